This design comes from an exercise in tuning for small area and a short achievable clock period on the open sky130 flow, not from production work.
In this exercise RTL edits were held to simulation tests only and were not proved equivalent to the original.
Order is by start time. A run may have started before the one above it ended, and the first run may already hold edits.
Not every run is shown, and edits may drop behaviour that the tests do not exercise.
Power figures rest on the tool's default switching activity, not on a simulated workload.

### constraint.sdc
create_clock -name core_clock -period 18.0 [get_ports {clk}]
set_input_delay 3.6000 -clock core_clock [delete_from_list [all_inputs] [get_ports {clk}]]
set_output_delay 3.6000 -clock core_clock [all_outputs]
set_load 0.01 [all_outputs]
### config.mk
export PLATFORM = sky130hd
export DESIGN_NAME = mips
export DESIGN_NICKNAME = mips
export VERILOG_FILES = /design/flow/design.v
export SDC_FILE = /design/flow/constraint.sdc
export NUM_CORES = 4
export LEC_CHECK = 0
export CAP_MARGIN = 20
export CORE_MARGIN = 2
export CORE_UTILIZATION = 40
export SLEW_MARGIN = 20
### run.sh
#!/bin/bash
# synth_recipe.tcl (not shown) runs the flow's synth.tcl, then flattens the netlist and writes it again
# the make line also repeats each setting of config.mk as NAME=value (left out here)
make -C /OpenROAD-flow-scripts/flow DESIGN_CONFIG=/design/flow/config.mk WORK_HOME=/design/flow/orfs CLKGATE_MAP_FILE= SYNTH_SCRIPT=/design/flow/synth_recipe.tcl finish
### design.v
	parameter ori = 'b001101, addi= 'b001000,
				 addiu='b001001,
				 lw  = 'b100011, 
				 lh  = 'b100001, lhu = 'b100101,
				 lb  = 'b100000, lbu = 'b100100,
				 sw  = 'b101011, sh  = 'b101001, sb  = 'b101000,
				 beq = 'b000100, bne = 'b000101,
				 bgtz= 'b000111, blez= 'b000110,
				 lui = 'b001111,
				 j   = 'b000010, jal = 'b000011,
				 lwl = 'b100010, lwr = 'b100110,
				 xori= 'b001110, slti= 'b001010,
				 sltiu='b001011, andi= 'b001100;
	parameter addu= 'b100001, subu= 'b100011,
				 jr  = 'b001000, sll = 'b000000,
				 jalr= 'b001001, movn= 'b001011,
				 movz= 'b001010, add = 'b100000,
				 sub = 'b100010, srl = 'b000010,
				 and_= 'b100100, or_ = 'b100101,
				 xor_= 'b100110, sra = 'b000011,
				 sllv= 'b000100, srlv= 'b000110,
				 srav= 'b000111, nor_= 'b100111,
				 sltu= 'b101011, slt = 'b101010,
				 mult= 'b011000, multu='b011001,
				 mthi= 'b010001, mtlo= 'b010011,
				 mfhi= 'b010000, mflo= 'b010010,
				 div = 'b011010, divu= 'b011011,
				 break_='b001101,
				 eret= 'b011000;
	parameter R   = 'b000000, SP2 = 'b011100,
				 SP3 = 'b011111, REGIMM = 'b000001,
				 COP0= 'b010000;
	parameter clo = 'b100001, clz = 'b100000,
				 mul = 'b000010, madd= 'b000000,
				 msub= 'b000100, maddu='b000001,
				 msubu='b000101;
	parameter ins = 'b000100, ext = 'b000000,
				 bshfl='b100000;
	parameter bgez= 'b00001, bltz= 'b00000,
				 bgezal = 'b10001, bltzal = 'b10000,
				 bal = 'b10001;
	parameter mfc0= 'b00000, mtc0= 'b00100;
`timescale 1ns / 1ps
module Ctrl(
    input [31:0] instr,
    output reg RegDst,
    output reg AluSrcA,
	 output reg AluSrcB,
    output reg [3:0] Branch,
    output reg MemtoReg,
    output reg [1:0] ExtOp,
    output reg RegWrite,
    output reg MemRead,
    output reg MemWrite,
	 output reg [3:0] MemMask,
	 output reg [1:0] MemExtPos,
    output reg [3:0] AluOp,
    output reg Jump,
	 output reg JumpSrc,
	 output reg Link,
	 output reg LinkSrc,
	 output reg Unsigned,
	 output reg [3:0] MDOp,
	 output reg MDStart,
	 output reg MDOutSel,
	 output reg ERet,
	 output reg CPWrite,
	 output reg Rd2AltCP,
	 output reg SWInt
    );
	 	parameter ori = 'b001101, addi= 'b001000,
				 addiu='b001001,
				 lw  = 'b100011, 
				 lh  = 'b100001, lhu = 'b100101,
				 lb  = 'b100000, lbu = 'b100100,
				 sw  = 'b101011, sh  = 'b101001, sb  = 'b101000,
				 beq = 'b000100, bne = 'b000101,
				 bgtz= 'b000111, blez= 'b000110,
				 lui = 'b001111,
				 j   = 'b000010, jal = 'b000011,
				 lwl = 'b100010, lwr = 'b100110,
				 xori= 'b001110, slti= 'b001010,
				 sltiu='b001011, andi= 'b001100;
	parameter addu= 'b100001, subu= 'b100011,
				 jr  = 'b001000, sll = 'b000000,
				 jalr= 'b001001, movn= 'b001011,
				 movz= 'b001010, add = 'b100000,
				 sub = 'b100010, srl = 'b000010,
				 and_= 'b100100, or_ = 'b100101,
				 xor_= 'b100110, sra = 'b000011,
				 sllv= 'b000100, srlv= 'b000110,
				 srav= 'b000111, nor_= 'b100111,
				 sltu= 'b101011, slt = 'b101010,
				 mult= 'b011000, multu='b011001,
				 mthi= 'b010001, mtlo= 'b010011,
				 mfhi= 'b010000, mflo= 'b010010,
				 div = 'b011010, divu= 'b011011,
				 break_='b001101,
				 eret= 'b011000;
	parameter R   = 'b000000, SP2 = 'b011100,
				 SP3 = 'b011111, REGIMM = 'b000001,
				 COP0= 'b010000;
	parameter clo = 'b100001, clz = 'b100000,
				 mul = 'b000010, madd= 'b000000,
				 msub= 'b000100, maddu='b000001,
				 msubu='b000101;
	parameter ins = 'b000100, ext = 'b000000,
				 bshfl='b100000;
	parameter bgez= 'b00001, bltz= 'b00000,
				 bgezal = 'b10001, bltzal = 'b10000,
				 bal = 'b10001;
	parameter mfc0= 'b00000, mtc0= 'b00100;
	wire [5:0] func = instr[5:0];
	wire [4:0] shamt = instr[10:6];
	wire [4:0] rd = instr[15:11];
	wire [4:0] rt = instr[20:16];
	wire [4:0] rs = instr[25:21];
	wire [5:0] op = instr[31:26];
	wire [15:0] imm16 = instr[15:0];
	wire [25:0] imm26 = instr[25:0];
	always @(*) begin
		RegDst = 0; AluSrcA = 0; AluSrcB = 0; Branch = 0; MemtoReg = 0; ExtOp = 0;
		RegWrite = 0; MemRead = 0; MemWrite = 0; MemMask = 0; MemExtPos = 0; AluOp = 0;
		Jump = 0; JumpSrc = 0; Link = 0; LinkSrc = 0; Unsigned = 0; 
		MDOp = 0; MDStart = 0; MDOutSel = 0;
		ERet = 0; CPWrite = 0; Rd2AltCP = 0; SWInt = 0;
		case (op)
			R: begin
				case (func)
					add: begin 
						RegDst = 1;
						RegWrite = 1;
						AluOp = 0;
						Unsigned = 0;
					end
					addu: begin 
						RegDst = 1;
						RegWrite = 1;
						AluOp = 0;
						Unsigned = 1;
					end
					sub: begin
						RegDst = 1;
						RegWrite = 1;
						AluOp = 1;
						Unsigned = 0;
					end
					subu: begin
						RegDst = 1;
						RegWrite = 1;
						AluOp = 1;
						Unsigned = 1;
					end
					jr: begin
						Jump = 1;
						JumpSrc = 1;
					end
					jalr: begin
						RegWrite = 1;
						Jump = 1;
						JumpSrc = 1;
						Link = 1;
						LinkSrc = 1;
					end
					sll: 
						if (instr != 0) begin
							RegDst = 1;
							AluSrcA = 1;
							ExtOp = 2;
							RegWrite = 1;
							AluOp = 15;
						end
					srl : begin
						RegDst = 1;
						AluSrcA = 1;
						ExtOp = 2;
						RegWrite = 1;
						if (rs == 0)
							AluOp = 13;
						else AluOp = 4;
					end
					sra: begin
						RegDst = 1;
						AluSrcA = 1;
						ExtOp = 2;
						RegWrite = 1;
						AluOp = 12;
					end
					sllv: begin
						RegDst = 1;
						RegWrite = 1;
						AluOp = 15;
					end
					srlv : begin
						RegDst = 1;
						RegWrite = 1;
						if (shamt == 0)
							AluOp = 13;
						else AluOp = 4;
					end
					srav: begin
						RegDst = 1;
						RegWrite = 1;
						AluOp = 12;
					end					
					and_: begin 
						RegDst = 1;
						RegWrite = 1;
						AluOp = 6;
					end
					or_: begin 
						RegDst = 1;
						RegWrite = 1;
						AluOp = 7;
					end
					xor_: begin 
						RegDst = 1;
						RegWrite = 1;
						AluOp = 9;
					end
					nor_: begin 
						RegDst = 1;
						RegWrite = 1;
						AluOp = 8;
					end
					slt: begin 
						RegDst = 1;
						RegWrite = 1;
						AluOp = 10;
						Unsigned = 0;
					end
					sltu: begin 
						RegDst = 1;
						RegWrite = 1;
						AluOp = 10;
						Unsigned = 1;
					end
					mult: begin
						MDStart = 1;
						MDOp = 1;
					end
					multu: begin
						MDStart = 1;
						MDOp = 2;
					end
					mthi: begin
						MDStart = 1;
						MDOp = 7;
					end
					mtlo: begin
						MDStart = 1;
						MDOp = 8;
					end
					mfhi: begin
						RegDst = 1;
						RegWrite = 1;
						MDStart = 1;
						MDOp = 9;
						MDOutSel = 1;
					end
					mflo: begin
						RegDst = 1;
						RegWrite = 1;
						MDStart = 1;
						MDOp = 10;
						MDOutSel = 1;
					end
					div: begin
						MDStart = 1;
						MDOp = 14;
					end
					divu: begin
						MDStart = 1;
						MDOp = 15;
					end
					break_: begin
						SWInt = 1;
					end
					default: ;
				endcase
			end
			SP2: begin
				case (func)
					madd: begin
						MDStart = 1;
						MDOp = 3;
					end
					maddu: begin
						MDStart = 1;
						MDOp = 4;
					end
					msub: begin
						MDStart = 1;
						MDOp = 5;
					end
					msubu: begin
						MDStart = 1;
						MDOp = 6;
					end
					default: ;
				endcase
			end
			COP0: begin
				if (rs == mfc0) begin
					RegWrite = 1;
					AluOp = 2;
					Rd2AltCP = 1;
				end
				else if (rs == mtc0) begin
					CPWrite = 1;
				end
				else if (func == eret) begin
					ERet = 1;
				end
			end
			ori: begin
				AluSrcB = 1;
				RegWrite = 1;
				AluOp = 7;
			end
			xori: begin
				AluSrcB = 1;
				RegWrite = 1;
				AluOp = 9;
			end
			andi: begin
				AluSrcB = 1;
				RegWrite = 1;
				AluOp = 6;
			end
			addi: begin
				AluSrcB = 1;
				ExtOp = 1;
				RegWrite = 1;
				AluOp = 0;
				Unsigned = 0;
			end
			addiu: begin
				AluSrcB = 1;
				ExtOp = 1;
				RegWrite = 1;
				AluOp = 0;
				Unsigned = 1;
			end
			slti: begin
				AluSrcB = 1;
				ExtOp = 1;
				RegWrite = 1;
				AluOp = 10;
				Unsigned = 0;
			end
			sltiu: begin
				AluSrcB = 1;
				ExtOp = 1;
				RegWrite = 1;
				AluOp = 10;
				Unsigned = 1;
			end
			lw: begin
				AluSrcB = 1;
				MemtoReg = 1;
				MemMask = 'b1111;
				MemExtPos = 3;
				ExtOp = 1;
				RegWrite = 1;
				MemRead = 1;
				AluOp = 0;
			end
			lh: begin
				AluSrcB = 1;
				MemtoReg = 1;
				MemMask = 'b0011;
				MemExtPos = 1;
				ExtOp = 1;
				RegWrite = 1;
				MemRead = 1;
				AluOp = 0;
			end
			lb: begin
				AluSrcB = 1;
				MemtoReg = 1;
				MemMask = 'b0001;
				MemExtPos = 0;
				ExtOp = 1;
				RegWrite = 1;
				MemRead = 1;
				AluOp = 0;
			end
			lhu: begin
				AluSrcB = 1;
				MemtoReg = 1;
				MemMask = 'b0011;
				MemExtPos = 3;
				ExtOp = 1;
				RegWrite = 1;
				MemRead = 1;
				AluOp = 0;
			end
			lbu: begin
				AluSrcB = 1;
				MemtoReg = 1;
				MemMask = 'b0001;
				MemExtPos = 3;
				ExtOp = 1;
				RegWrite = 1;
				MemRead = 1;
				AluOp = 0;
			end
			sw: begin
				AluSrcB = 1;
				ExtOp = 1;
				MemWrite = 1;
				MemMask = 'b1111;
				AluOp = 0;
			end
			sh: begin
				AluSrcB = 1;
				ExtOp = 1;
				MemWrite = 1;
				MemMask = 'b0011;
				AluOp = 0;
			end
			sb: begin
				AluSrcB = 1;
				ExtOp = 1;
				MemWrite = 1;
				MemMask = 'b0001;
				AluOp = 0;
			end
			beq: begin
				Branch = 'b0010;
				ExtOp = 1;
			end
			bne: begin
				Branch = 'b0101;
				ExtOp = 1;
			end
			lui: begin
				AluSrcB = 1;
				ExtOp = 0;
				RegWrite = 1;
				AluOp = 5;
			end
			j: begin
				ExtOp = 3;
				Jump = 1;
				JumpSrc = 0;
			end
			jal: begin
				ExtOp = 3;
				RegWrite = 1;
				Jump = 1;
				JumpSrc = 0;
				Link = 1;
				LinkSrc = 0;
			end
			bgtz: begin
				ExtOp = 1;
				Branch = 'b1100;
			end
			blez: begin
				ExtOp = 1;
				Branch = 'b1011;
			end
			REGIMM: begin
				ExtOp = 1;
				if (rt == bgez)
					Branch = 'b1110;
				else if (rt == bltz)
					Branch = 'b1001;
			end
			default: ;
		endcase
	end
endmodule
`timescale 1ns / 1ps
module InstrAnalysis(
    input [31:0] instr,
    output movC,
    output alr,
    output al,
    output cal_rd,
    output cal_rt,
    output load,
	 output readRs,
	 output readRt,
	 output needRsD,
	 output needRtD,
	 output useMD
    );
	 	parameter ori = 'b001101, addi= 'b001000,
				 addiu='b001001,
				 lw  = 'b100011, 
				 lh  = 'b100001, lhu = 'b100101,
				 lb  = 'b100000, lbu = 'b100100,
				 sw  = 'b101011, sh  = 'b101001, sb  = 'b101000,
				 beq = 'b000100, bne = 'b000101,
				 bgtz= 'b000111, blez= 'b000110,
				 lui = 'b001111,
				 j   = 'b000010, jal = 'b000011,
				 lwl = 'b100010, lwr = 'b100110,
				 xori= 'b001110, slti= 'b001010,
				 sltiu='b001011, andi= 'b001100;
	parameter addu= 'b100001, subu= 'b100011,
				 jr  = 'b001000, sll = 'b000000,
				 jalr= 'b001001, movn= 'b001011,
				 movz= 'b001010, add = 'b100000,
				 sub = 'b100010, srl = 'b000010,
				 and_= 'b100100, or_ = 'b100101,
				 xor_= 'b100110, sra = 'b000011,
				 sllv= 'b000100, srlv= 'b000110,
				 srav= 'b000111, nor_= 'b100111,
				 sltu= 'b101011, slt = 'b101010,
				 mult= 'b011000, multu='b011001,
				 mthi= 'b010001, mtlo= 'b010011,
				 mfhi= 'b010000, mflo= 'b010010,
				 div = 'b011010, divu= 'b011011,
				 break_='b001101,
				 eret= 'b011000;
	parameter R   = 'b000000, SP2 = 'b011100,
				 SP3 = 'b011111, REGIMM = 'b000001,
				 COP0= 'b010000;
	parameter clo = 'b100001, clz = 'b100000,
				 mul = 'b000010, madd= 'b000000,
				 msub= 'b000100, maddu='b000001,
				 msubu='b000101;
	parameter ins = 'b000100, ext = 'b000000,
				 bshfl='b100000;
	parameter bgez= 'b00001, bltz= 'b00000,
				 bgezal = 'b10001, bltzal = 'b10000,
				 bal = 'b10001;
	parameter mfc0= 'b00000, mtc0= 'b00100;
	wire [5:0] func = instr[5:0];
	wire [4:0] rd = instr[15:11];
	wire [4:0] rt = instr[20:16];
	wire [4:0] rs = instr[25:21];
	wire [5:0] op = instr[31:26];
	wire [15:0] imm16 = instr[15:0];
	wire [25:0] imm26 = instr[25:0];
	wire cal_i = op == addi || op == addiu || op == lui || op == slti || op == sltiu
	|| op == ori || op == andi || op == xori;
	assign useMD = (op == R && (func == mflo || func == mfhi || func == mtlo || func == mthi
	|| func == mult || func == multu || func == div || func == divu))
	|| (op == SP2 && (func == madd || func == msub || func == maddu || func == msubu || func == mul));
	assign movC = op == R && (func == movn || func == movz);
	assign alr = op == R && func == jalr;
	assign al = op == jal || (op == REGIMM && (rt == bal || rt == bgezal || rt == bltzal));
	assign cal_rd = (op == R && (!al && !alr && !movC && instr != 0 && (!useMD || func == mfhi || func == mflo))) 
	|| (op == SP2 && (func == clo || func == clz))
	|| (op == SP3 && (func == bshfl));
	assign cal_rt = (op == SP3 && (func == ins || func == ext)) || cal_i || (op == COP0 && rs == mfc0);
	assign load = op == lw || op == lh || op == lb || op == lhu || op == lbu;
	assign needRsD = movC || op == bgtz || op == blez || op == beq || op == bne
	|| (op == REGIMM && (rt == bgez || rt == bltz || rt == bgezal || rt == bltzal))
	|| (op == R && (func == jr || func == jalr));
	assign needRtD = movC || op == beq || op == bne || (op == COP0 && rs == mtc0);
	wire noReg = op == j || op == jal || op == lui 
	|| (op == R && (func == mfhi || func == mflo));
	wire singRs = op == bgtz || op == blez 
	|| (op == R && (func == jr || func == jalr || func == mthi || func == mtlo))
	|| (op == SP2 && (func == clo || func == clz))
	|| (op == SP3 && (func == ext))
	|| cal_i
	|| (load && op != lwl && op != lwr)
	|| (op == REGIMM && (rt == bgez || rt == bltz || rt == bgezal || rt == bltzal));
	wire singRt = (op == SP3 && func == bshfl)
	|| (op == R && (func == sll || func == sra || func == srl))
	|| (op == COP0 && rs == mtc0);
	assign readRs = !singRt && !noReg;
	assign readRt = !singRs && !noReg;
endmodule
`timescale 1ns / 1ps
module StageReg(
    input Clk,
    input Rst,
	 input StallClr,
    input Stall,
    input [31:0] PC_in,
    input [31:0] instr_in,
    input [31:0] Din1,
    input [31:0] Din2,
    input [31:0] Din3,
    output reg [31:0] PC,
    output reg [31:0] instr,
    output reg [31:0] D1,
    output reg [31:0] D2,
    output reg [31:0] D3
    );
	always @(posedge Clk) begin
		if (Rst) begin
			PC <= 'h0000_0000;
			instr <= 0;
			D1 <= 0;
			D2 <= 0;
			D3 <= 0;
		end
		else if (StallClr === 1) begin
			PC <= PC_in;
			instr <= 0;
			D1 <= 0;
			D2 <= 0;
			D3 <= 0;
		end
		else if (Stall !== 1) begin
			PC <= PC_in;
			instr <= instr_in;
			D1 <= Din1;
			D2 <= Din2;
			D3 <= Din3;
		end
	end
endmodule
`timescale 1ns / 1ps
module pc(
    input Clk,
    input Rst,
	 input Stall,
	 input [31:0] nPC,
    output reg [31:0] PC
    );
	always @(posedge Clk) begin
		if (Rst)
			PC <= 'h0000_3000;
		else if (!Stall)
			PC <= nPC;
	end
endmodule
`timescale 1ns / 1ps
module IF(
	 input Clk,
	 input Rst,
    input [31:0] nPCAlt,
	 input nPCSel,
	 input Stall,
	 input [31:0] InstrData,
    output [31:0] PC,
    output [31:0] instr
    );
	wire [31:0] nPC, cur_PC;
	assign nPC = nPCSel? nPCAlt : cur_PC + 4;
	pc pc (
		.Clk(Clk),
		.Rst(Rst),
		.Stall(Stall),
		.nPC(nPC),
		.PC(cur_PC)
	);
	assign instr = InstrData;
	assign PC = cur_PC;
endmodule
`timescale 1ns / 1ps
module grf(
    input Clk,
    input Rst,
    input [4:0] RS1,
    input [4:0] RS2,
    input [4:0] WAddr,
    input RegWrite,
    input [31:0] WData,
    output [31:0] RData1,
    output [31:0] RData2
    );
	reg [31:0] _reg[31:0];
	integer i;
	always @(posedge Clk) begin
		if (Rst) begin
			for (i=0;i<32;i=i+1)
				_reg[i] <= 0;
		end else
			if (RegWrite) begin
					_reg[WAddr] <= WData;
				end
	end
	assign RData1 = RS1 == 0? 0 : ( RegWrite && RS1 == WAddr ? WData : _reg[RS1]);
	assign RData2 = RS2 == 0? 0 : ( RegWrite && RS2 == WAddr ? WData : _reg[RS2]);
endmodule
`timescale 1ns / 1ps
module ImmExt(
    input [31:0] instr,
    input [1:0] ExtOp,
    output reg [31:0] imm32
    );
	wire [15:0] imm16 = instr[15:0];
	wire signed [15:0] sig_imm = imm16;
	wire [4:0] shamt = instr[10:6];
	wire [25:0] target = instr[25:0];
	always @(*) begin
		case (ExtOp)
			0: imm32 = imm16;
			1: imm32 = sig_imm;
			2: imm32 = shamt;
			3: imm32 = target;
			default: ;
		endcase
	end
endmodule
`timescale 1ns / 1ps
module nPC_Ctrl(
    input signed [31:0] Rd1,
    input signed [31:0] Rd2,
    input [31:0] imm,
	 input [31:0] target,
    input [31:0] PC,
    input Jump,
	 input JumpSrc,
    input [3:0] Branch,
    output reg [31:0] nPCAlt,
	 output reg nPCSel
    );
	wire signed [31:0] Res = Branch[3] ? Rd1 : Rd1 - Rd2;
	wire gtz = Res > 0;
	wire zero = Res == 0;
	wire ltz = Res < 0;
	always @(*) begin
		nPCSel = 0;
		nPCAlt = 0;
		if (Jump) begin
			nPCAlt = PC + 4;
			nPCSel = 1;
			if (JumpSrc)
				nPCAlt = target;
			else nPCAlt = {nPCAlt[31:28], imm[25:0], 2'b00};
		end
		else if ((Branch[2]&gtz) | (Branch[1]&zero) | (Branch[0]&ltz)) begin
			nPCSel = 1;
			nPCAlt = PC + 4 + (imm <<< 2);
		end
		else ;
	end
endmodule
`timescale 1ns / 1ps
module ID(
    input Clk,
    input Rst,
    input [31:0] PC_in,
    input [31:0] instr_in,
    input [31:0] Rd1F,
    input [31:0] Rd2F,
    input Rd1FSel,
    input Rd2FSel,
    input [31:0] RegWData,
	 input RegWrite,
	 input [4:0] RegWAddr,
    input Stall,
	 input ExcStall,
	 input [31:0] CPRData,
	 output CPWrite,
	 output ERet,
	 output SWInt,
    output [31:0] nPCAlt,
	 output nPCSel,
    output [31:0] Rd1,
    output [31:0] Rd2,
    output [31:0] imm,
	 output [31:0] PC,
    output [31:0] instr
    );
	StageReg IF_ID(
		.Clk(Clk),
		.Rst(Rst),
		.Stall(Stall),
		.StallClr(ExcStall),
		.PC_in(PC_in),
		.instr_in(instr_in),
		.Din1(32'b0),
		.Din2(32'b0),
		.Din3(32'b0),
		.PC(PC),
		.instr(instr)
	);
	wire [5:0] func = instr[5:0];
	wire [4:0] shamt = instr[10:6];
	wire [4:0] rd = instr[15:11];
	wire [4:0] rt = instr[20:16];
	wire [4:0] rs = instr[25:21];
	wire [5:0] op = instr[31:26];
	wire [3:0] Branch;
	wire [1:0] ExtOp;
	wire [3:0] AluOp;
	Ctrl Ctrl(
		.instr(instr),
		.Branch(Branch),
		.ExtOp(ExtOp),
		.AluOp(AluOp),
		.Jump(Jump),
		.JumpSrc(JumpSrc),
		.Link(Link),
		.LinkSrc(LinkSrc),
		.ERet(ERet),
		.CPWrite(CPWrite),
		.Rd2AltCP(Rd2AltCP),
		.SWInt(SWInt)
	);
	wire [31:0] RData1, RData2;
	grf grf(
		.Clk(Clk),
		.Rst(Rst),
		.RS1(rs),
		.RS2(rt),
		.WAddr(RegWAddr),
		.RegWrite(RegWrite),
		.WData(RegWData),
		.RData1(RData1),
		.RData2(RData2)
	);
	assign Rd1 = Rd1FSel? Rd1F : RData1;
	assign Rd2 = Rd2AltCP? CPRData : (Rd2FSel? Rd2F : RData2);
	ImmExt ImmExt(
		.instr(instr),
		.ExtOp(ExtOp),
		.imm32(imm)
	);
	nPC_Ctrl nPC_Ctrl(
		.Rd1(Rd1),
		.Rd2(Rd2),
		.imm(imm),
		.target(Rd1),
		.PC(PC),
		.Jump(Jump),
		.JumpSrc(JumpSrc),
		.Branch(Branch),
		.nPCAlt(nPCAlt),
		.nPCSel(nPCSel)
	);
endmodule
`timescale 1ns / 1ps
module alu(
    input signed [31:0] A,
    input signed [31:0] B,
	 input Unsigned,
    input [3:0] AluOp,
    output reg [31:0] Res,
    output gtz,
    output zero,
    output ltz
    );
	integer i;
	always@(*) begin
		case (AluOp)
			0: Res = A + B;
			1: Res = A - B;
			2: Res = B;
			4: Res = {B,B}>>A;
			5: Res = B << 16;
			6: Res = A & B;
			7: Res = A | B;
			8: Res = ~ (A | B);
			9: Res = A ^ B;
			10:
				if (Unsigned)
					Res = $unsigned(A)<$unsigned(B);
				else Res = A < B;
			11: Res = A;
			12: Res = (B >>> A[4:0]);
			13: Res = (B >> A[4:0]);
			14: Res = (B <<< A[4:0]);
			15: Res = (B << A[4:0]);
			default: Res = 32'b0;
		endcase
	end
	assign gtz = $signed(Res) > 0;
	assign zero = $signed(Res) == 0;
	assign ltz = $signed(Res) < 0;
endmodule
`timescale 1ns / 1ps
module MD(
    input Clk,
    input Rst,
    input [3:0] MDOp,
    input MDStart,
    input signed [31:0] A,
    input signed [31:0] B,
	 output [31:0] Out,
	 output MDBusy
    );
	integer cnt;
	reg signed [31:0] Hi, Lo;
	assign Out = MDOp == 9 ? Hi : (MDOp == 10 ? Lo : 32'b0);
	assign MDBusy = cnt > 0;
	reg [31:0] dq, dr, dv;
	reg dnq, dnr, drun;
	reg [3:0] dstep;
	wire sgn = MDOp == 14;
	wire [31:0] absA = (sgn && A[31]) ? -A : A;
	wire [31:0] absB = (sgn && B[31]) ? -B : B;
	reg [31:0] nq, nr;
	reg [32:0] t;
	integer k;
	always @(*) begin
		nq = dq;
		nr = dr;
		for (k = 0; k < 4; k = k + 1) begin
			t = {nr, nq[31]};
			nq = {nq[30:0], 1'b0};
			if (t >= {1'b0, dv}) begin
				t = t - {1'b0, dv};
				nq[0] = 1'b1;
			end
			nr = t[31:0];
		end
	end
	always @(posedge Clk) begin
		if (Rst) begin
			Hi <= 0;
			Lo <= 0;
			cnt <= 0;
			drun <= 0;
			dstep <= 0;
		end
		else if (MDOp == 7) begin
			Hi <= A;
		end
		else if (MDOp == 8) begin
			Lo <= A;
		end
		else if (MDStart && !(MDOp >= 14 && B == 0)) begin
			if (MDOp < 7)
				cnt <= 5;
			else if (MDOp >= 14)
				cnt <= 10;
			else ;
			case (MDOp)
				1: {Hi,Lo} <= A * B;
				2: {Hi,Lo} <= $unsigned({0,A}) * $unsigned({0,B});
				3: {Hi,Lo} <= {Hi,Lo} + A * B;
				4: {Hi,Lo} <= $unsigned({Hi,Lo}) + $unsigned({0,A}) * $unsigned({0,B});
				5: {Hi,Lo} <= {Hi,Lo} - A * B;
				6: {Hi,Lo} <= $unsigned({Hi,Lo}) - $unsigned({0,A}) * $unsigned({0,B});
				14, 15: begin
					dq <= absA;
					dr <= 0;
					dv <= absB;
					dnq <= sgn && (A[31] ^ B[31]);
					dnr <= sgn && A[31];
					drun <= 1;
					dstep <= 0;
				end
				default: ;
			endcase
		end
		else begin
			if (cnt > 0)
				cnt <= cnt - 1;
			if (drun) begin
				if (dstep == 8) begin
					drun <= 0;
					Lo <= dnq ? -dq : dq;
					Hi <= dnr ? -dr : dr;
				end
				else begin
					dq <= nq;
					dr <= nr;
					dstep <= dstep + 1;
				end
			end
		end
	end	
endmodule
`timescale 1ns / 1ps
module EX(
    input Clk,
    input Rst,
    input [31:0] PC_in,
    input [31:0] instr_in,
    input [31:0] Rd1,
    input [31:0] Rd2,
    input [31:0] imm_in,
    input [31:0] AF,
    input [31:0] BF,
    input [31:0] DataF,
    input AFSel,
    input BFSel,
    input DataFSel,
    input Stall,
	 output MDBusy,
	 output [31:0] Rd1E,
    output [31:0] Res,
    output [31:0] Data,
	 output [31:0] PC,
    output [31:0] instr
    );
	wire [31:0] RegA, RegB, imm;
	StageReg ID_EX(
		.Clk(Clk),
		.Rst(Rst),
		.StallClr(Stall),
		.Stall(1'b0),
		.PC_in(PC_in),
		.instr_in(instr_in),
		.Din1(Rd1),
		.Din2(Rd2),
		.Din3(imm_in),
		.D1(RegA),
		.D2(RegB),
		.D3(imm),
		.PC(PC),
		.instr(instr)
	);
	assign Rd1E = RegA;
	wire [3:0] AluOp, MDOp;
	Ctrl Ctrl(
		.instr(instr),
		.AluSrcA(AluSrcA),
		.AluSrcB(AluSrcB),
		.AluOp(AluOp),
		.Unsigned(Unsigned),
		.MDOp(MDOp),
		.MDStart(MDStart),
		.MDOutSel(MDOutSel),
		.Rd2AltCP(Rd2AltCP)
	);
	wire [31:0] AluA, AluB, AluRes;
	assign AluA = AluSrcA ? imm : (AFSel? AF: RegA);
	assign AluB = AluSrcB ? imm : (BFSel && !Rd2AltCP ? BF: RegB);
	alu alu(
		.A(AluA),
		.B(AluB),
		.Unsigned(Unsigned),
		.AluOp(AluOp),
		.Res(AluRes)
	);
	assign Data = DataFSel ? DataF : RegB;
	wire [31:0] MDOut;
	wire MDBusy_;
	MD MD(
		.Clk(Clk),
		.Rst(Rst),
		.MDOp(MDOp),
		.MDStart(MDStart),
		.A(AluA),
		.B(AluB),
		.Out(MDOut),
		.MDBusy(MDBusy_)
	);
	assign MDBusy = MDBusy_ || (MDStart && !(MDOp >= 7 && MDOp <= 10));
	assign Res = MDOutSel ? MDOut : AluRes;
endmodule
`timescale 1ns / 1ps
module MEM(
    input Clk,
    input Rst,
    input [31:0] PC_in,
    input [31:0] instr_in,
    input [31:0] Res_in,
    input [31:0] Data_in,
    input [31:0] DataF,
    input DataFSel,
	 input [31:0] PrRData,
	 output [31:0] PrAddr,
	 output [31:0] PrWData,
	 output [3:0] PrMask,
	 output PrWrite,
	 input [31:0] DmRData,
	 output [31:0] DmAddr,
	 output [31:0] DmWData,
	 output [3:0] DmBE,
	 output DmWrite,
    output [31:0] Res,
    output [31:0] MemRData,
	 output [31:0] PC,
    output [31:0] instr
    );
	wire AccessPr = Res >= 'h7f00;
	assign PrAddr = Res;
	assign PrWData = MemWData;
	assign PrMask = MemMask;
	assign PrWrite = AccessPr && MemWrite_;
	wire MemWrite = !AccessPr && MemWrite_;
	assign MemRData = AccessPr ? PrRData : MemRDataOut;
	wire [31:0] Data;
	StageReg EX_MEM(
		.Clk(Clk),
		.Rst(Rst),
		.PC_in(PC_in),
		.instr_in(instr_in),
		.Din1(Res_in),
		.StallClr(1'b0),
		.Stall(1'b0),
		.Din3(32'b0),
		.Din2(Data_in),
		.D1(Res),
		.D2(Data),
		.PC(PC),
		.instr(instr)
	);
	wire [3:0] MemMask;
	Ctrl Ctrl(
		.instr(instr),
		.MemRead(MemRead),
		.MemWrite(MemWrite_),
		.MemMask(MemMask)
	);
	wire [31:0] MemRDataOut;
	wire [31:0] MemWData = DataFSel ? DataF : Data;
	assign DmAddr = Res;
	assign DmWrite = MemWrite;
	assign DmBE = MemMask << Res[1:0];
	assign DmWData = MemMask[3] ? MemWData :
		(MemMask[1] ? {2{MemWData[15:0]}} : {4{MemWData[7:0]}});
	assign MemRDataOut = DmRData;
endmodule
`timescale 1ns / 1ps
module MemExt(
    input [31:0] MemRData,
    input [3:0] MemMask,
    input [1:0] MemExtPos,
	 input [1:0] subAddr,
    output reg [31:0] MemData
    );
	wire [3:0] mask;
	assign mask = MemMask << subAddr;
	always @(*) begin
		MemData = 0;
		if (mask[3])
			MemData[31:24] = MemRData[31:24];
		if (mask[2])
			MemData[23:16] = MemRData[23:16];
		if (mask[1])
			MemData[15:8] = MemRData[15:8];
		if (mask[0])
			MemData[7:0] = MemRData[7:0];
		MemData = MemData >> ( {32'b0,subAddr} << 3);
		case (MemExtPos)
			3: ;
			2: MemData[31:24] = {8{MemData[23]}};
			1: MemData[31:16] = {16{MemData[15]}};
			0: MemData[31:8] = {24{MemData[7]}};
		endcase
	end
endmodule
`timescale 1ns / 1ps
module WB(
    input Clk,
    input Rst,
	 input [31:0] PC_in,
    input [31:0] instr_in,
    input [31:0] Res_in,
    input [31:0] MemRData_in,
    output reg [31:0] RegWData,
    output RegWrite,
    output reg [4:0] RegWAddr,
	 output [31:0] ResW,
	 output [31:0] DataW,
	 output [31:0] PC,
	 output [31:0] instr
    );
	wire [31:0] Res, MemRData, MemData;
	StageReg EX_MEM(
		.Clk(Clk),
		.Rst(Rst),
		.PC_in(PC_in),
		.instr_in(instr_in),
		.Din1(Res_in),
		.StallClr(1'b0),
		.Stall(1'b0),
		.Din3(32'b0),
		.Din2(MemRData_in),
		.D1(Res),
		.D2(MemRData),
		.PC(PC),
		.instr(instr)
	);
	assign ResW = Res;
	assign DataW = MemData;
	wire [3:0] MemMask;
	wire [1:0] MemExtPos;
	Ctrl Ctrl(
		.instr(instr),
		.RegDst(RegDst),
		.MemtoReg(MemtoReg),
		.MemMask(MemMask),
		.MemExtPos(MemExtPos),
		.RegWrite(RegWrite),
		.Link(Link),
		.LinkSrc(LinkSrc)
	);
	wire [4:0] rd = instr[15:11];
	wire [4:0] rt = instr[20:16];
	always @(*) begin
		RegWData = 0;
		RegWAddr = 0;
		if (Link) begin
			RegWData = PC + 8;
			if (LinkSrc)
				RegWAddr = rd;
			else RegWAddr = 31;
		end
		else begin
			if (RegDst)
				RegWAddr = rd;
			else RegWAddr = rt;
			if (MemtoReg)
				RegWData = MemData;
			else RegWData = Res;
		end
	end
	MemExt MemExt(
		.MemRData(MemRData),
		.MemMask(MemMask),
		.MemExtPos(MemExtPos),
		.subAddr(Res[1:0]),
		.MemData(MemData)
	);
	assign RegData = MemtoReg ? MemData : Res;
endmodule
`timescale 1ns / 1ps
module Hazard(
    input [31:0] instrD,
    input [31:0] instrE,
    input [31:0] instrM,
	 input [31:0] instrW,
	 input [31:0] D_E_Rd1,
	 input [31:0] D_E_PC,
	 input E_MDBusy,
	 input [31:0] E_M_Res,
	 input [31:0] M_W_Res,
	 input [31:0] M_W_Data,
	 input [31:0] E_M_PC,
	 input [31:0] M_W_PC,
    output reg [31:0] Rd1F,
    output reg [31:0] Rd2F,
    output reg Rd1FSel,
    output reg Rd2FSel,
    output reg [31:0] AF,
    output reg [31:0] BF,
    output reg [31:0] DataF_E,
    output reg AFSel,
    output reg BFSel,
    output reg DataF_ESel,
    output reg [31:0] DataF_M,
    output reg DataF_MSel,
	 output reg Stall
    );
	InstrAnalysis InstrD(
		.instr(instrD),
		.readRs(readRsD),
		.readRt(readRtD),
		.needRsD(needRsD),
		.needRtD(needRtD),
		.useMD(D_useMD)
	);
	InstrAnalysis InstrE(
		.instr(instrE),
		.movC(E_movC),
		.alr(E_alr),
		.al(E_al),
		.cal_rd(E_cal_rd),
		.cal_rt(E_cal_rt),
		.load(E_load),
		.useMD(E_useMD)
	);
	InstrAnalysis InstrM(
		.instr(instrM),
		.movC(M_movC),
		.alr(M_alr),
		.al(M_al),
		.cal_rd(M_cal_rd),
		.cal_rt(M_cal_rt),
		.load(M_load)
	);
	InstrAnalysis InstrW(
		.instr(instrW),
		.movC(W_movC),
		.alr(W_alr),
		.al(W_al),
		.cal_rd(W_cal_rd),
		.cal_rt(W_cal_rt),
		.load(W_load)
	);
	wire [4:0] rdD = instrD[15:11];
	wire [4:0] rtD = instrD[20:16];
	wire [4:0] rsD = instrD[25:21];
	wire [5:0] opD = instrD[31:26];
	wire [5:0] funcD = instrD[5:0];
	wire [4:0] rdE = instrE[15:11];
	wire [4:0] rtE = instrE[20:16];
	wire [4:0] rsE = instrE[25:21];
	wire [5:0] opE = instrE[31:26];
	wire [5:0] funcE = instrE[5:0];
	wire [4:0] rdM = instrM[15:11];
	wire [4:0] rtM = instrM[20:16];
	wire [4:0] rsM = instrM[25:21];
	wire [5:0] opM = instrM[31:26];
	wire [5:0] funcM = instrM[5:0];
	wire [4:0] rdW = instrW[15:11];
	wire [4:0] rtW = instrW[20:16];
	wire [4:0] rsW = instrW[25:21];
	wire [5:0] opW = instrW[31:26];
	wire [5:0] funcW = instrW[5:0];
	reg [31:0] E_F, M_F, W_F;
	reg [4:0] E_Addr, M_Addr, W_Addr;
	reg E_toWrite, M_toWrite, W_toWrite;
	reg E_Unready, M_Unready;
	always @(*) begin
		Rd1FSel = 0; Rd2FSel = 0; AFSel = 0; BFSel = 0;
		DataF_ESel = 0; DataF_MSel = 0; Stall = 0;
		E_toWrite = 0; M_toWrite = 0; W_toWrite = 0;
		E_Unready = 0; M_Unready = 0;
		E_F = 0; M_F = 0; W_F = 0;
		E_Addr = 0; M_Addr = 0; W_Addr = 0;
		Rd1F = 0; Rd2F = 0;
		AF = 0; BF = 0; DataF_E = 0;
		DataF_M = 0;
		if (E_movC) begin
			E_F = D_E_Rd1;
			E_Addr = rdE;
			E_toWrite = 1;
		end
		else if (E_alr) begin
			E_F = D_E_PC+8;
			E_Addr = rdE;
			E_toWrite = 1;
		end
		else if (E_al) begin
			E_F = D_E_PC+8;
			E_Addr = 31;
			E_toWrite = 1;
		end
		else if (E_cal_rd || E_cal_rt || E_load) begin
			E_Unready = 1; E_toWrite = 1;
			if (E_cal_rd)
				E_Addr = rdE;
			else E_Addr = rtE;
		end
		else ;
		if (M_movC || M_cal_rd) begin
			M_F = E_M_Res;
			M_Addr = rdM;
			M_toWrite = 1;
		end
		else if (M_cal_rt) begin
			M_F = E_M_Res;
			M_Addr = rtM;
			M_toWrite = 1;
		end
		else if (M_alr) begin
			M_F = E_M_PC+8;
			M_Addr = rdM;
			M_toWrite = 1;
		end
		else if (M_al) begin
			M_F = E_M_PC+8;
			M_Addr = 31;
			M_toWrite = 1;
		end
		else if (M_load) begin
			M_Unready = 1; M_toWrite = 1;
			M_Addr = rtM;
		end
		else ;
		if (W_movC || W_cal_rd) begin
			W_F = M_W_Res;
			W_Addr = rdW;
			W_toWrite = 1;
		end
		else if (W_cal_rt) begin
			W_F = M_W_Res;
			W_Addr = rtW;
			W_toWrite = 1;
		end
		else if (W_alr) begin
			W_F = M_W_PC+8;
			W_Addr = rdW;
			W_toWrite = 1;
		end
		else if (W_al) begin
			W_F = M_W_PC+8;
			W_Addr = 31;
			W_toWrite = 1;
		end
		else if (W_load) begin
			W_F = M_W_Data;
			W_Addr = rtW;
			W_toWrite = 1;
		end
		else ;
		if (readRsD && rsD != 0)
			if (E_toWrite && rsD == E_Addr) begin
				if ((needRsD || E_load) && E_Unready)
					Stall = 1;
				else if (!E_Unready) begin
					Rd1F = E_F;
					Rd1FSel = 1;
				end
				else ;
			end
			else if (M_toWrite && rsD == M_Addr) begin
				if (M_Unready)
					if (needRsD)
						Stall = 1;
					else ;
				else begin
					Rd1F = M_F;
					Rd1FSel = 1;
				end
			end
			else ;
		else ;
		if (readRtD && rtD != 0)
			if (E_toWrite && rtD == E_Addr) begin
				if ((needRtD || E_load) && E_Unready)
					Stall = 1;
				else if (!E_Unready) begin
					Rd2F = E_F;
					Rd2FSel = 1;
				end
			end
			else if (M_toWrite && rtD == M_Addr) begin
				if (M_Unready)
					if (needRtD)
						Stall = 1;
					else ;
				else begin
					Rd2F = M_F;
					Rd2FSel = 1;
				end
			end
			else ;
		else ;
		if (D_useMD && E_MDBusy)
			Stall = 1;
		else ;
		if (rsE != 0)
			if (M_toWrite && rsE == M_Addr) begin
				AF = M_F;
				AFSel = 1;
			end
			else if (W_toWrite && rsE == W_Addr) begin
				AF = W_F;
				AFSel = 1;
			end
			else ;
		else ;
		if (rtE != 0)
			if (M_toWrite && rtE == M_Addr) begin
				BF = M_F; DataF_E = M_F;
				BFSel = 1; DataF_ESel = 1;
			end
			else if (W_toWrite && rtE == W_Addr) begin
				BF = W_F; DataF_E = W_F;
				BFSel = 1; DataF_ESel = 1;
			end
			else ;
		else ;
	end
endmodule
`timescale 1ns / 1ps
module cp0(
    input [4:0] Addr,
    input [31:0] WData,
    input [31:0] PC_F,
	 input [31:0] nPCAlt_in,
	 input nPCSel_in,
    input [6:2] ExcCode,
    input [7:2] HWInt,
    input CPWrite,
    input ERet,
	 input Clk,
	 input Rst,
    output reg [31:0] nPCAlt,
    output reg nPCSel,
    output reg [31:0] RData,
	 output reg ExcStall
    );
	parameter EXL = 1, BD = 31, IE = 0;
	reg [31:0] sr, cause, epc;
	wire Exc = ((|(HWInt & sr[15:10])) | (|ExcCode)) && !sr[EXL] && sr[IE];
	wire [31:0] PrID = 32'b0;
	always @(*) begin
		case (Addr)
			12: RData = sr;
			13: RData = cause;
			14: RData = epc;
			15: RData = PrID;
			default: RData = 0;
		endcase
	end
	always @(*) begin
		nPCAlt = nPCAlt_in;
		nPCSel = nPCSel_in;
		ExcStall = 0;
		if (Exc) begin
			nPCAlt = 'h0000_4180;
			nPCSel = 1;
			ExcStall = 1;
		end
		else if (ERet) begin
			nPCAlt = epc;
			nPCSel = 1;
			ExcStall = 1;
		end
	end
	always @(posedge Clk) begin
		if (Rst) begin
			sr <= 0;
			cause <= 0;
			epc <= 0;
		end
		else if (Exc) begin
			if (nPCSel_in) begin
				cause[BD] <= 1;
				epc <= PC_F - 4;
			end
			else begin
				cause[BD] <= 0;
				epc <= PC_F;
			end
			sr[EXL] <= 1;
			cause[15:10] <= HWInt;
			cause[6:2] <= ExcCode;
		end
		else if (ERet) begin
			sr[EXL] <= 0;
		end
		else if (CPWrite) begin
			case (Addr)
				12: begin 
					sr <= WData;
				end
				14: epc <= WData;
			endcase
		end
	end
endmodule
`timescale 1ns / 1ps
module mips(
    input clk,
    input reset,
	 input [31:0] PrRData,
	 input [7:2] HWInt,
	 output [31:0] PrAddr,
	 output [31:0] PrWData,
	 output [3:0] PrMask,
	 output PrWrite,
	 output [31:0] InstrAddr,
	 input [31:0] InstrData,
	 output [31:0] DmAddr,
	 output [31:0] DmWData,
	 output [3:0] DmBE,
	 output DmWrite,
	 input [31:0] DmRData
    );
	wire Clk = clk;
	wire Rst = reset;
	wire [31:0] nPCAlt, CPRData;
	wire [6:2] ExcCode;
	cp0 cp0(
		.Addr(instrD[15:11]),
		.WData(Rd2),
		.PC_F(PC_F),
		.nPCAlt_in(nPCAltD),
		.nPCSel_in(nPCSelD),
		.ExcCode(ExcCode),
		.HWInt(HWInt),
		.CPWrite(CPWrite),
		.ERet(ERet),
		.Clk(Clk),
		.Rst(Rst),
		.nPCAlt(nPCAlt),
		.nPCSel(nPCSel),
		.RData(CPRData),
		.ExcStall(ExcStall)
	);
	wire [31:0] PC_F, instrF;
	assign InstrAddr = PC_F;
	IF IF(
		.Clk(Clk),
		.Rst(Rst),
		.nPCAlt(nPCAlt),
		.nPCSel(nPCSel),
		.Stall(Stall && !ExcStall),
		.InstrData(InstrData),
		.PC(PC_F),
		.instr(instrF)
	);
	wire [31:0] nPCAltD, Rd1, Rd2, imm, PC_D, instrD;
	ID ID(
		.Clk(Clk),
		.Rst(Rst),
		.PC_in(PC_F),
		.instr_in(instrF),
		.Rd1F(Rd1F),
		.Rd2F(Rd2F),
		.Rd1FSel(Rd1FSel),
		.Rd2FSel(Rd2FSel),
		.RegWData(RegWData),
		.RegWrite(RegWrite),
		.RegWAddr(RegWAddr),
		.Stall(Stall),
		.ExcStall(ExcStall),
		.CPRData(CPRData),
		.CPWrite(CPWrite),
		.ERet(ERet),
		.SWInt(SWInt),
		.nPCAlt(nPCAltD),
		.nPCSel(nPCSelD),
		.Rd1(Rd1),
		.Rd2(Rd2),
		.imm(imm),
		.PC(PC_D),
		.instr(instrD)
	);
	assign ExcCode = SWInt ? 'b1001 : 0;
	wire [31:0] ResE, Data, PC_E, instrE, Rd1E;
	EX EX(
		.Clk(Clk),
		.Rst(Rst),
		.PC_in(PC_D),
		.instr_in(instrD),
		.Rd1(Rd1),
		.Rd2(Rd2),
		.imm_in(imm),
		.AF(AF),
		.BF(BF),
		.DataF(DataF_E),
		.AFSel(AFSel),
		.BFSel(BFSel),
		.DataFSel(DataF_ESel),
		.Stall(Stall),
		.Rd1E(Rd1E),
		.Res(ResE),
		.Data(Data),
		.MDBusy(MDBusy),
		.PC(PC_E),
		.instr(instrE)
	);
	wire [31:0] RegWData;
	wire [4:0] RegWAddr;
	wire [31:0] ResM, MemRData, PC_M, instrM, ResW, DataW, PC_W, instrW;
	MEM MEM(
		.Clk(Clk),
		.Rst(Rst),
		.PC_in(PC_E),
		.instr_in(instrE),
		.Res_in(ResE),
		.Data_in(Data),
		.DataF(DataF_M),
		.DataFSel(DataF_MSel),
		.PrRData(PrRData),
		.PrAddr(PrAddr),
		.PrWData(PrWData),
		.PrMask(PrMask),
		.PrWrite(PrWrite),
		.DmRData(DmRData),
		.DmAddr(DmAddr),
		.DmWData(DmWData),
		.DmBE(DmBE),
		.DmWrite(DmWrite),
		.Res(ResM),
		.MemRData(MemRData),
		.PC(PC_M),
		.instr(instrM)
	);
	wire [31:0] Rd1F, Rd2F, AF, BF, DataF_E, DataF_M;
	WB WB(
		.Clk(Clk),
		.Rst(Rst),
		.PC_in(PC_M),
		.instr_in(instrM),
		.Res_in(ResM),
		.MemRData_in(MemRData),
		.RegWData(RegWData),
		.RegWrite(RegWrite),
		.RegWAddr(RegWAddr),
		.ResW(ResW),
		.DataW(DataW),
		.PC(PC_W),
		.instr(instrW)
	);
	Hazard Hazard(
		.instrD(instrD),
		.instrE(instrE),
		.instrM(instrM),
		.instrW(instrW),
		.D_E_Rd1(Rd1E),
		.E_M_Res(ResM),
		.E_MDBusy(MDBusy),
		.M_W_Res(ResW),
		.M_W_Data(DataW),
		.D_E_PC(PC_E),
		.E_M_PC(PC_M),
		.M_W_PC(PC_W),
		.Rd1F(Rd1F),
		.Rd2F(Rd2F),
		.Rd1FSel(Rd1FSel),
		.Rd2FSel(Rd2FSel),
		.AF(AF),
		.BF(BF),
		.DataF_E(DataF_E),
		.AFSel(AFSel),
		.BFSel(BFSel),
		.DataF_ESel(DataF_ESel),
		.DataF_M(DataF_M),
		.DataF_MSel(DataF_MSel),
		.Stall(Stall)
	);
endmodule
==> impl_metrics.ini, run 1 <==
[clock_tree]
clkTransAtPathRegs_ns = 0.07
cts_buffers = 213
cts_tree = yes
cts_hold_buf = 0
post_cts_buffers = 0
ctsResizeCount = 0
worstSkewPairLatency_ns = 1.04
cts-htree-levels = 4
clock_sinks = 1812
cts_root_buf = clkbuf_16
clockBufferDepth = 4

[worst_setup_path]
crit_top_cell = fa_1
cp.arrival_ns = 17.57
rr_worst_depth = 53
required_ns = 18.92
end_kind = register
critPathMaxFanout = 31
worst-setup-path-type = reg2reg
cp-start-kind = register
slowest_stage = inv_1
slowest_delay_ns = 0.99

[global_route]
grt_usage_pct = 40.77
grt_max_degree = 137
grt_pass1_wl_mm = 1261
antenna_found_initial = 106
grt_pass1_vias = 154100
gr-total-overflow = 0

[routing]
wl_per_cell_um = 37.33
vias = 158500
vias_per_cell = 6.421
drcViolationCount = 0
drtPass1Iterations = 9
drt-initial-drc-count = 22110
wl_mm = 921.3
ant_nets = 0

[sta]
final_max_slew_viol_count = 0
grt_setup_unrepaired = no
tightest_slew_ns = 1.347
fin_crit_sh_pct = 92.54
setup_viol = 0
fmax_mhz = 60.03
setup_tns_ns = 0
fin_skew_ns = 0.1780
hold_viol_final = 0
slew_headroom_pct = 9.571
min_period_ns = 16.66

[synth]
yosysWarningCount = 69
synth_common_cells = nor2_1 (2,751), inv_1 (2,080), nand2_1 (1,485), fa_1 (1,470), edfxtp_1 (1,122)
syn-cell-area_um2 = 175200
yosysTopAreaCell = edfxtp_1
syn_area_per_cell_um2 = 9.379
synth-edff-count = 1122
synthArstFlopShare_pct = 0
synth_top_area_share_pct = 19.23
synth.most_common_cell = nor2_1
synth_seq_cells = 1812
ys_seq_area_share_pct = 27.12
synth_cell_type_count = 111
synth_area_leaders = edfxtp_1 (19%), fa_1 (17%), mux4_2 (8.4%)
ys.flop_type = edfxtp_1
synth_cells = 18680
syn_nets = 21090

[layout]
num-fill-cells = 42600
largest_reg_flops = 1024
syn_to_final_growth_pct = 11.00
final_nets = 21040
fin_util_pct = 44.48
top_register = ID.grf.
drive_gt1_share_pct = 11.96

[hold_path]
hold_depth = 1
hold_class = reg2reg

[run_status]
status = complete, no violations

[job]
cap_violations = 0

[floorplan]
dieArea_um2 = 443300
start_util_pct = 40.07
die_w_um = 665.8
die_h_um = 665.8
boundaryPins = 274
rows = 243
core_area_um2 = 437200

[place]
portBuffers = 273
dp_hpwl_mm = 696.6
gp_congestion = 1.110
## path summary, 6_finish.rpt
kind / start / to / slack (ns)
setup reg to reg: MEM.EX_MEM.instr[29] / EX.MD.Hi[25] / 1.34
hold reg to reg: EX.ID_EX.instr[12] / MEM.EX_MEM.instr[12] / 0.42
setup / recovery: MEM.EX_MEM.instr[29] / EX.MD.Hi[25] / 1.34
hold / removal: EX.ID_EX.instr[12] / MEM.EX_MEM.instr[12] / 0.42
## through the flow
| step | hold WS, ns | worst slack, ns | area [µm²] | instances |
|---|---|---|---|---|
| 2_1_floorplan | 0.4287 | 2.839 | 175200 | 18680 |
| 3_3_place_gp | 0.4397 | 1.563 | 186800 | 24160 |
| 3_5_place_dp | 0.4476 | 1.619 | 186800 | 24160 |
| 4_1_cts | 0.4561 | 1.616 | 194000 | 24550 |
| 5_1_grt | 0.4754 | 0.6107 | 194200 | 24580 |
| 6_report | 0.4242 | 1.343 | 194500 | 24680 |
## layout make-up
type	instances	area (µm²)	share of cell area [%]
multi-input cells	13470	115800	59.53
flip-flops and latches	1812	47540	24.45
repair buffers	1023	8544	4.394
inverters	2107	7921	4.074
well taps	5757	7203	3.704
clock buffers	266	5753	2.958
clock inverters	118	1400	0.7200
diodes	131	327.8	0.1686
## critical path: cells and delay by family (launching register included)
kind / cells / cell delay (ns)
buffers and inverters: 8 / 2.31
flip-flops: 1 / 0.39
XOR/XNOR: 2 / 0.71
adder cells (fa/ha/maj): 10 / 5.11
AND/OR/NAND/NOR: 13 / 3.11
AO/OA/AOI/OAI: 20 / 4.98
## cell usage in the layout (no fill, tap or decap), types with 131 or more instances in the layout
cell	n
a211oi_1	151
a21o_1	180
a21oi_1	878
a221oi_1	162
a22oi_1	148
a31oi_1	139
buf_4	730
clkbuf_16	216
clkdlybuf4s50_1	272
dfxtp_1	678
diode_2	131
edfxtp_1	1122
fa_1	1470
ha_1	835
inv_1	2074
mux2_2	133
mux2i_1	308
mux4_2	655
nand2_1	1419
nand3_1	237
nor2_1	2720
nor2b_1	281
nor3_1	255
o211ai_1	159
o21ai_0	583
o22ai_1	170
xnor2_1	399
xor2_1	200
## cells by family after synthesis
| kind of cell | synth area share (%) |
|---|---|
| AND/OR/NAND/NOR | 14.88 |
| XOR/XNOR | 3.008 |
| AO/OA/AOI/OAI | 13.71 |
| multiplexers | 11.08 |
| adder cells (fa/ha/maj) | 22.76 |
| buffers and inverters | 7.446 |
| flip-flops | 27.12 |
## metal layers
metal  global-route usage [%]  vias up  share of wire [%]
li1                         -    64830                  -
met1                    49.87    79420                 36
met4                    32.33       58                9.8
met2                    59.23    11180                 42
met3                    13.04     3015                 12
met5                        0        -              0.044
Power of run 1 is not shown: the default activity estimate is doubtful for this run.
==> run 2, diff against run 1 <==
==> design.v (replaced) <==
`timescale 1ns / 1ps
module mips(
    input clk,
    input reset,
    input [31:0] PrRData,
    input [7:2] HWInt,
    output [31:0] PrAddr,
    output [31:0] PrWData,
    output [3:0] PrMask,
    output PrWrite,
    output [31:0] InstrAddr,
    input [31:0] InstrData,
    output [31:0] DmAddr,
    output [31:0] DmWData,
    output [3:0] DmBE,
    output DmWrite,
    input [31:0] DmRData
    );
    reg  [31:0] PC_F;
    reg  [31:0] PC4_D, I_D;
    reg  [31:0] A_E, B_E, I_E;
    reg  [4:0]  sh_amt_E;
    reg         a_imm_E, a_fwM_E, a_fwW_E, b_imm_E, b_fwM_E, b_fwW_E;
    reg         r_sub_E, r_slt_E, r_sltu_E, r_and_E, r_or_E, r_xor_E, r_nor_E;
    reg         r_sll_E, r_srl_E, r_sra_E, r_rot_E, r_pass_E, r_hi_E, r_lo_E;
    reg         E_toWrite, E_Unready, E_load;
    reg  [4:0]  E_Addr;
    reg         E_rw;
    reg  [4:0]  E_wa;
    reg         E_st, E_sth, E_stw;
    reg         E_ld, E_ldh, E_ldw, E_ldsx;
    reg         md_busy_E, md_mul_E, md_sgn_E, md_acc_E, md_sub_E, md_div_E, md_mthi_E, md_mtlo_E;
    reg  [31:0] Res_M, Data_M;
    reg         M_toWrite, M_Unready;
    reg  [4:0]  M_Addr;
    reg         M_rw;
    reg  [4:0]  M_wa;
    reg         DmWrite_M, PrWrite_M, acc_M;
    reg  [3:0]  BE_M;
    reg         M_sth, M_stw;
    reg         M_ld, M_ldh, M_ldw, M_ldsx;
    reg  [31:0] WD_W;
    reg         W_rw;
    reg  [4:0]  W_wa;
    reg  [31:0] gr [1:31];
    reg  [31:0] sr, epc;
    reg         c_bd;
    reg  [5:0]  c_ip;
    reg         c_sw;
    reg  [31:0] Hi, Lo;
    reg  [3:0]  cnt;
    reg         fin;
    reg  [31:0] mA, mB;
    reg  [32:0] mW;
    reg  [2:0]  Lx;
    reg         s_div, s_sgn, s_sub, s_nq, s_nr;
    wire [5:0] op = I_D[31:26];
    wire [5:0] fn = I_D[5:0];
    wire [4:0] rs = I_D[25:21];
    wire [4:0] rt = I_D[20:16];
    wire [4:0] rd = I_D[15:11];
    wire [4:0] sa = I_D[10:6];
    wire opR   = op == 6'b000000;
    wire opSP2 = op == 6'b011100;
    wire opCP0 = op == 6'b010000;
    wire opRI  = op == 6'b000001;
    wire nz    = |I_D;
    wire f_add  = fn == 6'b100000, f_addu = fn == 6'b100001;
    wire f_sub  = fn == 6'b100010, f_subu = fn == 6'b100011;
    wire f_and  = fn == 6'b100100, f_or   = fn == 6'b100101;
    wire f_xor  = fn == 6'b100110, f_nor  = fn == 6'b100111;
    wire f_slt  = fn == 6'b101010, f_sltu = fn == 6'b101011;
    wire f_sll  = fn == 6'b000000, f_srl  = fn == 6'b000010, f_sra  = fn == 6'b000011;
    wire f_sllv = fn == 6'b000100, f_srlv = fn == 6'b000110, f_srav = fn == 6'b000111;
    wire f_jr   = fn == 6'b001000, f_jalr = fn == 6'b001001;
    wire f_mfhi = fn == 6'b010000, f_mthi = fn == 6'b010001;
    wire f_mflo = fn == 6'b010010, f_mtlo = fn == 6'b010011;
    wire f_mult = fn == 6'b011000, f_multu= fn == 6'b011001;
    wire f_div  = fn == 6'b011010, f_divu = fn == 6'b011011;
    wire f_brk  = fn == 6'b001101;
    wire i_ori  = op == 6'b001101, i_xori = op == 6'b001110, i_andi = op == 6'b001100;
    wire i_addi = op == 6'b001000, i_addiu= op == 6'b001001;
    wire i_slti = op == 6'b001010, i_sltiu= op == 6'b001011, i_lui = op == 6'b001111;
    wire i_lw   = op == 6'b100011, i_lh   = op == 6'b100001, i_lhu = op == 6'b100101;
    wire i_lb   = op == 6'b100000, i_lbu  = op == 6'b100100;
    wire i_sw   = op == 6'b101011, i_sh   = op == 6'b101001, i_sb  = op == 6'b101000;
    wire i_beq  = op == 6'b000100, i_bne  = op == 6'b000101;
    wire i_bgtz = op == 6'b000111, i_blez = op == 6'b000110;
    wire i_j    = op == 6'b000010, i_jal  = op == 6'b000011;
    wire i_bgez = opRI & (rt == 5'b00001);
    wire i_bltz = opRI & (rt == 5'b00000);
    wire i_jr    = opR & f_jr;
    wire i_jalr  = opR & f_jalr;
    wire i_mfc0  = opCP0 & (rs == 5'b00000);
    wire i_mtc0  = opCP0 & (rs == 5'b00100);
    wire i_eret  = opCP0 & !(rs == 5'b00000) & !(rs == 5'b00100) & (fn == 6'b011000);
    wire i_brk   = opR & f_brk;
    wire cal_i  = i_addi | i_addiu | i_lui | i_slti | i_sltiu | i_ori | i_andi | i_xori;
    wire load   = i_lw | i_lh | i_lb | i_lhu | i_lbu;
    wire store  = i_sw | i_sh | i_sb;
    wire md_R   = f_mflo | f_mfhi | f_mtlo | f_mthi | f_mult | f_multu | f_div | f_divu;
    wire useMD  = (opR & md_R) | (opSP2 & (fn == 6'b000000 | fn == 6'b000100 | fn == 6'b000001 | fn == 6'b000101 | fn == 6'b000010));
    wire alr    = i_jalr;
    wire al     = i_jal;
    wire cal_rd = opR & !f_jalr & nz & (!md_R | f_mfhi | f_mflo);
    wire cal_rt = cal_i | i_mfc0;
    wire toW    = alr | al | cal_rd | cal_rt | load;
    wire [4:0] cAddr = (alr | cal_rd) ? rd : (al ? 5'd31 : rt);
    wire needRs = i_bgtz | i_blez | i_beq | i_bne | i_bgez | i_bltz | i_jr | i_jalr;
    wire needRt = i_beq | i_bne | i_mtc0;
    wire noReg  = i_j | i_jal | i_lui | (opR & (f_mfhi | f_mflo));
    wire singRs = i_bgtz | i_blez | (opR & (f_jr | f_jalr | f_mthi | f_mtlo)) | cal_i | load | i_bgez | i_bltz;
    wire singRt = (opR & (f_sll | f_sra | f_srl)) | i_mtc0;
    wire readRs = !singRt & !noReg;
    wire readRt = !singRs & !noReg;
    wire rw = (opR & (f_add | f_addu | f_sub | f_subu | f_jalr | (f_sll & nz) | f_srl | f_sra |
                      f_sllv | f_srlv | f_srav | f_and | f_or | f_xor | f_nor | f_slt | f_sltu |
                      f_mfhi | f_mflo)) |
              i_mfc0 | cal_i | load | i_jal;
    wire [4:0] wa = i_jal ? 5'd31 : (opR ? rd : rt);
    wire [1023:0] gflat;
    assign gflat[31:0] = 32'b0;
    genvar gi;
    generate
        for (gi = 1; gi < 32; gi = gi + 1) begin : g_flat
            assign gflat[gi*32 +: 32] = gr[gi];
        end
    endgenerate
    wire [31:0] gr1 = gflat[rs*32 +: 32];
    wire [31:0] gr2 = gflat[rt*32 +: 32];
    wire byp1 = W_rw & (rs == W_wa) & (rs != 5'd0);
    wire byp2 = W_rw & (rt == W_wa) & (rt != 5'd0);
    wire [31:0] RData1 = byp1 ? WD_W : gr1;
    wire [31:0] RData2 = byp2 ? WD_W : gr2;
    wire rs_hitE = (rs != 5'd0) & E_toWrite & (rs == E_Addr);
    wire rs_hitM = (rs != 5'd0) & M_toWrite & (rs == M_Addr);
    wire rt_hitE = (rt != 5'd0) & E_toWrite & (rt == E_Addr);
    wire rt_hitM = (rt != 5'd0) & M_toWrite & (rt == M_Addr);
    wire E_MDBusy = (cnt != 4'd0) | md_busy_E;
    wire stall_rs = readRs & (rs_hitE ? (E_Unready & (needRs | E_load)) : (rs_hitM & M_Unready & needRs));
    wire stall_rt = readRt & (rt_hitE ? (E_Unready & (needRt | E_load)) : (rt_hitM & M_Unready & needRt));
    wire Stall = stall_rs | stall_rt | (useMD & E_MDBusy);
    wire fs1 = readRs & (rs_hitE ? !E_Unready : (rs_hitM & !M_Unready));
    wire fs2 = readRt & (rt_hitE ? !E_Unready : (rt_hitM & !M_Unready));
    wire [31:0] F1 = rs_hitE ? I_E : Res_M;
    wire [31:0] F2 = rt_hitE ? I_E : Res_M;
    wire [31:0] Rd1 = fs1 ? F1 : RData1;
    wire [31:0] CPRData;
    wire [31:0] Rd2 = i_mfc0 ? CPRData : (fs2 ? F2 : RData2);
    wire eq   = Rd1 == Rd2;
    wire r1z  = Rd1 == 32'b0;
    wire r1n  = Rd1[31];
    wire taken = (i_beq & eq) | (i_bne & !eq) | (i_bgtz & !r1n & !r1z) | (i_blez & (r1n | r1z)) |
                 (i_bgez & !r1n) | (i_bltz & r1n);
    wire jmp  = i_j | i_jal | i_jr | i_jalr;
    wire nPCSel_D = jmp | taken;
    wire [31:0] sext = {{16{I_D[15]}}, I_D[15:0]};
    wire [31:0] btarget = PC4_D + {sext[29:0], 2'b00};
    wire [31:0] nPCAlt_D = (i_jr | i_jalr) ? Rd1 :
                           ((i_j | i_jal) ? {PC4_D[31:28], I_D[25:0], 2'b00} : btarget);
    wire Exc   = ((|(HWInt & sr[15:10])) | i_brk) & !sr[1] & sr[0];
    wire ERet  = i_eret;
    wire ExcStall = Exc | ERet;
    wire [31:0] cause = {c_bd, 15'b0, c_ip, 4'b0, c_sw, 2'b0, c_sw, 2'b0};
    assign CPRData = (rd == 5'd12) ? sr : (rd == 5'd13) ? cause : (rd == 5'd14) ? epc : 32'b0;
    always @(posedge clk) begin
        if (reset) begin
            sr <= 0; epc <= 0; c_bd <= 0; c_ip <= 0; c_sw <= 0;
        end else if (Exc) begin
            c_bd <= nPCSel_D;
            epc <= nPCSel_D ? PC_F - 32'd4 : PC_F;
            sr[1] <= 1'b1;
            c_ip <= HWInt;
            c_sw <= i_brk;
        end else if (ERet) begin
            sr[1] <= 1'b0;
        end else if (i_mtc0) begin
            if (rd == 5'd12) sr <= Rd2;
            if (rd == 5'd14) epc <= Rd2;
        end
    end
    wire [31:0] PC4_F = PC_F + 32'd4;
    wire [31:0] nPC = Exc ? 32'h0000_4180 : (ERet ? epc : (nPCSel_D ? nPCAlt_D : PC4_F));
    assign InstrAddr = PC_F;
    always @(posedge clk) begin
        if (reset)
            PC_F <= 32'h0000_3000;
        else if (!Stall | ExcStall)
            PC_F <= nPC;
    end
    always @(posedge clk) begin
        if (reset)
            I_D <= 0;
        else if (ExcStall)
            I_D <= 0;
        else if (!Stall)
            I_D <= InstrData;
        if (ExcStall | !Stall)
            PC4_D <= PC4_F;
    end
    wire link   = i_jal | i_jalr;
    wire sh_imm = opR & (f_sll | f_srl | f_sra);
    wire sx_imm = i_addi | i_addiu | i_slti | i_sltiu | load | store;
    wire [31:0] I_next = link ? PC4_D + 32'd4 :
                         i_lui ? {I_D[15:0], 16'b0} :
                         sh_imm ? {27'b0, sa} :
                         sx_imm ? sext : {16'b0, I_D[15:0]};
    wire d_sub  = opR & (f_sub | f_subu);
    wire d_slt  = (opR & f_slt) | i_slti;
    wire d_sltu = (opR & f_sltu) | i_sltiu;
    wire d_and  = (opR & f_and) | i_andi;
    wire d_or   = (opR & f_or) | i_ori;
    wire d_xor  = (opR & f_xor) | i_xori;
    wire d_nor  = opR & f_nor;
    wire d_sll  = opR & ((f_sll & nz) | f_sllv);
    wire d_srl  = opR & ((f_srl & (rs == 5'd0)) | (f_srlv & (sa == 5'd0)));
    wire d_rot  = opR & ((f_srl & (rs != 5'd0)) | (f_srlv & (sa != 5'd0)));
    wire d_sra  = opR & (f_sra | f_srav);
    wire d_pass = i_mfc0 | link | i_lui;
    wire d_mfhi = opR & f_mfhi;
    wire d_mflo = opR & f_mflo;
    wire d_aimm = sh_imm;
    wire d_bimm = cal_i | load | store | link;
    wire m_mult = opR & f_mult, m_multu = opR & f_multu;
    wire m_madd = opSP2 & (fn == 6'b000000 | fn == 6'b000001);
    wire m_msub = opSP2 & (fn == 6'b000100 | fn == 6'b000101);
    wire m_div  = opR & (f_div | f_divu);
    wire m_mthi = opR & f_mthi, m_mtlo = opR & f_mtlo;
    wire m_start = m_mult | m_multu | m_madd | m_msub | m_div | m_mthi | m_mtlo | d_mfhi | d_mflo;
    always @(posedge clk) begin
        A_E <= Rd1;
        B_E <= Rd2;
        I_E <= I_next;
        if (reset | Stall) begin
            a_imm_E <= 0; a_fwM_E <= 0; a_fwW_E <= 0; b_imm_E <= 0; b_fwM_E <= 0; b_fwW_E <= 0;
            r_sub_E <= 0; r_slt_E <= 0; r_sltu_E <= 0; r_and_E <= 0; r_or_E <= 0; r_xor_E <= 0; r_nor_E <= 0;
            r_sll_E <= 0; r_srl_E <= 0; r_sra_E <= 0; r_rot_E <= 0; r_pass_E <= 0; r_hi_E <= 0; r_lo_E <= 0;
            E_toWrite <= 0; E_Unready <= 0; E_load <= 0; E_Addr <= 0; E_rw <= 0; E_wa <= 0;
            E_st <= 0; E_sth <= 0; E_stw <= 0; E_ld <= 0; E_ldh <= 0; E_ldw <= 0; E_ldsx <= 0;
            md_busy_E <= 0; md_mul_E <= 0; md_sgn_E <= 0; md_acc_E <= 0; md_sub_E <= 0; md_div_E <= 0;
            md_mthi_E <= 0; md_mtlo_E <= 0;
        end else begin
            a_imm_E <= d_aimm;
            a_fwM_E <= rs_hitE;
            a_fwW_E <= !rs_hitE & rs_hitM;
            b_imm_E <= d_bimm;
            b_fwM_E <= !i_mfc0 & rt_hitE;
            b_fwW_E <= !i_mfc0 & !rt_hitE & rt_hitM;
            r_sub_E <= d_sub | d_slt | d_sltu;
            r_slt_E <= d_slt; r_sltu_E <= d_sltu;
            r_and_E <= d_and; r_or_E <= d_or; r_xor_E <= d_xor; r_nor_E <= d_nor;
            r_sll_E <= d_sll; r_srl_E <= d_srl; r_sra_E <= d_sra; r_rot_E <= d_rot;
            r_pass_E <= d_pass; r_hi_E <= d_mfhi; r_lo_E <= d_mflo;
            E_toWrite <= toW; E_Unready <= cal_rd | cal_rt | load; E_load <= load; E_Addr <= cAddr;
            E_rw <= rw; E_wa <= wa;
            E_st <= store; E_sth <= i_sh; E_stw <= i_sw;
            E_ld <= load; E_ldh <= i_lh | i_lhu; E_ldw <= i_lw; E_ldsx <= i_lh | i_lb;
            md_busy_E <= m_mult | m_multu | m_madd | m_msub | m_div;
            md_mul_E <= m_mult | m_multu | m_madd | m_msub;
            md_sgn_E <= m_mult | (opR & f_div);
            md_acc_E <= m_madd;
            md_sub_E <= m_msub;
            md_div_E <= m_div;
            md_mthi_E <= m_mthi; md_mtlo_E <= m_mtlo;
        end
    end
    wire [31:0] fwA = a_fwM_E ? Res_M : (a_fwW_E ? WD_W : A_E);
    wire [31:0] AluA = a_imm_E ? I_E : fwA;
    wire [31:0] RT = b_fwM_E ? Res_M : (b_fwW_E ? WD_W : B_E);
    wire [31:0] AluB = b_imm_E ? I_E : RT;
    wire [32:0] sum = {1'b0, AluA} + {1'b0, AluB ^ {32{r_sub_E}}} + {32'b0, r_sub_E};
    wire lt_u = !sum[32];
    wire lt_s = (AluA[31] ^ AluB[31]) ? AluA[31] : sum[31];
    wire slt_bit = (r_slt_E & lt_s) | (r_sltu_E & lt_u);
    wire [31:0] lg = ({32{r_and_E}} & (AluA & AluB)) |
                     ({32{r_or_E}}  & (AluA | AluB)) |
                     ({32{r_xor_E}} & (AluA ^ AluB)) |
                     ({32{r_nor_E}} & ~(AluA | AluB));
    wire [4:0] s = AluA[4:0];
    wire [31:0] Bx = r_sll_E ? {AluB[0], AluB[31:1]} : AluB;
    wire [4:0] sx = r_sll_E ? ~s : s;
    wire [31:0] rt0 = sx[0] ? {Bx[0], Bx[31:1]} : Bx;
    wire [31:0] rt1 = sx[1] ? {rt0[1:0], rt0[31:2]} : rt0;
    wire [31:0] rt2 = sx[2] ? {rt1[3:0], rt1[31:4]} : rt1;
    wire [31:0] rt3 = sx[3] ? {rt2[7:0], rt2[31:8]} : rt2;
    wire [31:0] rot = sx[4] ? {rt3[15:0], rt3[31:16]} : rt3;
    wire [31:0] mR = 32'hffff_ffff >> s;
    wire [31:0] mL = 32'hffff_ffff << s;
    wire rot_big = |AluA[31:6];
    wire rot_keep = r_rot_E & !AluA[5];
    wire [31:0] msk = r_sll_E ? mL : ((rot_keep) ? 32'hffff_ffff : mR);
    wire [31:0] shres = ((r_rot_E & rot_big) ? 32'b0 : (rot & msk)) |
                        ({32{r_sra_E & AluB[31]}} & ~mR);
    wire r_sh = r_sll_E | r_srl_E | r_sra_E | r_rot_E;
    wire r_lg = r_and_E | r_or_E | r_xor_E | r_nor_E;
    wire r_cmp = r_slt_E | r_sltu_E;
    wire r_md = r_hi_E | r_lo_E;
    wire [31:0] ResE = r_md ? (r_hi_E ? Hi : Lo) :
                       r_pass_E ? AluB :
                       r_cmp ? {31'b0, slt_bit} :
                       r_lg ? lg :
                       r_sh ? shres : sum[31:0];
    wire accE = (|sum[31:15]) | (&sum[14:8]);
    wire [3:0] mskE = E_stw ? 4'b1111 : (E_sth ? 4'b0011 : 4'b0001);
    always @(posedge clk) begin
        Res_M <= ResE;
        Data_M <= RT;
        BE_M <= mskE << sum[1:0];
        acc_M <= accE;
        M_sth <= E_sth; M_stw <= E_stw;
        M_ldh <= E_ldh; M_ldw <= E_ldw; M_ldsx <= E_ldsx;
        if (reset) begin
            M_toWrite <= 0; M_Unready <= 0; M_Addr <= 0; M_rw <= 0; M_wa <= 0;
            DmWrite_M <= 0; PrWrite_M <= 0; M_ld <= 0;
        end else begin
            M_toWrite <= E_toWrite; M_Unready <= E_load; M_Addr <= E_Addr;
            M_rw <= E_rw; M_wa <= E_wa;
            DmWrite_M <= E_st & !accE;
            PrWrite_M <= E_st & accE;
            M_ld <= E_ld;
        end
    end
    assign DmAddr = Res_M;
    assign PrAddr = Res_M;
    assign DmWrite = DmWrite_M;
    assign PrWrite = PrWrite_M;
    assign DmBE = BE_M;
    assign PrWData = Data_M;
    assign PrMask = {M_stw, M_stw, M_stw | M_sth, 1'b1};
    assign DmWData = {M_stw ? Data_M[31:24] : (M_sth ? Data_M[15:8] : Data_M[7:0]),
                      M_stw ? Data_M[23:16] : Data_M[7:0],
                      (M_stw | M_sth) ? Data_M[15:8] : Data_M[7:0],
                      Data_M[7:0]};
    wire [31:0] mrd = acc_M ? PrRData : DmRData;
    wire [1:0] ba = Res_M[1:0];
    wire [31:0] msh = ba == 2'd0 ? mrd : ba == 2'd1 ? {8'b0, mrd[31:8]} :
                      ba == 2'd2 ? {16'b0, mrd[31:16]} : {24'b0, mrd[31:24]};
    wire [31:0] mext = M_ldw ? msh :
                       M_ldh ? {{16{M_ldsx & msh[15]}}, msh[15:0]} :
                               {{24{M_ldsx & msh[7]}}, msh[7:0]};
    always @(posedge clk) begin
        WD_W <= M_ld ? mext : Res_M;
        if (reset) begin
            W_rw <= 0; W_wa <= 0;
        end else begin
            W_rw <= M_rw; W_wa <= M_wa;
        end
    end
    wire [31:0] gwd = reset ? 32'b0 : WD_W;
    integer k;
    always @(posedge clk) begin
        for (k = 1; k < 32; k = k + 1)
            if (reset | (W_rw & (W_wa == k)))
                gr[k] <= gwd;
    end
    wire mul_start = md_mul_E;
    wire div_start = md_div_E & (AluB != 32'b0);
    wire run = cnt != 4'd0;
    wire mul_step = run & !s_div;
    wire div_step = run & s_div;
    wire mul_fin = fin & !s_div;
    wire div_fin = fin & s_div;
    wire [39:0] pp0 = mB[0] ? {8'b0, mA} : 40'b0;
    wire [39:0] pp1 = mB[1] ? {7'b0, mA, 1'b0} : 40'b0;
    wire [39:0] pp2 = mB[2] ? {6'b0, mA, 2'b0} : 40'b0;
    wire [39:0] pp3 = mB[3] ? {5'b0, mA, 3'b0} : 40'b0;
    wire [39:0] pp4 = mB[4] ? {4'b0, mA, 4'b0} : 40'b0;
    wire [39:0] pp5 = mB[5] ? {3'b0, mA, 5'b0} : 40'b0;
    wire [39:0] pp6 = mB[6] ? {2'b0, mA, 6'b0} : 40'b0;
    wire [39:0] pw  = {7'b0, mW};
    wire [39:0] s1 = pw ^ pp0 ^ pp1;
    wire [39:0] c1 = {((pw & pp0) | (pw & pp1) | (pp0 & pp1)), 1'b0};
    wire [39:0] s2 = pp2 ^ pp3 ^ pp4;
    wire [39:0] c2 = {((pp2 & pp3) | (pp2 & pp4) | (pp3 & pp4)), 1'b0};
    wire [39:0] s3 = s1 ^ c1 ^ s2;
    wire [39:0] c3 = {((s1 & c1) | (s1 & s2) | (c1 & s2)), 1'b0};
    wire [39:0] s4 = c2 ^ pp5 ^ pp6;
    wire [39:0] c4 = {((c2 & pp5) | (c2 & pp6) | (pp5 & pp6)), 1'b0};
    wire [39:0] s5 = s3 ^ c3 ^ s4;
    wire [39:0] c5 = {((s3 & c3) | (s3 & s4) | (c3 & s4)), 1'b0};
    wire [39:0] s6 = s5 ^ c5 ^ c4;
    wire [39:0] c6 = {((s5 & c5) | (s5 & c4) | (c5 & c4)), 1'b0};
    wire [39:0] T = s6 + c6;
    wire corr = mul_step & (cnt == 4'd5);
    wire [31:0] adP = corr ? (mA[31] ? mB : 32'b0) : {mW[28:0], Lx};
    wire [31:0] adQ = corr ? (mB[31] ? mA : 32'b0) : (s_sgn ? ~Hi : Hi);
    wire [31:0] adS = adP + adQ + {31'b0, !corr & s_sgn};
    wire [32:0] dx1 = {mW[31:0], mB[31]};
    wire [33:0] dd1 = {1'b0, dx1} - {2'b0, mA};
    wire q1 = !dd1[33];
    wire [31:0] dr1 = q1 ? dd1[31:0] : dx1[31:0];
    wire [32:0] dx2 = {dr1, mB[30]};
    wire [33:0] dd2 = {1'b0, dx2} - {2'b0, mA};
    wire q2 = !dd2[33];
    wire [31:0] dr2 = q2 ? dd2[31:0] : dx2[31:0];
    wire [32:0] dx3 = {dr2, mB[29]};
    wire [33:0] dd3 = {1'b0, dx3} - {2'b0, mA};
    wire q3 = !dd3[33];
    wire [31:0] dr3 = q3 ? dd3[31:0] : dx3[31:0];
    wire [31:0] qa1 = {mB[30:0], q1};
    wire [31:0] qm1 = q1 ? {mB[30:0], 1'b0} : {Lo[30:0], 1'b1};
    wire [31:0] qa2 = {qa1[30:0], q2};
    wire [31:0] qm2 = q2 ? {qa1[30:0], 1'b0} : {qm1[30:0], 1'b1};
    wire [31:0] qm3 = q3 ? {qa2[30:0], 1'b0} : {qm2[30:0], 1'b1};
    wire [31:0] absA = (md_sgn_E & AluA[31]) ? -AluA : AluA;
    wire [31:0] absB = (md_sgn_E & AluB[31]) ? -AluB : AluB;
    always @(posedge clk) begin
        if (reset) begin
            cnt <= 0;
            fin <= 0;
        end else begin
            fin <= cnt == 4'd1;
            if (mul_start)
                cnt <= 4'd5;
            else if (div_start)
                cnt <= 4'd10;
            else if (run)
                cnt <= cnt - 4'd1;
        end
        if (mul_start | div_start) begin
            mA <= div_start ? absB : AluA;
            mB <= div_start ? absA : AluB;
            mW <= div_start ? 33'b0 : {1'b0, md_sub_E ? ~Lo : (md_acc_E ? Lo : 32'b0)};
            s_div <= div_start;
            s_sgn <= md_sgn_E & !div_start;
            s_sub <= md_sub_E;
            s_nq <= md_sgn_E & (AluA[31] ^ AluB[31]);
            s_nr <= md_sgn_E & AluA[31];
        end else if (mul_step) begin
            mB <= {7'b0, mB[31:7]};
            mW <= T[39:7];
            Lx <= T[6:4];
        end else if (div_step) begin
            mB <= {mB[28:0], q1, q2, q3};
            mW <= {1'b0, dr3};
        end
        if (reset)
            Hi <= 0;
        else if (md_mthi_E)
            Hi <= AluA;
        else if (mul_start)
            Hi <= md_sub_E ? ~Hi : (md_acc_E ? Hi : 32'b0);
        else if (corr & s_sgn)
            Hi <= adS;
        else if (mul_fin)
            Hi <= adS ^ {32{s_sub}};
        else if (div_fin)
            Hi <= s_nr ? -dr2 : dr2;
        if (reset)
            Lo <= 0;
        else if (md_mtlo_E)
            Lo <= AluA;
        else if (mul_step)
            Lo <= {T[3:0], Lx, Lo[31:7]};
        else if (mul_fin)
            Lo <= Lo ^ {32{s_sub}};
        else if (div_step)
            Lo <= qm3;
        else if (div_fin)
            Lo <= s_nq ? ~qm2 : qa2;
    end
endmodule
==> run 2 against run 1 <==
Net effect:
- cell count down 42%
- utilization up 0.73 points
- area after synthesis down 37%
- die area down 37%
- clock-buffer cell count down 45
- largest cell class unchanged
==> impl_metrics.ini, run 2 <==
[hold_path]
hold_class = reg2reg

[synth]
yosysTopAreaCell = edfxtp_1
ys_seq_area_share_pct = 39.65
syn_nets = 11200
yosysWarningCount = 2
syn_area_per_cell_um2 = 10.34
synth_cell_type_count = 110
synth_area_leaders = edfxtp_1 (31%), mux4_2 (9.4%), dfxtp_1 (8.7%)
synth_cells = 10590
ys.flop_type = edfxtp_1
synth-edff-count = 1129
synth_seq_cells = 1605
synthArstFlopShare_pct = 0
synth_common_cells = edfxtp_1 (1,129), nand2_1 (984), nor2_1 (691), a21oi_1 (622), inv_1 (541)
synth.most_common_cell = edfxtp_1
syn-cell-area_um2 = 109500
synth_top_area_share_pct = 30.95

[place]
portBuffers = 272
dp_hpwl_mm = 401.7
gp_congestion = 1.055

[layout]
syn_to_final_growth_pct = 12.63
num-fill-cells = 25580
largest_reg_flops = 992
final_nets = 11220
drive_gt1_share_pct = 14.52
layout_common_cells = edfxtp_1 (1,129), nand2_1 (974), nor2_1 (668)
top_regs = gr (992), mW (33)
fin_util_pct = 45.21
layout_commonest_cell = edfxtp_1
top_register = gr

[routing]
wl_mm = 553.1
vias_per_cell = 6.625
drt-initial-drc-count = 12350
vias = 95430
drcViolationCount = 0
drtPass1Iterations = 8
wl_per_cell_um = 38.40
ant_nets = 0

[clock_tree]
cts_hold_buf = 0
worstSkewPairLatency_ns = 0.92
cts_buffers = 185
ctsResizeCount = 0
cts_root_buf = clkbuf_16
post_cts_buffers = 0
cts-htree-levels = 4
clock_sinks = 1605
clockBufferDepth = 3
clkTransAtPathRegs_ns = 0.07
cts_tree = yes

[worst_setup_path]
cp.arrival_ns = 14.05
critPathMaxFanout = 51
end_kind = register
slowest_stage = a21boi_0
worst-setup-path-type = reg2reg
crit_top_cell = buf_4
cp-start-kind = register
slowest_delay_ns = 0.61
required_ns = 18.75

[sta]
slew_headroom_pct = 7.891
setup_viol = 0
grt_setup_unrepaired = no
final_max_slew_viol_count = 0
fin_skew_ns = 0.08260
fmax_mhz = 75.19
setup_tns_ns = 0
fin_crit_sh_pct = 73.89
min_period_ns = 13.30
hold_viol_final = 0
tightest_slew_ns = 1.382

[floorplan]
rows = 192
start_util_pct = 40.14
dieArea_um2 = 278000
die_h_um = 527.3
core_area_um2 = 272900
die_w_um = 527.3
boundaryPins = 274

[global_route]
grtUsageMet2_pct = 62.56
grt_use_met3_pct = 8.728
grt_pass1_vias = 93190
antenna_found_initial = 49
grt-busiest-layer = met2
grt_max_degree = 118
grt_usage_pct = 38.95
gr-total-overflow = 0
grt_util_met1_pct = 42.98
grt_pass1_wl_mm = 759.0

[run_status]
status = complete, no violations

[job]
cap_violations = 0
-- run 2: cell count changes after synthesis, sizes merged, moves of 202 or more --
cell / before / now
nor2: 2753 / 694
inv: 2098 / 545
fa: 1470 / 192
ha: 835 / 311
nand2: 1486 / 985
clkbuf: 993 / 535
a21oi: 894 / 623
dfxtp: 690 / 476
mux2i: 316 / 518
-- run 2: final timing paths --
check,start,end,slack (ns),cells past startpoint
min reg2reg,E_ldsx,M_ldsx,0.34,0
max reg2reg,mA[1],Lo[0],4.70,39
max,mA[1],Lo[0],4.70,39
min,E_ldsx,M_ldsx,0.34,0
-- run 2: critical path, delay by kind of cell (launching register included) --
family / cells / cell delay [ns]
AOI/OAI and AO/OA: 18 / 5.58
adders and majority gates: 3 / 1.09
buffers and inverters: 6 / 2.33
DFF: 1 / 0.54
muxes: 1 / 0.44
and+or+nand+nor: 11 / 3.02
-- run 2: routing by layer --
layer	part of all wire, %	up-vias
met2	46	6424
met5	0.039	-
met4	11	30
met1	34	47430
li1	-	39530
met3	8.8	2028
-- run 2: area by class of cell --
class / instances / area [µm²] / area share (%)
antenna: 46 / 115.1 / 0.09330
clock buffer: 221 / 4858 / 3.938
clock inverter: 125 / 1659 / 1.345
inverter: 547 / 2053 / 1.664
multi-input combinational: 7617 / 60990 / 49.44
sequential: 1605 / 43490 / 35.25
tap: 3589 / 4491 / 3.640
timing repair buffer: 655 / 5717 / 4.634
-- run 2: cell families (layout without fill, tap and decap cells) --
logic type | count (synthesis) | in the layout | synth area share, %
adders and majority gates | 503 | 503 | 7.061
muxes | 1160 | 1160 | 16.06
and+or+nand+nor | 2912 | 2912 | 12.65
DFF | 1605 | 1605 | 39.65
xor gates and xnor gates | 503 | 503 | 4.022
buffers and inverters | 1370 | 1548 | 5.338
other | 1 | 47 | 0.003423
AOI/OAI and AO/OA | 2538 | 2538 | 15.22
-- run 2: through the flow --
step	cells	instance area (µm²)	setup slack (ns)	hold slack [ns]
5_1_grt	14380	123300	4.062	0.3457
3_5_place_dp	14010	116500	5.098	0.3223
2_1_floorplan	10590	109500	7.390	0.3096
3_3_place_gp	14010	116500	5.124	0.3203
6_report	14410	123400	4.700	0.3367
4_1_cts	14350	123100	5.023	0.3370
Power of run 2 is not shown: the default activity estimate is doubtful for this run.
==> run 3, diff against run 2 <==
==> flow/run.sh (new file) <==
#!/bin/bash
# Standard layout, with timing repair aiming at a shorter period than the
# clock it is built at (repair_timing -setup_margin), so that gate sizing and
# buffering work on the paths that set the achieved period.
set -euo pipefail
bash standard.sh SETUP_SLACK_MARGIN=9 finish > standard_flow.log 2>&1
==> standard.sh (new file) <==
#!/bin/bash
# synth_recipe.tcl (not shown) runs the flow's synth.tcl, then flattens the netlist and writes it again
# the make line also repeats each setting of config.mk as NAME=value (left out here)
make -C /OpenROAD-flow-scripts/flow DESIGN_CONFIG=/design/flow/config.mk WORK_HOME=/design/flow/orfs CLKGATE_MAP_FILE= SYNTH_SCRIPT=/design/flow/synth_recipe.tcl "${@:-finish}"
removed: run.sh
==> run 3 against run 2 <==
Net effect:
- still clean
- synthesized cell count unchanged
- sequential share of layout area down 0.56 points
- first-iteration DRC count up 7.9%
- routed wire length down 0.44%
- flip-flop and latch count unchanged
- global-route usage down 0.34 points
- hold slack worse by 0.0062 ns
- cell area up 1.6%
- area after synthesis unchanged
- cell count up 0.81%
- die area unchanged
- worst setup slack better by 4.3 ns
- critical endpoint is now mW[0]
==> impl_metrics.ini, run 3 <==
[run_status]
status = complete, no violations

[global_route]
gr-total-overflow = 0
grt_max_degree = 115
antenna_found_initial = 32
grt_pass1_vias = 93320
grt_usage_pct = 38.61
grt_pass1_wl_mm = 753.5

[worst_setup_path]
crit_top_cell = buf_6
cp.arrival_ns = 9.59
worst-setup-path-type = reg2reg
r2r_setup_slack_ns = 9.02
rr_worst_depth = 42
critPathMaxFanout = 6
end_kind = register
required_ns = 18.61
cp-start-kind = register
slowest_delay_ns = 0.53
slowest_stage = or4_4

[clock_tree]
cts_buffers = 177
cts-htree-levels = 4
clkTransAtPathRegs_ns = 0.07
cts_tree = yes
cts_root_buf = clkbuf_16
clockBufferDepth = 3
worstSkewPairLatency_ns = 0.93
cts_hold_buf = 0
clock_sinks = 1605

[synth]
ys.flop_type = edfxtp_1
synth_cells = 10590
synth.most_common_cell = edfxtp_1
synthArstFlopShare_pct = 0
synth-edff-count = 1129
ys_seq_area_share_pct = 39.65
synth_cell_type_count = 110
synth_common_cells = edfxtp_1 (1,129), nand2_1 (984), nor2_1 (691), a21oi_1 (622), inv_1 (541)
syn_area_per_cell_um2 = 10.34
synth_area_leaders = edfxtp_1 (31%), mux4_2 (9.4%), dfxtp_1 (8.7%)
yosysWarningCount = 2
syn_nets = 11200
syn-cell-area_um2 = 109500
synth_seq_cells = 1605
yosysTopAreaCell = edfxtp_1
synth_top_area_share_pct = 30.95

[place]
portBuffers = 272
dp_hpwl_mm = 391.8
gp_congestion = 1.034
placed_area_um2 = 116600

[layout]
num-fill-cells = 25430
layout_common_cells = edfxtp_1 (1,129), nand2_1 (962), nor2_1 (658)
top_regs = gr (992), mW (33)
finish.instance_area_um2 = 125400
top_register = gr
final_nets = 11350
largest_reg_flops = 992
layout_commonest_cell = edfxtp_1
syn_to_final_growth_pct = 14.45
drive_gt1_share_pct = 16.89

[floorplan]
dieArea_um2 = 278000
die_w_um = 527.3
core_area_um2 = 272900
boundaryPins = 274
rows = 192
die_h_um = 527.3
start_util_pct = 40.14

[routing]
ant_nets = 0
vias_per_cell = 6.613
wl_per_cell_um = 37.92
wl_mm = 550.7
vias = 96040
drt-initial-drc-count = 13320
drtPass1Iterations = 9
drcViolationCount = 0

[sta]
hold_viol_final = 0
slew_headroom_pct = 10.97
grt_setup_unrepaired = yes
fin_skew_ns = 0.06491
fmax_mhz = 111.4
final_max_slew_viol_count = 0
min_period_ns = 8.978
tightest_slew_ns = 1.330
fin_crit_sh_pct = 49.88
setup_tns_ns = 0
setup_viol = 0

[job]
cap_violations = 0

[hold_path]
hold_depth = 0
hold_class = reg2reg
[run 3: cell counts after synthesis]
Identical to the previous run, type by type.
[run 3: logic make-up after synthesis]
group	share of synthesized area, %
AND/OR/NAND/NOR	12.65
AO/OA/AOI/OAI	15.22
flip-flops	39.65
buffers and inverters	5.338
multiplexers	16.06
adder cells (fa/ha/maj)	7.061
XOR/XNOR	4.022
other	0.003423
[run 3: metal layers]
metal / global-route usage (%) / part of all wire (%)
met3: 8.048 / 8.7
met4: 37.06 / 12
met2: 62.01 / 46
met1: 42.41 / 33
met5: 0 / 0.019
[run 3: through the flow]
step / worst slack [ns] / hold slack (ns) / cells / util, %
after floorplan: 9.005 / 0.3096 / 10590 / -
after global placement: 5.085 / 0.3217 / 14000 / 42.71
after detailed placement: 5.178 / 0.3236 / 14010 / 42.73
after CTS: 9.004 / 0.3334 / 14420 / 45.41
after global routing: 8.787 / 0.3384 / 14510 / 45.92
final: 9.022 / 0.3305 / 14520 / 45.94
[run 3: path summary, 6_finish.rpt]
path	from	to
worst max-delay path	mB[31]	mW[0]
worst max register to register	mB[31]	mW[0]
worst min-delay path	E_ldsx	M_ldsx
worst min register to register	E_ldsx	M_ldsx
[run 3: layout make-up]
type	instances	area [µm²]	area share [%]
antenna	37	92.59	0.07386
clock buffer	220	4842	3.862
clock inverter	109	1210	0.9651
inverter	547	2058	1.642
multi-input combinational	7619	61970	49.43
sequential	1605	43490	34.69
tap	3589	4491	3.582
timing repair buffer	796	7217	5.757
[run 3: what timing repair did]
action,4_1_cts,5_1_grt
cloned,9,6
buffers inserted,78,49
gates resized for setup,117,151
pin swaps,30,82
endpoints found under the setup margin,91,66
[run 3: critical path: cells and delay by family, from the launching register on]
kind	cells	cell delay, ns
adders and majority gates	4	1.22
buffers and inverters	9	1.27
AOI/OAI and AO/OA	17	3.25
muxes	1	0.33
and+or+nand+nor	10	1.91
DFF	1	0.42
xor gates and xnor gates	1	0.23
Power of run 3 is not shown: the default activity estimate is doubtful for this run.
==> run 4, diff against run 3 <==
--- a/design.v
+++ b/design.v
@@ -53,4 +53,6 @@
     reg  [31:0] mA, mB;
     reg  [32:0] mW;
+    reg  [33:0] m3;
+    reg  [34:0] m5, m7;
     reg  [2:0]  Lx;
     reg         s_div, s_sgn, s_sub, s_nq, s_nr;
@@ -386,21 +388,40 @@
     wire [31:0] adQ = corr ? (mB[31] ? mA : 32'b0) : (s_sgn ? ~Hi : Hi);
     wire [31:0] adS = adP + adQ + {31'b0, !corr & s_sgn};
-    wire [32:0] dx1 = {mW[31:0], mB[31]};
-    wire [33:0] dd1 = {1'b0, dx1} - {2'b0, mA};
-    wire q1 = !dd1[33];
-    wire [31:0] dr1 = q1 ? dd1[31:0] : dx1[31:0];
-    wire [32:0] dx2 = {dr1, mB[30]};
-    wire [33:0] dd2 = {1'b0, dx2} - {2'b0, mA};
-    wire q2 = !dd2[33];
-    wire [31:0] dr2 = q2 ? dd2[31:0] : dx2[31:0];
-    wire [32:0] dx3 = {dr2, mB[29]};
-    wire [33:0] dd3 = {1'b0, dx3} - {2'b0, mA};
-    wire q3 = !dd3[33];
-    wire [31:0] dr3 = q3 ? dd3[31:0] : dx3[31:0];
-    wire [31:0] qa1 = {mB[30:0], q1};
-    wire [31:0] qm1 = q1 ? {mB[30:0], 1'b0} : {Lo[30:0], 1'b1};
-    wire [31:0] qa2 = {qa1[30:0], q2};
-    wire [31:0] qm2 = q2 ? {qa1[30:0], 1'b0} : {qm1[30:0], 1'b1};
-    wire [31:0] qm3 = q3 ? {qa2[30:0], 1'b0} : {qm2[30:0], 1'b1};
+    wire dv_mul = div_step & (cnt == 4'd10);
+    wire dv_stp = (div_step & (cnt != 4'd10)) | div_fin;
+    wire neg_r = div_fin & s_nr;           
+    wire [34:0] dX = {mW[31:0], mB[31:29]};
+    wire [34:0] k1 = {3'b0, mA};
+    wire [34:0] k2 = {2'b0, mA, 1'b0};
+    wire [34:0] k3 = {1'b0, m3};
+    wire [34:0] k4 = {1'b0, mA, 2'b0};
+    wire [34:0] k5 = m5;
+    wire [34:0] k6 = {m3, 1'b0};
+    wire [34:0] k7 = m7;
+    wire g1 = dX >= k1, g2 = dX >= k2, g3 = dX >= k3, g4 = dX >= k4;
+    wire g5 = dX >= k5, g6 = dX >= k6, g7 = dX >= k7;
+    wire ci = !neg_r;
+    wire [34:0] S0 = dX + {35{!ci}};
+    wire [34:0] S1 = dX + ~k1 + {34'b0, ci};
+    wire [34:0] S2 = dX + ~k2 + {34'b0, ci};
+    wire [34:0] S3 = dX + ~k3 + {34'b0, ci};
+    wire [34:0] S4 = dX + ~k4 + {34'b0, ci};
+    wire [34:0] S5 = dX + ~k5 + {34'b0, ci};
+    wire [34:0] S6 = dX + ~k6 + {34'b0, ci};
+    wire [34:0] S7 = dX + ~k7 + {34'b0, ci};
+    wire h0 = !g1, h1 = g1 & !g2, h2 = g2 & !g3, h3 = g3 & !g4;
+    wire h4 = g4 & !g5, h5 = g5 & !g6, h6 = g6 & !g7, h7 = g7;
+    wire [31:0] dR = ({32{h0}} & S0[31:0]) | ({32{h1}} & S1[31:0]) | ({32{h2}} & S2[31:0]) |
+                     ({32{h3}} & S3[31:0]) | ({32{h4}} & S4[31:0]) | ({32{h5}} & S5[31:0]) |
+                     ({32{h6}} & S6[31:0]) | ({32{h7}} & S7[31:0]);
+    wire [2:0] dq = {g4, (h2 | h3 | h6 | h7), (h1 | h3 | h5 | h7)};
+    wire [2:0] dqm = dq - 3'd1;
+    wire [31:0] qa = {mB[28:0], dq};
+    wire [31:0] qm = g1 ? {mB[28:0], dqm} : {Lo[28:0], 3'b111};
+    wire [1:0] tx = mB[31:30];
+    wire dis1 = mA == 32'd1, dis2 = mA == 32'd2, dis3 = mA == 32'd3;
+    wire [1:0] sq = dis1 ? tx : dis2 ? {1'b0, tx[1]} : dis3 ? {1'b0, &tx} : 2'b0;
+    wire [1:0] tr = dis1 ? 2'b0 : dis2 ? {1'b0, tx[0]} : (dis3 & (&tx)) ? 2'b0 : tx;
+    wire [31:0] sqm = (sq != 2'd0) ? {mB[29:0], sq - 2'd1} : {Lo[29:0], 2'b11};
     wire [31:0] absA = (md_sgn_E & AluA[31]) ? -AluA : AluA;
     wire [31:0] absB = (md_sgn_E & AluB[31]) ? -AluB : AluB;
@@ -431,7 +452,15 @@
             mW <= T[39:7];
             Lx <= T[6:4];
-        end else if (div_step) begin
-            mB <= {mB[28:0], q1, q2, q3};
-            mW <= {1'b0, dr3};
+        end else if (dv_mul) begin
+            mB <= {mB[29:0], sq};
+            mW <= {31'b0, tr};
+        end else if (dv_stp) begin
+            mB <= {mB[28:0], dq};
+            mW <= {1'b0, dR};
+        end
+        if (dv_mul) begin
+            m3 <= {2'b0, mA} + {1'b0, mA, 1'b0};
+            m5 <= {3'b0, mA} + {1'b0, mA, 2'b0};
+            m7 <= {mA, 3'b0} - {3'b0, mA};
         end
         if (reset)
@@ -446,5 +475,5 @@
             Hi <= adS ^ {32{s_sub}};
         else if (div_fin)
-            Hi <= s_nr ? -dr2 : dr2;
+            Hi <= s_nr ? ~dR : dR;
         if (reset)
             Lo <= 0;
@@ -455,8 +484,10 @@
         else if (mul_fin)
             Lo <= Lo ^ {32{s_sub}};
-        else if (div_step)
-            Lo <= qm3;
         else if (div_fin)
-            Lo <= s_nq ? ~qm2 : qa2;
+            Lo <= s_nq ? ~qm : qa;
+        else if (dv_mul)
+            Lo <= sqm;
+        else if (dv_stp)
+            Lo <= qm;
     end
 endmodule
--- a/flow/run.sh
+++ b/flow/run.sh
@@ -4,3 +4,3 @@
 # buffering work on the paths that set the achieved period.
 set -euo pipefail
-bash standard.sh SETUP_SLACK_MARGIN=9 finish > standard_flow.log 2>&1
+bash standard.sh SETUP_SLACK_MARGIN=11 finish > standard_flow.log 2>&1
==> run 4 against run 3 <==
Net effect:
- hold slack about the same
- largest cell class unchanged
- still clean
- worst setup slack better by 1.8 ns
- critical path depth down 22
- fmax up 26%
- critical endpoint is now Hi[1]
- global-route usage down 2.6 points
- non-clock buffer count down 74
- clock-buffer cell count up 36
- routed wire length up 6.7%
- die area up 14%
- sequential share of layout area down 1.6 points
- critical path type unchanged
==> impl_metrics.ini, run 4 <==
[global_route]
grt_pass1_vias = 105100
grt_pass1_wl_mm = 812.1
grt_util_met1_pct = 40.04
grt_max_degree = 102
antenna_found_initial = 62
gr-total-overflow = 0
grt_use_met3_pct = 9.803
grt-busiest-layer = met2
grtUsageMet2_pct = 55.81
grt_usage_pct = 36.03

[sta]
tightest_slew_ns = 1.318
fin_crit_sh_pct = 39.67
worst_hold_slack_ns = 0.3304
grt_setup_unrepaired = no
slew_headroom_pct = 11.18
setup_viol = 0
setup_tns_ns = 0
setup_slack_ns = 10.86
fin_skew_ns = 0.1304
final_max_slew_viol_count = 0
fmax_mhz = 140.0
hold_viol_final = 0
min_period_ns = 7.140

[layout]
final_nets = 13330
fin_util_pct = 45.39
syn_to_final_growth_pct = 12.72
drive_gt1_share_pct = 13.49
finish.instance_area_um2 = 140400
top_register = gr
num-fill-cells = 29190
top_regs = gr (992), m3 (34), m5 (34)
layout_commonest_cell = edfxtp_1
largest_reg_flops = 992
layout_common_cells = edfxtp_1 (1,230), nand2_1 (1,095), a21oi_1 (850)

[floorplan]
die_w_um = 562.1
die_h_um = 562.1
boundaryPins = 274
start_util_pct = 40.27
rows = 204
core_area_um2 = 309400
dieArea_um2 = 315900

[worst_setup_path]
path_cells = buf_4 > inv_1 > ha_1 > nor2b_1 > o21ai_0 > a21oi_1 > a31oi_2 > o31ai_1 > a21oi_1 > o21ai_1 > and2_1 > buf_4 > a22oi_1 > nand3_1 > a211oi_1 > xnor2_1 > nor2_1 > a2111oi_0 > o22ai_1 > o22ai_1
slowest_delay_ns = 0.82
cp-start-kind = register
critPathMaxFanout = 26
cp.arrival_ns = 7.91
required_ns = 18.77
slowest_stage = a211oi_1
end_kind = register
worst-setup-path-type = reg2reg

[synth]
synth_cell_type_count = 114
synth_area_leaders = edfxtp_1 (30%), mux4_2 (8.6%), dfxtp_1 (7.6%)
synthArstFlopShare_pct = 0
ys.flop_type = edfxtp_1
synth_common_cells = edfxtp_1 (1,230), nand2_1 (1,109), a21oi_1 (856), nor2_1 (798), inv_1 (693)
yosysWarningCount = 2
synth_cells = 12360
yosysTopAreaCell = edfxtp_1
synth-edff-count = 1230
syn-cell-area_um2 = 124600
synth_seq_cells = 1706
synth_top_area_share_pct = 29.65
syn_area_per_cell_um2 = 10.08
ys_seq_area_share_pct = 37.30
synth.most_common_cell = edfxtp_1
syn_nets = 13260

[place]
portBuffers = 272
placed_area_um2 = 132500
gp_congestion = 1.050
dp_hpwl_mm = 417.9
dp_worst_setup_slack_ns = 10.19

[run_status]
status = complete, no violations

[routing]
drcViolationCount = 0
drt-initial-drc-count = 15010
vias_per_cell = 6.557
vias = 110100
drtPass1Iterations = 8
wl_per_cell_um = 34.99
wl_mm = 587.4
ant_nets = 0

[pwr]
share_comb_of_total_power_pct = 62.8
internal-power_w = 0.01465
swShare_pct = 48.47
clockPowerShare_pct = 15.3
power_density_nw_per_um2 = 202.5
leakage_nw = 53.95
max-vdd-ir-drop_v = 0.0003203
seqPwrFrac_pct = 21.9
p_switching_w = 0.01378

[clock_tree]
cts-htree-levels = 4
worstSkewPairLatency_ns = 0.96
cts_buffers = 200
clock_sinks = 1706
cts_hold_buf = 0
cts_root_buf = clkbuf_16
clkTransAtPathRegs_ns = 0.06
clockBufferDepth = 4
cts_tree = yes

[job]
cap_violations = 0

[hold_path]
hold_class = reg2reg
==> run 4: cell types whose count changed after synthesis, sizes merged, moves of 62 or more <==
cell	delta
ha	+286
a21oi	+235
xnor2	+182
a21o	+166
inv	+154
nand2	+125
o21ai	+108
nor2	+106
edfxtp	+101
a221oi	+82
a22oi	+78
mux2i	-62
==> run 4: path summary, 6_finish.rpt <==
check,end,from,slack [ns],cells after the start
setup / recovery,Hi[1],mB[29],10.86,20
setup reg to reg,Hi[1],mB[29],10.86,20
hold reg to reg,M_ldsx,E_ldsx,0.33,0
hold / removal,M_ldsx,E_ldsx,0.33,0
==> run 4: power by group through the flow <==
stage	Sequential, W	Clock (W)	Combinational (W)
6_report	0.00623	0.00435	0.0178
5_1_grt	0.00626	0.00450	0.0191
3_3_place_gp	0.00623	0	0.0169
3_5_place_dp	0.00624	0	0.0168
4_1_cts	0.00615	0.00436	0.0172
2_1_floorplan	0.00587	0	0.0113
==> run 4: layout make-up <==
type                       count  area [µm²]  share of cell area, %
multi-input combinational   9094       72560                  51.67
clock inverter               113        1313                 0.9347
inverter                     707        2674                  1.904
timing repair buffer         722        6470                  4.608
tap                         4120        5155                  3.671
antenna                       69       172.7                 0.1230
clock buffer                 256        5563                  3.962
sequential                  1706       46510                  33.12
==> run 4: stage by stage <==
stage / std cells / power (W)
2_1_floorplan: 12360 / 0.01714
3_3_place_gp: 16310 / 0.02314
3_5_place_dp: 16310 / 0.02308
4_1_cts: 16700 / 0.02768
5_1_grt: 16740 / 0.02985
6_report: 16790 / 0.02843
==> run 4: critical path, delay by kind of cell (launching register included) <==
family,cells,cell delay [ns]
AOI/OAI and AO/OA,11,3.89
DFF,1,0.38
xor gates and xnor gates,1,0.20
buffers and inverters,3,1.33
adders and majority gates,1,0.30
and+or+nand+nor,4,0.77
==> run 4: routing by layer <==
metal | share of wire, % | up-vias | routed length, µm
li1 | - | 46370 | -
met5 | 0.063 | - | 369
met2 | 44 | 7611 | 259300
met1 | 34 | 53620 | 198100
met3 | 11 | 2438 | 61810
met4 | 12 | 38 | 67760
==> run 4: cell families after synthesis <==
kind of cell             count (synthesis)  share of synthesized area [%]
AND/OR/NAND/NOR                       3140                          11.79
XOR/XNOR                               734                          5.161
buffers and inverters                 1561                          5.209
flip-flops                            1706                          37.30
multiplexers                          1109                          13.84
adder cells (fa/ha/maj)                796                          9.194
AO/OA/AOI/OAI                         3314                          17.50
other                                    1                       0.003010
==> run 4: repair_timing <==
item,in CTS,in global routing
cloned,1,2
pin swaps,1,3
gates resized for setup,39,44
buffers inserted,19,14
endpoints found under the setup margin,175,178
==> run 5, diff against run 4 <==
--- a/design.v
+++ b/design.v
@@ -54,5 +54,4 @@
     reg  [32:0] mW;
     reg  [33:0] m3;
-    reg  [34:0] m5, m7;
     reg  [2:0]  Lx;
     reg         s_div, s_sgn, s_sub, s_nq, s_nr;
@@ -391,32 +390,23 @@
     wire dv_stp = (div_step & (cnt != 4'd10)) | div_fin;
     wire neg_r = div_fin & s_nr;           
-    wire [34:0] dX = {mW[31:0], mB[31:29]};
-    wire [34:0] k1 = {3'b0, mA};
-    wire [34:0] k2 = {2'b0, mA, 1'b0};
-    wire [34:0] k3 = {1'b0, m3};
-    wire [34:0] k4 = {1'b0, mA, 2'b0};
-    wire [34:0] k5 = m5;
-    wire [34:0] k6 = {m3, 1'b0};
-    wire [34:0] k7 = m7;
-    wire g1 = dX >= k1, g2 = dX >= k2, g3 = dX >= k3, g4 = dX >= k4;
-    wire g5 = dX >= k5, g6 = dX >= k6, g7 = dX >= k7;
+    wire [33:0] dX = {mW[31:0], mB[31:30]};
+    wire [33:0] k1 = {2'b0, mA};
+    wire [33:0] k2 = {1'b0, mA, 1'b0};
+    wire [33:0] k3 = m3;
+    wire [34:0] T1 = {1'b0, dX} + {1'b0, ~k1} + 35'd1;
+    wire [34:0] T2 = {1'b0, dX} + {1'b0, ~k2} + 35'd1;
+    wire [34:0] T3 = {1'b0, dX} + {1'b0, ~k3} + 35'd1;
+    wire g1 = T1[34], g2 = T2[34], g3 = T3[34];
+    wire [31:0] dR4 = g3 ? T3[31:0] : g2 ? T2[31:0] : g1 ? T1[31:0] : dX[31:0];
+    wire [32:0] dY = {dR4, mB[29]};
+    wire gy = dY >= {1'b0, mA};
     wire ci = !neg_r;
-    wire [34:0] S0 = dX + {35{!ci}};
-    wire [34:0] S1 = dX + ~k1 + {34'b0, ci};
-    wire [34:0] S2 = dX + ~k2 + {34'b0, ci};
-    wire [34:0] S3 = dX + ~k3 + {34'b0, ci};
-    wire [34:0] S4 = dX + ~k4 + {34'b0, ci};
-    wire [34:0] S5 = dX + ~k5 + {34'b0, ci};
-    wire [34:0] S6 = dX + ~k6 + {34'b0, ci};
-    wire [34:0] S7 = dX + ~k7 + {34'b0, ci};
-    wire h0 = !g1, h1 = g1 & !g2, h2 = g2 & !g3, h3 = g3 & !g4;
-    wire h4 = g4 & !g5, h5 = g5 & !g6, h6 = g6 & !g7, h7 = g7;
-    wire [31:0] dR = ({32{h0}} & S0[31:0]) | ({32{h1}} & S1[31:0]) | ({32{h2}} & S2[31:0]) |
-                     ({32{h3}} & S3[31:0]) | ({32{h4}} & S4[31:0]) | ({32{h5}} & S5[31:0]) |
-                     ({32{h6}} & S6[31:0]) | ({32{h7}} & S7[31:0]);
-    wire [2:0] dq = {g4, (h2 | h3 | h6 | h7), (h1 | h3 | h5 | h7)};
+    wire [32:0] U0 = dY + {33{!ci}};
+    wire [32:0] U1 = dY + {1'b0, ~mA} + {32'b0, ci};
+    wire [31:0] dR = gy ? U1[31:0] : U0[31:0];
+    wire [2:0] dq = {g2, g1 & !g2 | g3, gy};
     wire [2:0] dqm = dq - 3'd1;
     wire [31:0] qa = {mB[28:0], dq};
-    wire [31:0] qm = g1 ? {mB[28:0], dqm} : {Lo[28:0], 3'b111};
+    wire [31:0] qm = (g1 | gy) ? {mB[28:0], dqm} : {Lo[28:0], 3'b111};
     wire [1:0] tx = mB[31:30];
     wire dis1 = mA == 32'd1, dis2 = mA == 32'd2, dis3 = mA == 32'd3;
@@ -461,6 +451,4 @@
         if (dv_mul) begin
             m3 <= {2'b0, mA} + {1'b0, mA, 1'b0};
-            m5 <= {3'b0, mA} + {1'b0, mA, 2'b0};
-            m7 <= {mA, 3'b0} - {3'b0, mA};
         end
         if (reset)
==> run 5 against run 4 <==
Net effect:
- flip-flop and latch count shrank 67
- first-iteration DRC count fell by 16%
- critical path depth decreased by 2
- utilization is 1.3 points higher
==> impl_metrics.ini, run 5 <==
[synth]
yosysWarningCount = 2
synth_seq_cells = 1639
synth_cells = 11370
synth-edff-count = 1163
ys.flop_type = edfxtp_1
syn_nets = 12100
synth_common_cells = edfxtp_1 (1,163), nand2_1 (955), a21oi_1 (761), nor2_1 (708), o21ai_0 (595)
syn-cell-area_um2 = 116100
yosysTopAreaCell = edfxtp_1
synthArstFlopShare_pct = 0
synth_area_leaders = edfxtp_1 (30%), mux4_2 (8.7%), dfxtp_1 (8.2%)
synth_cell_type_count = 103
synth.most_common_cell = edfxtp_1
syn_area_per_cell_um2 = 10.21
ys_seq_area_share_pct = 38.28
synth_top_area_share_pct = 30.07

[floorplan]
die_h_um = 542.8
start_util_pct = 40.27
die_w_um = 542.8
boundaryPins = 274
rows = 197
core_area_um2 = 288400
dieArea_um2 = 294600

[worst_setup_path]
cp.arrival_ns = 7.92
path_cells = buf_6 > buf_4 > mux4_2 > mux2i_1 > a22oi_1 > nand4_1 > a21boi_1 > mux2_2 > xnor2_1 > nor4_1 > nand3_1 > nor3_2 > mux2i_2 > buf_4 > or2_2 > buf_6 > mux2_4 > a211o_1
required_ns = 18.74
slowest_stage = a21boi_1
worst-setup-path-type = reg2reg
critPathMaxFanout = 36
slowest_delay_ns = 0.77
cp-start-kind = register
end_kind = register
cp.buffers_inverters = 4
cp_top_family = multiplexers

[global_route]
grt_max_degree = 93
grt_usage_pct = 38.97
gr-total-overflow = 0
grt_pass1_wl_mm = 808.5
antenna_found_initial = 35
grt_pass1_vias = 101000

[layout]
layout_common_cells = edfxtp_1 (1,163), nand2_1 (939), a21oi_1 (719)
largest_reg_flops = 992
syn_to_final_growth_pct = 15.91
num-fill-cells = 26660
top_regs = gr (992), m3 (34), mW (33)
final_nets = 12300
top_register = gr
layout_commonest_cell = edfxtp_1
drive_gt1_share_pct = 17.26

[clock_tree]
cts_root_buf = clkbuf_16
worstSkewPairLatency_ns = 0.92
clock_sinks = 1639
cts_buffers = 189
clockBufferDepth = 4
cts-htree-levels = 4
cts_tree = yes
clkTransAtPathRegs_ns = 0.07
cts_hold_buf = 0

[sta]
fin_skew_ns = 0.07542
worst_hold_slack_ns = 0.3295
setup_slack_ns = 10.81
tightest_slew_ns = 1.356
slew_headroom_pct = 9.516
grt_setup_unrepaired = yes
min_period_ns = 7.188
final_max_slew_viol_count = 0
setup_viol = 0
setup_tns_ns = 0
fin_crit_sh_pct = 39.93
hold_viol_final = 0
fmax_mhz = 139.1

[routing]
drt-initial-drc-count = 12620
wl_mm = 592.7
vias = 104600
drcViolationCount = 0
ant_nets = 0
vias_per_cell = 6.728
wl_per_cell_um = 38.10
drtPass1Iterations = 8

[place]
gp_congestion = 1.050
dp_hpwl_mm = 417.7
dp_worst_setup_slack_ns = 7.395
portBuffers = 272

[run_status]
status = complete, no violations

[job]
cap_violations = 0

[hold_path]
hold_class = reg2reg
[run 5: cell types whose count changed after synthesis, moves of 38 or more]
cell and delta:
nor2_1 -90, nand2_1 -154, xnor2_1 -133, inv_1 -103, ha_1 -167, a21oi_1 -95
a21o_1 -85, edfxtp_1 -67, mux2i_1 +84, o21bai_1 -38
[run 5: metal layers]
metal / GRT usage [%] / share of wire (%) / vias up
met5: 0 / 0.024 / -
met3: 8.287 / 9.3 / 2460
li1: - / - / 42940
met2: 62.82 / 46 / 7362
met1: 42.03 / 33 / 51860
met4: 38.58 / 12 / 22
[run 5: what timing repair did]
action	CTS	global route
resized for setup	311	237
buffers inserted	126	64
endpoints found under the setup margin	165	168
cloned	15	4
pin swaps	87	109
[run 5: layout make-up]
| cell class | count | area, µm² | area share (%) |
|---|---|---|---|
| multi-input cells | 8267 | 68260 | 50.71 |
| flip-flops and latches | 1639 | 44520 | 33.07 |
| repair buffers | 865 | 8165 | 6.066 |
| clock buffers | 252 | 5256 | 3.905 |
| well taps | 3781 | 4731 | 3.515 |
| inverters | 604 | 2311 | 1.717 |
| clock inverters | 96 | 1210 | 0.8989 |
| diodes | 49 | 122.6 | 0.09110 |
| repair inverters | 1 | 30.03 | 0.02231 |
[run 5: worst paths after layout]
kind,endpoint,depth (start not counted),slack (ns),start
setup / recovery,PC_F[13],18,10.81,I_D[23]
setup reg to reg,PC_F[13],18,10.81,I_D[23]
hold / removal,M_ldh,0,0.33,E_ldh
hold reg to reg,M_ldh,0,0.33,E_ldh
[run 5: worst reg2reg max path, cell delays in order, from the launching register on]
cell and delay (ns):
dfxtp_4 0.61, buf_6 0.44, buf_4 0.67, mux4_2 0.44
mux2i_1 0.27, a22oi_1 0.14, nand4_1 0.28, a21boi_1 0.77
mux2_2 0.54, xnor2_1 0.12, nor4_1 0.33, nand3_1 0.18
nor3_2 0.27, mux2i_2 0.23, buf_4 0.31, or2_2 0.41
buf_6 0.36, mux2_4 0.35, a211o_1 0.29
[run 5: cells by family after synthesis]
kind of cell | Yosys count | share of synthesized area [%]
flops | 1639 | 38.28
other cells | 1 | 0.003229
buf+inv | 1468 | 5.342
mux | 1192 | 15.33
compound gates | 2971 | 16.81
fa+ha+maj | 626 | 8.012
simple gates | 2889 | 11.79
xor+xnor | 588 | 4.435
[run 5: through the flow]
stage	area, µm²	utilization [%]	std cells
floorplan	116100	-	11370
global placement	123300	42.77	14940
detailed placement	123400	42.77	14940
CTS	132600	45.98	15430
global route	134500	46.64	15520
finish	134600	46.67	15550
Power of run 5 is not shown: the default activity estimate is doubtful for this run.
==> run 6, diff against run 5 <==
==> design.v: back to that of run 4 <==
--- a/flow/run.sh
+++ b/flow/run.sh
@@ -4,3 +4,3 @@
 # buffering work on the paths that set the achieved period.
 set -euo pipefail
-bash standard.sh SETUP_SLACK_MARGIN=11 finish > standard_flow.log 2>&1
+bash standard.sh SETUP_SLACK_MARGIN=12 finish > standard_flow.log 2>&1
==> run 6 against run 5 <==
Net effect:
- sequential share of layout area decreased by 0.59 points
- register-to-register slack improved by 0.75 ns
- clock skew increased by 0.051 ns
- global-route usage decreased by 3.0 points
- clock-buffer cell count decreased by 2
- die area increased by 7.2%
- first-iteration DRC count increased by 21%
- critical endpoint is now mW[28]
- largest cell class unchanged
- via count increased by 6.4%
- area after synthesis increased by 7.3%
- still clean
- cell area increased by 6.5%
==> impl_metrics.ini, run 6 <==
[clock_tree]
cts_tree = yes
cts_hold_buf = 0
cts_root_buf = clkbuf_16
clock_sinks = 1706
worstSkewPairLatency_ns = 0.96
clkTransAtPathRegs_ns = 0.06
cts-htree-levels = 4
clockBufferDepth = 4
cts_buffers = 200

[worst_setup_path]
critPathMaxFanout = 3
worst-setup-path-type = reg2reg
cp-start-kind = register
end_kind = register
cp.arrival_ns = 7.10
cp.buffers_inverters = 7
slowest_delay_ns = 0.52
crit_top_cell = fa_1
cp_top_family = adder cells
slowest_stage = fa_1
required_ns = 18.66

[floorplan]
dieArea_um2 = 315900
core_area_um2 = 309400
die_w_um = 562.1
start_util_pct = 40.27
rows = 204
die_h_um = 562.1
boundaryPins = 274

[layout]
fin_cells = 16910
layout_common_cells = edfxtp_1 (1,230), nand2_1 (1,094), a21oi_1 (820)
top_regs = gr (992), m3 (34), m5 (34)
syn_to_final_growth_pct = 15.03
ff_latch_area_um2 = 46540
drive_gt1_share_pct = 16.01
layout_commonest_cell = edfxtp_1
num-fill-cells = 29200
final_nets = 13460
top_register = gr
fin_util_pct = 46.32
multi_input_area_um2 = 73860
largest_reg_flops = 992

[sta]
fin_crit_sh_pct = 35.79
fmax_mhz = 155.2
setup_tns_ns = 0
setup_slack_ns = 11.56
grt_setup_unrepaired = yes
fin_skew_ns = 0.1267
worst_hold_slack_ns = 0.3278
hold_viol_final = 0
min_period_ns = 6.441
slew_headroom_pct = 6.170
final_max_slew_viol_count = 0
tightest_slew_ns = 1.402
setup_viol = 0

[place]
portBuffers = 272
gp_congestion = 1.093
placed_cells_incl_taps = 16280
dp_worst_setup_slack_ns = 9.845
dp_hpwl_mm = 410.1

[pwr]
power_density_nw_per_um2 = 211.0
max-vdd-ir-drop_v = 0.0004122
leakage_nw = 54.98

[synth]
yosysWarningCount = 2
syn-cell-area_um2 = 124600
synthArstFlopShare_pct = 0
synth_top_area_share_pct = 29.65
syn_nets = 13260
ys.flop_type = edfxtp_1
synth_seq_cells = 1706
syn_area_per_cell_um2 = 10.08
synth.most_common_cell = edfxtp_1
yosysTopAreaCell = edfxtp_1
ys_seq_area_share_pct = 37.30
synth_cells = 12360
synth_area_leaders = edfxtp_1 (30%), mux4_2 (8.6%), dfxtp_1 (7.6%)
synth_cell_type_count = 114
synth-edff-count = 1230
synth_common_cells = edfxtp_1 (1,230), nand2_1 (1,109), a21oi_1 (856), nor2_1 (798), inv_1 (693)

[routing]
drtPass1Iterations = 7
ant_nets = 0
vias_per_cell = 6.585
vias = 111400
drcViolationCount = 0
drt-initial-drc-count = 15300
wl_per_cell_um = 34.68
wl_mm = 586.6

[global_route]
gr-total-overflow = 0
grt_pass1_wl_mm = 813.2
grt_pass1_vias = 106200
grt_usage_pct = 36.00
grt_max_degree = 79
antenna_found_initial = 53

[hold_path]
hold_class = reg2reg

[run_status]
status = complete, no violations

[job]
cap_violations = 0
[run 6: power by group]
group,switching [W],internal (W),leakage [nW],total [W]
sequential,0.000904,0.00535,16.3,0.00626
combinational,0.0117,0.00807,35.4,0.0198
clock,0.00185,0.00231,3.20,0.00415
[run 6: area by class of cell]
class | instances | share of cell area [%]
multi-input combinational | 9096 | 51.55
clock buffer | 250 | 3.762
inverter | 707 | 1.893
timing repair buffer | 852 | 5.841
tap | 4120 | 3.598
clock inverter | 122 | 0.7771
sequential | 1706 | 32.48
antenna | 59 | 0.1030
[run 6: kinds of logic (layout without fill, tap and decap cells)]
group,after synthesis,count (layout),share of synthesized area [%]
flops,1706,1706,37.30
compound gates,3314,3315,17.50
simple gates,3140,3141,11.79
buf+inv,1561,1931,5.209
mux,1109,1109,13.84
other cells,1,60,0.003010
fa+ha+maj,796,796,9.194
xor+xnor,734,734,5.161
[run 6: worst paths after layout]
check	startpoint	endpoint	slack (ns)	cells after the start
setup / recovery	mA[10]	mW[28]	11.56	27
hold / removal	E_ldsx	M_ldsx	0.33	0
setup reg to reg	mA[10]	mW[28]	11.56	27
hold reg to reg	E_ldsx	M_ldsx	0.33	0
[run 6: worst reg2reg max path, stage by stage, from the launching register on]
cell and delay [ns]:
edfxtp_1 0.49, buf_6 0.17, and2_4 0.15, fa_1 0.51
inv_1 0.06, fa_1 0.52, inv_1 0.06, fa_1 0.47
inv_1 0.05, fa_1 0.50, inv_2 0.05, ha_4 0.27
a21o_1 0.12, a21o_4 0.15, buf_12 0.10, a2111oi_4 0.04
o31a_1 0.28, buf_12 0.15, o41a_1 0.40, a21oi_4 0.24
nand4_1 0.27, a31oi_4 0.26, o21ai_2 0.08, nand2b_1 0.10
a21oi_2 0.08, xor2_1 0.25, o221ai_1 0.16, and3_1 0.26
[run 6: what timing repair did]
item | CTS | global route
setup endpoints to repair | 362 | 123
buffers inserted | 123 | 53
pin swaps | 39 | 33
gates resized for setup | 311 | 191
cloned | 11 | 7
[run 6: metrics by stage]
stage	area, µm²	total power (W)
finish	143300	0.03023
global route	143200	0.03168
CTS	141600	0.02875
detailed placement	132300	0.02306
global placement	132300	0.02300
floorplan	124800	0.01728
[run 6: metal layers]
metal,wire length (µm),GRT usage (%),share of wire (%)
met1,194800,40.09,33
met3,62310,9.560,11
met4,68840,33.73,12
met5,174,0,0.030
met2,260400,56.04,44
==> run 7, diff against run 6 <==
--- a/design.v
+++ b/design.v
@@ -52,8 +52,7 @@
     reg         fin;
     reg  [31:0] mA, mB;
-    reg  [32:0] mW;
+    reg  [33:0] mW;
     reg  [33:0] m3;
     reg  [34:0] m5, m7;
-    reg  [2:0]  Lx;
     reg         s_div, s_sgn, s_sub, s_nq, s_nr;
     wire [5:0] op = I_D[31:26];
@@ -231,5 +230,5 @@
     wire m_start = m_mult | m_multu | m_madd | m_msub | m_div | m_mthi | m_mtlo | d_mfhi | d_mflo;
     always @(posedge clk) begin
-        A_E <= Rd1;
+        A_E <= sh_imm ? {27'b0, sa} : Rd1;
         B_E <= Rd2;
         I_E <= I_next;
@@ -244,6 +243,6 @@
         end else begin
             a_imm_E <= d_aimm;
-            a_fwM_E <= rs_hitE;
-            a_fwW_E <= !rs_hitE & rs_hitM;
+            a_fwM_E <= !sh_imm & rs_hitE;
+            a_fwW_E <= !sh_imm & !rs_hitE & rs_hitM;
             b_imm_E <= d_bimm;
             b_fwM_E <= !i_mfc0 & rt_hitE;
@@ -268,5 +267,5 @@
     end
     wire [31:0] fwA = a_fwM_E ? Res_M : (a_fwW_E ? WD_W : A_E);
-    wire [31:0] AluA = a_imm_E ? I_E : fwA;
+    wire [31:0] AluA = fwA;
     wire [31:0] RT = b_fwM_E ? Res_M : (b_fwW_E ? WD_W : B_E);
     wire [31:0] AluB = b_imm_E ? I_E : RT;
@@ -275,8 +274,11 @@
     wire lt_s = (AluA[31] ^ AluB[31]) ? AluA[31] : sum[31];
     wire slt_bit = (r_slt_E & lt_s) | (r_sltu_E & lt_u);
-    wire [31:0] lg = ({32{r_and_E}} & (AluA & AluB)) |
-                     ({32{r_or_E}}  & (AluA | AluB)) |
-                     ({32{r_xor_E}} & (AluA ^ AluB)) |
-                     ({32{r_nor_E}} & ~(AluA | AluB));
+    wire [3:0] lut = {r_and_E | r_or_E | r_pass_E, r_or_E | r_xor_E,
+                      r_or_E | r_xor_E | r_pass_E, r_nor_E};
+    reg [31:0] lg;
+    integer li;
+    always @(*)
+        for (li = 0; li < 32; li = li + 1)
+            lg[li] = lut[{AluA[li], AluB[li]}];
     wire [4:0] s = AluA[4:0];
     wire [31:0] Bx = r_sll_E ? {AluB[0], AluB[31:1]} : AluB;
@@ -295,9 +297,8 @@
                         ({32{r_sra_E & AluB[31]}} & ~mR);
     wire r_sh = r_sll_E | r_srl_E | r_sra_E | r_rot_E;
-    wire r_lg = r_and_E | r_or_E | r_xor_E | r_nor_E;
+    wire r_lg = r_and_E | r_or_E | r_xor_E | r_nor_E | r_pass_E;
     wire r_cmp = r_slt_E | r_sltu_E;
     wire r_md = r_hi_E | r_lo_E;
     wire [31:0] ResE = r_md ? (r_hi_E ? Hi : Lo) :
-                       r_pass_E ? AluB :
                        r_cmp ? {31'b0, slt_bit} :
                        r_lg ? lg :
@@ -363,20 +364,24 @@
     wire mul_fin = fin & !s_div;
     wire div_fin = fin & s_div;
-    wire [39:0] pp0 = mB[0] ? {8'b0, mA} : 40'b0;
-    wire [39:0] pp1 = mB[1] ? {7'b0, mA, 1'b0} : 40'b0;
-    wire [39:0] pp2 = mB[2] ? {6'b0, mA, 2'b0} : 40'b0;
-    wire [39:0] pp3 = mB[3] ? {5'b0, mA, 3'b0} : 40'b0;
-    wire [39:0] pp4 = mB[4] ? {4'b0, mA, 4'b0} : 40'b0;
-    wire [39:0] pp5 = mB[5] ? {3'b0, mA, 5'b0} : 40'b0;
-    wire [39:0] pp6 = mB[6] ? {2'b0, mA, 6'b0} : 40'b0;
-    wire [39:0] pw  = {7'b0, mW};
+    wire mlast = mul_fin;
+    wire sgA = s_sgn & mA[31];
+    wire [39:0] aX = {{8{sgA}}, mA};
+    wire neg1 = mlast & s_sgn & mB[1];
+    wire [39:0] pp0 = mB[0] ? aX : 40'b0;
+    wire [39:0] pp1 = mB[1] ? ({aX[38:0], 1'b0} ^ {40{neg1}}) : 40'b0;
+    wire [39:0] pp2 = mB[2] ? {aX[37:0], 2'b0} : 40'b0;
+    wire [39:0] pp3 = mB[3] ? {aX[36:0], 3'b0} : 40'b0;
+    wire [39:0] pp4 = mB[4] ? {aX[35:0], 4'b0} : 40'b0;
+    wire [39:0] pp5 = mB[5] ? {aX[34:0], 5'b0} : 40'b0;
+    wire [39:0] pw  = {{6{mW[33]}}, mW};
+    wire [39:0] ph  = mlast ? {6'b0, Hi, 2'b0} : 40'b0;
     wire [39:0] s1 = pw ^ pp0 ^ pp1;
-    wire [39:0] c1 = {((pw & pp0) | (pw & pp1) | (pp0 & pp1)), 1'b0};
+    wire [39:0] c1 = {((pw & pp0) | (pw & pp1) | (pp0 & pp1)), neg1};
     wire [39:0] s2 = pp2 ^ pp3 ^ pp4;
     wire [39:0] c2 = {((pp2 & pp3) | (pp2 & pp4) | (pp3 & pp4)), 1'b0};
     wire [39:0] s3 = s1 ^ c1 ^ s2;
     wire [39:0] c3 = {((s1 & c1) | (s1 & s2) | (c1 & s2)), 1'b0};
-    wire [39:0] s4 = c2 ^ pp5 ^ pp6;
-    wire [39:0] c4 = {((c2 & pp5) | (c2 & pp6) | (pp5 & pp6)), 1'b0};
+    wire [39:0] s4 = c2 ^ pp5 ^ ph;
+    wire [39:0] c4 = {((c2 & pp5) | (c2 & ph) | (pp5 & ph)), 1'b0};
     wire [39:0] s5 = s3 ^ c3 ^ s4;
     wire [39:0] c5 = {((s3 & c3) | (s3 & s4) | (c3 & s4)), 1'b0};
@@ -384,8 +389,4 @@
     wire [39:0] c6 = {((s5 & c5) | (s5 & c4) | (c5 & c4)), 1'b0};
     wire [39:0] T = s6 + c6;
-    wire corr = mul_step & (cnt == 4'd5);
-    wire [31:0] adP = corr ? (mA[31] ? mB : 32'b0) : {mW[28:0], Lx};
-    wire [31:0] adQ = corr ? (mB[31] ? mA : 32'b0) : (s_sgn ? ~Hi : Hi);
-    wire [31:0] adS = adP + adQ + {31'b0, !corr & s_sgn};
     wire dv_mul = div_step & (cnt == 4'd10);
     wire dv_stp = (div_step & (cnt != 4'd10)) | div_fin;
@@ -442,5 +443,5 @@
             mA <= div_start ? absB : AluA;
             mB <= div_start ? absA : AluB;
-            mW <= div_start ? 33'b0 : {1'b0, md_sub_E ? ~Lo : (md_acc_E ? Lo : 32'b0)};
+            mW <= div_start ? 34'b0 : {2'b0, md_sub_E ? ~Lo : (md_acc_E ? Lo : 32'b0)};
             s_div <= div_start;
             s_sgn <= md_sgn_E & !div_start;
@@ -449,13 +450,12 @@
             s_nr <= md_sgn_E & AluA[31];
         end else if (mul_step) begin
-            mB <= {7'b0, mB[31:7]};
-            mW <= T[39:7];
-            Lx <= T[6:4];
+            mB <= {6'b0, mB[31:6]};
+            mW <= T[39:6];
         end else if (dv_mul) begin
             mB <= {mB[29:0], sq};
-            mW <= {31'b0, tr};
+            mW <= {32'b0, tr};
         end else if (dv_stp) begin
             mB <= {mB[28:0], dq};
-            mW <= {1'b0, dR};
+            mW <= {2'b0, dR};
         end
         if (dv_mul) begin
@@ -470,8 +470,6 @@
         else if (mul_start)
             Hi <= md_sub_E ? ~Hi : (md_acc_E ? Hi : 32'b0);
-        else if (corr & s_sgn)
-            Hi <= adS;
         else if (mul_fin)
-            Hi <= adS ^ {32{s_sub}};
+            Hi <= T[33:2] ^ {32{s_sub}};
         else if (div_fin)
             Hi <= s_nr ? ~dR : dR;
@@ -481,7 +479,7 @@
             Lo <= AluA;
         else if (mul_step)
-            Lo <= {T[3:0], Lx, Lo[31:7]};
+            Lo <= {T[5:0], Lo[31:6]};
         else if (mul_fin)
-            Lo <= Lo ^ {32{s_sub}};
+            Lo <= {T[1:0], Lo[31:2]} ^ {32{s_sub}};
         else if (div_fin)
             Lo <= s_nq ? ~qm : qa;
==> run 7 against run 6 <==
Net effect:
- still clean
- first-iteration DRC count grew 11%
- critical path depth shrank 2
- combinational power is 4% higher
- worst setup slack got worse by 0.12 ns
- clock power is 2% higher
- synthesized cell count is 2.5% lower
- area after synthesis down 1.8%
- fmax down 1.9%
- flip-flop and latch count decreased by 3
- sequential share of layout area increased by 0.44 points
- global-route usage rose by 0.48 points
- largest cell class unchanged
- highest routed layer unchanged
==> impl_metrics.ini, run 7 <==
[clock_tree]
clockBufferDepth = 4
clock_sinks = 1703
cts_buffers = 201
worstSkewPairLatency_ns = 0.93
cts_root_buf = clkbuf_16
cts-htree-levels = 4
clkTransAtPathRegs_ns = 0.06
cts_tree = yes

[worst_setup_path]
worst-setup-path-type = reg2reg
crit_top_cell = fa_1
end_kind = register
cp-start-kind = register
reg2reg_to = mW[29]
cp.buffers_inverters = 3
critPathMaxFanout = 11
rr_worst_depth = 25
required_ns = 18.56
rr_startpoint = s_div
slowest_delay_ns = 0.51
cp.arrival_ns = 7.13
r2r_setup_slack_ns = 11.44
slowest_stage = fa_1
cp_top_family = adder cells

[hold_path]
hold_depth = 0
min_to = M_ldw
worstHoldStart = E_ldw
hold_class = reg2reg

[layout]
largest_reg_flops = 992
drive_gt1_share_pct = 15.96
layout_common_cells = edfxtp_1 (1,228), nand2_1 (1,023), nor2_1 (806)
top_register = gr
layout_commonest_cell = edfxtp_1
final_nets = 13080
syn_to_final_growth_pct = 15.40

[routing]
wl_per_cell_um = 35.53
wl_mm = 587.7
drcViolationCount = 0
ant_nets = 0
vias = 110600
vias_per_cell = 6.685
drtPass1Iterations = 9
drt-initial-drc-count = 16950

[global_route]
antenna_found_initial = 34
grt_usage_pct = 36.48
grt_pass1_wl_mm = 809.9
gr-total-overflow = 0
grt_max_degree = 99
grt_pass1_vias = 104900

[synth]
synth_cell_type_count = 106
yosysTopAreaCell = edfxtp_1
syn_area_per_cell_um2 = 10.15
synth_top_area_share_pct = 30.15
synth.most_common_cell = edfxtp_1
ys.flop_type = edfxtp_1
syn-cell-area_um2 = 122300
syn_nets = 12870
synth_cells = 12050
synthArstFlopShare_pct = 0
synth_common_cells = edfxtp_1 (1,228), nand2_1 (1,039), nor2_1 (831), a21oi_1 (763), inv_1 (599)
synth_area_leaders = edfxtp_1 (30%), mux4_2 (7.9%), dfxtp_1 (7.8%)
synth_seq_cells = 1703
ys_seq_area_share_pct = 37.92
yosysWarningCount = 2
synth-edff-count = 1228

[sta]
fin_skew_ns = 0.1158
tightest_slew_ns = 1.367
hold_viol_final = 0
setup_slack_ns = 11.44
setup_viol = 0
setup_tns_ns = 0
fmax_mhz = 152.3
slew_headroom_pct = 8.277
min_period_ns = 6.564
final_max_slew_viol_count = 0
fin_crit_sh_pct = 36.47
grt_setup_unrepaired = yes

[pwr]
leakage_nw = 54.08
power_density_nw_per_um2 = 219.3
max-vdd-ir-drop_v = 0.0004654

[floorplan]
rows = 203
start_util_pct = 40.10
die_w_um = 557.0
dieArea_um2 = 310200
boundaryPins = 274
core_area_um2 = 305000
die_h_um = 557.0

[place]
gp_congestion = 1.069
portBuffers = 272
dp_hpwl_mm = 411.1
dp_worst_setup_slack_ns = 9.919

[run_status]
status = complete, no violations

[job]
cap_violations = 0
==> run 7: changes by cell type after synthesis, moves of 43 or more <==
cell      previous run  this run
o21ai_0            615       515
ha_1               597       501
inv_1              693       599
a21oi_1            856       763
nand2_1           1109      1039
nor3_1             161       218
xnor2_1            525       468
a221oi_1           171       121
xor2_1             209       257
mux2i_1            456       503
o221ai_1            31        75
mux4_2             473       430
==> run 7: report_power, final <==
group | internal [W] | switching [W] | total [W]
clock | 0.00242 | 0.00180 | 0.00422
sequential | 0.00532 | 0.000914 | 0.00624
combinational | 0.00851 | 0.0120 | 0.0205
total | 0.0163 | 0.0147 | 0.0310
==> run 7: through the flow <==
stage                     power, W  util [%]  cell area, µm²  hold slack [ns]  instances
after global placement     0.02313     42.76          130400           0.3214      16000
after global routing       0.03230     46.26          141100           0.3188      16530
after floorplan            0.01731         -          122500           0.3096      12050
after detailed placement   0.02320     42.77          130500           0.3221      16000
after CTS                  0.02900     45.75          139600           0.3023      16460
final                      0.03095     46.28          141200           0.3125      16540
==> run 7: per-layer routing <==
metal / global-route usage (%) / share of wire, % / vias to the layer above
met5: 0 / 0.022 / -
met4: 25.32 / 8.6 / 20
met3: 9.213 / 12 / 2008
met2: 53.02 / 42 / 8289
met1: 47.47 / 37 / 54610
li1: - / - / 45660
==> run 7: area by class of cell <==
type                    instances  area, µm²
fillers                     28120     163900
multi-input cells            8913      72440
flip-flops and latches       1703      46480
repair buffers                830       8164
clock buffers                 260       5409
well taps                    4100       5130
inverters                     615       2360
clock inverters               103       1141
diodes                         18      45.04
==> run 7: worst max path at each step <==
stage             from  slack, ns  depth (start not counted)     end
2_1_floorplan    s_div      11.84                         27  Hi[24]
3_3_place_gp   I_D[17]       9.98                         18  epc[8]
3_5_place_dp   I_D[17]       9.92                         18  epc[8]
4_1_cts          s_div      11.48                         23  Hi[24]
5_1_grt          s_div      11.21                         25  mW[31]
6_report         s_div      11.44                         25  mW[29]
==> run 7: logic make-up after synthesis <==
family / after synthesis / synth area share, %
flip-flops: 1703 / 37.92
adder cells (fa/ha/maj): 715 / 8.627
XOR/XNOR: 725 / 5.191
AND/OR/NAND/NOR: 3162 / 12.09
AO/OA/AOI/OAI: 3163 / 17.32
other: 1 / 0.003066
multiplexers: 1145 / 13.99
buffers and inverters: 1432 / 4.859
==> run 7: repair_timing <==
| action | CTS | global route |
|---|---|---|
| hold buffers | 0 | 0 |
| pin swaps | 66 | 91 |
| resized for setup | 295 | 181 |
| cloned | 10 | 8 |
| setup buffers | 86 | 52 |
| setup endpoints to repair | 514 | 142 |
==> run 8, diff against run 7 <==
--- a/flow/run.sh
+++ b/flow/run.sh
@@ -4,3 +4,3 @@
 # buffering work on the paths that set the achieved period.
 set -euo pipefail
-bash standard.sh SETUP_SLACK_MARGIN=12 finish > standard_flow.log 2>&1
+bash standard.sh SETUP_SLACK_MARGIN=12.5 finish > standard_flow.log 2>&1
==> run 8 against run 7 <==
Net effect:
- global-route usage increased by 0.78 points
- via count increased by 0.89%
- synthesized cell count unchanged
- critical path type unchanged
==> impl_metrics.ini, run 8 <==
[sta]
fin_skew_ns = 0.1250
fin_crit_sh_pct = 36.37
final_max_slew_viol_count = 0
hold_viol_final = 0
setup_viol = 0
fmax_mhz = 152.7
grt_setup_unrepaired = yes
tightest_slew_ns = 1.252
setup_tns_ns = 0
min_period_ns = 6.547
slew_headroom_pct = 16.19

[routing]
ant_nets = 0
vias_per_cell = 6.654
wl_mm = 600.9
drcViolationCount = 0
wl_per_cell_um = 35.83
drtPass1Iterations = 8
drt-initial-drc-count = 16030
vias = 111600

[hold_path]
hold_class = reg2reg
worstHoldStart = E_ldw

[floorplan]
die_w_um = 557.0
dieArea_um2 = 310200
core_area_um2 = 305000
boundaryPins = 274
rows = 203
start_util_pct = 40.10
die_h_um = 557.0

[worst_setup_path]
cp-start-kind = register
cp.arrival_ns = 7.10
cp-startpoint = s_div
critPathMaxFanout = 6
slowest_stage = fa_1
slowest_delay_ns = 0.53
crit_top_cell = fa_1
worst-setup-path-type = reg2reg
rr_startpoint = s_div
required_ns = 18.56
end_kind = register

[global_route]
grt_pass1_vias = 105700
grt_pass1_wl_mm = 822.9
gr-total-overflow = 0
antenna_found_initial = 26
grt_max_degree = 91
grt_usage_pct = 37.26

[place]
dp_hpwl_mm = 412.8
portBuffers = 272
gp_congestion = 1.055
placed_cells_incl_taps = 16000

[clock_tree]
clock_sinks = 1703
clkTransAtPathRegs_ns = 0.06
cts_buffers = 200
cts_hold_buf = 0
worstSkewPairLatency_ns = 0.92
cts_tree = yes
cts-htree-levels = 4
clockBufferDepth = 4
cts_root_buf = clkbuf_16

[synth]
synth_common_cells = edfxtp_1 (1,228), nand2_1 (1,039), nor2_1 (831), a21oi_1 (763), inv_1 (599)
synth_cell_type_count = 106
synthArstFlopShare_pct = 0
ys.flop_type = edfxtp_1
synth_seq_cells = 1703
ys_seq_area_share_pct = 37.92
yosysWarningCount = 2
synth_area_leaders = edfxtp_1 (30%), mux4_2 (7.9%), dfxtp_1 (7.8%)
syn_nets = 12870
syn-cell-area_um2 = 122300
syn_area_per_cell_um2 = 10.15
synth_top_area_share_pct = 30.15
synth.most_common_cell = edfxtp_1
yosysTopAreaCell = edfxtp_1
synth-edff-count = 1228
synth_cells = 12050

[layout]
layout_commonest_cell = edfxtp_1
final_nets = 13320
layout_common_cells = edfxtp_1 (1,228), nand2_1 (1,019), nor2_1 (799)
num-fill-cells = 27870
ff_latch_area_um2 = 46640
fin_util_pct = 47.59
syn_to_final_growth_pct = 18.68
largest_reg_flops = 992
top_register = gr
multi_input_area_um2 = 73840
drive_gt1_share_pct = 19.54
fin_cells = 16770

[run_status]
status = complete, no violations

[job]
cap_violations = 0
==> run 8: final timing paths <==
kind                               end  slack, ns  cells after the start
worst max-delay path            mW[32]      11.45                     27
worst min-delay path             M_ldw       0.33                      0
worst max register to register  mW[32]      11.45                     27
worst min register to register   M_ldw       0.33                      0
==> run 8: cell families (layout without fill, tap and decap cells) <==
family / count (synthesis) / in the layout / share of synthesized area (%)
other: 1 / 16 / 0.003066
muxes: 1145 / 1145 / 13.99
buffers and inverters: 1432 / 2039 / 4.859
adders and majority gates: 715 / 715 / 8.627
DFF: 1703 / 1703 / 37.92
AOI/OAI and AO/OA: 3163 / 3163 / 17.32
and+or+nand+nor: 3162 / 3163 / 12.09
xor gates and xnor gates: 725 / 725 / 5.191
==> run 8: stage by stage <==
| step | hold slack [ns] | cell area [µm²] | setup slack (ns) |
|---|---|---|---|
| 6_report | 0.3295 | 145200 | 11.45 |
| 4_1_cts | 0.3317 | 142000 | 11.41 |
| 3_5_place_dp | 0.3182 | 130700 | 10.28 |
| 2_1_floorplan | 0.3096 | 122800 | 11.84 |
| 5_1_grt | 0.3414 | 145100 | 11.23 |
| 3_3_place_gp | 0.3168 | 130700 | 10.28 |
==> run 8: worst max-delay path, delay by kind of cell, from the launching register on <==
| family | cells | cell delay [ns] |
|---|---|---|
| fa+ha+maj | 5 | 2.22 |
| compound gates | 9 | 1.80 |
| simple gates | 6 | 0.99 |
| buf+inv | 5 | 0.58 |
| flops | 1 | 0.44 |
| xor+xnor | 2 | 0.25 |
==> run 8: cell type report <==
| class | count | area share (%) |
|---|---|---|
| clock buffer | 263 | 3.729 |
| timing repair inverter | 1 | 0.005171 |
| tap | 4100 | 3.534 |
| inverter | 615 | 1.632 |
| timing repair buffer | 1068 | 7.429 |
| multi-input combinational | 8912 | 50.87 |
| antenna | 15 | 0.02586 |
| clock inverter | 92 | 0.6490 |
| sequential | 1703 | 32.13 |
==> run 8: timing repair <==
action,4_1_cts,5_1_grt
gates resized for setup,790,357
endpoints found under the setup margin,786,226
gates cloned,24,10
setup buffers,210,151
pin swaps,110,162
==> run 8: metal layers <==
layer | vias to the layer above | global-route usage [%] | part of all wire, %
met5 | - | 0.3396 | 0.048
met1 | 55310 | 47.36 | 37
met4 | 24 | 26.01 | 8.7
li1 | 46130 | - | -
met3 | 1985 | 9.615 | 12
met2 | 8133 | 55.22 | 43
Power of run 8 is not shown: the default activity estimate is doubtful for this run.
==> run 9, diff against run 8 <==
--- a/design.v
+++ b/design.v
@@ -51,4 +51,5 @@
     reg  [3:0]  cnt;
     reg         fin;
+    reg         nrow;
     reg  [31:0] mA, mB;
     reg  [33:0] mW;
@@ -367,7 +368,7 @@
     wire sgA = s_sgn & mA[31];
     wire [39:0] aX = {{8{sgA}}, mA};
-    wire neg1 = mlast & s_sgn & mB[1];
+    wire neg1 = nrow & mB[1];
     wire [39:0] pp0 = mB[0] ? aX : 40'b0;
-    wire [39:0] pp1 = mB[1] ? ({aX[38:0], 1'b0} ^ {40{neg1}}) : 40'b0;
+    wire [39:0] pp1 = mB[1] ? ({aX[38:0], 1'b0} ^ {40{nrow}}) : 40'b0;
     wire [39:0] pp2 = mB[2] ? {aX[37:0], 2'b0} : 40'b0;
     wire [39:0] pp3 = mB[3] ? {aX[36:0], 3'b0} : 40'b0;
@@ -376,12 +377,12 @@
     wire [39:0] pw  = {{6{mW[33]}}, mW};
     wire [39:0] ph  = mlast ? {6'b0, Hi, 2'b0} : 40'b0;
-    wire [39:0] s1 = pw ^ pp0 ^ pp1;
-    wire [39:0] c1 = {((pw & pp0) | (pw & pp1) | (pp0 & pp1)), neg1};
+    wire [39:0] s1 = pw ^ pp0 ^ pp5;
+    wire [39:0] c1 = {((pw & pp0) | (pw & pp5) | (pp0 & pp5)), neg1};
     wire [39:0] s2 = pp2 ^ pp3 ^ pp4;
     wire [39:0] c2 = {((pp2 & pp3) | (pp2 & pp4) | (pp3 & pp4)), 1'b0};
     wire [39:0] s3 = s1 ^ c1 ^ s2;
     wire [39:0] c3 = {((s1 & c1) | (s1 & s2) | (c1 & s2)), 1'b0};
-    wire [39:0] s4 = c2 ^ pp5 ^ ph;
-    wire [39:0] c4 = {((c2 & pp5) | (c2 & ph) | (pp5 & ph)), 1'b0};
+    wire [39:0] s4 = c2 ^ pp1 ^ ph;
+    wire [39:0] c4 = {((c2 & pp1) | (c2 & ph) | (pp1 & ph)), 1'b0};
     wire [39:0] s5 = s3 ^ c3 ^ s4;
     wire [39:0] c5 = {((s3 & c3) | (s3 & s4) | (c3 & s4)), 1'b0};
@@ -431,6 +432,8 @@
             cnt <= 0;
             fin <= 0;
+            nrow <= 0;
         end else begin
             fin <= cnt == 4'd1;
+            nrow <= (cnt == 4'd1) & !s_div & s_sgn;
             if (mul_start)
                 cnt <= 4'd5;
--- a/flow/run.sh
+++ b/flow/run.sh
@@ -4,3 +4,3 @@
 # buffering work on the paths that set the achieved period.
 set -euo pipefail
-bash standard.sh SETUP_SLACK_MARGIN=12.5 finish > standard_flow.log 2>&1
+bash standard.sh SETUP_SLACK_MARGIN=12 finish > standard_flow.log 2>&1
==> run 9 against run 8 <==
Net effect:
- still clean on timing, DRC and antenna
- register-to-register slack improved by 0.49 ns
- cell count is 0.77% lower
- die area increased by 0.36%
- clock-buffer cell count shrank 13
- non-clock buffer count down 246
- fmax increased by 7.9%
- first-iteration DRC count increased by 2.9%
- via count shrank 0.97%
- utilization decreased by 1.5 points
- worst setup slack improved by 0.48 ns
- cell area decreased by 3.1%
- flip-flop and latch count increased by 1
- critical path type is now reg2out
- highest routed layer unchanged
==> impl_metrics.ini, run 9 <==
[synth]
synth_area_leaders = edfxtp_1 (30%), dfxtp_1 (7.8%), mux4_2 (7.6%)
synth_cell_type_count = 105
syn_area_per_cell_um2 = 10.11
ys.flop_type = edfxtp_1
syn-cell-area_um2 = 122800
synth_common_cells = edfxtp_1 (1,228), nand2_1 (1,023), nor2_1 (850), a21oi_1 (758), inv_1 (614)
synth_seq_cells = 1704
syn_nets = 12970
yosysTopAreaCell = edfxtp_1
synth_cells = 12150
synth.most_common_cell = edfxtp_1
synth_top_area_share_pct = 30.04
ys_seq_area_share_pct = 37.80
yosysWarningCount = 2
synth-edff-count = 1228
synthArstFlopShare_pct = 0

[layout]
syn_to_final_growth_pct = 14.60
layout_commonest_cell = edfxtp_1
fin_cells = 16640
top_register = gr
finish.instance_area_um2 = 140700
layout_common_cells = edfxtp_1 (1,228), nand2_1 (1,006), nor2_1 (828)
drive_gt1_share_pct = 15.35
final_nets = 13170
largest_reg_flops = 992
fin_util_pct = 46.04

[clock_tree]
cts_root_buf = clkbuf_16
cts-htree-levels = 4
worstSkewPairLatency_ns = 0.94
clkTransAtPathRegs_ns = 0.06
cts_buffers = 199
clock_sinks = 1704
clockBufferDepth = 4
cts_tree = yes

[hold_path]
hold_class = reg2reg

[global_route]
grtUsageMet2_pct = 55.53
grt_use_met3_pct = 9.434
antenna_found_initial = 62
grt_max_degree = 107
gr-total-overflow = 0
grt_pass1_wl_mm = 825.8
grt_pass1_vias = 104500
grt_util_met1_pct = 48.49
grt_usage_pct = 37.40
grt-busiest-layer = met2

[sta]
setup_slack_ns = 11.93
tightest_slew_ns = 1.279
grt_setup_unrepaired = yes
setup_tns_ns = 0
setup_viol = 0
min_period_ns = 6.066
final_max_slew_viol_count = 0
slew_headroom_pct = 14.64
fin_crit_sh_pct = 33.70
fmax_mhz = 164.9
hold_viol_final = 0
fin_skew_ns = 0.1003

[floorplan]
core_area_um2 = 305600
boundaryPins = 274
rows = 203
start_util_pct = 40.18
die_h_um = 558.0
dieArea_um2 = 311400
die_w_um = 558.0

[worst_setup_path]
cp_top_family = flip-flops
cp-start-kind = register
slowest_delay_ns = 0.90
end_kind = primary output
cp.arrival_ns = 2.47
required_ns = 14.40
r2r_setup_slack_ns = 11.94
critPathMaxFanout = 7
cp.buffers_inverters = 1
worst-setup-path-type = reg2out
path_cells = clkdlybuf4s50_1
slowest_stage = dfxtp_1

[job]
cap_violations = 0

[routing]
drcViolationCount = 0
wl_per_cell_um = 36.25
ant_nets = 0
drt-initial-drc-count = 16490
wl_mm = 603.1
vias = 110500
drtPass1Iterations = 9
vias_per_cell = 6.640

[run_status]
status = complete, no violations

[place]
gp_congestion = 1.042
portBuffers = 272
dp_worst_setup_slack_ns = 10.44
placed_area_um2 = 131000
placed_cells_incl_taps = 16090
dp_hpwl_mm = 424.5

[pwr]
leakage_nw = 54.46
max-vdd-ir-drop_v = 0.0005703
power_density_nw_per_um2 = 208.0
## run 9: cell types whose count changed after synthesis, moves of 24 or more
cell	before	now
a221oi_1	121	172
o21ai_0	515	557
clkbuf_1	532	580
a31oi_1	92	116
o22ai_1	122	90
nand2b_1	102	75
or2_2	20	46
mux2i_1	503	569
buf_4	86	54
## run 9: area by class of cell
type	instances	area [µm²]
fill	28480	164900
multi-input combinational	8985	72220
sequential	1704	46490
timing repair buffer	822	7802
clock buffer	250	5335
tap	4100	5130
inverter	624	2372
clock inverter	116	1246
antenna	39	97.59
## run 9: cells by family (layout without fill, tap and decap cells)
family | after synthesis | count (layout) | synth area share [%]
AND/OR/NAND/NOR | 3216 | 3220 | 12.36
AO/OA/AOI/OAI | 3140 | 3140 | 17.12
flip-flops | 1704 | 1704 | 37.80
buffers and inverters | 1460 | 1812 | 4.779
multiplexers | 1191 | 1191 | 14.13
adder cells (fa/ha/maj) | 725 | 725 | 8.735
XOR/XNOR | 708 | 708 | 5.074
other | 1 | 40 | 0.003055
## run 9: stage by stage
stage                     power (W)  hold slack [ns]
after floorplan             0.01724           0.3096
after global placement      0.02327           0.3138
after detailed placement    0.02332           0.3121
after CTS                   0.02792           0.3270
after global routing        0.03066           0.3420
final                       0.02927           0.3274
## run 9: repair_timing
action                                  CTS  global route
hold buffers                              0             0
gates cloned                              9             8
pin swaps                                14            36
endpoints found under the setup margin  198           107
setup buffers                            53            78
resized for setup                       204           149
## run 9: final timing paths
path | startpoint | to | cells after the start
min reg2reg | E_ldw | M_ldw | 0
min | E_ldw | M_ldw | 0
max reg2reg | WD_W[11] | Res_M[31] | 19
max | Res_M[25] | DmAddr[25] | 1
## run 9: power by group
group	leakage (nW)	switching (W)	internal (W)	total, W
Combinational	35.0	0.0114	0.00730	0.0187
Sequential	16.3	0.000998	0.00534	0.00633
Clock	3.18	0.00184	0.00236	0.00420
## run 9: per-layer routing
metal	part of all wire (%)	wire, µm	up-vias
met2	43	257600	7863
met3	12	71230	1737
met5	0.034	207	-
met1	38	228000	55010
li1	-	-	45860
met4	7.6	46090	24
==> run 10, diff against run 9 <==
--- a/flow/run.sh
+++ b/flow/run.sh
@@ -4,3 +4,3 @@
 # buffering work on the paths that set the achieved period.
 set -euo pipefail
-bash standard.sh SETUP_SLACK_MARGIN=12 finish > standard_flow.log 2>&1
+bash standard.sh SETUP_SLACK_MARGIN=12.5 finish > standard_flow.log 2>&1
==> run 10 against run 9 <==
Net effect:
- utilization rose by 1.4 points
- still clean on timing, DRC and antenna
- cell count rose by 0.97%
- fmax rose by 4.7%
- routed wire length fell by 0.71%
==> impl_metrics.ini, run 10 <==
[clock_tree]
cts-htree-levels = 4
cts_tree = yes
clockBufferDepth = 4
worstSkewPairLatency_ns = 0.98
cts_root_buf = clkbuf_16
cts_buffers = 193
clkTransAtPathRegs_ns = 0.06
clock_sinks = 1704

[floorplan]
start_util_pct = 40.18
boundaryPins = 274
core_area_um2 = 305600
dieArea_um2 = 311400
rows = 203
die_w_um = 558.0
die_h_um = 558.0

[global_route]
grt_usage_pct = 36.91
grt_pass1_wl_mm = 818.2
grt_max_degree = 83
gr-total-overflow = 0
grt_pass1_vias = 106200
antenna_found_initial = 39

[synth]
yosysWarningCount = 2
syn-cell-area_um2 = 122800
ys_seq_area_share_pct = 37.80
synth_area_leaders = edfxtp_1 (30%), dfxtp_1 (7.8%), mux4_2 (7.6%)
synth_top_area_share_pct = 30.04
syn_area_per_cell_um2 = 10.11
syn_nets = 12970
synth_cell_type_count = 105
synth.most_common_cell = edfxtp_1
yosysTopAreaCell = edfxtp_1
ys.flop_type = edfxtp_1
synth_seq_cells = 1704
synth_cells = 12150
synthArstFlopShare_pct = 0
synth_common_cells = edfxtp_1 (1,228), nand2_1 (1,023), nor2_1 (850), a21oi_1 (758), inv_1 (614)
synth-edff-count = 1228

[routing]
vias = 112400
wl_mm = 598.9
drcViolationCount = 0
wl_per_cell_um = 35.64
vias_per_cell = 6.692
drtPass1Iterations = 8
ant_nets = 0
drt-initial-drc-count = 17300

[layout]
num-fill-cells = 27990
final_nets = 13340
drive_gt1_share_pct = 18.84
top_register = gr
syn_to_final_growth_pct = 18.07
layout_commonest_cell = edfxtp_1
largest_reg_flops = 992
layout_common_cells = edfxtp_1 (1,228), nand2_1 (996), nor2_1 (817)

[sta]
setup_viol = 0
fin_skew_ns = 0.1374
min_period_ns = 5.793
slew_headroom_pct = 16.41
hold_viol_final = 0
fin_crit_sh_pct = 32.18
worst_hold_slack_ns = 0.3362
fmax_mhz = 172.6
grt_setup_unrepaired = yes
setup_slack_ns = 12.21
final_max_slew_viol_count = 0
setup_tns_ns = 0
tightest_slew_ns = 1.245

[worst_setup_path]
cp.arrival_ns = 2.19
worst-setup-path-type = reg2out
end_kind = primary output
cp-start-kind = register
critPathMaxFanout = 5
required_ns = 14.40

[hold_path]
hold_class = reg2reg

[place]
dp_hpwl_mm = 408.0
portBuffers = 272
gp_congestion = 1.063
dp_worst_setup_slack_ns = 10.19

[job]
cap_violations = 0

[run_status]
status = complete, no violations
[run 10: final timing paths]
kind                             from    endpoint  slack [ns]  depth (start not counted)
worst min register to register  E_ldw       M_ldw        0.34                          0
worst min-delay path            E_ldw       M_ldw        0.34                          0
worst max register to register  mB[0]      Hi[27]       12.24                         25
worst max-delay path            M_sth  DmWData[8]       12.21                          6
[run 10: metrics by stage]
step	instance area (µm²)	cells	utilization, %
2_1_floorplan	123200	12150	-
4_1_cts	142000	16630	46.47
6_report	144900	16800	47.44
3_5_place_dp	131100	16080	42.91
3_3_place_gp	131000	16080	42.89
5_1_grt	144900	16780	47.42
[run 10: cell type report]
class	instances	area [µm²]	share of cell area [%]
multi-input combinational	8983	73880	50.97
sequential	1704	46600	32.15
timing repair buffer	999	10450	7.206
clock buffer	238	5162	3.562
tap	4100	5130	3.539
inverter	624	2409	1.662
clock inverter	113	1209	0.8339
antenna	39	97.59	0.06733
timing repair inverter	2	12.51	0.008632
[run 10: critical path, stage by stage (launching register included)]
cell	delay, ns
dfxtp_4	0.35
buf_12	0.13
nor2_4	0.18
buf_6	0.14
buf_4	0.10
mux2_2	0.32
clkbuf_2	0.14
[run 10: per-layer routing]
layer  track usage, %  part of all wire [%]  up-vias
li1                 -                     -    46240
met4            25.83                   8.6       18
met1            46.91                    37    55650
met2            52.91                    41     8485
met5                0                 0.019        -
met3            11.84                    13     2043
[run 10: cells by family (layout without fill, tap and decap cells)]
logic type,Yosys count,in the layout,synth area share [%]
AOI/OAI and AO/OA,3140,3140,17.12
other,1,40,0.003055
xor gates and xnor gates,708,708,5.074
and+or+nand+nor,3216,3218,12.36
muxes,1191,1191,14.13
buffers and inverters,1460,1976,4.779
DFF,1704,1704,37.80
adders and majority gates,725,725,8.735
[run 10: what timing repair did]
| action | in CTS | in global routing |
|---|---|---|
| setup buffers | 166 | 117 |
| hold buffers | 0 | 0 |
| gates cloned | 31 | 14 |
| endpoints found under the setup margin | 756 | 435 |
| resized for setup | 701 | 379 |
| pin swaps | 105 | 143 |
Power of run 10 is not shown: the default activity estimate is doubtful for this run.
==> run 11, diff against run 10 <==
--- a/design.v
+++ b/design.v
@@ -51,7 +51,9 @@
     reg  [3:0]  cnt;
     reg         fin;
-    reg         nrow;
     reg  [31:0] mA, mB;
     reg  [33:0] mW;
+    reg  [32:0] mWc;
+    reg         cy;
+    reg  [2:0]  Lx;
     reg  [33:0] m3;
     reg  [34:0] m5, m7;
@@ -121,18 +123,16 @@
               i_mfc0 | cal_i | load | i_jal;
     wire [4:0] wa = i_jal ? 5'd31 : (opR ? rd : rt);
-    wire [1023:0] gflat;
-    assign gflat[31:0] = 32'b0;
-    genvar gi;
-    generate
-        for (gi = 1; gi < 32; gi = gi + 1) begin : g_flat
-            assign gflat[gi*32 +: 32] = gr[gi];
-        end
-    endgenerate
-    wire [31:0] gr1 = gflat[rs*32 +: 32];
-    wire [31:0] gr2 = gflat[rt*32 +: 32];
     wire byp1 = W_rw & (rs == W_wa) & (rs != 5'd0);
     wire byp2 = W_rw & (rt == W_wa) & (rt != 5'd0);
-    wire [31:0] RData1 = byp1 ? WD_W : gr1;
-    wire [31:0] RData2 = byp2 ? WD_W : gr2;
+    reg [31:0] RData1, RData2;
+    integer ri;
+    always @(*) begin
+        RData1 = {32{byp1}} & WD_W;
+        RData2 = {32{byp2}} & WD_W;
+        for (ri = 1; ri < 32; ri = ri + 1) begin
+            RData1 = RData1 | ({32{!byp1 & (rs == ri)}} & gr[ri]);
+            RData2 = RData2 | ({32{!byp2 & (rt == ri)}} & gr[ri]);
+        end
+    end
     wire rs_hitE = (rs != 5'd0) & E_toWrite & (rs == E_Addr);
     wire rs_hitM = (rs != 5'd0) & M_toWrite & (rs == M_Addr);
@@ -365,29 +365,42 @@
     wire mul_fin = fin & !s_div;
     wire div_fin = fin & s_div;
-    wire mlast = mul_fin;
-    wire sgA = s_sgn & mA[31];
-    wire [39:0] aX = {{8{sgA}}, mA};
-    wire neg1 = nrow & mB[1];
-    wire [39:0] pp0 = mB[0] ? aX : 40'b0;
-    wire [39:0] pp1 = mB[1] ? ({aX[38:0], 1'b0} ^ {40{nrow}}) : 40'b0;
-    wire [39:0] pp2 = mB[2] ? {aX[37:0], 2'b0} : 40'b0;
-    wire [39:0] pp3 = mB[3] ? {aX[36:0], 3'b0} : 40'b0;
-    wire [39:0] pp4 = mB[4] ? {aX[35:0], 4'b0} : 40'b0;
-    wire [39:0] pp5 = mB[5] ? {aX[34:0], 5'b0} : 40'b0;
-    wire [39:0] pw  = {{6{mW[33]}}, mW};
-    wire [39:0] ph  = mlast ? {6'b0, Hi, 2'b0} : 40'b0;
-    wire [39:0] s1 = pw ^ pp0 ^ pp5;
-    wire [39:0] c1 = {((pw & pp0) | (pw & pp5) | (pp0 & pp5)), neg1};
-    wire [39:0] s2 = pp2 ^ pp3 ^ pp4;
-    wire [39:0] c2 = {((pp2 & pp3) | (pp2 & pp4) | (pp3 & pp4)), 1'b0};
-    wire [39:0] s3 = s1 ^ c1 ^ s2;
-    wire [39:0] c3 = {((s1 & c1) | (s1 & s2) | (c1 & s2)), 1'b0};
-    wire [39:0] s4 = c2 ^ pp1 ^ ph;
-    wire [39:0] c4 = {((c2 & pp1) | (c2 & ph) | (pp1 & ph)), 1'b0};
-    wire [39:0] s5 = s3 ^ c3 ^ s4;
-    wire [39:0] c5 = {((s3 & c3) | (s3 & s4) | (c3 & s4)), 1'b0};
-    wire [39:0] s6 = s5 ^ c5 ^ c4;
-    wire [39:0] c6 = {((s5 & c5) | (s5 & c4) | (c5 & c4)), 1'b0};
-    wire [39:0] T = s6 + c6;
+    wire [39:0] pp0 = mB[0] ? {8'b0, mA} : 40'b0;
+    wire [39:0] pp1 = mB[1] ? {7'b0, mA, 1'b0} : 40'b0;
+    wire [39:0] pp2 = mB[2] ? {6'b0, mA, 2'b0} : 40'b0;
+    wire [39:0] pp3 = mB[3] ? {5'b0, mA, 3'b0} : 40'b0;
+    wire [39:0] pp4 = mB[4] ? {4'b0, mA, 4'b0} : 40'b0;
+    wire [39:0] pp5 = mB[5] ? {3'b0, mA, 5'b0} : 40'b0;
+    wire [39:0] pp6 = mB[6] ? {2'b0, mA, 6'b0} : 40'b0;
+    wire [39:0] pw  = {7'b0, mW[32:0]};
+    wire [39:0] pc  = {7'b0, mWc};
+    wire [39:0] s1 = pw ^ pc ^ pp0;
+    wire [39:0] c1 = {((pw & pc) | (pw & pp0) | (pc & pp0)), cy};
+    wire [39:0] s2 = pp1 ^ pp2 ^ pp3;
+    wire [39:0] c2 = {((pp1 & pp2) | (pp1 & pp3) | (pp2 & pp3)), 1'b0};
+    wire [39:0] s3 = pp4 ^ pp5 ^ pp6;
+    wire [39:0] c3 = {((pp4 & pp5) | (pp4 & pp6) | (pp5 & pp6)), 1'b0};
+    wire [39:0] s4 = s1 ^ c1 ^ s2;
+    wire [39:0] c4 = {((s1 & c1) | (s1 & s2) | (c1 & s2)), 1'b0};
+    wire [39:0] s5 = c2 ^ s3 ^ c3;
+    wire [39:0] c5 = {((c2 & s3) | (c2 & c3) | (s3 & c3)), 1'b0};
+    wire [39:0] s6 = s4 ^ c4 ^ s5;
+    wire [39:0] c6 = {((s4 & c4) | (s4 & s5) | (c4 & s5)), 1'b0};
+    wire [39:0] s7 = s6 ^ c6 ^ c5;
+    wire [39:0] c7 = {((s6 & c6) | (s6 & c5) | (c6 & c5)), 1'b0};
+    wire [7:0] mlow = {1'b0, s7[6:0]} + {1'b0, c7[6:0]};
+    wire corr = mul_step & (cnt == 4'd5);
+    wire [31:0] f1 = {mW[28:0], Lx};
+    wire [31:0] f2 = {mWc[28:0], 3'b0};
+    wire [31:0] f3 = s_sgn ? ~Hi : Hi;
+    wire [31:0] f4 = {28'b0, cy, 3'b0};
+    wire [31:0] hs1 = f1 ^ f2 ^ f3;
+    wire [31:0] hm1 = (f1 & f2) | (f1 & f3) | (f2 & f3);
+    wire [31:0] hc1 = {hm1[30:0], s_sgn};
+    wire [31:0] hs2 = hs1 ^ hc1 ^ f4;
+    wire [31:0] hm2 = (hs1 & hc1) | (hs1 & f4) | (hc1 & f4);
+    wire [31:0] hc2 = {hm2[30:0], 1'b0};
+    wire [31:0] adP = corr ? (mA[31] ? mB : 32'b0) : hs2;
+    wire [31:0] adQ = corr ? (mB[31] ? mA : 32'b0) : hc2;
+    wire [31:0] adS = adP + adQ;
     wire dv_mul = div_step & (cnt == 4'd10);
     wire dv_stp = (div_step & (cnt != 4'd10)) | div_fin;
@@ -432,8 +445,6 @@
             cnt <= 0;
             fin <= 0;
-            nrow <= 0;
         end else begin
             fin <= cnt == 4'd1;
-            nrow <= (cnt == 4'd1) & !s_div & s_sgn;
             if (mul_start)
                 cnt <= 4'd5;
@@ -447,4 +458,6 @@
             mB <= div_start ? absA : AluB;
             mW <= div_start ? 34'b0 : {2'b0, md_sub_E ? ~Lo : (md_acc_E ? Lo : 32'b0)};
+            mWc <= 33'b0;
+            cy <= 1'b0;
             s_div <= div_start;
             s_sgn <= md_sgn_E & !div_start;
@@ -453,6 +466,9 @@
             s_nr <= md_sgn_E & AluA[31];
         end else if (mul_step) begin
-            mB <= {6'b0, mB[31:6]};
-            mW <= T[39:6];
+            mB <= {7'b0, mB[31:7]};
+            mW <= {1'b0, s7[39:7]};
+            mWc <= c7[39:7];
+            cy <= mlow[7];
+            Lx <= mlow[6:4];
         end else if (dv_mul) begin
             mB <= {mB[29:0], sq};
@@ -473,6 +489,8 @@
         else if (mul_start)
             Hi <= md_sub_E ? ~Hi : (md_acc_E ? Hi : 32'b0);
+        else if (corr & s_sgn)
+            Hi <= adS;
         else if (mul_fin)
-            Hi <= T[33:2] ^ {32{s_sub}};
+            Hi <= adS ^ {32{s_sub}};
         else if (div_fin)
             Hi <= s_nr ? ~dR : dR;
@@ -482,7 +500,7 @@
             Lo <= AluA;
         else if (mul_step)
-            Lo <= {T[5:0], Lo[31:6]};
+            Lo <= {mlow[3:0], Lx, Lo[31:7]};
         else if (mul_fin)
-            Lo <= {T[1:0], Lo[31:2]} ^ {32{s_sub}};
+            Lo <= Lo ^ {32{s_sub}};
         else if (div_fin)
             Lo <= s_nq ? ~qm : qa;
==> flow/run.sh (replaced) <==
#!/bin/bash
# Standard layout, with two changes to how it is made:
#  - timing repair aims at a shorter period than the clock it is built at
#    (repair_timing -setup_margin), so that gate sizing and buffering work on
#    the paths that set the achieved period;
#  - the port buffers that the standard flow puts on every input and output
#    are plain buffers (buf_2) instead of the delay cell it picks by default.
set -euo pipefail
bash standard.sh "BUFFER_PORTS_ARGS=-inputs -outputs -buffer_cell sky130_fd_sc_hd__buf_2" SETUP_SLACK_MARGIN=12.5 finish > standard_flow.log 2>&1
==> run 11 against run 10 <==
Net effect:
- clock-buffer cell count grew 13
- cell area is 3.3% higher
- worst setup slack got worse by 0.15 ns
- hold slack got worse by 0.0080 ns
- via count is 15% higher
- first-iteration DRC count grew 37%
- global-route usage is 11 points higher
- clock skew down 0.052 ns
- synthesized cell count rose by 9.0%
- register-to-register slack worse by 0.19 ns
==> impl_metrics.ini, run 11 <==
[run_status]
status = complete, no violations

[clock_tree]
cts-htree-levels = 4
cts_root_buf = clkbuf_16
worstSkewPairLatency_ns = 0.96
cts_buffers = 201
clkTransAtPathRegs_ns = 0.06
clockBufferDepth = 4
clock_sinks = 1737
cts_hold_buf = 0
cts_tree = yes

[routing]
drcViolationCount = 0
wl_per_cell_um = 43.20
vias = 129600
wl_mm = 789.3
drtPass1Iterations = 11
ant_nets = 0
drt-initial-drc-count = 23630
vias_per_cell = 7.093

[sta]
setup_viol = 0
fmax_mhz = 168.2
grt_setup_unrepaired = yes
tightest_slew_ns = 1.314
worst_hold_slack_ns = 0.3282
slew_headroom_pct = 12.38
min_period_ns = 5.946
hold_viol_final = 0
fin_crit_sh_pct = 33.03
setup_tns_ns = 0
fin_skew_ns = 0.08526
final_max_slew_viol_count = 0

[pwr]
swShare_pct = 48.97
p_switching_w = 0.01303
clockPowerShare_pct = 16.4
share_comb_of_total_power_pct = 58.7
leakage_nw = 57.40
internal-power_w = 0.01358
power_density_nw_per_um2 = 177.7
seqPwrFrac_pct = 24.9
max-vdd-ir-drop_v = 0.0001136

[synth]
synth_common_cells = edfxtp_1 (1,229), nand2_1 (1,153), nor2_1 (981), a21oi_1 (933), inv_1 (675)
synth_seq_cells = 1737
yosysTopAreaCell = edfxtp_1
synth_area_leaders = edfxtp_1 (30%), dfxtp_1 (8.2%), ha_1 (5.4%)
synth_top_area_share_pct = 29.59
synthArstFlopShare_pct = 0
synth_cells = 13240
ys.flop_type = edfxtp_1
ys_seq_area_share_pct = 37.75
syn_nets = 14140
syn-cell-area_um2 = 124700
synth_cell_type_count = 131
synth.most_common_cell = edfxtp_1
syn_area_per_cell_um2 = 9.421
synth-edff-count = 1229
yosysWarningCount = 2

[worst_setup_path]
rr_worst_depth = 23
rr_startpoint = I_D[17]
worst-setup-path-type = reg2reg
r2r_setup_slack_ns = 12.05
cp-endpoint = epc[8]
cp.arrival_ns = 6.73
cp-startpoint = I_D[17]
required_ns = 18.79
end_kind = register
reg2reg_to = epc[8]
cp-start-kind = register
critPathMaxFanout = 10

[floorplan]
boundaryPins = 274
die_w_um = 562.4
die_h_um = 562.4
start_util_pct = 40.08
core_area_um2 = 311100
rows = 205
dieArea_um2 = 316200

[place]
dp_hpwl_mm = 544.0
gp_congestion = 1.113
placed_area_um2 = 133100
portBuffers = 272
placed_cells_incl_taps = 17310

[layout]
top_register = gr
top_regs = gr (992), m3 (34), m5 (34)
drive_gt1_share_pct = 18.73
largest_reg_flops = 992
final_nets = 14790
layout_commonest_cell = edfxtp_1
finish.instance_area_um2 = 149800
syn_to_final_growth_pct = 20.10
fin_util_pct = 48.14
layout_common_cells = edfxtp_1 (1,229), nand2_1 (1,128), nor2_1 (946)
fin_cells = 18270

[global_route]
grt_usage_pct = 47.93
grt_max_degree = 76
grt_pass1_wl_mm = 1038
gr-total-overflow = 0
antenna_found_initial = 93
grt_pass1_vias = 117000

[hold_path]
worstHoldStart = E_ldh
hold_class = reg2reg

[job]
cap_violations = 0
run 11: changes by cell type in the layout (fill, tap and decap cells not counted), sizes merged, moves of 81 or more:
cell and delta:
buf +628, mux4 -367, a22oi +232, a21oi +183
clkdlybuf4s50 -179, nand2 +135, nor2 +135, a21o -104
a211oi +93, mux2i -81
run 11: worst max-delay path: stages (launching register included):
cell and delay (ns):
dfxtp_4 0.35, buf_12 0.16, xnor2_4 0.16, and4_4 0.35
buf_16 0.18, buf_4 0.14, a21oi_4 0.09, buf_4 0.25
buf_4 0.26, a221oi_1 0.28, a22oi_1 0.14, o21a_1 0.24
nor4_4 0.42, buf_4 0.36, nor3_1 0.12, nor3_2 0.43
nand4_1 0.22, o31ai_4 0.41, buf_4 0.18, buf_6 0.10
mux2_4 0.38, o211ai_1 0.22, xor2_1 0.18, o22ai_1 0.10
run 11: worst min-delay path by stage:
stage / depth (start not counted) / end / slack (ns)
after floorplan: 0 / M_ldh / 0.31
after global placement: 0 / M_ldh / 0.31
after detailed placement: 0 / M_ldh / 0.31
after CTS: 0 / M_ldh / 0.33
after global routing: 0 / M_ldh / 0.34
final: 0 / M_ldh / 0.33
run 11: stage by stage:
stage | total power [W] | worst slack (ns)
finish | 0.02661 | 12.05
global route | 0.02753 | 12.17
CTS | 0.02552 | 12.31
detailed placement | 0.02042 | 9.782
global placement | 0.02042 | 9.717
floorplan | 0.01454 | 12.21
run 11: power by group through the flow:
stage,Sequential (W),Clock (W),Combinational [W]
after detailed placement,0.00666,0,0.0138
after floorplan,0.00593,0,0.00861
after CTS,0.00649,0.00433,0.0147
after global placement,0.00671,0,0.0137
after global routing,0.00658,0.00448,0.0165
final,0.00663,0.00435,0.0156
run 11: cell families after synthesis:
group	share of synthesized area [%]
adder cells (fa/ha/maj)	9.562
other	0.003007
multiplexers	6.078
flip-flops	37.75
AND/OR/NAND/NOR	14.21
buffers and inverters	5.357
AO/OA/AOI/OAI	22.05
XOR/XNOR	4.992
run 11: area by class of cell:
| class | count | area [µm²] |
|---|---|---|
| Clock buffer | 251 | 5434 |
| Sequential cell | 1737 | 47210 |
| Tap cell | 4140 | 5180 |
| Fill cell | 29350 | 161400 |
| Inverter | 680 | 2689 |
| Multi-Input combinational cell | 9898 | 75360 |
| Clock inverter | 119 | 1281 |
| Timing Repair Buffer | 1372 | 12440 |
| Antenna cell | 74 | 185.2 |
run 11: timing repair:
item	in CTS	in global routing
pin swaps	97	139
resized for setup	669	379
buffers inserted	271	204
endpoints found under the setup margin	1129	195
cloned	23	16
run 11: per-layer routing:
metal | wire, µm | vias up | GRT usage (%)
li1 | - | 50880 | -
met1 | 273900 | 62880 | 56.74
met2 | 312800 | 12030 | 67.01
met3 | 115000 | 3748 | 20.03
met4 | 87160 | 46 | 40.34
met5 | 386 | - | 0.4669
==> run 12, diff against run 11 <==
==> design.v: back to that of run 9 <==
==> run 12 against run 11 <==
Net effect:
- clock skew rose by 0.045 ns
- cell area fell by 5.4%
- clock-buffer cell count fell by 9
- synthesized cell count fell by 8.2%
- first-iteration DRC count fell by 27%
==> impl_metrics.ini, run 12 <==
[worst_setup_path]
rr_startpoint = mB[4]
worst-setup-path-type = reg2reg
cp.arrival_ns = 6.48
cp.buffers_inverters = 4
r2r_setup_slack_ns = 12.08
reg2reg_to = mW[26]
path_cells = buf_12 > nand2_1 > fa_1 > fa_1 > fa_1 > fa_1 > inv_1 > ha_4 > nor2b_2 > o21ai_2 > a21boi_2 > o21ai_2 > a21boi_2 > or4_4 > nand2_4 > o21ai_4 > a211oi_2 > buf_4 > o31ai_1 > a21oi_1 > buf_4 > xor2_1 > o221ai_1
rr_worst_depth = 23
crit_top_cell = fa_1
required_ns = 18.55
cp_top_family = adder cells
slowest_stage = fa_1
critPathMaxFanout = 20
end_kind = register
cp-start-kind = register
slowest_delay_ns = 0.54

[floorplan]
die_h_um = 558.0
start_util_pct = 40.18
rows = 203
core_area_um2 = 305600
die_w_um = 558.0
dieArea_um2 = 311400
boundaryPins = 274

[clock_tree]
clock_sinks = 1704
clockBufferDepth = 4
cts_tree = yes
worstSkewPairLatency_ns = 0.94
cts_root_buf = clkbuf_16
cts_hold_buf = 0
cts-htree-levels = 4
clkTransAtPathRegs_ns = 0.07
cts_buffers = 197

[sta]
min_period_ns = 5.922
final_max_slew_viol_count = 0
setup_slack_ns = 12.08
fin_skew_ns = 0.1298
fin_crit_sh_pct = 32.90
slew_headroom_pct = 13.35
grt_setup_unrepaired = yes
fmax_mhz = 168.9
tightest_slew_ns = 1.291
setup_tns_ns = 0
setup_viol = 0
hold_viol_final = 0

[layout]
num-fill-cells = 28470
top_register = gr
largest_reg_flops = 992
multi_input_area_um2 = 73330
drive_gt1_share_pct = 19.02
syn_to_final_growth_pct = 15.37
layout_common_cells = edfxtp_1 (1,228), nand2_1 (1,002), nor2_1 (814)
layout_commonest_cell = edfxtp_1
final_nets = 13200
ff_latch_area_um2 = 46510

[synth]
synth-edff-count = 1228
ys.flop_type = edfxtp_1
synth_seq_cells = 1704
synthArstFlopShare_pct = 0
syn_area_per_cell_um2 = 10.11
yosysWarningCount = 2
syn-cell-area_um2 = 122800
synth.most_common_cell = edfxtp_1
synth_cells = 12150
synth_area_leaders = edfxtp_1 (30%), dfxtp_1 (7.8%), mux4_2 (7.6%)
synth_top_area_share_pct = 30.04
ys_seq_area_share_pct = 37.80
synth_cell_type_count = 105
yosysTopAreaCell = edfxtp_1
syn_nets = 12970
synth_common_cells = edfxtp_1 (1,228), nand2_1 (1,023), nor2_1 (850), a21oi_1 (758), inv_1 (614)

[global_route]
grt_usage_pct = 35.89
antenna_found_initial = 48
grt_pass1_vias = 103000
grt_max_degree = 78
gr-total-overflow = 0
grt_pass1_wl_mm = 798.1

[routing]
wl_per_cell_um = 34.75
wl_mm = 579.4
vias = 110100
ant_nets = 0
drt-initial-drc-count = 17220
drcViolationCount = 0
vias_per_cell = 6.607
drtPass1Iterations = 9

[place]
dp_worst_setup_slack_ns = 10.46
portBuffers = 272
dp_hpwl_mm = 399.6
gp_congestion = 1.055

[job]
cap_violations = 0

[hold_path]
hold_class = reg2reg
min_to = M_ldh
hold_depth = 0
worstHoldStart = E_ldh

[run_status]
status = complete, no violations
run 12: kinds of logic after synthesis:
family / count (synthesis) / share of synthesized area [%]
AND/OR/NAND/NOR: 3216 / 12.36
buffers and inverters: 1460 / 4.779
XOR/XNOR: 708 / 5.074
adder cells (fa/ha/maj): 725 / 8.735
other: 1 / 0.003055
multiplexers: 1191 / 14.13
AO/OA/AOI/OAI: 3140 / 17.12
flip-flops: 1704 / 37.80
run 12: worst max path at each step:
stage / start / endpoint / slack, ns / depth (start not counted)
floorplan: b_fwW_E / mB[0] / 11.89 / 17
global placement: I_D[22] / PC_F[12] / 10.49 / 17
detailed placement: I_D[22] / PC_F[12] / 10.46 / 17
CTS: mB[5] / Hi[31] / 12.19 / 23
global route: mB[5] / Hi[27] / 11.91 / 22
finish: mB[4] / mW[26] / 12.08 / 23
run 12: final cells by class:
| cell class | count | share of cell area (%) |
|---|---|---|
| inverters | 624 | 1.691 |
| flip-flops and latches | 1704 | 32.84 |
| diodes | 35 | 0.06184 |
| repair inverters | 1 | 0.005300 |
| well taps | 4100 | 3.622 |
| clock inverters | 118 | 0.8772 |
| multi-input cells | 8985 | 51.78 |
| repair buffers | 862 | 5.404 |
| clock buffers | 242 | 3.724 |
run 12: worst register-to-register path: cells and delay by family, from the launching register on:
family / cells / cell delay [ns]
adder cells (fa/ha/maj): 5 / 2.18
AO/OA/AOI/OAI: 9 / 1.35
AND/OR/NAND/NOR: 4 / 0.96
buffers and inverters: 4 / 0.60
flip-flops: 1 / 0.40
XOR/XNOR: 1 / 0.15
run 12: per-layer routing:
layer | up-vias | GRT usage [%] | routed length (µm)
met2 | 8111 | 52.44 | 242700
met3 | 2002 | 10.16 | 73920
met4 | 22 | 26.00 | 50700
li1 | 46000 | - | -
met1 | 54010 | 45.32 | 211900
met5 | - | 0 | 147
run 12: repair_timing:
item / CTS / global route
pin swaps: 61 / 73
buffers inserted: 130 / 69
gates resized for setup: 417 / 261
gates cloned: 24 / 11
setup endpoints to repair: 432 / 220
run 12: per-stage QoR:
step           util [%]  hold slack, ns  area (µm²)  cells
2_1_floorplan         -          0.3096      123200  12150
3_3_place_gp      42.34          0.3133      129400  16040
3_5_place_dp      42.35          0.3135      129400  16040
4_1_cts           45.66          0.3344      139500  16560
5_1_grt           46.34          0.3380      141600  16650
6_report          46.35          0.3359      141600  16670
Power of run 12 is not shown: the default activity estimate is doubtful for this run.
==> run 13, diff against run 12 <==
==> flow/run.sh (replaced) <==
#!/bin/bash
# Standard layout, with these changes to how it is made:
#  - timing repair aims at a shorter period than the clock it is built at
#    (repair_timing -setup_margin), so that gate sizing and buffering work on
#    the paths that set the achieved period, and repairs only the worst 20%
#    of the endpoints it sees as violating (repair_timing -repair_tns);
#  - the port buffers that the standard flow puts on every input and output
#    are plain buffers (buf_2) instead of the delay cell it picks by default.
set -euo pipefail
bash standard.sh "BUFFER_PORTS_ARGS=-inputs -outputs -buffer_cell sky130_fd_sc_hd__buf_2" SETUP_SLACK_MARGIN=12.5 TNS_END_PERCENT=20 finish > standard_flow.log 2>&1
==> run 13 against run 12 <==
Net effect:
- routed wire length rose by 0.38%
- hold slack lost 0.0090 ns
- via count is 0.11% lower
- clock-buffer cell count rose by 3
- area after synthesis is the same
- cell count is 0.53% higher
- fmax grew 2.3%
- first-iteration DRC count is 7.2% lower
- synthesized cell count did not move
- cell area grew 0.83%
- utilization increased by 0.39 points
- largest cell class unchanged
==> impl_metrics.ini, run 13 <==
[run_status]
status = complete, no violations

[floorplan]
die_w_um = 558.0
start_util_pct = 40.18
core_area_um2 = 305600
dieArea_um2 = 311400
rows = 203
boundaryPins = 274
die_h_um = 558.0

[global_route]
grt_usage_pct = 36.00
gr-total-overflow = 0
grt_pass1_vias = 102700
grt_pass1_wl_mm = 799.4
grt_max_degree = 106
antenna_found_initial = 38

[layout]
layout_common_cells = edfxtp_1 (1,228), nand2_1 (997), nor2_1 (819)
largest_reg_flops = 992
top_register = gr
drive_gt1_share_pct = 19.99
final_nets = 13290
layout_commonest_cell = edfxtp_1
finish.instance_area_um2 = 142800
syn_to_final_growth_pct = 16.33
num-fill-cells = 28400

[synth]
synth_cell_type_count = 105
syn-cell-area_um2 = 122800
synth_common_cells = edfxtp_1 (1,228), nand2_1 (1,023), nor2_1 (850), a21oi_1 (758), inv_1 (614)
syn_nets = 12970
ys_seq_area_share_pct = 37.80
synthArstFlopShare_pct = 0
yosysTopAreaCell = edfxtp_1
yosysWarningCount = 2
syn_area_per_cell_um2 = 10.11
synth_cells = 12150
ys.flop_type = edfxtp_1
synth.most_common_cell = edfxtp_1
synth-edff-count = 1228
synth_area_leaders = edfxtp_1 (30%), dfxtp_1 (7.8%), mux4_2 (7.6%)
synth_seq_cells = 1704
synth_top_area_share_pct = 30.04

[worst_setup_path]
cp.buffers_inverters = 1
worst-setup-path-type = reg2out
cp_top_family = flip-flops
cp-start-kind = register
path_cells = buf_2
end_kind = primary output
slowest_delay_ns = 1.01
critPathMaxFanout = 7
reg2reg_to = Res_M[20]
rr_worst_depth = 17
cp.arrival_ns = 2.19
rr_startpoint = b_fwW_E
r2r_setup_slack_ns = 12.31
cp_num_cells = 1
slowest_stage = dfxtp_1
required_ns = 14.40

[routing]
drtPass1Iterations = 9
drcViolationCount = 0
vias = 110000
wl_mm = 581.6
ant_nets = 0
drt-initial-drc-count = 15970
vias_per_cell = 6.564
wl_per_cell_um = 34.70

[sta]
final_max_slew_viol_count = 0
hold_viol_final = 0
grt_setup_unrepaired = yes
setup_viol = 0
slew_headroom_pct = 17.01
min_period_ns = 5.787
tightest_slew_ns = 1.237
fin_crit_sh_pct = 32.15
setup_tns_ns = 0
fin_skew_ns = 0.1112
fmax_mhz = 172.8

[place]
portBuffers = 272
placed_area_um2 = 129600
dp_hpwl_mm = 402.3
gp_congestion = 1.014

[clock_tree]
worstSkewPairLatency_ns = 0.94
clock_sinks = 1704
cts_hold_buf = 0
cts_tree = yes
cts-htree-levels = 4
clockBufferDepth = 4
clkTransAtPathRegs_ns = 0.06
cts_root_buf = clkbuf_16
cts_buffers = 194

[hold_path]
worstHoldStart = E_ldsx
hold_depth = 0
min_to = M_ldsx
hold_class = reg2reg

[job]
cap_violations = 0
[run 13: cell families after synthesis]
kind of cell / Yosys count / share of synthesized area, %
AOI/OAI and AO/OA: 3140 / 17.12
DFF: 1704 / 37.80
xor gates and xnor gates: 708 / 5.074
other: 1 / 0.003055
muxes: 1191 / 14.13
adders and majority gates: 725 / 8.735
buffers and inverters: 1460 / 4.779
and+or+nand+nor: 3216 / 12.36
[run 13: metal layers]
layer  GRT usage [%]  wire [µm]  up-vias
met5               0        100        -
met4           26.20      51250       14
met3           8.730      70570     1923
met2           52.70     244300     8061
met1           46.29     215400    53830
li1                -          -    46190
[run 13: cell type report]
cell class	count	area [µm²]	area share, %
diodes	36	90.09	0.06308
multi-input cells	8986	73660	51.57
inverters	624	2392	1.675
clock buffers	245	5202	3.643
well taps	4100	5130	3.592
repair buffers	955	8732	6.114
flip-flops and latches	1704	46490	32.55
clock inverters	110	1126	0.7885
[run 13: metrics by stage]
stage / utilization (%) / instances / hold WS [ns] / setup WS [ns]
floorplan: - / 12150 / 0.3096 / 11.89
global placement: 42.38 / 16070 / 0.3149 / 9.746
detailed placement: 42.42 / 16080 / 0.3121 / 9.701
CTS: 46.03 / 16630 / 0.3301 / 12.31
global route: 46.72 / 16730 / 0.3403 / 12.12
finish: 46.74 / 16760 / 0.3268 / 12.21
[run 13: repair_timing]
action,CTS,global route
endpoints found under the hold margin,0,0
cloned,30,11
endpoints found under the setup margin,946,302
gates resized for setup,509,250
buffers inserted,171,80
pin swaps,120,136
[run 13: worst max path at each step]
stage                         start  slack, ns          to
after floorplan             b_fwW_E      11.89       mB[0]
after global placement      I_D[21]       9.75    PC_F[12]
after detailed placement    I_D[21]       9.70    PC_F[12]
after CTS                     mB[0]      12.31      Hi[27]
after global routing          mB[0]      12.12      Hi[16]
final                     Res_M[10]      12.21  PrAddr[10]
[run 13: worst register-to-register path, delay by kind of cell, from the launching register on]
kind / cells / cell delay (ns)
AO/OA/AOI/OAI: 6 / 2.23
buffers and inverters: 3 / 0.56
flip-flops: 1 / 0.38
multiplexers: 6 / 2.07
AND/OR/NAND/NOR: 2 / 0.17
Power of run 13 is not shown: the default activity estimate is doubtful for this run.
==> run 14, diff against run 13 <==
--- a/flow/run.sh
+++ b/flow/run.sh
@@ -8,3 +8,3 @@
 #    are plain buffers (buf_2) instead of the delay cell it picks by default.
 set -euo pipefail
-bash standard.sh "BUFFER_PORTS_ARGS=-inputs -outputs -buffer_cell sky130_fd_sc_hd__buf_2" SETUP_SLACK_MARGIN=12.5 TNS_END_PERCENT=20 finish > standard_flow.log 2>&1
+bash standard.sh "BUFFER_PORTS_ARGS=-inputs -outputs -buffer_cell sky130_fd_sc_hd__buf_2" SETUP_SLACK_MARGIN=12.75 TNS_END_PERCENT=20 finish > standard_flow.log 2>&1
==> run 14 against run 13 <==
Net effect:
- register-to-register slack got worse by 0.13 ns
- still clean
- non-clock buffer count increased by 180
- clock-buffer cell count decreased by 9
- cell count increased by 1.0%
- first-iteration DRC count increased by 8.5%
- global-route usage decreased by 0.53 points
==> impl_metrics.ini, run 14 <==
[place]
dp_hpwl_mm = 394.1
portBuffers = 272
gp_congestion = 1.058

[global_route]
grt_max_degree = 76
gr-total-overflow = 0
antenna_found_initial = 41
grt_pass1_wl_mm = 793.2
grt_pass1_vias = 103700
grt_usage_pct = 35.47

[sta]
slew_headroom_pct = 9.041
fin_skew_ns = 0.1104
setup_tns_ns = 0
min_period_ns = 5.821
tightest_slew_ns = 1.350
final_max_slew_viol_count = 0
worst_hold_slack_ns = 0.3280
setup_viol = 0
grt_setup_unrepaired = yes
fin_crit_sh_pct = 32.34
hold_viol_final = 0
fmax_mhz = 171.8

[clock_tree]
clock_sinks = 1704
cts_buffers = 193
worstSkewPairLatency_ns = 0.93
clkTransAtPathRegs_ns = 0.06
clockBufferDepth = 4
cts_hold_buf = 0
cts-htree-levels = 4
cts_tree = yes
cts_root_buf = clkbuf_16

[worst_setup_path]
crit_top_cell = fa_1
cp-start-kind = register
required_ns = 18.58
end_kind = register
path_cells = buf_6 > buf_16 > and2_4 > fa_2 > inv_1 > fa_1 > fa_1 > inv_1 > fa_1 > ha_4 > a21o_1 > a21oi_2 > o21ai_2 > or4_4 > nand2_4 > o21ai_4 > a211oi_4 > o211ai_1 > a31oi_1 > xnor2_1 > nand2_1 > o221ai_2
worst-setup-path-type = reg2reg
cp_top_family = adder cells
cp.arrival_ns = 6.40
slowest_stage = fa_2
slowest_delay_ns = 0.56
critPathMaxFanout = 5
cp.buffers_inverters = 4

[routing]
vias = 112000
ant_nets = 0
vias_per_cell = 6.618
drcViolationCount = 0
wl_per_cell_um = 34.04
wl_mm = 576.3
drtPass1Iterations = 7
drt-initial-drc-count = 17330

[synth]
syn_area_per_cell_um2 = 10.11
synth_cell_type_count = 105
yosysTopAreaCell = edfxtp_1
yosysWarningCount = 2
synth-edff-count = 1228
ys_seq_area_share_pct = 37.80
synth.most_common_cell = edfxtp_1
syn-cell-area_um2 = 122800
syn_nets = 12970
synth_top_area_share_pct = 30.04
synth_seq_cells = 1704
synthArstFlopShare_pct = 0
synth_common_cells = edfxtp_1 (1,228), nand2_1 (1,023), nor2_1 (850), a21oi_1 (758), inv_1 (614)
synth_cells = 12150
synth_area_leaders = edfxtp_1 (30%), dfxtp_1 (7.8%), mux4_2 (7.6%)
ys.flop_type = edfxtp_1

[floorplan]
rows = 203
boundaryPins = 274
start_util_pct = 40.18
dieArea_um2 = 311400
die_w_um = 558.0
core_area_um2 = 305600
die_h_um = 558.0

[job]
cap_violations = 0

[layout]
drive_gt1_share_pct = 21.96
layout_commonest_cell = edfxtp_1
largest_reg_flops = 992
final_nets = 13470
layout_common_cells = edfxtp_1 (1,228), nand2_1 (985), nor2_1 (813)
syn_to_final_growth_pct = 18.26
top_register = gr

[run_status]
status = complete, no violations

[hold_path]
hold_class = reg2reg
==> run 14: cell counts after synthesis <==
No cell type changed its count.
==> run 14: cell type report <==
cell class              count  area (µm²)
repair buffers           1135       10270
diodes                     34       85.08
well taps                4100        5130
clock buffers             236        5116
multi-input cells        8984       74410
clock inverters           110        1256
flip-flops and latches   1704       46510
inverters                 624        2414
fillers                 28000      160400
==> run 14: cells by family (layout without fill, tap and decap cells) <==
logic type | count (synthesis) | after routing | share of synthesized area (%)
other | 1 | 35 | 0.003055
adder cells (fa/ha/maj) | 725 | 725 | 8.735
XOR/XNOR | 708 | 708 | 5.074
flip-flops | 1704 | 1704 | 37.80
buffers and inverters | 1460 | 2105 | 4.779
AO/OA/AOI/OAI | 3140 | 3140 | 17.12
multiplexers | 1191 | 1191 | 14.13
AND/OR/NAND/NOR | 3216 | 3219 | 12.36
==> run 14: path summary, 6_finish.rpt <==
| kind | start | end | slack (ns) | cells past startpoint |
|---|---|---|---|---|
| hold / removal | E_ldw | M_ldw | 0.33 | 0 |
| setup reg to reg | mB[0] | mW[30] | 12.18 | 22 |
| setup / recovery | mB[0] | mW[30] | 12.18 | 22 |
| hold reg to reg | E_ldw | M_ldw | 0.33 | 0 |
==> run 14: stage by stage <==
step           cell area, µm²  worst slack (ns)  util, %  instances
2_1_floorplan          123100             11.89        -      12150
3_3_place_gp           129400             9.685    42.36      16060
3_5_place_dp           129500             9.665    42.37      16060
4_1_cts                141400             12.22    46.28      16670
5_1_grt                145100             12.10    47.49      16900
6_report               145200             12.18    47.51      16930
==> run 14: timing repair <==
| action | in CTS | in global routing |
|---|---|---|
| buffers inserted | 238 | 203 |
| cloned | 27 | 17 |
| gates resized for setup | 640 | 387 |
| setup endpoints to repair | 1222 | 1101 |
| pin swaps | 168 | 176 |
==> run 14: routing by layer <==
| layer | vias up | GRT usage (%) | share of wire, % |
|---|---|---|---|
| met2 | 8544 | 51.51 | 42 |
| met5 | - | 0 | 0.014 |
| met1 | 54790 | 44.94 | 36 |
| met3 | 2158 | 10.30 | 13 |
| met4 | 10 | 25.58 | 8.9 |
| li1 | 46520 | - | - |
Power of run 14 is not shown: the default activity estimate is doubtful for this run.
==> run 15, diff against run 14 <==
==> flow/run.sh (replaced) <==
#!/bin/bash
# Standard layout, with these changes to how it is made:
#  - timing repair aims at a shorter period than the clock it is built at
#    (repair_timing -setup_margin), so that gate sizing and buffering work on
#    the paths that set the achieved period, and repairs only the worst 5%
#    of the endpoints it sees as violating (repair_timing -repair_tns);
#  - the port buffers that the standard flow puts on every input and output
#    are plain buffers (buf_2) instead of the delay cell it picks by default.
set -euo pipefail
bash standard.sh "BUFFER_PORTS_ARGS=-inputs -outputs -buffer_cell sky130_fd_sc_hd__buf_2" SETUP_SLACK_MARGIN=12.5 TNS_END_PERCENT=5 finish > standard_flow.log 2>&1
==> run 15 against run 14 <==
Net effect:
- area after synthesis stayed put
- largest cell class unchanged
- still clean
- flip-flop and latch count stayed put
- global-route usage is 0.39 points higher
- routed wire length is 0.77% higher
- die area stayed put
- critical endpoint is now gr[27][15]
- highest routed layer unchanged
- synthesized cell count stayed put
- cell count is 1.1% lower
==> impl_metrics.ini, run 15 <==
[worst_setup_path]
crit_top_cell = buf_4
required_ns = 18.52
critPathMaxFanout = 31
cp.arrival_ns = 6.53
end_kind = register
slowest_stage = buf_4
slowest_delay_ns = 0.69
cp-start-kind = primary input
worst-setup-path-type = in2reg
path_cells = buf_6 > clkinv_2 > buf_4 > o21ai_4 > buf_4

[layout]
fin_util_pct = 46.36
multi_input_area_um2 = 72950
largest_reg_flops = 992
layout_commonest_cell = edfxtp_1
drive_gt1_share_pct = 18.95
num-fill-cells = 28490
top_register = gr
final_nets = 13270
ff_latch_area_um2 = 46470
layout_common_cells = edfxtp_1 (1,228), nand2_1 (1,003), nor2_1 (819)
syn_to_final_growth_pct = 15.40

[pwr]
power_w = 0.02964
power_density_nw_per_um2 = 209.2
leakage_nw = 55.51
max-vdd-ir-drop_v = 0.0004696

[clock_tree]
cts_hold_buf = 0
cts_buffers = 199
cts-htree-levels = 4
worstSkewPairLatency_ns = 0.97
cts_root_buf = clkbuf_16
cts_tree = yes
clkTransAtPathRegs_ns = 0.06
clockBufferDepth = 4
clock_sinks = 1704

[sta]
fin_skew_ns = 0.1545
grt_setup_unrepaired = yes
setup_viol = 0
tightest_slew_ns = 1.356
fmax_mhz = 166.3
min_period_ns = 6.014
setup_tns_ns = 0
slew_headroom_pct = 9.011
hold_viol_final = 0
fin_crit_sh_pct = 33.41
final_max_slew_viol_count = 0

[global_route]
grt_pass1_wl_mm = 797.7
antenna_found_initial = 45
gr-total-overflow = 0
grt_max_degree = 94
grt_usage_pct = 35.85
grt_pass1_vias = 102600

[synth]
synthArstFlopShare_pct = 0
synth_cells = 12150
ys_seq_area_share_pct = 37.80
syn-cell-area_um2 = 122800
synth.most_common_cell = edfxtp_1
yosysWarningCount = 2
synth-edff-count = 1228
synth_common_cells = edfxtp_1 (1,228), nand2_1 (1,023), nor2_1 (850), a21oi_1 (758), inv_1 (614)
syn_nets = 12970
ys.flop_type = edfxtp_1
synth_top_area_share_pct = 30.04
syn_area_per_cell_um2 = 10.11
yosysTopAreaCell = edfxtp_1
synth_seq_cells = 1704
synth_area_leaders = edfxtp_1 (30%), dfxtp_1 (7.8%), mux4_2 (7.6%)
synth_cell_type_count = 105

[routing]
drtPass1Iterations = 7
vias_per_cell = 6.598
ant_nets = 0
drcViolationCount = 0
drt-initial-drc-count = 17090
vias = 110500
wl_per_cell_um = 34.68
wl_mm = 580.7

[place]
portBuffers = 272
gp_congestion = 1.057
dp_hpwl_mm = 400.6

[floorplan]
dieArea_um2 = 311400
boundaryPins = 274
die_w_um = 558.0
core_area_um2 = 305600
start_util_pct = 40.18
rows = 203
die_h_um = 558.0

[run_status]
status = complete, no violations

[job]
cap_violations = 0

[hold_path]
hold_class = reg2reg
run 15: cell counts after synthesis:
Identical to the previous run, type by type.
run 15: critical path: cells and delay by family:
kind                   cells  cell delay, ns
AOI/OAI and AO/OA          1            0.39
buffers and inverters      4            2.39
run 15: layout make-up:
type                    instances  area share, %
flip-flops and latches       1704          32.80
diodes                         43        0.07596
well taps                    4100          3.621
clock buffers                 252          3.815
clock inverters               109         0.7649
inverters                     624          1.687
repair buffers                928          5.741
multi-input cells            8983          51.49
run 15: report_power, final:
group,leakage [nW],switching (W),internal [W],total (W)
registers,16.3,0.00105,0.00533,0.00638
logic,36.1,0.0115,0.00762,0.0191
clock network,3.14,0.00182,0.00234,0.00416
total,55.5,0.0143,0.0153,0.0296
run 15: path summary, 6_finish.rpt:
| kind | to | startpoint | slack (ns) | depth (start not counted) |
|---|---|---|---|---|
| min | M_ldh | E_ldh | 0.32 | 0 |
| min reg2reg | M_ldh | E_ldh | 0.32 | 0 |
| max reg2reg | Hi[29] | mB[0] | 12.12 | 23 |
| max | gr[27][15] | reset | 11.99 | 5 |
run 15: metrics by stage:
step | setup slack, ns | area, µm² | hold WS, ns | std cells
finish | 11.99 | 141700 | 0.3244 | 16740
global route | 11.96 | 141600 | 0.3358 | 16710
CTS | 12.15 | 138600 | 0.3279 | 16540
detailed placement | 10.33 | 129500 | 0.3165 | 16070
global placement | 10.35 | 129400 | 0.3121 | 16070
floorplan | 11.89 | 122900 | 0.3096 | 12150
run 15: per-layer routing:
| layer | wire [µm] | up-vias | GRT usage, % |
|---|---|---|---|
| met1 | 210900 | 54080 | 45.17 |
| met5 | 106 | - | 0 |
| met2 | 245200 | 8147 | 52.81 |
| met3 | 71180 | 2096 | 9.376 |
| li1 | - | 46130 | - |
| met4 | 53230 | 16 | 26.65 |
run 15: cell families after synthesis:
family | after synthesis | share of synthesized area, %
flip-flops | 1704 | 37.80
AO/OA/AOI/OAI | 3140 | 17.12
multiplexers | 1191 | 14.13
adder cells (fa/ha/maj) | 725 | 8.735
XOR/XNOR | 708 | 5.074
AND/OR/NAND/NOR | 3216 | 12.36
buffers and inverters | 1460 | 4.779
other | 1 | 0.003055
run 15: repair_timing:
action	CTS	global route
pin swaps	33	84
hold endpoints to repair	0	0
buffers inserted	92	136
gates cloned	19	20
gates resized for setup	302	299
setup endpoints to repair	777	862

what the ideal ports hide:
The results above use ideal ports. As a check the final layouts listed here were re-extracted and re-timed, cells and wires unchanged.
Step 1: set_driving_cell puts a clkbuf_16 on clk and a buf_2 on each other input, an assumption about the parent block.
Step 2 also shifts input and output timing later by t, the mid clock arrival at the registers, as if the neighbouring blocks saw the same clock.
a / b / c = no drivers / after step 1 / after step 2; a / b = the first two.
run	t (ns)	slack for setup (ns)	slew at the worst register clock pin (ns)	worst data-port slew with drivers (ns)
run 1	1.054	1.343 / 1.343 / 1.343	0.07 / 0.07	0.13
run 2	0.980	4.700 / 4.700 / 4.700	0.08 / 0.08	0.08
run 3	0.980	9.022 / 9.022 / 9.022	0.07 / 0.07	0.07
run 4	1.000	10.860 / 10.860 / 10.508	0.07 / 0.07	0.07
run 5	0.988	10.812 / 10.812 / 10.399	0.07 / 0.07	0.05
run 6	1.027	11.559 / 11.559 / 11.147	0.07 / 0.07	0.06
run 7	0.960	11.436 / 11.436 / 11.005	0.08 / 0.08	0.11
run 8	0.986	11.453 / 11.453 / 11.453	0.07 / 0.07	0.08
run 9	0.990	11.934 / 11.830 / 11.101	0.07 / 0.07	0.07
run 10	1.030	12.207 / 12.081 / 11.497	0.07 / 0.07	0.07
run 11	1.032	12.054 / 12.054 / 11.333	0.08 / 0.08	0.16
run 12	1.004	12.078 / 12.078 / 11.590	0.07 / 0.07	0.10
run 13	0.982	12.213 / 12.113 / 11.353	0.07 / 0.07	0.11
run 14	0.998	12.179 / 12.179 / 11.440	0.07 / 0.07	0.11
run 15	0.993	11.986 / 12.035 / 11.042	0.07 / 0.07	0.08
After both steps setup and hold are still met in every run listed. For run 15, which loses most, drivers alone change the setup slack by +0.049 ns; drivers and shift together by -0.944 ns.
